This design comes from an exercise in tuning for small area, a short achievable clock period and few clock cycles on the open sky130 flow, not from production work. Function was checked by simulation only, so behaviour that the tests miss may differ from the original. The runs stand in the order in which they began. Some may have run side by side, so a run need not build on the results above it, and the first need not be the original design. The series may have gaps, and a smaller design here may also do less where the tests do not look.

## flow/constraint.sdc

```tcl
create_clock -name core_clock -period 11.0 [get_ports {clk}]
set_input_delay 2.2000 -clock core_clock [delete_from_list [all_inputs] [get_ports {clk}]]
set_output_delay 2.2000 -clock core_clock [all_outputs]
set_load 0.01 [all_outputs]
```

## flow/run.sh

```bash
#!/bin/bash
# synth_recipe.tcl (not shown) runs the flow's synth.tcl, then flattens the netlist and writes it again
# the make line also repeats each setting of config.mk as NAME=value (left out here)
make -C /OpenROAD-flow-scripts/flow DESIGN_CONFIG=/design/flow/config.mk WORK_HOME=/design/flow/orfs CLKGATE_MAP_FILE= SYNTH_SCRIPT=/design/flow/synth_recipe.tcl finish
```

## flow/config.mk

```make
export PLATFORM = sky130hd
export DESIGN_NAME = CHIP
export DESIGN_NICKNAME = CHIP
export VERILOG_FILES = /design/flow/design.v
export SDC_FILE = /design/flow/constraint.sdc
export NUM_CORES = 8
export LEC_CHECK = 0
export CAP_MARGIN = 60
export CORE_MARGIN = 2
export CORE_UTILIZATION = 30
export SLEW_MARGIN = 60
```

## flow/design.v

```verilog
module CHIP (	clk,
				rst_n,
				mem_read_D,
				mem_write_D,
				mem_addr_D,
				mem_wdata_D,
				mem_rdata_D,
				mem_ready_D,
				mem_read_I,
				mem_write_I,
				mem_addr_I,
				mem_wdata_I,
				mem_rdata_I,
				mem_ready_I,
				DCACHE_addr,
				DCACHE_wdata,
				DCACHE_wen,
				DCACHE_stall
			);
input			clk, rst_n;
output			mem_read_D;
output			mem_write_D;
output	[31:4]	mem_addr_D;
output	[127:0]	mem_wdata_D;
input	[127:0]	mem_rdata_D;
input			mem_ready_D;
output			mem_read_I;
output			mem_write_I;
output	[31:4]	mem_addr_I;
output	[127:0]	mem_wdata_I;
input	[127:0]	mem_rdata_I;
input			mem_ready_I;
output	[29:0]	DCACHE_addr;
output	[31:0]	DCACHE_wdata;
output			DCACHE_wen;
output			DCACHE_stall;
	RISCV_Pipeline i_RISCV(
		.clk         (clk),
		.rst_n       (rst_n),
		.mem_read_D  (mem_read_D),
		.mem_write_D (mem_write_D),
		.mem_addr_D  (mem_addr_D),
		.mem_wdata_D (mem_wdata_D),
		.mem_rdata_D (mem_rdata_D),
		.mem_ready_D (mem_ready_D),
		.mem_read_I  (mem_read_I),
		.mem_addr_I  (mem_addr_I),
		.mem_rdata_I (mem_rdata_I),
		.mem_ready_I (mem_ready_I),
		.DCACHE_addr (DCACHE_addr),
		.DCACHE_wdata(DCACHE_wdata),
		.DCACHE_wen  (DCACHE_wen),
		.DCACHE_stall(DCACHE_stall)
	);
	assign mem_write_I = 1'b0;
	assign mem_wdata_I = 128'd0;
endmodule
module Icache #(
    parameter SL = 2                   
) (
    input              clk,
    input              rst,
    input      [24:0]  pc_line,        
    input      [1:0]   pc_word,        
    input              no_req,         
    output             hit,            
    output     [31:0]  instr,          
    output reg         mem_read,
    output     [27:0]  mem_addr,
    input      [127:0] mem_rdata,
    input              mem_ready
);
localparam NS = 1 << SL;
localparam TW = 25 - SL;
reg [127:0]  d0 [0:NS-1];
reg [127:0]  d1 [0:NS-1];
reg [TW-1:0] t0 [0:NS-1];
reg [TW-1:0] t1 [0:NS-1];
reg [NS-1:0] v0, v1;
reg [NS-1:0] lru;                      
reg          busy;                     
reg [24:0]   rline;                    
assign mem_addr = {3'b000, rline};
wire [SL-1:0] set = pc_line[SL-1:0];
wire [TW-1:0] tag = pc_line[24:SL];
wire h0 = v0[set] & (t0[set] == tag);
wire h1 = v1[set] & (t1[set] == tag);
wire rmatch = (rline == pc_line);
wire arrive = busy & mem_ready & rmatch;
assign hit = h0 | h1 | arrive;
wire [31:0] w0 = d0[set][pc_word*32 +: 32];
wire [31:0] w1 = d1[set][pc_word*32 +: 32];
wire [31:0] wm = mem_rdata[pc_word*32 +: 32];
assign instr = arrive ? wm : (h1 ? w1 : w0);
wire [24:0]   nline = pc_line + 25'd1;
wire [SL-1:0] nset  = nline[SL-1:0];
wire [TW-1:0] ntag  = nline[24:SL];
wire npresent = (v0[nset] & (t0[nset] == ntag)) |
                (v1[nset] & (t1[nset] == ntag)) |
                ((busy | mem_read) & (rline == nline));
wire idle_next = busy ? mem_ready : ~mem_read;
wire inflight  = (busy | mem_read) & rmatch;
wire demand    = ~(h0 | h1) & ~inflight;
wire prefetch  = hit & ~npresent;
wire issue     = idle_next & ~no_req & (demand | prefetch);
always @(posedge clk) begin
    if (rst) begin
        mem_read <= 1'b0;
        busy     <= 1'b0;
    end else begin
        mem_read <= issue;
        busy     <= mem_read | (busy & ~mem_ready);
    end
end
always @(posedge clk) begin
    if (issue) rline <= demand ? pc_line : nline;
end
wire          fill  = busy & mem_ready;
wire [SL-1:0] fset  = rline[SL-1:0];
wire          fway  = lru[fset];
genvar s;
generate
    for (s = 0; s < NS; s = s + 1) begin : g_set
        always @(posedge clk) begin
            if (fill && fset == s && !fway) begin
                d0[s] <= mem_rdata;
                t0[s] <= rline[24:SL];
            end
            if (fill && fset == s && fway) begin
                d1[s] <= mem_rdata;
                t1[s] <= rline[24:SL];
            end
        end
        always @(posedge clk) begin
            if (rst) begin
                v0[s]  <= 1'b0;
                v1[s]  <= 1'b0;
                lru[s] <= 1'b0;
            end else if (fill && fset == s) begin
                if (!fway) v0[s] <= 1'b1;
                else       v1[s] <= 1'b1;
                lru[s] <= ~fway;
            end else if (set == s && (h0 | h1)) begin
                lru[s] <= h0;
            end
        end
    end
endgenerate
endmodule
module Dcache #(
    parameter SL = 2                   
) (
    input              clk,
    input              rst,
    input      [31:0]  ex_addr,        
    input              ex_enter,       
    input              m_valid,
    input              m_load,
    input              m_store,
    input      [31:0]  m_addr,
    input      [31:0]  m_wdata,        
    output             m_stall,        
    output             m_fill,         
    output     [31:0]  m_rdata,        
    output reg         m_miss,         
    output reg         mem_read,
    output reg         mem_write,
    output     [27:0]  mem_addr,
    output reg [127:0] mem_wdata,
    input      [127:0] mem_rdata,
    input              mem_ready
);
localparam NS = 1 << SL;
localparam TW = 28 - SL;
function [31:0] bswap(input [31:0] v);
    bswap = {v[7:0], v[15:8], v[23:16], v[31:24]};
endfunction
reg [127:0]  d0 [0:NS-1];
reg [127:0]  d1 [0:NS-1];
reg [TW-1:0] t0 [0:NS-1];
reg [TW-1:0] t1 [0:NS-1];
reg [NS-1:0] v0, v1, y0, y1;           
reg [NS-1:0] lru;                      
reg          m_way;                    
reg          busy;                     
reg          rd;                       
reg          wpend;                    
reg [27:0]   waddr;
wire [SL-1:0] eset = ex_addr[SL+3:4];
wire [TW-1:0] etag = ex_addr[31:SL+4];
wire eh0 = v0[eset] & (t0[eset] == etag);
wire eh1 = v1[eset] & (t1[eset] == etag);
wire ehit = eh0 | eh1;
wire eway = ehit ? eh1 : lru[eset];
wire [SL-1:0] mset  = m_addr[SL+3:4];
wire [1:0]    mword = m_addr[3:2];
wire [127:0]  mline = m_way ? d1[mset] : d0[mset];
wire [TW-1:0] mvtag = m_way ? t1[mset] : t0[mset];
wire          mvdirty = m_way ? y1[mset] : y0[mset];
wire   fill = busy & rd & mem_ready;
assign m_fill  = fill & m_load;
assign m_stall = m_valid & (m_load | m_store) & m_miss & ~(m_load & fill);
assign m_rdata = bswap(fill ? mem_rdata[mword*32 +: 32] : mline[mword*32 +: 32]);
wire   st_hit = m_valid & m_store & ~m_miss;
wire   ld_hit = m_valid & m_load & ~m_miss;
always @(posedge clk) begin
    if (rst) begin
        m_miss <= 1'b0;
    end else if (!m_stall) begin
        m_miss <= ex_enter & ~ehit;
    end else if (fill) begin
        m_miss <= 1'b0;
    end
end
always @(posedge clk) begin
    if (!m_stall) m_way <= eway;
end
wire idle_next = busy ? mem_ready : ~(mem_read | mem_write);
wire need_mem  = m_valid & (m_load | m_store) & m_miss & ~mem_read & ~(busy & rd);
wire need_ex   = ex_enter & ~ehit & ~m_stall;
wire do_write  = idle_next & wpend;
wire do_read   = idle_next & ~wpend & (need_mem | need_ex);
assign mem_addr = mem_write ? waddr : m_addr[31:4];
always @(posedge clk) begin
    if (rst) begin
        mem_read  <= 1'b0;
        mem_write <= 1'b0;
        busy      <= 1'b0;
        rd        <= 1'b0;
        wpend     <= 1'b0;
    end else begin
        mem_read  <= do_read;
        mem_write <= do_write;
        busy      <= mem_read | mem_write | (busy & ~mem_ready);
        if (mem_read)       rd <= 1'b1;
        else if (mem_ready) rd <= 1'b0;
        if (do_write)                  wpend <= 1'b0;
        else if (mem_read && mvdirty)  wpend <= 1'b1;
    end
end
always @(posedge clk) begin
    if (mem_read && mvdirty) begin
        mem_wdata <= mline;
        waddr     <= {mvtag, mset};
    end
end
wire [127:0] wbus = fill ? mem_rdata : {4{bswap(m_wdata)}};
genvar s, k;
generate
    for (s = 0; s < NS; s = s + 1) begin : g_set
        wire fs = fill & (mset == s);
        wire ss = st_hit & (mset == s);
        for (k = 0; k < 4; k = k + 1) begin : g_word
            always @(posedge clk) begin
                if ((fs | (ss & mword == k)) & !m_way) d0[s][k*32 +: 32] <= wbus[k*32 +: 32];
                if ((fs | (ss & mword == k)) &  m_way) d1[s][k*32 +: 32] <= wbus[k*32 +: 32];
            end
        end
        always @(posedge clk) begin
            if (fs & !m_way) t0[s] <= m_addr[31:SL+4];
            if (fs &  m_way) t1[s] <= m_addr[31:SL+4];
        end
        always @(posedge clk) begin
            if (rst) begin
                v0[s] <= 1'b0; v1[s] <= 1'b0;
                y0[s] <= 1'b0; y1[s] <= 1'b0;
                lru[s] <= 1'b0;
            end else begin
                if (fs) begin
                    if (!m_way) begin v0[s] <= 1'b1; y0[s] <= 1'b0; end
                    else        begin v1[s] <= 1'b1; y1[s] <= 1'b0; end
                    lru[s] <= ~m_way;
                end else if (ss) begin
                    if (!m_way) y0[s] <= 1'b1;
                    else        y1[s] <= 1'b1;
                    lru[s] <= ~m_way;
                end else if (ld_hit & (mset == s)) begin
                    lru[s] <= ~m_way;
                end
            end
        end
    end
endgenerate
endmodule
module RISCV_Pipeline (
    input          clk,
    input          rst_n,
    output         mem_read_D,
    output         mem_write_D,
    output [31:4]  mem_addr_D,
    output [127:0] mem_wdata_D,
    input  [127:0] mem_rdata_D,
    input          mem_ready_D,
    output         mem_read_I,
    output [31:4]  mem_addr_I,
    input  [127:0] mem_rdata_I,
    input          mem_ready_I,
    output [29:0]  DCACHE_addr,
    output [31:0]  DCACHE_wdata,
    output         DCACHE_wen,
    output         DCACHE_stall
);
function [31:0] bswap(input [31:0] v);
    bswap = {v[7:0], v[15:8], v[23:16], v[31:24]};
endfunction
wire rst = ~rst_n;
reg  [26:0] PC;
reg         ID_valid;
reg  [31:0] ID_instr;
reg  [26:0] ID_PC;
reg         EX_valid;
reg  [31:0] EX_a, EX_b;
reg  [11:0] EX_imm;
reg  [26:0] EX_alt;           
reg  [4:0]  EX_rd;
reg         EX_we, EX_load, EX_store, EX_useimm, EX_sub, EX_sra;
reg  [2:0]  EX_f3;
reg         EX_link, EX_jalr, EX_branch, EX_bne, EX_pred;
reg         MEM_valid;
reg  [31:0] MEM_res, MEM_b;
reg  [4:0]  MEM_rd;
reg         MEM_we, MEM_load, MEM_store;
reg  [31:0] rf [1:31];
wire        m_stall, m_fill, m_miss;
wire [31:0] m_rdata;
wire        ex_redir;
wire [26:0] ex_tgt;
wire        id_redir;
wire [26:0] id_tgt;
wire        ld_stall;
wire        front_hold = m_stall | (m_fill & EX_valid & (EX_load | EX_store));
wire        ic_hit;
wire [31:0] ic_instr;
Icache #(.SL(2)) I_cache (
    .clk      (clk),
    .rst      (rst),
    .pc_line  (PC[26:2]),
    .pc_word  (PC[1:0]),
    .no_req   (ex_redir | id_redir),
    .hit      (ic_hit),
    .instr    (ic_instr),
    .mem_read (mem_read_I),
    .mem_addr (mem_addr_I),
    .mem_rdata(mem_rdata_I),
    .mem_ready(mem_ready_I)
);
wire [26:0] next_PC = ex_redir ? ex_tgt :
                      id_redir ? id_tgt :
                      ic_hit   ? PC + 27'd1 : PC;
always @(posedge clk) begin
    if (rst)                        PC <= 27'd0;
    else if (!front_hold && !ld_stall) PC <= next_PC;
end
always @(posedge clk) begin
    if (rst) ID_valid <= 1'b0;
    else if (!front_hold && !ld_stall) ID_valid <= ic_hit & ~ex_redir & ~id_redir;
end
always @(posedge clk) begin
    if (!front_hold && !ld_stall) begin
        ID_instr <= bswap(ic_instr);
        ID_PC    <= PC;
    end
end
wire [31:0] ins = ID_instr;
wire [4:0]  rs1 = ins[19:15];
wire [4:0]  rs2 = ins[24:20];
wire [4:0]  rd  = ins[11:7];
wire [2:0]  f3  = ins[14:12];
wire i_ctl  = ins[6];                         
wire i_R    = ~ins[6] &  ins[5] &  ins[4];
wire i_I    = ~ins[6] & ~ins[5] &  ins[4];
wire i_L    = ~ins[6] & ~ins[5] & ~ins[4];
wire i_S    = ~ins[6] &  ins[5] & ~ins[4];
wire i_B    =  ins[6] & ~ins[2];
wire i_JAL  =  ins[6] &  ins[2] &  ins[3];
wire i_JALR =  ins[6] &  ins[2] & ~ins[3];
wire use1 = ~i_JAL;
wire use2 = i_R | i_S | i_B;
wire wr   = (i_R | i_I | i_L | i_JAL | i_JALR) & (rd != 5'd0);
wire [31:0] ex_res;
wire [31:0] mem_res = MEM_load ? m_rdata : MEM_res;
wire ex_fw1  = EX_valid  & EX_we  & (EX_rd  == rs1);
wire ex_fw2  = EX_valid  & EX_we  & (EX_rd  == rs2);
wire mem_fw1 = MEM_valid & MEM_we & (MEM_rd == rs1);
wire mem_fw2 = MEM_valid & MEM_we & (MEM_rd == rs2);
wire [31:0] rf1 = (rs1 == 5'd0) ? 32'd0 : rf[rs1];
wire [31:0] rf2 = (rs2 == 5'd0) ? 32'd0 : rf[rs2];
wire [31:0] op1 = ex_fw1 ? ex_res : mem_fw1 ? mem_res : rf1;
wire [31:0] op2 = ex_fw2 ? ex_res : mem_fw2 ? mem_res : rf2;
assign ld_stall = ID_valid & EX_valid & EX_load & EX_we &
                  ((use1 & (EX_rd == rs1)) | (use2 & (EX_rd == rs2)));
wire [11:0] imm12 = i_S ? {ins[31:25], ins[11:7]} : ins[31:20];
wire [26:0] immJ  = {{9{ins[31]}}, ins[19:12], ins[20], ins[30:22]};      
wire [26:0] immB  = {{17{ins[31]}}, ins[7], ins[30:25], ins[11:9]};       
assign id_tgt   = ID_PC + (i_JAL ? immJ : immB);
wire   pred     = i_B & ins[31];               
assign id_redir = ID_valid & ~ld_stall & ~ex_redir & (i_JAL | pred);
wire [26:0] id_pc1 = ID_PC + 27'd1;
wire id_adv = ID_valid & ~ld_stall & ~ex_redir;
always @(posedge clk) begin
    if (rst) EX_valid <= 1'b0;
    else if (!front_hold) EX_valid <= id_adv;
end
always @(posedge clk) begin
    if (!front_hold) begin
        EX_a      <= op1;
        EX_b      <= op2;
        EX_imm    <= imm12;
        EX_alt    <= (i_B & ~pred) ? id_tgt : id_pc1;
        EX_rd     <= rd;
        EX_we     <= wr;
        EX_load   <= i_L;
        EX_store  <= i_S;
        EX_useimm <= ~i_R;
        EX_sub    <= i_R & ((f3 == 3'b000) & ins[30] | (f3 == 3'b010)) | i_I & (f3 == 3'b010);
        EX_f3     <= (i_R | i_I) ? f3 : 3'b000;
        EX_sra    <= ins[30];
        EX_link   <= i_JAL | i_JALR;
        EX_jalr   <= i_JALR;
        EX_branch <= i_B;
        EX_bne    <= f3[0];
        EX_pred   <= pred;
    end
end
wire [31:0] bop = EX_useimm ? {{20{EX_imm[11]}}, EX_imm} : EX_b;
wire [31:0] sum = EX_a + (EX_sub ? ~bop : bop) + {31'd0, EX_sub};
wire        slt = (EX_a[31] ^ bop[31]) ? EX_a[31] : sum[31];
wire [4:0]  shamt = bop[4:0];
wire        left  = ~EX_f3[2];
reg  [31:0] shin;
integer j;
always @(*) for (j = 0; j < 32; j = j + 1) shin[j] = left ? EX_a[31-j] : EX_a[j];
wire        fillb = EX_sra & EX_a[31] & ~left;
wire [31:0] shr = $signed({fillb, shin}) >>> shamt;
reg  [31:0] shout;
always @(*) for (j = 0; j < 32; j = j + 1) shout[j] = left ? shr[31-j] : shr[j];
reg [31:0] alu;
always @(*) begin
    case (EX_f3)
        3'b000:  alu = sum;
        3'b010:  alu = {31'd0, slt};
        3'b100:  alu = EX_a ^ bop;
        3'b110:  alu = EX_a | bop;
        3'b111:  alu = EX_a & bop;
        default: alu = shout;           
    endcase
end
assign ex_res = EX_link ? {3'b000, EX_alt, 2'b00} : alu;
wire taken = (EX_a == EX_b) ^ EX_bne;
assign ex_redir = EX_valid & (EX_jalr | (EX_branch & (taken ^ EX_pred)));
assign ex_tgt   = EX_jalr ? sum[28:2] : EX_alt;
Dcache #(.SL(2)) D_cache (
    .clk      (clk),
    .rst      (rst),
    .ex_addr  (sum),
    .ex_enter (EX_valid & (EX_load | EX_store) & ~front_hold),
    .m_valid  (MEM_valid),
    .m_load   (MEM_load),
    .m_store  (MEM_store),
    .m_addr   (MEM_res),
    .m_wdata  (MEM_b),
    .m_stall  (m_stall),
    .m_fill   (m_fill),
    .m_rdata  (m_rdata),
    .m_miss   (m_miss),
    .mem_read (mem_read_D),
    .mem_write(mem_write_D),
    .mem_addr (mem_addr_D),
    .mem_wdata(mem_wdata_D),
    .mem_rdata(mem_rdata_D),
    .mem_ready(mem_ready_D)
);
always @(posedge clk) begin
    if (rst) MEM_valid <= 1'b0;
    else if (!m_stall) MEM_valid <= EX_valid & ~front_hold;
end
always @(posedge clk) begin
    if (!m_stall) begin
        MEM_res   <= ex_res;
        MEM_b     <= EX_b;
        MEM_rd    <= EX_rd;
        MEM_we    <= EX_we;
        MEM_load  <= EX_load;
        MEM_store <= EX_store;
    end
end
genvar r;
generate
    for (r = 1; r < 32; r = r + 1) begin : g_rf
        always @(posedge clk) begin
            if (MEM_valid && MEM_we && MEM_rd == r) rf[r] <= mem_res;
        end
    end
endgenerate
assign DCACHE_addr  = MEM_res[31:2];
assign DCACHE_wdata = bswap(MEM_b);
assign DCACHE_wen   = MEM_valid & MEM_store;
assign DCACHE_stall = m_miss;
endmodule
```

==> results of run 1 <==
-- layer usage --
metal,share of wire [%],up-vias
met1,37,59000
li1,-,47400
met2,42,9073
met3,15,1998
met5,0.10,-
met4,6.0,94
-- final timing paths --
path / start / end / slack (ps) / depth (start not counted)
setup / recovery: i_RISCV.EX_b[4]$_DFFE_PN_ / i_RISCV.D_cache.m_miss$_SDFFE_PN0P_ / 4690 / 16
hold / removal: i_RISCV.D_cache.y0[3]$_SDFFE_PN0P_ / i_RISCV.D_cache.y0[3]$_SDFFE_PN0P_ / 470 / 2
setup reg to reg: i_RISCV.EX_b[4]$_DFFE_PN_ / i_RISCV.D_cache.m_miss$_SDFFE_PN0P_ / 4690 / 16
hold reg to reg: i_RISCV.D_cache.y0[3]$_SDFFE_PN0P_ / i_RISCV.D_cache.y0[3]$_SDFFE_PN0P_ / 470 / 2
-- final cells by class --
class | instances | area (µm²)
tap | 7506 | 9390
clock inverter | 244 | 2330
antenna | 36 | 90.1
fill | 53300 | 363000
sequential | 3870 | 116000
clock buffer | 465 | 10100
timing repair buffer | 1063 | 11200
inverter | 176 | 704
multi-input combinational | 6763 | 51900
-- flip-flops by register name, indices dropped and copies added, names as in the netlist, 32 cells and up --
name                       flops
i_RISCV.D_cache.d1           512
i_RISCV.I_cache.d0           480
i_RISCV.MEM_res               32
i_RISCV.EX_a                  32
i_RISCV.D_cache.d0           512
i_RISCV.D_cache.t0           104
i_RISCV.rf                   992
i_RISCV.MEM_b                 32
i_RISCV.I_cache.t1            92
i_RISCV.D_cache.mem_wdata    128
i_RISCV.I_cache.t0            92
i_RISCV.I_cache.d1           480
i_RISCV.EX_b                  32
i_RISCV.D_cache.t1           104
-- worst reg2reg max path, delay by kind of cell, from the launching register on --
| family | cells | cell delay (ps) |
|---|---|---|
| simple gates | 4 | 2000 |
| compound gates | 5 | 1320 |
| mux | 2 | 770 |
| buf+inv | 2 | 770 |
| flops | 1 | 650 |
| xor+xnor | 2 | 370 |
| fa+ha+maj | 1 | 320 |
-- per-stage QoR --
| stage | hold WS (ps) | utilization (%) | worst slack (ps) | instance area [µm²] |
|---|---|---|---|---|
| floorplan | 403 | - | 1720 | 170000 |
| global placement | 452 | 32.7 | 3820 | 185000 |
| detailed placement | 451 | 33.4 | 4780 | 188000 |
| CTS | 463 | 35.6 | 4740 | 201000 |
| global route | 490 | 35.7 | 4390 | 201000 |
| finish | 472 | 35.7 | 4690 | 201000 |
-- cell usage after synthesis (190+ instances only) --
cell type,number
mux2i_1,418
a22o_1,249
clkbuf_1,644
o21ai_0,305
a221oi_1,250
nand3_1,190
edfxtp_1,3800
a21oi_1,510
nor2_1,477
xnor2_1,280
mux4_2,376
nand2_1,1439
a22oi_1,363
a222oi_1,396
-- cell families after synthesis --
logic type      share of synthesized area, %
mux                                     7.80
buf+inv                                 2.90
compound gates                          11.1
flops                                   68.1
other cells                          0.00221
simple gates                            6.89
xor+xnor                                2.16
fa+ha+maj                              0.991
==> results_dict.tcl, run 1 <==
set metrics [dict create \
    grt_pass1_wl_mm 876 \
    synth-edff-count 3800 \
    busiest_layer "met2" \
    design.die.area_um2 571000 \
    crit_buf_inv 2 \
    yosys_register_bits 3870 \
    worst_setup_path_start_kind "flip-flop" \
    dp.cells 19400 \
    crit_chain "mux2i_2 > buf_4 > xnor2_1 > ha_1 > or4_1 > o2bb2ai_1 > a2111o_1 > or2_4 > buf_4 > mux2i_1 > xor2_1 > a2111o_1 > nor4_1 > nand4_1 > o211ai_1 > o31ai_1" \
    post-dp-hpwl_mm 407 \
    ys.flop_type "edfxtp_1" \
    cp_max_fo 29 \
    synth_area_leaders "edfxtp_1, mux4_2, nand2_1, mux2i_1, a222oi_1" \
    htree_levels 5 \
    hold_path.class "flip-flop to flip-flop" \
    final_nets 12700 \
    worst_slew_pin_slew_ps 736 \
    grt_start_max_net_pins 107 \
    io_buffers 499 \
    post-route-period-util_pct 57.4 \
    slew_violations 0 \
    max_freq_ghz 0.158 \
    routed_wl_mm 641 \
    rsz0062_at_grt "no" \
    via_count 118000 \
    drt-pass1-iter-count 13 \
    die_x_um 756 \
    netlist_instances 11600 \
    clkSinkCount 3870 \
    status "complete, no violations" \
    avgSynthCellArea_um2 14.6 \
    drive_gt1_share_pct 15.3 \
    min_period_ps 6310 \
    synth_cell_type_count 86 \
    grt_util_met1_pct 28.0 \
    layout_common_cells "edfxtp_1, nand2_1, clkdlybuf4s50_1" \
    clockBufferDepth 4 \
    cts_buffers 384 \
    worstPathRequired_ps 11860 \
    tns_ps 0 \
    core-area_um2 564000 \
    finalSetupViolCount 0 \
    die_h_um 756 \
    cp-end-kind "flip-flop" \
    post_cts_buffers 0 \
    async_reset_ff_share_pct 0 \
    root_buffer "clkbuf_16" \
    ctsHoldBuffers 0 \
    clk_pin_slew_worst_paths_ps 60 \
    io-pin-count 640 \
    final_common_cell "edfxtp_1" \
    area_delta_synth_final_pct 18.7 \
    cts_resized 0 \
    drc 0 \
    fin_cells 20100 \
    path_delay_family "simple AND/OR/NAND/NOR gates" \
    floorplan.initialDensity_pct 30.1 \
    finalHoldViolations 0 \
    cts_tree "built" \
    synth_top_area_share_pct 67.3 \
    drtIter0Drc 20100 \
    skew_ps 132 \
    synth_area_um2 170000 \
    grt_util_met2_pct 31.4 \
    critPathKind "flip-flop to flip-flop" \
    ys_warn_count 44 \
    wire_per_inst_um 31.8 \
    track_usage_pct 21.4 \
    maxSlewHeadroom_pct 51.0 \
    critPathArrivalTime_ps 7170 \
    antenna_found_initial 97 \
    rows 276 \
    slowest_delay_ps 650 \
    gp_congestion 0.963 \
    clock_latency_ps 1070 \
    ys_seq_area_share_pct 68.1 \
    grt_use_met3_pct 7.77 \
    crit_slowest_cell "edfxtp_1" \
    gr-total-overflow 0 \
    grt_pass1_vias 110000 \
    vias_per_cell 5.84 \
    yosys.area.top_type "edfxtp_1" \
    maxCapViolations 0 \
    final_antenna_net_count 0 \
]
Testbench counts, summed over its fixed seeds: cycles 304,478.
Power of run 1 is not shown: the default activity estimate is doubtful for this run.
==> run 2: changes to the inputs <==
--- a/flow/design.v
+++ b/flow/design.v
@@ -147,12 +147,12 @@
     end
 endgenerate
 endmodule
-module Dcache #(
-    parameter SL = 2                   
-) (
+module Dcache (
     input              clk,
     input              rst,
-    input      [31:0]  ex_addr,        
+    input      [31:0]  ex_base,        
+    input      [11:0]  ex_off,
+    input      [27:0]  ex_line,        
     input              ex_enter,       
     input              m_valid,
     input              m_load,
@@ -165,44 +165,34 @@
     output reg         m_miss,         
     output reg         mem_read,
     output reg         mem_write,
-    output     [27:0]  mem_addr,
+    output reg [27:0]  mem_addr,
     output reg [127:0] mem_wdata,
     input      [127:0] mem_rdata,
     input              mem_ready
 );
-localparam NS = 1 << SL;
-localparam TW = 28 - SL;
 function [31:0] bswap(input [31:0] v);
     bswap = {v[7:0], v[15:8], v[23:16], v[31:24]};
 endfunction
-reg [127:0]  d0 [0:NS-1];
-reg [127:0]  d1 [0:NS-1];
-reg [TW-1:0] t0 [0:NS-1];
-reg [TW-1:0] t1 [0:NS-1];
-reg [NS-1:0] v0, v1, y0, y1;           
-reg [NS-1:0] lru;                      
-reg          m_way;                    
+reg [127:0]  d;
+reg [27:0]   t;
+reg          v, y;                     
 reg          busy;                     
 reg          rd;                       
 reg          wpend;                    
 reg [27:0]   waddr;
-wire [SL-1:0] eset = ex_addr[SL+3:4];
-wire [TW-1:0] etag = ex_addr[31:SL+4];
-wire eh0 = v0[eset] & (t0[eset] == etag);
-wire eh1 = v1[eset] & (t1[eset] == etag);
-wire ehit = eh0 | eh1;
-wire eway = ehit ? eh1 : lru[eset];
-wire [SL-1:0] mset  = m_addr[SL+3:4];
-wire [1:0]    mword = m_addr[3:2];
-wire [127:0]  mline = m_way ? d1[mset] : d0[mset];
-wire [TW-1:0] mvtag = m_way ? t1[mset] : t0[mset];
-wire          mvdirty = m_way ? y1[mset] : y0[mset];
+wire [31:0] ea = ex_base;
+wire [31:0] eb = {{20{ex_off[11]}}, ex_off};
+wire [4:0]  lo = {1'b0, ea[3:0]} + {1'b0, eb[3:0]};
+wire [31:0] eg = ea & eb;
+wire [31:0] ep = ea ^ eb;
+wire [31:4] cin = {eg[30:4] | (ep[30:4] & ~t[26:0]), lo[4]};
+wire ehit = v & (&(ep[31:4] ^ t ^ ~cin));
+wire [1:0] mword = m_addr[3:2];
 wire   fill = busy & rd & mem_ready;
 assign m_fill  = fill & m_load;
 assign m_stall = m_valid & (m_load | m_store) & m_miss & ~(m_load & fill);
-assign m_rdata = bswap(fill ? mem_rdata[mword*32 +: 32] : mline[mword*32 +: 32]);
+assign m_rdata = bswap(fill ? mem_rdata[mword*32 +: 32] : d[mword*32 +: 32]);
 wire   st_hit = m_valid & m_store & ~m_miss;
-wire   ld_hit = m_valid & m_load & ~m_miss;
 always @(posedge clk) begin
     if (rst) begin
         m_miss <= 1'b0;
@@ -212,15 +202,16 @@
         m_miss <= 1'b0;
     end
 end
-always @(posedge clk) begin
-    if (!m_stall) m_way <= eway;
-end
 wire idle_next = busy ? mem_ready : ~(mem_read | mem_write);
 wire need_mem  = m_valid & (m_load | m_store) & m_miss & ~mem_read & ~(busy & rd);
 wire need_ex   = ex_enter & ~ehit & ~m_stall;
 wire do_write  = idle_next & wpend;
 wire do_read   = idle_next & ~wpend & (need_mem | need_ex);
-assign mem_addr = mem_write ? waddr : m_addr[31:4];
+always @(posedge clk) begin
+    if (do_write)      mem_addr <= waddr;
+    else if (need_mem) mem_addr <= m_addr[31:4];
+    else               mem_addr <= ex_line;
+end
 always @(posedge clk) begin
     if (rst) begin
         mem_read  <= 1'b0;
@@ -234,53 +225,39 @@
         busy      <= mem_read | mem_write | (busy & ~mem_ready);
         if (mem_read)       rd <= 1'b1;
         else if (mem_ready) rd <= 1'b0;
-        if (do_write)                  wpend <= 1'b0;
-        else if (mem_read && mvdirty)  wpend <= 1'b1;
+        if (do_write)           wpend <= 1'b0;
+        else if (mem_read && y) wpend <= 1'b1;
     end
 end
 always @(posedge clk) begin
-    if (mem_read && mvdirty) begin
-        mem_wdata <= mline;
-        waddr     <= {mvtag, mset};
+    if (mem_read && y) begin
+        mem_wdata <= d;
+        waddr     <= t;
     end
 end
 wire [127:0] wbus = fill ? mem_rdata : {4{bswap(m_wdata)}};
-genvar s, k;
+genvar k;
 generate
-    for (s = 0; s < NS; s = s + 1) begin : g_set
-        wire fs = fill & (mset == s);
-        wire ss = st_hit & (mset == s);
-        for (k = 0; k < 4; k = k + 1) begin : g_word
-            always @(posedge clk) begin
-                if ((fs | (ss & mword == k)) & !m_way) d0[s][k*32 +: 32] <= wbus[k*32 +: 32];
-                if ((fs | (ss & mword == k)) &  m_way) d1[s][k*32 +: 32] <= wbus[k*32 +: 32];
-            end
-        end
+    for (k = 0; k < 4; k = k + 1) begin : g_word
         always @(posedge clk) begin
-            if (fs & !m_way) t0[s] <= m_addr[31:SL+4];
-            if (fs &  m_way) t1[s] <= m_addr[31:SL+4];
-        end
-        always @(posedge clk) begin
-            if (rst) begin
-                v0[s] <= 1'b0; v1[s] <= 1'b0;
-                y0[s] <= 1'b0; y1[s] <= 1'b0;
-                lru[s] <= 1'b0;
-            end else begin
-                if (fs) begin
-                    if (!m_way) begin v0[s] <= 1'b1; y0[s] <= 1'b0; end
-                    else        begin v1[s] <= 1'b1; y1[s] <= 1'b0; end
-                    lru[s] <= ~m_way;
-                end else if (ss) begin
-                    if (!m_way) y0[s] <= 1'b1;
-                    else        y1[s] <= 1'b1;
-                    lru[s] <= ~m_way;
-                end else if (ld_hit & (mset == s)) begin
-                    lru[s] <= ~m_way;
-                end
-            end
+            if (fill | (st_hit & mword == k)) d[k*32 +: 32] <= wbus[k*32 +: 32];
         end
     end
 endgenerate
+always @(posedge clk) begin
+    if (fill) t <= m_addr[31:4];
+end
+always @(posedge clk) begin
+    if (rst) begin
+        v <= 1'b0;
+        y <= 1'b0;
+    end else if (fill) begin
+        v <= 1'b1;
+        y <= 1'b0;
+    end else if (st_hit) begin
+        y <= 1'b1;
+    end
+end
 endmodule
 module RISCV_Pipeline (
     input          clk,
@@ -319,7 +296,7 @@
 reg         MEM_valid;
 reg  [31:0] MEM_res, MEM_b;
 reg  [4:0]  MEM_rd;
-reg         MEM_we, MEM_load, MEM_store;
+reg         MEM_we, MEM_load, MEM_store, MEM_st;
 reg  [31:0] rf [1:31];
 wire        m_stall, m_fill, m_miss;
 wire [31:0] m_rdata;
@@ -331,7 +308,7 @@
 wire        front_hold = m_stall | (m_fill & EX_valid & (EX_load | EX_store));
 wire        ic_hit;
 wire [31:0] ic_instr;
-Icache #(.SL(2)) I_cache (
+Icache #(.SL(1)) I_cache (
     .clk      (clk),
     .rst      (rst),
     .pc_line  (PC[26:2]),
@@ -383,8 +360,16 @@
 wire ex_fw2  = EX_valid  & EX_we  & (EX_rd  == rs2);
 wire mem_fw1 = MEM_valid & MEM_we & (MEM_rd == rs1);
 wire mem_fw2 = MEM_valid & MEM_we & (MEM_rd == rs2);
-wire [31:0] rf1 = (rs1 == 5'd0) ? 32'd0 : rf[rs1];
-wire [31:0] rf2 = (rs2 == 5'd0) ? 32'd0 : rf[rs2];
+reg  [31:0] rf1, rf2;
+integer q;
+always @(*) begin
+    rf1 = 32'd0;
+    rf2 = 32'd0;
+    for (q = 1; q < 32; q = q + 1) begin
+        rf1 = rf1 | ({32{rs1 == q}} & rf[q]);
+        rf2 = rf2 | ({32{rs2 == q}} & rf[q]);
+    end
+end
 wire [31:0] op1 = ex_fw1 ? ex_res : mem_fw1 ? mem_res : rf1;
 wire [31:0] op2 = ex_fw2 ? ex_res : mem_fw2 ? mem_res : rf2;
 assign ld_stall = ID_valid & EX_valid & EX_load & EX_we &
@@ -449,10 +434,12 @@
 wire taken = (EX_a == EX_b) ^ EX_bne;
 assign ex_redir = EX_valid & (EX_jalr | (EX_branch & (taken ^ EX_pred)));
 assign ex_tgt   = EX_jalr ? sum[28:2] : EX_alt;
-Dcache #(.SL(2)) D_cache (
+Dcache D_cache (
     .clk      (clk),
     .rst      (rst),
-    .ex_addr  (sum),
+    .ex_base  (EX_a),
+    .ex_off   (EX_imm),
+    .ex_line  (sum[31:4]),
     .ex_enter (EX_valid & (EX_load | EX_store) & ~front_hold),
     .m_valid  (MEM_valid),
     .m_load   (MEM_load),
@@ -475,6 +462,10 @@
     else if (!m_stall) MEM_valid <= EX_valid & ~front_hold;
 end
 always @(posedge clk) begin
+    if (rst) MEM_st <= 1'b0;
+    else if (!m_stall) MEM_st <= EX_valid & ~front_hold & EX_store;
+end
+always @(posedge clk) begin
     if (!m_stall) begin
         MEM_res   <= ex_res;
         MEM_b     <= EX_b;
@@ -494,6 +485,6 @@
 endgenerate
 assign DCACHE_addr  = MEM_res[31:2];
 assign DCACHE_wdata = bswap(MEM_b);
-assign DCACHE_wen   = MEM_valid & MEM_store;
+assign DCACHE_wen   = MEM_st;
 assign DCACHE_stall = m_miss;
 endmodule
--- a/flow/config.mk
+++ b/flow/config.mk
@@ -7,5 +7,6 @@
 export LEC_CHECK = 0
 export CAP_MARGIN = 60
 export CORE_MARGIN = 2
-export CORE_UTILIZATION = 30
+export CORE_UTILIZATION = 50
+export SETUP_SLACK_MARGIN = 5
 export SLEW_MARGIN = 60
==> run 2 against run 1 <==
Register-to-register slack better by 930 ps. Area after synthesis shrank 37%. Cell area is 38% lower. Core utilization is 24 points higher. Highest routed layer unchanged. Synthesized cell count decreased by 31%. Die area is 62% lower. Via count decreased by 31%. Global-route usage is 19 points higher. Hold slack lost 42 ps. Non-clock buffer count down 172. Still clean on timing, DRC and antenna.
==> results_dict.tcl, run 2 <==
set metrics [dict create \
    status "complete, no violations" \
    crit_top_cell "buf_16" \
    maxCapViolations 0 \
    largest_register "i_RISCV.rf" \
    clk_pin_slew_worst_paths_ps 60 \
    vias_per_cell 6.94 \
    crit_chain "clkdlybuf4s50_1 > nand3_4 > buf_16 > inv_8 > buf_16 > buf_16 > mux4_2 > mux2i_1 > a21oi_2 > buf_4 > o22ai_1 > mux2i_1" \
    grt_start_max_net_pins 76 \
    layout_common_cells "edfxtp_1, nand2_1, a22oi_1" \
    synth_area_leaders "edfxtp_1, a22oi_1, mux4_2, nand2_1, mux2i_1" \
    synth-edff-count 2155 \
    antenna_found_initial 39 \
    root_buffer "clkbuf_16" \
    floorplan.initialDensity_pct 50.2 \
    ys_warn_count 8 \
    slew_violations 0 \
    area_delta_synth_final_pct 18.0 \
    routed_wl_mm 446 \
    final_common_cell "edfxtp_1" \
    drt-pass1-iter-count 10 \
    grt_pass1_vias 76000 \
    synth_top_area_share_pct 61.0 \
    rsz0062_at_grt "no" \
    tns_ps 0 \
    clockBufferDepth 3 \
    slowest_delay_ps 550 \
    drtIter0Drc 14500 \
    worstPathRequired_ps 11580 \
    ys.flop_type "edfxtp_1" \
    synth_most_common_cell "edfxtp_1" \
    maxSlewHeadroom_pct 51.2 \
    critPathKind "input port to flip-flop" \
    hold_path.class "flip-flop to flip-flop" \
    die_x_um 465 \
    drc 0 \
    async_reset_ff_share_pct 0 \
    clock_latency_ps 940 \
    worst_slew_pin_slew_ps 732 \
    min_period_ps 5940 \
    grt_pass1_wl_mm 607 \
    ys_seq_area_share_pct 62.4 \
    via_count 81000 \
    biggestRegsByFlops "i_RISCV.rf x992, i_RISCV.I_cache.d0 x240, i_RISCV.I_cache.d1 x240" \
    cp-end-kind "flip-flop" \
    rows 169 \
    max_freq_ghz 0.168 \
    netlist_instances 8037 \
    htree_levels 4 \
    largest_reg_flops 992 \
    synth_cell_type_count 100 \
    skew_ps 91.5 \
    post-route-period-util_pct 54.0 \
    finalSetupViolCount 0 \
    yosys_register_bits 2230 \
    crit_buf_inv 6 \
    cts_buffers 229 \
    cp_max_fo 75 \
    yosys.area.top_type "edfxtp_1" \
    io-pin-count 640 \
    track_usage_pct 40.3 \
    ys_top_cells_by_count "edfxtp_1, nand2_1, a22oi_1" \
    final_nets 9046 \
    critPathArrivalTime_ps 6520 \
    die_h_um 465 \
    post-dp-hpwl_mm 285 \
    synth_area_um2 106000 \
    worst_setup_path_start_kind "input port" \
    final_antenna_net_count 0 \
    finalHoldViolations 0 \
    cts_tree "built" \
    avgSynthCellArea_um2 13.2 \
    clkSinkCount 2230 \
    crit_slowest_cell "clkdlybuf4s50_1" \
    gr-total-overflow 0 \
    design.die.area_um2 216000 \
    io_buffers 499 \
    path_delay_family "buffers and inverters" \
    wire_per_inst_um 38.2 \
    core-area_um2 211000 \
    gp_congestion 1.02 \
    drive_gt1_share_pct 14.7 \
]
-- run 2: worst register-to-register path, delay by kind of cell (launching register included) --
kind	cells	cell delay, ps
flops	1	320
buf+inv	3	910
mux	1	320
compound gates	6	2290
simple gates	4	690
fa+ha+maj	1	310
xor+xnor	1	210
-- run 2: worst paths after layout --
path / startpoint / to / slack [ps] / cells after the start
setup / recovery: mem_ready_D / i_RISCV.EX_a[14]$_DFFE_PN_ / 5060 / 12
hold / removal: i_RISCV.D_cache.d[14]$_DFFE_PP_ / i_RISCV.D_cache.mem_wdata[14]$_DFFE_PP_ / 430 / 0
setup reg to reg: i_RISCV.EX_useimm$_DFFE_PN_ / i_RISCV.MEM_res[28]$_DFFE_PN_ / 5620 / 16
hold reg to reg: i_RISCV.D_cache.d[14]$_DFFE_PP_ / i_RISCV.D_cache.mem_wdata[14]$_DFFE_PP_ / 430 / 0
-- run 2: metrics by stage --
step | worst slack [ps] | util (%) | instance area [µm²] | hold slack (ps) | instances
2_1_floorplan | 4290 | - | 107000 | 403 | 8168
3_5_place_dp | 4290 | 55.4 | 117000 | 429 | 11200
4_1_cts | 5200 | 58.9 | 125000 | 424 | 11600
5_1_grt | 5010 | 59.2 | 125000 | 448 | 11700
3_3_place_gp | 3800 | 54.4 | 115000 | 427 | 11100
6_report | 5060 | 59.2 | 125000 | 429 | 11700
-- run 2: area by class of cell --
type | count | area (µm²)
Clock inverter | 144 | 1380
Sequential cell | 2230 | 66200
Fill cell | 16800 | 86300
Antenna cell | 25 | 62.6
Clock buffer | 286 | 5970
Multi-Input combinational cell | 5114 | 38200
Inverter | 165 | 637
Timing Repair Buffer | 891 | 9160
Tap cell | 2821 | 3530
-- run 2: what timing repair did --
action	in CTS	in global routing
endpoints found under the setup margin	0	4
buffers inserted	0	0
hold buffers	0	0
resized for setup	0	3
-- run 2: routing by layer --
layer / up-vias / share of wire (%) / track usage (%) / routed length (µm)
li1: 32200 / - / - / -
met1: 40000 / 36 / 53.7 / 160000
met2: 7122 / 42 / 58.1 / 188000
met3: 1601 / 15 / 13.8 / 66300
met4: 45 / 7.0 / 21.4 / 31000
met5: - / 0.094 / 0.379 / 419
-- run 2: cell families (layout without fill, tap and decap cells) --
logic type / Yosys count / after routing / synth area share (%)
AND/OR/NAND/NOR: 2118 / 2118 / 8.98
buffers and inverters: 824 / 1486 / 3.72
multiplexers: 477 / 477 / 7.12
flip-flops: 2230 / 2230 / 62.4
AO/OA/AOI/OAI: 1843 / 1843 / 12.3
adder cells (fa/ha/maj): 155 / 155 / 2.03
XOR/XNOR: 389 / 389 / 3.37
other: 1 / 157 / 0.00354
Testbench counts for the RTL of run 2, summed over its fixed seeds: cycles 420,124.
Power of run 2 is not shown: the default activity estimate is doubtful for this run.
==> run 3: changes to the inputs <==
--- a/flow/design.v
+++ b/flow/design.v
@@ -191,7 +191,7 @@
 wire   fill = busy & rd & mem_ready;
 assign m_fill  = fill & m_load;
 assign m_stall = m_valid & (m_load | m_store) & m_miss & ~(m_load & fill);
-assign m_rdata = bswap(fill ? mem_rdata[mword*32 +: 32] : d[mword*32 +: 32]);
+assign m_rdata = bswap(m_miss ? mem_rdata[mword*32 +: 32] : d[mword*32 +: 32]);
 wire   st_hit = m_valid & m_store & ~m_miss;
 always @(posedge clk) begin
     if (rst) begin
@@ -235,7 +235,7 @@
         waddr     <= t;
     end
 end
-wire [127:0] wbus = fill ? mem_rdata : {4{bswap(m_wdata)}};
+wire [127:0] wbus = m_miss ? mem_rdata : {4{bswap(m_wdata)}};
 genvar k;
 generate
     for (k = 0; k < 4; k = k + 1) begin : g_word
==> flow/flow/run.sh (new file) <==
#!/bin/bash
# Layout flow: the standard ORFS flow (standard.sh), with the standard
# synthesis unchanged and a larger setup margin for ORFS's timing repair in
# the later steps. Each step's full output goes to its own log in this folder.
set -uo pipefail
bash standard.sh synth > synth.log 2>&1 || exit 1
bash standard.sh SETUP_SLACK_MARGIN=7 finish > layout.log 2>&1 || exit 1
==> flow/standard.sh (new file) <==
#!/bin/bash
# synth_recipe.tcl (not shown) runs the flow's synth.tcl, then flattens the netlist and writes it again
# the make line also repeats each setting of config.mk as NAME=value (left out here)
make -C /OpenROAD-flow-scripts/flow DESIGN_CONFIG=/design/flow/config.mk WORK_HOME=/design/flow/orfs CLKGATE_MAP_FILE= SYNTH_SCRIPT=/design/flow/synth_recipe.tcl "${@:-finish}"
--- a/flow/config.mk
+++ b/flow/config.mk
@@ -7,6 +7,5 @@
 export LEC_CHECK = 0
 export CAP_MARGIN = 60
 export CORE_MARGIN = 2
-export CORE_UTILIZATION = 50
-export SETUP_SLACK_MARGIN = 5
+export CORE_UTILIZATION = 45
 export SLEW_MARGIN = 60
removed: flow/run.sh
==> run 3 against run 2 <==
Non-clock buffer count increased by 208. Wire length rose by 3.7%. Global-route usage fell by 2.8 points. Core utilization down 4.1 points. Hold slack got worse by 22 ps. Synthesized cell count shrank 0.37%. Flip-flop and latch count did not move. Setup slack improved by 1800 ps. Clock skew is 23 ps higher. Still clean. Via count grew 2.5%. Die area is 11% higher. Critical path depth rose by 4.
==> results_dict.tcl, run 3 <==
set metrics [dict create \
    critPathKind "flip-flop to flip-flop" \
    crit_cells 16 \
    floorplan.initialDensity_pct 45.2 \
    synth_area_um2 106000 \
    via_count 83000 \
    rsz0062_at_grt "yes" \
    drc 0 \
    layout_common_cells "edfxtp_1, nand2_1, a22oi_1" \
    grt_start_max_net_pins 66 \
    largest_reg_flops 992 \
    drtIter0Drc 15100 \
    clkSinkCount 2230 \
    yosys.area.top_type "edfxtp_1" \
    maxCapViolations 0 \
    io_buffers 499 \
    post-dp-hpwl_mm 294 \
    yosys_register_bits 2230 \
    maxSlewHeadroom_pct 52.2 \
    gr-total-overflow 0 \
    multiInputGateArea_um2 39700 \
    biggestRegsByFlops "i_RISCV.rf x992, i_RISCV.I_cache.d0 x240, i_RISCV.I_cache.d1 x240" \
    grt_pass1_vias 78400 \
    netlist_instances 8007 \
    root_buffer "clkbuf_16" \
    critPathArrivalTime_ps 4890 \
    clk_pin_slew_worst_paths_ps 60 \
    synth_top_area_share_pct 61.0 \
    rows 178 \
    synth_cell_type_count 92 \
    clock_latency_ps 980 \
    whs_ps 407 \
    path_delay_family "compound AO/OA/AOI/OAI gates" \
    io-pin-count 640 \
    drive_gt1_share_pct 18.8 \
    grt_pass1_wl_mm 627 \
    min_period_ps 4130 \
    finalSetupViolCount 0 \
    ctsHoldBuffers 0 \
    layout_setup_ws_ps 6870 \
    core-area_um2 235000 \
    ff_latch_area_um2 66300 \
    drt-pass1-iter-count 13 \
    ys_seq_area_share_pct 62.4 \
    min_delay_path_depth 0 \
    skew_ps 115 \
    async_reset_ff_share_pct 0 \
    ys.flop_type "edfxtp_1" \
    cts_buffers 229 \
    design.die.area_um2 240000 \
    post-route-period-util_pct 37.5 \
    final_nets 9219 \
    avgSynthCellArea_um2 13.3 \
    max_freq_ghz 0.242 \
    crit_buf_inv 3 \
    synth-edff-count 2155 \
    crit_slowest_cell "or4b_4" \
    largest_register "i_RISCV.rf" \
    cp_max_fo 8 \
    final_antenna_net_count 0 \
    finalHoldViolations 0 \
    clockBufferDepth 3 \
    cts_tree "built" \
    final_common_cell "edfxtp_1" \
    track_usage_pct 37.5 \
    worst_slew_pin_slew_ps 717 \
    die_x_um 490 \
    wire_per_inst_um 37.9 \
    tns_ps 0 \
    status "complete, no violations" \
    gp_congestion 1.01 \
    pre_cts_ws_ps 5140 \
    area_delta_synth_final_pct 21.8 \
    hold_path.class "flip-flop to flip-flop" \
    worstPathRequired_ps 11760 \
    synth_area_leaders "edfxtp_1, a22oi_1, mux4_2, nand2_1, mux2i_1" \
    ys_warn_count 8 \
    crit_chain "buf_12 > buf_6 > and2_4 > buf_4 > a21oi_4 > xnor2_2 > ha_4 > o21ai_0 > a21boi_1 > o211ai_1 > a31oi_4 > or4b_4 > o31ai_4 > nand2_1 > a311o_2 > a21oi_2" \
    slew_violations 0 \
    ys_top_cells_by_count "edfxtp_1, nand2_1, a22oi_1" \
    routed_wl_mm 462 \
    worst_setup_path_start_kind "flip-flop" \
    htree_levels 4 \
    die_h_um 490 \
    vias_per_cell 6.81 \
    antenna_found_initial 80 \
    fillers 19400 \
    cp-end-kind "flip-flop" \
    synth_most_common_cell "edfxtp_1" \
    reg2reg_depth 16 \
    slowest_delay_ps 580 \
]
==> run 3: path summary, 6_finish.rpt <==
path,start,endpoint,slack [ps]
setup / recovery,i_RISCV.EX_useimm$_DFFE_PN_,i_RISCV.EX_b[30]$_DFFE_PN_,6870
hold / removal,i_RISCV.D_cache.d[76]$_DFFE_PP_,i_RISCV.D_cache.mem_wdata[76]$_DFFE_PP_,410
setup reg to reg,i_RISCV.EX_useimm$_DFFE_PN_,i_RISCV.EX_b[30]$_DFFE_PN_,6870
hold reg to reg,i_RISCV.D_cache.d[76]$_DFFE_PP_,i_RISCV.D_cache.mem_wdata[76]$_DFFE_PP_,410
==> run 3: metrics by stage <==
stage	utilization, %	std cells	instance area (µm²)
2_1_floorplan	-	8138	107000
3_3_place_gp	49.1	11400	115000
3_5_place_dp	50.1	11500	118000
4_1_cts	54.3	12100	127000
5_1_grt	55.0	12200	129000
6_report	55.1	12200	129000
==> run 3: timing repair <==
item                                   4_1_cts  5_1_grt
setup endpoints to repair                  600      265
gates cloned                                16        2
gates resized for setup                    434      200
buffers inserted                           141       58
endpoints found under the hold margin        0        0
pin swaps                                   47       92
==> run 3: metal layers <==
layer	part of all wire (%)	GRT usage (%)
met3	15	13.2
met4	7.8	23.0
met5	0.15	0.101
met1	35	48.8
met2	42	53.6
==> run 3: layout make-up <==
class | count | area share [%]
sequential | 2230 | 51.3
multi-input combinational | 5074 | 30.7
timing repair buffer | 1099 | 8.51
clock buffer | 285 | 4.69
tap | 3150 | 3.05
clock inverter | 144 | 1.11
inverter | 169 | 0.553
antenna | 32 | 0.0620
timing repair inverter | 1 | 0.00678
==> run 3: worst register-to-register path, delay by kind of cell, from the launching register on <==
family	cells	cell delay (ps)
DFF	1	420
xor gates and xnor gates	1	170
AOI/OAI and AO/OA	8	1790
adders and majority gates	1	280
buffers and inverters	3	480
and+or+nand+nor	3	880
==> run 3: logic make-up (layout without fill, tap and decap cells) <==
group / Yosys count / after routing / share of synthesized area, %
buf+inv: 835 / 1698 / 3.67
other cells: 1 / 164 / 0.00353
simple gates: 1982 / 1983 / 8.43
xor+xnor: 395 / 395 / 3.29
fa+ha+maj: 155 / 155 / 2.03
mux: 534 / 534 / 7.53
flops: 2230 / 2230 / 62.4
compound gates: 1875 / 1875 / 12.6
Testbench counts for the RTL of run 3, summed over its fixed seeds: cycles 420,124.
Power of run 3 is not shown: the default activity estimate is doubtful for this run.
==> run 4: changes to the inputs <==
==> flow/design.v (replaced) <==
module CHIP (	clk,
				rst_n,
				mem_read_D,
				mem_write_D,
				mem_addr_D,
				mem_wdata_D,
				mem_rdata_D,
				mem_ready_D,
				mem_read_I,
				mem_write_I,
				mem_addr_I,
				mem_wdata_I,
				mem_rdata_I,
				mem_ready_I,
				DCACHE_addr,
				DCACHE_wdata,
				DCACHE_wen,
				DCACHE_stall
			);
input			clk, rst_n;
output			mem_read_D;
output			mem_write_D;
output	[31:4]	mem_addr_D;
output	[127:0]	mem_wdata_D;
input	[127:0]	mem_rdata_D;
input			mem_ready_D;
output			mem_read_I;
output			mem_write_I;
output	[31:4]	mem_addr_I;
output	[127:0]	mem_wdata_I;
input	[127:0]	mem_rdata_I;
input			mem_ready_I;
output	[29:0]	DCACHE_addr;
output	[31:0]	DCACHE_wdata;
output			DCACHE_wen;
output			DCACHE_stall;
	RISCV_Pipeline i_RISCV(
		.clk         (clk),
		.rst_n       (rst_n),
		.mem_read_D  (mem_read_D),
		.mem_write_D (mem_write_D),
		.mem_addr_D  (mem_addr_D),
		.mem_wdata_D (mem_wdata_D),
		.mem_rdata_D (mem_rdata_D),
		.mem_ready_D (mem_ready_D),
		.mem_read_I  (mem_read_I),
		.mem_addr_I  (mem_addr_I),
		.mem_rdata_I (mem_rdata_I),
		.mem_ready_I (mem_ready_I),
		.DCACHE_addr (DCACHE_addr),
		.DCACHE_wdata(DCACHE_wdata),
		.DCACHE_wen  (DCACHE_wen),
		.DCACHE_stall(DCACHE_stall)
	);
	assign mem_write_I = 1'b0;
	assign mem_wdata_I = 128'd0;
endmodule
module Icache #(
    parameter SL = 2                   
) (
    input              clk,
    input              rst,
    input      [24:0]  pc_line,        
    input      [1:0]   pc_word,        
    input              no_req,         
    output             hit,            
    output     [27:0]  instr,          
    output reg         mem_read,
    output     [27:0]  mem_addr,
    input      [127:0] mem_rdata,
    input              mem_ready
);
localparam NS = 1 << SL;
localparam TW = 25 - SL;
reg [111:0]  d0 [0:NS-1];
reg [111:0]  d1 [0:NS-1];
reg [TW-1:0] t0 [0:NS-1];
reg [TW-1:0] t1 [0:NS-1];
reg [NS-1:0] v0, v1;
reg [NS-1:0] lru;                      
reg [3:0]    s0 [0:NS-1];              
reg [3:0]    s1 [0:NS-1];
function stopw(input [31:0] w);        
    reg [31:0] i;
    begin
        i = {w[7:0], w[15:8], w[23:16], w[31:24]};
        stopw = i[6] & ((~i[2] & i[31]) | (i[2] & ~i[3] & (i[11:7] == 5'd0)));
    end
endfunction
wire [3:0] mstop = {stopw(mem_rdata[127:96]), stopw(mem_rdata[95:64]),
                    stopw(mem_rdata[63:32]),  stopw(mem_rdata[31:0])};
function [27:0] pack(input [31:0] w);   
    reg [31:0] i;
    begin
        i = {w[7:0], w[15:8], w[23:16], w[31:24]};
        pack = {i[31:7], i[6], i[6] ? i[3:2] : i[5:4]};
    end
endfunction
wire [111:0] mpack = {pack(mem_rdata[127:96]), pack(mem_rdata[95:64]),
                      pack(mem_rdata[63:32]),  pack(mem_rdata[31:0])};
reg          busy;                     
reg [24:0]   rline;                    
assign mem_addr = {3'b000, rline};
wire [SL-1:0] set = pc_line[SL-1:0];
wire [TW-1:0] tag = pc_line[24:SL];
reg [NS-1:0] hs0, hs1;                 
reg [27:0]   wsel;                     
reg [3:0]    ssel;
integer q;
always @(*) begin
    wsel = 28'd0;
    ssel = 4'd0;
    for (q = 0; q < NS; q = q + 1) begin
        hs0[q] = v0[q] & (t0[q] == tag) & (set == q);
        hs1[q] = v1[q] & (t1[q] == tag) & (set == q);
        wsel = wsel | ({28{hs0[q]}} & d0[q][pc_word*28 +: 28]) | ({28{hs1[q]}} & d1[q][pc_word*28 +: 28]);
        ssel = ssel | ({4{hs0[q]}} & s0[q]) | ({4{hs1[q]}} & s1[q]);
    end
end
wire h0 = |hs0;
wire h1 = |hs1;
wire rmatch = (rline == pc_line);
wire arrive = busy & mem_ready & rmatch;
assign hit = h0 | h1 | arrive;
wire [27:0] wm = mpack[pc_word*28 +: 28];
assign instr = arrive ? wm : wsel;
wire [24:0]   nline = pc_line + 25'd1;
wire [SL-1:0] nset  = nline[SL-1:0];
wire [TW-1:0] ntag  = nline[24:SL];
wire npresent = (v0[nset] & (t0[nset] == ntag)) |
                (v1[nset] & (t1[nset] == ntag)) |
                ((busy | mem_read) & (rline == nline));
wire idle_next = busy ? mem_ready : ~mem_read;
wire inflight  = (busy | mem_read) & rmatch;
wire demand    = ~(h0 | h1) & ~inflight;
wire [3:0] lstop = arrive ? mstop : ssel;
wire [3:0] wmask = {1'b1, pc_word != 2'd3, pc_word[1] == 1'b0, pc_word == 2'd0};
wire prefetch  = hit & ~npresent & ~|(lstop & wmask);
wire issue     = idle_next & ~no_req & (demand | prefetch);
always @(posedge clk) begin
    if (rst) begin
        mem_read <= 1'b0;
        busy     <= 1'b0;
    end else begin
        mem_read <= issue;
        busy     <= mem_read | (busy & ~mem_ready);
    end
end
always @(posedge clk) begin
    if (idle_next) rline <= demand ? pc_line : nline;
end
wire          fill  = busy & mem_ready;
wire [SL-1:0] fset  = rline[SL-1:0];
wire          fway  = lru[fset];
genvar s;
generate
    for (s = 0; s < NS; s = s + 1) begin : g_set
        always @(posedge clk) begin
            if (fill && fset == s && !fway) begin
                d0[s] <= mpack;
                t0[s] <= rline[24:SL];
                s0[s] <= mstop;
            end
            if (fill && fset == s && fway) begin
                d1[s] <= mpack;
                t1[s] <= rline[24:SL];
                s1[s] <= mstop;
            end
        end
        always @(posedge clk) begin
            if (rst) begin
                v0[s]  <= 1'b0;
                v1[s]  <= 1'b0;
                lru[s] <= 1'b0;
            end else if (fill && fset == s) begin
                if (!fway) v0[s] <= 1'b1;
                else       v1[s] <= 1'b1;
                lru[s] <= ~fway;
            end else if (set == s && (h0 | h1)) begin
                lru[s] <= h0;
            end
        end
    end
endgenerate
endmodule
module Dcache (
    input              clk,
    input              rst,
    input      [31:0]  ex_base,        
    input      [31:0]  ex_off,
    input      [27:0]  ex_line,        
    input              ex_enter,       
    input              m_valid,
    input              m_load,
    input              m_store,
    input      [31:0]  m_addr,
    input      [31:0]  m_wdata,        
    output             m_stall,        
    output             m_stdone,       
    output             m_sbhold,       
    input              m_xhold,        
    output             m_ltake,        
    output             lp_fill,        
    output     [31:0]  lp_data,        
    output     [31:0]  m_rdata,        
    output reg         m_miss,         
    output reg         mem_read,
    output reg         mem_write,
    output reg [27:0]  mem_addr,
    output     [127:0] mem_wdata,
    input      [127:0] mem_rdata,
    input              mem_ready
);
function [31:0] bswap(input [31:0] v);
    bswap = {v[7:0], v[15:8], v[23:16], v[31:24]};
endfunction
reg [127:0]  d;
reg [27:0]   t;
reg          v, y;                     
reg          busy;                     
reg          rd;                       
reg          pend;                     
reg          lpv;                      
reg  [1:0]   lpw;                      
reg          sbv;                      
reg  [31:0]  sbd;
reg  [1:0]   sbw;
assign mem_wdata = d;
wire [31:0] ea = ex_base;
wire [31:0] eb = ex_off;
wire [4:0]  lo = {1'b0, ea[3:0]} + {1'b0, eb[3:0]};
wire [27:0] et  = m_miss ? m_addr[31:4] : t;
wire        ev  = m_miss | v;
wire [31:0] eg = ea & eb;
wire [31:0] ep = ea ^ eb;
wire [31:4] cin = {eg[30:4] | (ep[30:4] & ~et[26:0]), lo[4]};
wire ehit = ev & (&(ep[31:4] ^ et ^ ~cin));
wire [1:0] mword = m_addr[3:2];
wire   fill   = busy & rd & mem_ready;    
wire   fclean = fill & ~y;                 
wire   fdirty = fill & y;                  
wire   rdout  = mem_read | (busy & rd);    
wire   sbtake = m_valid & m_store & m_miss & rdout & ~fill;
assign m_ltake = m_valid & m_load & m_miss & rdout & ~fill & ~m_xhold;
wire   mwait  = m_valid & (m_load | m_store) & m_miss & ~(fill & (m_load | ~y)) & ~sbtake & ~m_ltake;
assign m_stall = mwait | m_xhold;
assign lp_fill = lpv & fill;
assign lp_data = bswap(mem_rdata[lpw*32 +: 32]);
assign m_rdata = bswap((m_miss | pend) ? mem_rdata[mword*32 +: 32] : d[mword*32 +: 32]);
wire   st_hit = m_valid & m_store & ~m_miss;
assign m_stdone = m_valid & m_store & (~m_miss | fclean | sbtake);
assign m_sbhold = sbv | lpv | (m_valid & (m_load | m_store) & m_miss);
always @(posedge clk) begin
    if (rst) begin
        m_miss <= 1'b0;
    end else if (!m_stall) begin
        m_miss <= ex_enter & ~ehit;
    end else if (fill) begin
        m_miss <= 1'b0;
    end
end
wire idle_next = busy ? mem_ready : ~(mem_read | mem_write);
wire need_mem  = m_valid & (m_load | m_store) & m_miss & ~mem_read & ~(busy & rd);
wire need_ex   = ex_enter & ~ehit & ~m_stall;
wire do_read   = idle_next & ~fdirty & (need_mem | need_ex);
always @(posedge clk) begin
    if (fdirty)       mem_addr <= t;
    else if (do_read) mem_addr <= need_mem ? m_addr[31:4] : ex_line;
end
always @(posedge clk) begin
    if (rst) begin
        mem_read  <= 1'b0;
        mem_write <= 1'b0;
        busy      <= 1'b0;
        rd        <= 1'b0;
        pend      <= 1'b0;
        sbv       <= 1'b0;
        lpv       <= 1'b0;
    end else begin
        mem_read  <= do_read;
        mem_write <= fdirty;
        pend      <= fdirty;
        busy      <= mem_read | mem_write | (busy & ~mem_ready);
        if (mem_read)       rd <= 1'b1;
        else if (mem_ready) rd <= 1'b0;
        if (sbtake)              sbv <= 1'b1;
        else if (fclean | pend)  sbv <= 1'b0;
        if (m_ltake)             lpv <= 1'b1;
        else if (fill)           lpv <= 1'b0;
    end
end
always @(posedge clk) begin
    if (sbtake) begin
        sbd <= m_wdata;
        sbw <= mword;
    end
    if (m_ltake) lpw <= mword;
end
wire        lfill = fclean | pend;         
wire        wst   = sbv | m_stdone;
wire [1:0]  ww    = sbv ? sbw : mword;
wire [31:0] wd    = bswap(sbv ? sbd : m_wdata);
genvar k;
generate
    for (k = 0; k < 4; k = k + 1) begin : g_word
        wire [31:0] wbus = (lfill & ~(wst & ww == k)) ? mem_rdata[k*32 +: 32] : wd;
        always @(posedge clk) begin
            if (lfill | (st_hit & mword == k)) d[k*32 +: 32] <= wbus;
        end
    end
endgenerate
always @(posedge clk) begin
    if (fill) t <= mem_addr;
end
always @(posedge clk) begin
    if (rst) begin
        v <= 1'b0;
        y <= 1'b0;
    end else if (fill) begin
        v <= 1'b1;
        if (!y) y <= sbv | (m_valid & m_store);
    end else if (pend) begin
        y <= sbv | st_hit;
    end else if (st_hit) begin
        y <= 1'b1;
    end
end
endmodule
module RISCV_Pipeline (
    input          clk,
    input          rst_n,
    output         mem_read_D,
    output         mem_write_D,
    output [31:4]  mem_addr_D,
    output [127:0] mem_wdata_D,
    input  [127:0] mem_rdata_D,
    input          mem_ready_D,
    output         mem_read_I,
    output [31:4]  mem_addr_I,
    input  [127:0] mem_rdata_I,
    input          mem_ready_I,
    output [29:0]  DCACHE_addr,
    output [31:0]  DCACHE_wdata,
    output         DCACHE_wen,
    output         DCACHE_stall
);
function [31:0] bswap(input [31:0] v);
    bswap = {v[7:0], v[15:8], v[23:16], v[31:24]};
endfunction
wire rst = ~rst_n;
reg  [26:0] PC;
reg         ID_valid;
reg  [27:0] ID_instr;        
reg  [26:0] ID_PC;
reg         EX_valid;
reg  [31:0] EX_a, EX_b;        
reg  [31:0] EX_sd;             
reg  [26:0] EX_alt;           
reg  [4:0]  EX_rd;
reg         EX_we, EX_load, EX_store, EX_sub, EX_sra, EX_left;
reg         EX_radd, EX_rslt, EX_rxor, EX_ror, EX_rand, EX_rsh, EX_rlink;    
reg         EX_jalr, EX_branch, EX_bne, EX_pred;
reg         MEM_valid;
reg  [31:0] MEM_res, MEM_b;
reg  [4:0]  MEM_rd;
reg         MEM_we, MEM_load, MEM_store;
reg         SP_wen;
reg  [29:0] SP_addr;
reg  [31:0] SP_data;
reg  [31:0] rf [1:31];
wire        m_stall, m_miss, m_stdone, m_sbhold, m_ltake, lp_fill;
wire [31:0] lp_data;
reg  [4:0]  lp_rd;             
wire        wconf;
wire [31:0] m_rdata;
wire        ex_redir;
wire [26:0] ex_tgt;
wire        id_redir;
wire [26:0] id_tgt;
wire        ld_stall;
wire        front_hold = m_stall | (EX_valid & (EX_load | EX_store) & m_sbhold);
wire        ic_hit;
wire [27:0] ic_instr;
Icache #(.SL(1)) I_cache (
    .clk      (clk),
    .rst      (rst),
    .pc_line  (PC[26:2]),
    .pc_word  (PC[1:0]),
    .no_req   (ex_redir | id_redir),
    .hit      (ic_hit),
    .instr    (ic_instr),
    .mem_read (mem_read_I),
    .mem_addr (mem_addr_I),
    .mem_rdata(mem_rdata_I),
    .mem_ready(mem_ready_I)
);
wire [26:0] next_PC = ex_redir ? ex_tgt :
                      id_redir ? id_tgt :
                      ic_hit   ? PC + 27'd1 : PC;
always @(posedge clk) begin
    if (rst)                        PC <= 27'd0;
    else if (!front_hold && !ld_stall) PC <= next_PC;
end
always @(posedge clk) begin
    if (rst) ID_valid <= 1'b0;
    else if (!front_hold && !ld_stall) ID_valid <= ic_hit & ~ex_redir & ~id_redir;
end
always @(posedge clk) begin
    if (!front_hold && !ld_stall) begin
        ID_instr <= ic_instr;
        ID_PC    <= PC;
    end
end
wire [31:0] ins = {ID_instr[27:3], 7'd0};
wire [2:0]  knd = ID_instr[2:0];
wire [4:0]  rs1 = ins[19:15];
wire [4:0]  rs2 = ins[24:20];
wire [4:0]  rd  = ins[11:7];
wire [2:0]  f3  = ins[14:12];
wire i_R    = ~knd[2] &  knd[1] &  knd[0];
wire i_I    = ~knd[2] & ~knd[1] &  knd[0];
wire i_L    = ~knd[2] & ~knd[1] & ~knd[0];
wire i_S    = ~knd[2] &  knd[1] & ~knd[0];
wire i_B    =  knd[2] & ~knd[0];
wire i_JAL  =  knd[2] &  knd[1] &  knd[0];
wire i_JALR =  knd[2] & ~knd[1] &  knd[0];
wire use1 = ~i_JAL;
wire use2 = i_R | i_S | i_B;
wire wr   = (i_R | i_I | i_L | i_JAL | i_JALR) & (rd != 5'd0);
wire [31:0] ex_res;
wire [31:0] mem_res = MEM_load ? m_rdata : MEM_res;
wire ex_fw1  = EX_valid  & EX_we  & (EX_rd  == rs1);
wire ex_fw2  = EX_valid  & EX_we  & (EX_rd  == rs2);
wire mem_fw1 = MEM_valid & MEM_we & (MEM_rd == rs1);
wire mem_fw2 = MEM_valid & MEM_we & (MEM_rd == rs2);
wire [31:0] rf1 = (rs1 == 5'd0) ? 32'd0 : rf[rs1];
wire [31:0] rf2 = (rs2 == 5'd0) ? 32'd0 : rf[rs2];
wire [31:0] op1 = ex_fw1 ? ex_res : mem_fw1 ? mem_res : rf1;
wire [31:0] op2 = ex_fw2 ? ex_res : mem_fw2 ? mem_res : rf2;
wire   lp_dep = (lp_rd != 5'd0) & ((use1 & (lp_rd == rs1)) | (use2 & (lp_rd == rs2)));
wire   ml_dep = MEM_valid & MEM_load & MEM_we & m_miss &
                ((use1 & (MEM_rd == rs1)) | (use2 & (MEM_rd == rs2)));
assign ld_stall = ID_valid & ~ex_redir & ((EX_valid & EX_load & EX_we &
                  ((use1 & (EX_rd == rs1)) | (use2 & (EX_rd == rs2)))) | lp_dep | ml_dep);
wire [11:0] imm12 = i_S ? {ins[31:25], ins[11:7]} : ins[31:20];
wire [26:0] immJ  = {{9{ins[31]}}, ins[19:12], ins[20], ins[30:22]};      
wire [26:0] immB  = {{17{ins[31]}}, ins[7], ins[30:25], ins[11:9]};       
assign id_tgt   = ID_PC + (i_JAL ? immJ : immB);
wire   pred     = i_B & ins[31];               
assign id_redir = ID_valid & ~ld_stall & ~ex_redir & (i_JAL | pred);
wire [26:0] id_pc1 = ID_PC + 27'd1;
wire id_adv = ID_valid & ~ld_stall & ~ex_redir;
always @(posedge clk) begin
    if (rst) EX_valid <= 1'b0;
    else if (!front_hold) EX_valid <= id_adv;
end
wire        sub_op = (i_R & (f3 == 3'b000) & ins[30]) | ((i_R | i_I) & (f3 == 3'b010));
wire [31:0] bsel   = (i_R | i_B) ? op2 : {{20{imm12[11]}}, imm12};
wire        arith  = i_R | i_I;
always @(posedge clk) begin
    if (!front_hold) begin
        EX_a      <= op1;
        EX_b      <= bsel;
        EX_sd     <= op2;
        EX_alt    <= (i_B & ~pred) ? id_tgt : id_pc1;
        EX_rd     <= rd;
        EX_we     <= wr;
        EX_load   <= i_L;
        EX_store  <= i_S;
        EX_sub    <= sub_op;
        EX_sra    <= ins[30];
        EX_left   <= ~f3[2];
        EX_radd   <= ~(i_JAL | i_JALR) & ~(arith & (f3 != 3'b000));
        EX_rslt   <= arith & (f3 == 3'b010);
        EX_rxor   <= arith & (f3 == 3'b100);
        EX_ror    <= arith & (f3 == 3'b110);
        EX_rand   <= arith & (f3 == 3'b111);
        EX_rsh    <= arith & (f3[1:0] == 2'b01);
        EX_rlink  <= i_JAL | i_JALR;
        EX_jalr   <= i_JALR;
        EX_branch <= i_B;
        EX_bne    <= f3[0];
        EX_pred   <= pred;
    end
end
function [31:0] ks_add(input [31:0] a, input [31:0] b, input cin);
    reg [31:0] g, p, gg, pp, gn, pn;
    reg [32:0] c;
    integer i, d;
    begin
        g = a & (b ^ {32{cin}});
        p = a ^ b ^ {32{cin}};
        gg = g;
        pp = p;
        gg[0] = g[0] | (p[0] & cin);
        for (d = 1; d < 32; d = d * 2) begin
            gn = gg;
            pn = pp;
            for (i = d; i < 32; i = i + 1) begin
                gn[i] = gg[i] | (pp[i] & gg[i-d]);
                pn[i] = pp[i] & pp[i-d];
            end
            gg = gn;
            pp = pn;
        end
        ks_add = p ^ {gg[30:0], cin};
    end
endfunction
wire [31:0] sum = ks_add(EX_a, EX_b, EX_sub);
wire        slt = (EX_a[31] != EX_b[31]) ? EX_a[31] : sum[31];
wire [4:0]  shamt = EX_b[4:0];
wire        left  = EX_left;
reg  [31:0] shin;
integer j;
always @(*) for (j = 0; j < 32; j = j + 1) shin[j] = left ? EX_a[31-j] : EX_a[j];
wire        fillb = EX_sra & EX_a[31] & ~left;
wire [31:0] shr = $signed({fillb, shin}) >>> shamt;
reg  [31:0] shout;
always @(*) for (j = 0; j < 32; j = j + 1) shout[j] = left ? shr[31-j] : shr[j];
assign ex_res = ({32{EX_radd}}  & sum) |
                ({32{EX_rslt}}  & {31'd0, slt}) |
                ({32{EX_rxor}}  & (EX_a ^ EX_b)) |
                ({32{EX_ror}}   & (EX_a | EX_b)) |
                ({32{EX_rand}}  & (EX_a & EX_b)) |
                ({32{EX_rsh}}   & shout) |
                ({32{EX_rlink}} & {3'b000, EX_alt, 2'b00});
wire taken = (EX_a == EX_b) ^ EX_bne;
assign ex_redir = EX_valid & (EX_jalr | (EX_branch & (taken ^ EX_pred)));
assign ex_tgt   = EX_jalr ? sum[28:2] : EX_alt;
Dcache D_cache (
    .clk      (clk),
    .rst      (rst),
    .ex_base  (EX_a),
    .ex_off   (EX_b),
    .ex_line  (sum[31:4]),
    .ex_enter (EX_valid & (EX_load | EX_store) & ~front_hold),
    .m_valid  (MEM_valid),
    .m_load   (MEM_load),
    .m_store  (MEM_store),
    .m_addr   (MEM_res),
    .m_wdata  (MEM_b),
    .m_stall  (m_stall),
    .m_stdone (m_stdone),
    .m_sbhold (m_sbhold),
    .m_xhold  (wconf),
    .m_ltake  (m_ltake),
    .lp_fill  (lp_fill),
    .lp_data  (lp_data),
    .m_rdata  (m_rdata),
    .m_miss   (m_miss),
    .mem_read (mem_read_D),
    .mem_write(mem_write_D),
    .mem_addr (mem_addr_D),
    .mem_wdata(mem_wdata_D),
    .mem_rdata(mem_rdata_D),
    .mem_ready(mem_ready_D)
);
always @(posedge clk) begin
    if (rst) MEM_valid <= 1'b0;
    else if (!m_stall) MEM_valid <= EX_valid & ~front_hold;
end
always @(posedge clk) begin
    if (rst) SP_wen <= 1'b0;
    else     SP_wen <= m_stdone;
end
always @(posedge clk) begin
    SP_addr <= MEM_res[31:2];
    SP_data <= bswap(MEM_b);
end
always @(posedge clk) begin
    if (!m_stall) begin
        MEM_res   <= ex_res;
        MEM_b     <= EX_sd;
        MEM_rd    <= EX_rd;
        MEM_we    <= EX_we;
        MEM_load  <= EX_load;
        MEM_store <= EX_store;
    end
end
assign wconf = lp_fill & MEM_valid & MEM_we;
wire [4:0]  wr_rd   = lp_fill ? lp_rd : MEM_rd;
wire        wr_en   = lp_fill | (MEM_valid & MEM_we);
wire [31:0] wr_data = lp_fill ? lp_data : mem_res;
genvar r;
generate
    for (r = 1; r < 32; r = r + 1) begin : g_rf
        always @(posedge clk) begin
            if (wr_en && wr_rd == r) rf[r] <= wr_data;
        end
    end
endgenerate
always @(posedge clk) begin
    if (rst)                     lp_rd <= 5'd0;
    else if (m_ltake)            lp_rd <= MEM_we ? MEM_rd : 5'd0;
    else if (lp_fill)            lp_rd <= 5'd0;
    else if (MEM_valid && MEM_we && MEM_rd == lp_rd)
                                 lp_rd <= 5'd0;    
end
assign DCACHE_addr  = SP_addr;
assign DCACHE_wdata = SP_data;
assign DCACHE_wen   = SP_wen;
assign DCACHE_stall = 1'b0;
endmodule
==> flow/flow/run.sh (replaced) <==
#!/bin/bash
# Layout flow: the standard ORFS flow (standard.sh), with the standard
# synthesis unchanged, port buffers of buf_2 cells and a larger setup margin
# for ORFS's timing repair in the later steps. Each step's full output goes
# to its own log in this folder (and ORFS's per-step logs under orfs/logs).
set -uo pipefail
bash standard.sh synth > synth.log 2>&1 || exit 1
bash standard.sh SETUP_SLACK_MARGIN=7 "BUFFER_PORTS_ARGS=-buffer_cell sky130_fd_sc_hd__buf_2" finish > layout.log 2>&1 || exit 1
--- a/flow/config.mk
+++ b/flow/config.mk
@@ -7,5 +7,7 @@
 export LEC_CHECK = 0
 export CAP_MARGIN = 60
 export CORE_MARGIN = 2
-export CORE_UTILIZATION = 45
+export CORE_UTILIZATION = 50
+export CTS_CLUSTER_DIAMETER = 80
+export CTS_CLUSTER_SIZE = 20
 export SLEW_MARGIN = 60
==> run 4 against run 3 <==
Non-clock buffer count fell by 130. Largest cell class unchanged. Sequential share of layout area is 1.5 points higher. Cell area shrank 5.5%.
==> results_dict.tcl, run 4 <==
set metrics [dict create \
    ys_warn_count 42 \
    cts_tree "built" \
    vias_per_cell 7.24 \
    floorplan.initialDensity_pct 50.2 \
    track_usage_pct 41.3 \
    status "complete, no violations" \
    grt_start_max_net_pins 77 \
    rows 169 \
    via_count 83400 \
    slew_violations 0 \
    ys_top_cells_by_count "edfxtp_1, a22oi_1, nor2_1" \
    synth_area_um2 106000 \
    hold_end "i_RISCV.SP_data[4]$_DFF_P_" \
    skew_ps 58.4 \
    min_period_ps 4060 \
    die_x_um 465 \
    rsz0062_at_grt "yes" \
    max_freq_ghz 0.246 \
    post-dp-hpwl_mm 293 \
    drtIter0Drc 15400 \
    drive_gt1_share_pct 22.7 \
    cp-end-kind "flip-flop" \
    worst_setup_path_start_kind "input port" \
    yosys_register_bits 2184 \
    largest_reg_flops 992 \
    hp-start "i_RISCV.MEM_b[28]$_DFFE_PP_" \
    startpoint "mem_ready_D" \
    clockBufferDepth 3 \
    io_buffers 498 \
    drt-pass1-iter-count 10 \
    synth_top_area_share_pct 58.5 \
    synth_cell_type_count 106 \
    final_antenna_net_count 0 \
    root_buffer "clkbuf_16" \
    netlist_instances 8029 \
    wire_per_inst_um 39.9 \
    hold_path.class "flip-flop to flip-flop" \
    htree_levels 4 \
    gr-total-overflow 0 \
    synth-edff-count 2069 \
    cts_buffers 139 \
    layout_common_cells "edfxtp_1, a22oi_1, buf_2" \
    largest_register "i_RISCV.rf" \
    antenna_found_initial 75 \
    yosys.area.top_type "edfxtp_1" \
    regToRegEndpoint "i_RISCV.EX_a[20]$_DFFE_PN_" \
    rrSetupSlack_ps 6950 \
    final_nets 8958 \
    synth_area_leaders "edfxtp_1, mux4_2, a22oi_1, dfxtp_1, a21oi_1" \
    design.die.area_um2 216000 \
    io-pin-count 640 \
    clk_pin_slew_worst_paths_ps 80 \
    die_h_um 465 \
    reg2reg_depth 13 \
    ys_seq_area_share_pct 60.7 \
    finalHoldViolations 0 \
    maxSlewHeadroom_pct 36.6 \
    critPathArrivalTime_ps 4590 \
    drc 0 \
    critPathKind "input port to flip-flop" \
    worstPathRequired_ps 11530 \
    grt_pass1_vias 77900 \
    routed_wl_mm 460 \
    clock_latency_ps 860 \
    timing.rr.start "i_RISCV.ID_instr[13]$_DFFE_PP_" \
    clkSinkCount 2184 \
    avgSynthCellArea_um2 13.2 \
    finalSetupViolCount 0 \
    post-route-period-util_pct 36.9 \
    maxCapViolations 0 \
    synth_most_common_cell "edfxtp_1" \
    cp_max_fo 25 \
    ctsHoldBuffers 0 \
    final_common_cell "edfxtp_1" \
    area_delta_synth_final_pct 14.9 \
    async_reset_ff_share_pct 0 \
    gp_congestion 1.01 \
    ys.flop_type "edfxtp_1" \
    tns_ps 0 \
    biggestRegsByFlops "i_RISCV.rf x992, i_RISCV.I_cache.d0 x224, i_RISCV.I_cache.d1 x224" \
    core-area_um2 212000 \
    grt_pass1_wl_mm 622 \
    min_delay_path_depth 0 \
    worst_slew_pin_slew_ps 940 \
]
[run 4: cell count changes in the layout (fill, tap and decap cells not counted), moves of 128 or more]
cell             delta
a21oi_1           +273
a22oi_1           -222
buf_2             +503
buf_4             -128
clkdlybuf4s50_1   -268
dlygate4sd2_1     -205
nand2_1           -508
nor2_1            +130
[run 4: how the worst max path moves through the flow]
stage / end / slack, ps / cells past startpoint
floorplan: i_RISCV.PC[24]$_SDFFE_PN0P_ / 4680 / 12
global placement: i_RISCV.PC[24]$_SDFFE_PN0P_ / 4740 / 14
detailed placement: i_RISCV.PC[24]$_SDFFE_PN0P_ / 4910 / 15
CTS: i_RISCV.EX_b[31]$_DFFE_PN_ / 6930 / 14
global route: i_RISCV.EX_sd[28]$_DFFE_PN_ / 6940 / 13
finish: i_RISCV.rf[5][27]$_DFFE_PP_ / 6940 / 11
[run 4: logic make-up after synthesis]
logic type               share of synthesized area [%]
AO/OA/AOI/OAI                                     14.1
XOR/XNOR                                          3.65
adder cells (fa/ha/maj)                           1.65
buffers and inverters                             3.61
flip-flops                                        60.7
multiplexers                                      8.45
other                                          0.00353
AND/OR/NAND/NOR                                   7.90
[run 4: final cells by class]
type,count,area (µm²)
Antenna cell,54,135
Clock buffer,171,3660
Clock inverter,45,483
Fill cell,17000,89600
Inverter,144,596
Multi-Input combinational cell,5136,41400
Sequential cell,2184,64500
Tap cell,2821,3530
Timing Repair Buffer,969,7810
Timing Repair inverter,1,11.3
[run 4: timing repair]
item | in CTS | in global routing
buffers inserted | 59 | 41
endpoints found under the setup margin | 1451 | 812
gates cloned | 6 | 10
gates resized for setup | 165 | 103
pin swaps | 27 | 26
endpoints found under the hold margin | 0 | 0
[run 4: layer usage]
metal  wire [µm]  GRT usage (%)  vias to the layer above
li1            -              -                    32600
met1      162000           54.3                    41400
met2      192000           58.9                     7518
met3       68900           14.3                     1851
met4       36700           25.0                       48
met5         363              0                        -
[run 4: metrics by stage]
| step | util [%] | cells | worst slack [ps] | instance area [µm²] | hold slack, ps |
|---|---|---|---|---|---|
| 6_report | 57.7 | 11500 | 6940 | 122000 | 409 |
| 5_1_grt | 57.6 | 11500 | 6940 | 122000 | 420 |
| 4_1_cts | 57.0 | 11400 | 6930 | 121000 | 411 |
| 3_5_place_dp | 54.3 | 11100 | 4910 | 115000 | 393 |
| 3_3_place_gp | 53.1 | 11000 | 4740 | 112000 | 387 |
| 2_1_floorplan | - | 8161 | 4680 | 107000 | 365 |
[run 4: worst max-delay path, cell delays in order]
cell       delay [ps]
buf_2             160
nand3_4           180
clkinv_16         150
and2_4            250
buf_12            170
or3_1             350
o21ai_2           150
nand2_4           150
nor2_4            240
buf_6             230
buf_12            230
Testbench counts for the RTL of run 4, summed over its fixed seeds: cycles 378,700.
Power of run 4 is not shown: the default activity estimate is doubtful for this run.
==> run 5: changes to the inputs <==
--- a/flow/design.v
+++ b/flow/design.v
@@ -203,6 +203,8 @@
     output             lp_fill,        
     output     [31:0]  lp_data,        
     output     [31:0]  m_rdata,        
+    output     [31:0]  m_rdline,       
+    output             m_rdmem,        
     output reg         m_miss,         
     output reg         mem_read,
     output reg         mem_write,
@@ -246,7 +248,9 @@
 assign m_stall = mwait | m_xhold;
 assign lp_fill = lpv & fill;
 assign lp_data = bswap(mem_rdata[lpw*32 +: 32]);
-assign m_rdata = bswap((m_miss | pend) ? mem_rdata[mword*32 +: 32] : d[mword*32 +: 32]);
+assign m_rdmem  = m_miss | pend;
+assign m_rdline = bswap(d[mword*32 +: 32]);
+assign m_rdata  = m_rdmem ? bswap(mem_rdata[mword*32 +: 32]) : m_rdline;
 wire   st_hit = m_valid & m_store & ~m_miss;
 assign m_stdone = m_valid & m_store & (~m_miss | fclean | sbtake);
 assign m_sbhold = sbv | lpv | (m_valid & (m_load | m_store) & m_miss);
@@ -351,6 +355,8 @@
 reg  [26:0] PC;
 reg         ID_valid;
 reg  [27:0] ID_instr;        
+reg  [3:0]  ID_s1h, ID_s2h;   
+reg  [7:0]  ID_s1l, ID_s2l;   
 reg  [26:0] ID_PC;
 reg         EX_valid;
 reg  [31:0] EX_a, EX_b;        
@@ -372,7 +378,8 @@
 wire [31:0] lp_data;
 reg  [4:0]  lp_rd;             
 wire        wconf;
-wire [31:0] m_rdata;
+wire [31:0] m_rdata, m_rdline;
+wire        m_rdmem;
 wire        ex_redir;
 wire [26:0] ex_tgt;
 wire        id_redir;
@@ -408,6 +415,10 @@
 always @(posedge clk) begin
     if (!front_hold && !ld_stall) begin
         ID_instr <= ic_instr;
+        ID_s1h   <= 4'd1 << ic_instr[15:14];
+        ID_s1l   <= 8'd1 << ic_instr[13:11];
+        ID_s2h   <= 4'd1 << ic_instr[20:19];
+        ID_s2l   <= 8'd1 << ic_instr[18:16];
         ID_PC    <= PC;
     end
 end
@@ -429,16 +440,25 @@
 wire wr   = (i_R | i_I | i_L | i_JAL | i_JALR) & (rd != 5'd0);
 wire [31:0] ex_res;
 wire [31:0] mem_res = MEM_load ? m_rdata : MEM_res;
+wire [31:0] mem_fwd = MEM_load ? m_rdline : MEM_res;
 wire ex_fw1  = EX_valid  & EX_we  & (EX_rd  == rs1);
 wire ex_fw2  = EX_valid  & EX_we  & (EX_rd  == rs2);
 wire mem_fw1 = MEM_valid & MEM_we & (MEM_rd == rs1);
 wire mem_fw2 = MEM_valid & MEM_we & (MEM_rd == rs2);
-wire [31:0] rf1 = (rs1 == 5'd0) ? 32'd0 : rf[rs1];
-wire [31:0] rf2 = (rs2 == 5'd0) ? 32'd0 : rf[rs2];
-wire [31:0] op1 = ex_fw1 ? ex_res : mem_fw1 ? mem_res : rf1;
-wire [31:0] op2 = ex_fw2 ? ex_res : mem_fw2 ? mem_res : rf2;
+reg  [31:0] rf1, rf2;
+integer q;
+always @(*) begin
+    rf1 = 32'd0;
+    rf2 = 32'd0;
+    for (q = 1; q < 32; q = q + 1) begin
+        rf1 = rf1 | ({32{ID_s1h[q/8] & ID_s1l[q%8]}} & rf[q]);
+        rf2 = rf2 | ({32{ID_s2h[q/8] & ID_s2l[q%8]}} & rf[q]);
+    end
+end
+wire [31:0] op1 = ex_fw1 ? ex_res : mem_fw1 ? mem_fwd : rf1;
+wire [31:0] op2 = ex_fw2 ? ex_res : mem_fw2 ? mem_fwd : rf2;
 wire   lp_dep = (lp_rd != 5'd0) & ((use1 & (lp_rd == rs1)) | (use2 & (lp_rd == rs2)));
-wire   ml_dep = MEM_valid & MEM_load & MEM_we & m_miss &
+wire   ml_dep = MEM_valid & MEM_load & MEM_we & m_rdmem &
                 ((use1 & (MEM_rd == rs1)) | (use2 & (MEM_rd == rs2)));
 assign ld_stall = ID_valid & ~ex_redir & ((EX_valid & EX_load & EX_we &
                   ((use1 & (EX_rd == rs1)) | (use2 & (EX_rd == rs2)))) | lp_dep | ml_dep);
@@ -547,6 +567,8 @@
     .lp_fill  (lp_fill),
     .lp_data  (lp_data),
     .m_rdata  (m_rdata),
+    .m_rdline (m_rdline),
+    .m_rdmem  (m_rdmem),
     .m_miss   (m_miss),
     .mem_read (mem_read_D),
     .mem_write(mem_write_D),
==> run 5 against run 4 <==
Count of clock-buffer cells in the layout unchanged. Flip-flop and latch count is 24 higher. Final cell count shrank 1.2%. Non-clock buffer count up 77. Cell area up 1.9%. Critical path depth unchanged. Hold slack gained 8.5 ps. Still clean. Fmax grew 0.47%.
==> results_dict.tcl, run 5 <==
set metrics [dict create \
    yosys.area.top_type "edfxtp_1" \
    min_period_ps 4040 \
    crit_slowest_cell "buf_12" \
    track_usage_pct 42.0 \
    io-pin-count 640 \
    max_freq_ghz 0.247 \
    rsz0062_at_grt "yes" \
    post-dp-hpwl_mm 301 \
    gp_congestion 0.971 \
    drc 0 \
    dp.cells 11000 \
    synth-edff-count 2093 \
    drive_gt1_share_pct 23.5 \
    avgSynthCellArea_um2 13.5 \
    largest_register "i_RISCV.rf" \
    layout_common_cells "edfxtp_1, buf_2, a221oi_1" \
    cts_buffers 138 \
    io_buffers 498 \
    post-route-period-util_pct 36.7 \
    slew_violations 0 \
    clock_latency_ps 880 \
    critPathArrivalTime_ps 4540 \
    maxCapViolations 0 \
    grt_pass1_vias 78500 \
    async_reset_ff_share_pct 0 \
    htree_levels 4 \
    largest_reg_flops 992 \
    cts_tree "built" \
    routed_wl_mm 471 \
    vias_per_cell 7.39 \
    crit_chain "buf_2 > and3_4 > buf_16 > and2_4 > buf_8 > or3_1 > o21ai_4 > nand2_2 > buf_4 > nor2_4 > buf_12" \
    final_nets 8843 \
    synth_top_area_share_pct 58.8 \
    worstPathRequired_ps 11490 \
    critPathKind "input port to flip-flop" \
    die_h_um 466 \
    crit_buf_inv 5 \
    ys_seq_area_share_pct 60.9 \
    status "complete, no violations" \
    synth_area_leaders "edfxtp_1, mux4_2, a221oi_1, a22o_1, dfxtp_1" \
    hold_path.class "flip-flop to flip-flop" \
    antenna_found_initial 56 \
    core-area_um2 212000 \
    gr-total-overflow 0 \
    slowest_delay_ps 400 \
    yosys_register_bits 2208 \
    ys.flop_type "edfxtp_1" \
    finalSetupViolCount 0 \
    fin_cells 11400 \
    clk_pin_slew_worst_paths_ps 80 \
    root_buffer "clkbuf_16" \
    drtIter0Drc 15900 \
    netlist_instances 7892 \
    final_antenna_net_count 0 \
    maxSlewHeadroom_pct 52.4 \
    cp-end-kind "flip-flop" \
    cp_max_fo 32 \
    skew_ps 48.9 \
    synth_cell_type_count 96 \
    final_common_cell "edfxtp_1" \
    finalHoldViolations 0 \
    via_count 84100 \
    design.die.area_um2 218000 \
    tns_ps 0 \
    synth_area_um2 107000 \
    floorplan.initialDensity_pct 50.4 \
    rows 169 \
    worst_slew_pin_slew_ps 715 \
    path_delay_family "buffers and inverters" \
    area_delta_synth_final_pct 16.4 \
    ys_top_cells_by_count "edfxtp_1, a221oi_1, a22o_1" \
    wire_per_inst_um 41.3 \
    worst_setup_path_start_kind "input port" \
    grt_start_max_net_pins 104 \
    grt_pass1_wl_mm 634 \
    clkSinkCount 2208 \
    biggestRegsByFlops "i_RISCV.rf x992, i_RISCV.I_cache.d0 x224, i_RISCV.I_cache.d1 x224" \
    die_x_um 466 \
    drt-pass1-iter-count 10 \
    ys_warn_count 10 \
    clockBufferDepth 3 \
    synth_most_common_cell "edfxtp_1" \
]
-- run 5: changes by cell type after synthesis, moves of 18 or more --
cell / before / now
and2_1: 26 / 83
nor2_1: 575 / 398
a22o_1: 151 / 484
edfxtp_1: 2069 / 2093
nand3_1: 162 / 124
a221oi_1: 163 / 504
clkbuf_1: 405 / 483
a21o_1: 67 / 36
o21ai_1: 16 / 46
nand2b_1: 52 / 34
a21oi_1: 458 / 354
o21ai_0: 266 / 303
a22oi_1: 626 / 36
-- run 5: cell type report --
class	count	area, µm²
Fill cell	16500	87900
Tap cell	2821	3530
Clock inverter	41	483
Timing Repair Buffer	1046	10100
Multi-Input combinational cell	4934	40800
Timing Repair inverter	1	8.76
Clock buffer	171	3600
Sequential cell	2208	65200
Inverter	131	559
Antenna cell	31	77.6
-- run 5: final timing paths --
path         cells after the start                         from  slack [ps]                    endpoint
min                              0  i_RISCV.MEM_b[17]$_DFFE_PP_         420  i_RISCV.SP_data[9]$_DFF_P_
max                             11                  mem_ready_D        6960  i_RISCV.rf[5][0]$_DFFE_PP_
max reg2reg                     11    i_RISCV.EX_a[1]$_DFFE_PN_        6970  i_RISCV.EX_b[23]$_DFFE_PN_
min reg2reg                      0  i_RISCV.MEM_b[17]$_DFFE_PP_         420  i_RISCV.SP_data[9]$_DFF_P_
-- run 5: layer usage --
layer  part of all wire (%)  wire length [µm]  global-route usage (%)
met1                     35            163000                    54.2
met4                    8.1             38300                    26.3
met2                     41            192000                    58.7
met5                   0.19               887                   0.264
met3                     16             76100                    17.3
-- run 5: through the flow --
stage                     utilization, %  cell area (µm²)  worst slack (ps)  hold WS (ps)
after floorplan                        -           108000              3650           365
after global placement              53.0           113000              5150           385
after detailed placement            55.1           117000              5060           400
after CTS                           57.8           123000              6960           420
after global routing                58.6           124000              6940           433
final                               58.6           124000              6960           418
-- run 5: logic make-up after synthesis --
group | synth area share (%)
other | 0.00351
muxes | 8.06
buffers and inverters | 3.65
xor gates and xnor gates | 3.62
adders and majority gates | 1.64
and+or+nand+nor | 7.23
AOI/OAI and AO/OA | 14.8
DFF | 60.9
-- run 5: worst reg2reg max path, delay by kind of cell (launching register included) --
family | cells | cell delay [ps]
AOI/OAI and AO/OA | 6 | 2040
muxes | 2 | 790
DFF | 1 | 510
buffers and inverters | 1 | 260
and+or+nand+nor | 2 | 160
-- run 5: what timing repair did --
item | in CTS | in global routing
buffers inserted | 61 | 66
cloned | 18 | 7
gates resized for setup | 174 | 102
hold buffers | 0 | 0
setup endpoints to repair | 1729 | 440
pin swaps | 30 | 37
Testbench counts for the RTL of run 5, summed over its fixed seeds: cycles 378,700.
Power of run 5 is not shown: the default activity estimate is doubtful for this run.
==> run 6: changes to the inputs <==
--- a/flow/config.mk
+++ b/flow/config.mk
@@ -5,9 +5,9 @@
 export SDC_FILE = /design/flow/constraint.sdc
 export NUM_CORES = 8
 export LEC_CHECK = 0
-export CAP_MARGIN = 60
+export CAP_MARGIN = 20
 export CORE_MARGIN = 2
 export CORE_UTILIZATION = 50
 export CTS_CLUSTER_DIAMETER = 80
 export CTS_CLUSTER_SIZE = 20
-export SLEW_MARGIN = 60
+export SLEW_MARGIN = 20
==> run 6 against run 5 <==
Still clean. First-iteration DRC count down 3.4%. Area after synthesis unchanged. Global-route usage down 0.66 points. Flip-flop and latch count unchanged. Die area unchanged. Final cell count down 1.4%. Critical path type unchanged. Largest cell class unchanged. Highest routed layer unchanged.
==> results_dict.tcl, run 6 <==
set metrics [dict create \
    fillers 17100 \
    skew_ps 48.0 \
    synth_cell_type_count 96 \
    critPathKind "input port to flip-flop" \
    clk_pin_slew_worst_paths_ps 80 \
    clock_latency_ps 860 \
    synth_most_common_cell "edfxtp_1" \
    ys.flop_type "edfxtp_1" \
    clockBufferDepth 3 \
    drt-pass1-iter-count 13 \
    final_common_cell "edfxtp_1" \
    floorplan.initialDensity_pct 50.4 \
    io_buffers 498 \
    cts_buffers 136 \
    synth_area_um2 107000 \
    max_freq_ghz 0.242 \
    synth-edff-count 2093 \
    grt_start_max_net_pins 134 \
    drive_gt1_share_pct 20.9 \
    io-pin-count 640 \
    crit_chain "buf_2 > and3_4 > and2_4 > nand2_1 > o21ai_4 > nand2_1 > nor2_4 > buf_4" \
    yosys.area.top_type "edfxtp_1" \
    worstPathRequired_ps 11460 \
    drc 0 \
    crit_slowest_cell "buf_4" \
    largest_register "i_RISCV.rf" \
    ys_warn_count 10 \
    area_delta_synth_final_pct 12.4 \
    maxCapViolations 0 \
    slew_violations 0 \
    ys_seq_area_share_pct 60.9 \
    biggestRegsByFlops "i_RISCV.rf x992, i_RISCV.I_cache.d0 x224, i_RISCV.I_cache.d1 x224" \
    via_count 83400 \
    status "complete, no violations" \
    cts_tree "built" \
    antenna_found_initial 69 \
    core-area_um2 212000 \
    rows 169 \
    multiInputGateArea_um2 40300 \
    die_h_um 466 \
    root_buffer "clkbuf_16" \
    slowest_delay_ps 800 \
    drtIter0Drc 15400 \
    tns_ps 0 \
    crit_buf_inv 2 \
    rsz0062_at_grt "yes" \
    worst_slew_pin_slew_ps 1370 \
    ys_top_cells_by_count "edfxtp_1, a221oi_1, a22o_1" \
    finalSetupViolCount 0 \
    routed_wl_mm 464 \
    post-route-period-util_pct 37.6 \
    vias_per_cell 7.43 \
    layout_common_cells "edfxtp_1, buf_2, a221oi_1" \
    gr-total-overflow 0 \
    track_usage_pct 41.4 \
    synth_area_leaders "edfxtp_1, mux4_2, a221oi_1, a22o_1, dfxtp_1" \
    worst_setup_path_start_kind "input port" \
    min_period_ps 4140 \
    grt_pass1_wl_mm 625 \
    avgSynthCellArea_um2 13.5 \
    design.die.area_um2 218000 \
    largest_reg_flops 992 \
    cp_max_fo 32 \
    ctsHoldBuffers 0 \
    htree_levels 4 \
    hold_path.class "flip-flop to flip-flop" \
    final_nets 8670 \
    async_reset_ff_share_pct 0 \
    crit_top_cell "nand2_1" \
    netlist_instances 7892 \
    path_delay_family "simple AND/OR/NAND/NOR gates" \
    gp_congestion 0.971 \
    final_antenna_net_count 0 \
    grt_pass1_vias 77700 \
    ff_latch_area_um2 65200 \
    synth_top_area_share_pct 58.8 \
    clkSinkCount 2208 \
    yosys_register_bits 2208 \
    critPathArrivalTime_ps 4600 \
    cp-end-kind "flip-flop" \
    finalHoldViolations 0 \
    post-dp-hpwl_mm 275 \
    wire_per_inst_um 41.3 \
    maxSlewHeadroom_pct 7.84 \
    die_x_um 466 \
]
run 6: worst reg2reg max path: cells and delay by family, from the launching register on:
family	cells	cell delay [ps]
DFF	1	530
AOI/OAI and AO/OA	4	1160
muxes	1	280
buffers and inverters	1	390
and+or+nand+nor	4	1530
run 6: final timing paths:
path	start	endpoint	depth (start not counted)	slack, ps
worst min register to register	i_RISCV.EX_sd[14]$_DFFE_PN_	i_RISCV.MEM_b[14]$_DFFE_PP_	0	430
worst max register to register	i_RISCV.ID_s2h[2]$_SDFFCE_PN0P_	i_RISCV.EX_b[7]$_DFFE_PN_	10	6870
worst min-delay path	i_RISCV.EX_sd[14]$_DFFE_PN_	i_RISCV.MEM_b[14]$_DFFE_PP_	0	430
worst max-delay path	mem_ready_D	i_RISCV.rf[26][6]$_DFFE_PP_	8	6860
run 6: what timing repair did:
| action | 4_1_cts | 5_1_grt |
|---|---|---|
| buffers inserted | 82 | 48 |
| gates resized for setup | 274 | 114 |
| cloned | 15 | 6 |
| endpoints found under the setup margin | 2503 | 1016 |
| pin swaps | 33 | 30 |
| hold endpoints to repair | 0 | 0 |
run 6: final cells by class:
class	instances	share of cell area, %
Sequential cell	2208	54.3
Multi-Input combinational cell	4937	33.6
Timing Repair Buffer	872	5.28
Clock buffer	183	3.13
Tap cell	2821	2.94
Inverter	131	0.457
Clock inverter	30	0.266
Antenna cell	46	0.0958
Timing Repair inverter	1	0.00729
run 6: kinds of logic after synthesis:
kind of cell	count (synthesis)	synth area share (%)
compound gates	2139	14.8
xor+xnor	442	3.62
fa+ha+maj	123	1.64
buf+inv	882	3.65
flops	2208	60.9
mux	510	8.06
other cells	1	0.00351
simple gates	1587	7.23
run 6: per-layer routing:
| metal | up-vias | track usage [%] | wire length (µm) |
|---|---|---|---|
| met5 | - | 0.220 | 493 |
| met4 | 62 | 25.4 | 36500 |
| met3 | 1891 | 17.2 | 73700 |
| met2 | 7874 | 57.9 | 190000 |
| met1 | 41500 | 53.3 | 163000 |
| li1 | 32100 | - | - |
run 6: metrics by stage:
| step | area [µm²] | hold slack (ps) | std cells | worst slack [ps] | utilization, % |
|---|---|---|---|---|---|
| global placement | 113000 | 385 | 10800 | 5150 | 53.0 |
| CTS | 119000 | 417 | 11100 | 6990 | 56.0 |
| global route | 120000 | 432 | 11200 | 6910 | 56.5 |
| detailed placement | 113000 | 400 | 10800 | 5080 | 53.1 |
| floorplan | 108000 | 365 | 8024 | 3650 | - |
| finish | 120000 | 429 | 11200 | 6860 | 56.6 |
Power of run 6 is not shown: the default activity estimate is doubtful for this run.
==> run 7: changes to the inputs <==
--- a/flow/design.v
+++ b/flow/design.v
@@ -197,6 +197,7 @@
     input      [31:0]  m_wdata,        
     output             m_stall,        
     output             m_stdone,       
+    output             m_stwait,       
     output             m_sbhold,       
     input              m_xhold,        
     output             m_ltake,        
@@ -225,7 +226,6 @@
 reg          lpv;                      
 reg  [1:0]   lpw;                      
 reg          sbv;                      
-reg  [31:0]  sbd;
 reg  [1:0]   sbw;
 assign mem_wdata = d;
 wire [31:0] ea = ex_base;
@@ -242,9 +242,9 @@
 wire   fclean = fill & ~y;                 
 wire   fdirty = fill & y;                  
 wire   rdout  = mem_read | (busy & rd);    
-wire   sbtake = m_valid & m_store & m_miss & rdout & ~fill;
+wire   sbtake = m_valid & m_store & m_miss & rdout;
 assign m_ltake = m_valid & m_load & m_miss & rdout & ~fill & ~m_xhold;
-wire   mwait  = m_valid & (m_load | m_store) & m_miss & ~(fill & (m_load | ~y)) & ~sbtake & ~m_ltake;
+wire   mwait  = m_valid & (m_load | m_store) & m_miss & ~(fill & m_load) & ~sbtake & ~m_ltake;
 assign m_stall = mwait | m_xhold;
 assign lp_fill = lpv & fill;
 assign lp_data = bswap(mem_rdata[lpw*32 +: 32]);
@@ -252,7 +252,8 @@
 assign m_rdline = bswap(d[mword*32 +: 32]);
 assign m_rdata  = m_rdmem ? bswap(mem_rdata[mword*32 +: 32]) : m_rdline;
 wire   st_hit = m_valid & m_store & ~m_miss;
-assign m_stdone = m_valid & m_store & (~m_miss | fclean | sbtake);
+assign m_stdone = m_valid & m_store & (~m_miss | sbtake);
+assign m_stwait = m_miss & ~rdout;
 assign m_sbhold = sbv | lpv | (m_valid & (m_load | m_store) & m_miss);
 always @(posedge clk) begin
     if (rst) begin
@@ -294,16 +295,13 @@
     end
 end
 always @(posedge clk) begin
-    if (sbtake) begin
-        sbd <= m_wdata;
-        sbw <= mword;
-    end
+    if (sbtake) sbw <= mword;
     if (m_ltake) lpw <= mword;
 end
 wire        lfill = fclean | pend;         
 wire        wst   = sbv | m_stdone;
 wire [1:0]  ww    = sbv ? sbw : mword;
-wire [31:0] wd    = bswap(sbv ? sbd : m_wdata);
+wire [31:0] wd    = bswap(m_wdata);         
 genvar k;
 generate
     for (k = 0; k < 4; k = k + 1) begin : g_word
@@ -355,8 +353,6 @@
 reg  [26:0] PC;
 reg         ID_valid;
 reg  [27:0] ID_instr;        
-reg  [3:0]  ID_s1h, ID_s2h;   
-reg  [7:0]  ID_s1l, ID_s2l;   
 reg  [26:0] ID_PC;
 reg         EX_valid;
 reg  [31:0] EX_a, EX_b;        
@@ -370,11 +366,8 @@
 reg  [31:0] MEM_res, MEM_b;
 reg  [4:0]  MEM_rd;
 reg         MEM_we, MEM_load, MEM_store;
-reg         SP_wen;
-reg  [29:0] SP_addr;
-reg  [31:0] SP_data;
 reg  [31:0] rf [1:31];
-wire        m_stall, m_miss, m_stdone, m_sbhold, m_ltake, lp_fill;
+wire        m_stall, m_miss, m_stdone, m_stwait, m_sbhold, m_ltake, lp_fill;
 wire [31:0] lp_data;
 reg  [4:0]  lp_rd;             
 wire        wconf;
@@ -415,10 +408,6 @@
 always @(posedge clk) begin
     if (!front_hold && !ld_stall) begin
         ID_instr <= ic_instr;
-        ID_s1h   <= 4'd1 << ic_instr[15:14];
-        ID_s1l   <= 8'd1 << ic_instr[13:11];
-        ID_s2h   <= 4'd1 << ic_instr[20:19];
-        ID_s2l   <= 8'd1 << ic_instr[18:16];
         ID_PC    <= PC;
     end
 end
@@ -445,16 +434,8 @@
 wire ex_fw2  = EX_valid  & EX_we  & (EX_rd  == rs2);
 wire mem_fw1 = MEM_valid & MEM_we & (MEM_rd == rs1);
 wire mem_fw2 = MEM_valid & MEM_we & (MEM_rd == rs2);
-reg  [31:0] rf1, rf2;
-integer q;
-always @(*) begin
-    rf1 = 32'd0;
-    rf2 = 32'd0;
-    for (q = 1; q < 32; q = q + 1) begin
-        rf1 = rf1 | ({32{ID_s1h[q/8] & ID_s1l[q%8]}} & rf[q]);
-        rf2 = rf2 | ({32{ID_s2h[q/8] & ID_s2l[q%8]}} & rf[q]);
-    end
-end
+wire [31:0] rf1 = (rs1 == 5'd0) ? 32'd0 : rf[rs1];
+wire [31:0] rf2 = (rs2 == 5'd0) ? 32'd0 : rf[rs2];
 wire [31:0] op1 = ex_fw1 ? ex_res : mem_fw1 ? mem_fwd : rf1;
 wire [31:0] op2 = ex_fw2 ? ex_res : mem_fw2 ? mem_fwd : rf2;
 wire   lp_dep = (lp_rd != 5'd0) & ((use1 & (lp_rd == rs1)) | (use2 & (lp_rd == rs2)));
@@ -561,6 +542,7 @@
     .m_wdata  (MEM_b),
     .m_stall  (m_stall),
     .m_stdone (m_stdone),
+    .m_stwait (m_stwait),
     .m_sbhold (m_sbhold),
     .m_xhold  (wconf),
     .m_ltake  (m_ltake),
@@ -582,23 +564,17 @@
     else if (!m_stall) MEM_valid <= EX_valid & ~front_hold;
 end
 always @(posedge clk) begin
-    if (rst) SP_wen <= 1'b0;
-    else     SP_wen <= m_stdone;
-end
-always @(posedge clk) begin
-    SP_addr <= MEM_res[31:2];
-    SP_data <= bswap(MEM_b);
-end
-always @(posedge clk) begin
     if (!m_stall) begin
         MEM_res   <= ex_res;
-        MEM_b     <= EX_sd;
         MEM_rd    <= EX_rd;
         MEM_we    <= EX_we;
         MEM_load  <= EX_load;
         MEM_store <= EX_store;
     end
 end
+always @(posedge clk) begin
+    if (EX_valid && EX_store && !front_hold) MEM_b <= EX_sd;
+end
 assign wconf = lp_fill & MEM_valid & MEM_we;
 wire [4:0]  wr_rd   = lp_fill ? lp_rd : MEM_rd;
 wire        wr_en   = lp_fill | (MEM_valid & MEM_we);
@@ -618,8 +594,8 @@
     else if (MEM_valid && MEM_we && MEM_rd == lp_rd)
                                  lp_rd <= 5'd0;    
 end
-assign DCACHE_addr  = SP_addr;
-assign DCACHE_wdata = SP_data;
-assign DCACHE_wen   = SP_wen;
-assign DCACHE_stall = 1'b0;
+assign DCACHE_addr  = MEM_res[31:2];
+assign DCACHE_wdata = bswap(MEM_b);
+assign DCACHE_wen   = MEM_valid & MEM_store;
+assign DCACHE_stall = m_stwait;
 endmodule
--- a/flow/config.mk
+++ b/flow/config.mk
@@ -5,9 +5,9 @@
 export SDC_FILE = /design/flow/constraint.sdc
 export NUM_CORES = 8
 export LEC_CHECK = 0
-export CAP_MARGIN = 20
+export CAP_MARGIN = 60
 export CORE_MARGIN = 2
 export CORE_UTILIZATION = 50
 export CTS_CLUSTER_DIAMETER = 80
 export CTS_CLUSTER_SIZE = 20
-export SLEW_MARGIN = 20
+export SLEW_MARGIN = 60
==> run 7 against run 6 <==
Flip-flop and latch count fell by 119. Via count barely moved. Global-route usage rose by 2.4 points. Clock skew rose by 11 ps. Register-to-register slack improved by 40 ps. Wire length rose by 3.1%. First-iteration DRC count rose by 4.7%. Die area fell by 1.8%. Core utilization rose by 1.2 points. Sequential share of layout area fell by 2.8 points. Highest routed layer unchanged. Count of clock-buffer cells in the layout fell by 26. Area after synthesis fell by 1.8%. Critical endpoint is now i_RISCV.EX_b[7]$_DFFE_PN_.
==> results_dict.tcl, run 7 <==
set metrics [dict create \
    status "complete, no violations" \
    slew_violations 0 \
    maxSlewHeadroom_pct 50.5 \
    rsz0062_at_grt "yes" \
    synth_area_um2 105000 \
    synth_most_common_cell "edfxtp_1" \
    drtIter0Drc 16100 \
    routed_wl_mm 478 \
    worstPathRequired_ps 11710 \
    root_buffer "clkbuf_16" \
    wire_per_inst_um 41.8 \
    synth-edff-count 2037 \
    synth_cell_type_count 105 \
    io-pin-count 640 \
    drc 0 \
    worst_slew_pin_slew_ps 742 \
    wl_met3_mm 73.6 \
    cp-end-kind "flip-flop" \
    hold_path.class "flip-flop to flip-flop" \
    synth_top_area_share_pct 58.3 \
    yosys.area.top_type "edfxtp_1" \
    worst_setup_path_start_kind "flip-flop" \
    dr_wl_met2_mm 195 \
    ys_seq_area_share_pct 59.3 \
    min_period_ps 4090 \
    async_reset_ff_share_pct 0 \
    clock_latency_ps 870 \
    ys_top_cells_by_count "edfxtp_1, a22oi_1, nand2_1" \
    final_common_cell "edfxtp_1" \
    finalSetupViolCount 0 \
    grt_pass1_vias 77900 \
    critPathArrivalTime_ps 4800 \
    area_delta_synth_final_pct 15.2 \
    layout_common_cells "edfxtp_1, a22oi_1, nand2_1" \
    critPathKind "flip-flop to flip-flop" \
    gp_congestion 1.02 \
    track_usage_pct 43.7 \
    largest_register "i_RISCV.rf" \
    post-route-period-util_pct 37.2 \
    floorplan.initialDensity_pct 50.2 \
    avgSynthCellArea_um2 13.2 \
    cp_max_fo 27 \
    drt-pass1-iter-count 10 \
    htree_levels 4 \
    gr-total-overflow 0 \
    die_h_um 462 \
    antenna_found_initial 65 \
    fillers 17000 \
    yosys_register_bits 2089 \
    ff_latch_area_um2 62300 \
    grt_start_max_net_pins 70 \
    rows 168 \
    vias_per_cell 7.29 \
    ys_warn_count 42 \
    synth_area_leaders "edfxtp_1, mux4_2, a22oi_1, mux2_2, xnor2_1" \
    ys.flop_type "edfxtp_1" \
    post-dp-hpwl_mm 302 \
    biggestRegsByFlops "i_RISCV.rf x992, i_RISCV.I_cache.d0 x224, i_RISCV.I_cache.d1 x224" \
    netlist_instances 7954 \
    highest_layer "met5" \
    rrSetupSlack_ps 6910 \
    dp.cells 11000 \
    max_freq_ghz 0.244 \
    design.die.area_um2 214000 \
    core-area_um2 209000 \
    die_x_um 462 \
    wl_met1_mm 167 \
    maxCapViolations 0 \
    via_count 83400 \
    clockBufferDepth 3 \
    clk_pin_slew_worst_paths_ps 90 \
    multiInputGateArea_um2 41900 \
    grt_pass1_wl_mm 640 \
    largest_reg_flops 992 \
    cts_buffers 136 \
    clkSinkCount 2089 \
    finalHoldViolations 0 \
    tns_ps 0 \
    fin_cells 11400 \
    skew_ps 58.8 \
    final_nets 8912 \
    cts_tree "built" \
    final_antenna_net_count 0 \
    ctsHoldBuffers 0 \
    drive_gt1_share_pct 25.4 \
    io_buffers 499 \
]
## run 7: critical path, stage by stage, from the launching register on
cell,delay [ps]
edfxtp_1,530
buf_4,240
or3b_2,610
nor2_4,370
buf_6,510
a22oi_1,230
nand4_1,160
nor2_1,70
a21oi_1,460
a211oi_1,120
a21oi_1,380
mux2_2,240
## run 7: per-stage QoR
stage                     hold WS, ps  utilization [%]  instance area, µm²  setup slack [ps]
after floorplan                   400                -              106000              3440
after global placement            405             53.2              111000              5060
final                             402             57.8              121000              6910
after CTS                         393             57.1              119000              6990
after detailed placement          405             54.3              114000              5210
after global routing              409             57.8              121000              6980
## run 7: cell families after synthesis
kind of cell | after synthesis | share of synthesized area [%]
AOI/OAI and AO/OA | 2095 | 13.8
DFF | 2089 | 59.3
and+or+nand+nor | 1719 | 7.93
buffers and inverters | 879 | 3.84
muxes | 624 | 9.66
xor gates and xnor gates | 424 | 3.83
adders and majority gates | 123 | 1.67
other | 1 | 0.00357
## run 7: routing by layer
metal  vias up  GRT usage, %
li1      32300             -
met1     41400          56.5
met2      7788          60.7
met3      1896          16.4
met4        46          30.4
met5         -         0.181
## run 7: final timing paths
kind / startpoint / end / cells after the start
max reg2reg: i_RISCV.ID_instr[18]$_DFFE_PP_ / i_RISCV.EX_b[7]$_DFFE_PN_ / 11
max: i_RISCV.ID_instr[18]$_DFFE_PP_ / i_RISCV.EX_b[7]$_DFFE_PN_ / 11
min: i_RISCV.EX_sd[21]$_DFFE_PN_ / i_RISCV.MEM_b[21]$_DFFE_PP_ / 0
min reg2reg: i_RISCV.EX_sd[21]$_DFFE_PN_ / i_RISCV.MEM_b[21]$_DFFE_PP_ / 0
## run 7: repair_timing
action	4_1_cts	5_1_grt
pin swaps	20	25
buffers inserted	73	55
cloned	13	4
resized for setup	142	87
setup endpoints to repair	579	636
## run 7: area by class of cell
type / instances / area share [%]
diodes: 46 / 0.0952
clock buffers: 157 / 2.96
clock inverters: 44 / 0.528
inverters: 156 / 0.496
multi-input cells: 5118 / 34.7
flip-flops and latches: 2089 / 51.5
well taps: 2805 / 2.90
repair buffers: 1028 / 6.85
Testbench counts for the RTL of run 7, summed over its fixed seeds: cycles 378,604.
Power of run 7 is not shown: the default activity estimate is doubtful for this run.
==> run 8: changes to the inputs <==
--- a/flow/config.mk
+++ b/flow/config.mk
@@ -5,9 +5,9 @@
 export SDC_FILE = /design/flow/constraint.sdc
 export NUM_CORES = 8
 export LEC_CHECK = 0
-export CAP_MARGIN = 60
+export CAP_MARGIN = 20
 export CORE_MARGIN = 2
 export CORE_UTILIZATION = 50
 export CTS_CLUSTER_DIAMETER = 80
 export CTS_CLUSTER_SIZE = 20
-export SLEW_MARGIN = 60
+export SLEW_MARGIN = 20
==> run 8 against run 7 <==
Global-route usage up 0.17 points. Fmax down 2.5%. Hold slack better by 22 ps. Area after synthesis unchanged. Synthesized cell count unchanged. Setup slack worse by 110 ps. Non-clock buffer count down 65. Wire length up 0.36%. Clock skew down 0.63 ps.
==> results_dict.tcl, run 8 <==
set metrics [dict create \
    gp_congestion 1.02 \
    tns_ps 0 \
    fillers 17100 \
    hold_end "i_RISCV.MEM_b[22]$_DFFE_PP_" \
    ys_top_cells_by_count "edfxtp_1, a22oi_1, nand2_1" \
    post-dp-hpwl_mm 297 \
    wire_per_inst_um 42.2 \
    max_freq_ghz 0.238 \
    synth_top_area_share_pct 58.3 \
    cts_buffers 136 \
    async_reset_ff_share_pct 0 \
    cts_tree "built" \
    drc 0 \
    synth_cell_type_count 105 \
    routed_wl_mm 480 \
    final_common_cell "edfxtp_1" \
    synthXorXnorAreaFrac_pct 3.83 \
    clockBufferDepth 3 \
    clkSinkCount 2089 \
    rows 168 \
    gr-total-overflow 0 \
    largest_reg_flops 992 \
    die_h_um 462 \
    drt-pass1-iter-count 13 \
    post-route-period-util_pct 38.2 \
    die_x_um 462 \
    io_buffers 499 \
    vias_per_cell 7.34 \
    synth_most_common_cell "edfxtp_1" \
    skew_ps 58.2 \
    netlist_instances 7954 \
    min_period_ps 4200 \
    synth_compound_area_share_pct 13.8 \
    root_buffer "clkbuf_16" \
    synth_top_family_by_area "compound AO/OA/AOI/OAI gates" \
    crit_chain "or3b_2 > nor2_4 > buf_4 > a22oi_1 > nand3_1 > nor3_1 > a21oi_1 > a21oi_1 > mux2i_1" \
    ys_warn_count 42 \
    core-area_um2 209000 \
    drtIter0Drc 15900 \
    finalSetupViolCount 0 \
    min_delay_path_depth 0 \
    worstPathRequired_ps 11700 \
    maxCapViolations 0 \
    ctsHoldBuffers 0 \
    synth.area.mux_share_pct 9.66 \
    critPathArrivalTime_ps 4900 \
    htree_levels 4 \
    synth_simple_gate_area_share_pct 7.93 \
    crit_top_cell "a21oi_1" \
    worst_setup_path_start_kind "flip-flop" \
    multiInputGateArea_um2 41600 \
    rsz0062_at_grt "yes" \
    status "complete, no violations" \
    critPathKind "flip-flop to flip-flop" \
    path_delay_family "simple AND/OR/NAND/NOR gates" \
    synthAdderAreaFrac_pct 1.67 \
    slowest_delay_ps 730 \
    maxSlewHeadroom_pct 18.9 \
    rrSetupSlack_ps 6800 \
    yosys.area.top_type "edfxtp_1" \
    final_antenna_net_count 0 \
    avgSynthCellArea_um2 13.2 \
    design.die.area_um2 214000 \
    regToRegEndpoint "i_RISCV.EX_a[20]$_DFFE_PN_" \
    ff_latch_area_um2 62200 \
    clock_latency_ps 870 \
    grt_pass1_wl_mm 642 \
    cp-end-kind "flip-flop" \
    yosys_register_bits 2089 \
    clk_pin_slew_worst_paths_ps 90 \
    via_count 83500 \
    biggestRegsByFlops "i_RISCV.rf x992, i_RISCV.I_cache.d0 x224, i_RISCV.I_cache.d1 x224" \
    io-pin-count 640 \
    floorplan.initialDensity_pct 50.2 \
    drive_gt1_share_pct 24.0 \
    ys.flop_type "edfxtp_1" \
    hp-start "i_RISCV.EX_sd[22]$_DFFE_PN_" \
    slew_violations 0 \
    final_nets 8848 \
    layout_common_cells "edfxtp_1, a22oi_1, nand2_1" \
    grt_start_max_net_pins 80 \
    synth_area_um2 105000 \
    hold_path.class "flip-flop to flip-flop" \
    grt_pass1_vias 78400 \
    finalHoldViolations 0 \
    largest_register "i_RISCV.rf" \
    crit_buf_inv 1 \
    cp_max_fo 19 \
    antenna_found_initial 65 \
    synth_area_leaders "edfxtp_1, mux4_2, a22oi_1, mux2_2, xnor2_1" \
    synth-edff-count 2037 \
    timing.rr.start "i_RISCV.ID_instr[13]$_DFFE_PP_" \
    ys_seq_area_share_pct 59.3 \
    area_delta_synth_final_pct 13.6 \
    reg2reg_depth 9 \
    crit_slowest_cell "a21oi_1" \
    track_usage_pct 43.9 \
    worst_slew_pin_slew_ps 1200 \
]
run 8: logic make-up after synthesis:
kind of cell | Yosys count
and+or+nand+nor | 1719
other | 1
DFF | 2089
xor gates and xnor gates | 424
buffers and inverters | 879
muxes | 624
AOI/OAI and AO/OA | 2095
adders and majority gates | 123
run 8: layer usage:
layer,vias to the layer above,GRT usage (%),wire (µm)
met5,-,0.498,406
met4,46,29.9,42500
met3,1868,16.6,75000
met2,7766,60.9,196000
met1,41600,56.9,167000
li1,32200,-,-
run 8: cell type report:
type,instances,area share [%]
sequential,2089,52.2
clock inverter,43,0.516
inverter,156,0.510
timing repair buffer,963,5.94
multi-input combinational,5119,34.9
tap,2805,2.94
clock buffer,156,2.95
antenna,41,0.0860
run 8: worst max path at each step:
stage	start	to	slack (ps)	depth (start not counted)
floorplan	mem_ready_D	i_RISCV.D_cache.mem_addr[0]$_DFFE_PP_	3440	8
global placement	mem_ready_D	i_RISCV.PC[14]$_SDFFE_PN0P_	5060	14
detailed placement	mem_ready_D	i_RISCV.PC[10]$_SDFFE_PN0P_	5010	14
CTS	i_RISCV.EX_b[4]$_DFFE_PN_	i_RISCV.EX_b[29]$_DFFE_PN_	6910	16
global route	mem_ready_D	i_RISCV.PC[10]$_SDFFE_PN0P_	6910	14
finish	i_RISCV.ID_instr[13]$_DFFE_PP_	i_RISCV.EX_a[20]$_DFFE_PN_	6800	9
run 8: through the flow:
stage | hold slack (ps) | util (%) | cell area, µm² | std cells | worst slack (ps)
detailed placement | 405 | 53.2 | 111000 | 10900 | 5010
global placement | 405 | 53.2 | 111000 | 10900 | 5060
floorplan | 400 | - | 106000 | 8085 | 3440
global route | 434 | 57.0 | 119000 | 11300 | 6910
CTS | 426 | 56.4 | 118000 | 11300 | 6910
finish | 424 | 57.0 | 119000 | 11400 | 6800
run 8: what timing repair did:
action | CTS | global route
buffers inserted | 114 | 56
endpoints found under the setup margin | 1578 | 833
pin swaps | 41 | 24
resized for setup | 265 | 122
cloned | 12 | 6
Power of run 8 is not shown: the default activity estimate is doubtful for this run.
==> run 9: changes to the inputs <==
==> flow/config.mk (replaced) <==
export PLATFORM = sky130hd
export DESIGN_NAME = CHIP
export DESIGN_NICKNAME = CHIP
export VERILOG_FILES = /design/flow/design.v
export SDC_FILE = /design/flow/constraint.sdc
export NUM_CORES = 8
export LEC_CHECK = 0
export CAP_MARGIN = 60
export CORE_MARGIN = 2
export CORE_UTILIZATION = 60
export CTS_CLUSTER_DIAMETER = 80
export CTS_CLUSTER_SIZE = 20
export SLEW_MARGIN = 60
==> run 9 against run 8 <==
Cell area is 0.24% higher. Critical path depth is 1 higher. Die area is 17% lower. Clock skew is 0.74 ps lower. Core utilization is 12 points higher. Wire length is 7.3% lower. Global-route usage is 4.9 points higher. Setup slack worse by 33 ps. Still clean. Register-to-register slack worse by 30 ps. Final cell count is 4.1% lower. Critical endpoint is now i_RISCV.EX_b[16]$_DFFE_PN_. Non-clock buffer count is 37 higher. First-iteration DRC count is 7.2% higher.
==> results_dict.tcl, run 9 <==
set metrics [dict create \
    io-pin-count 640 \
    layout_common_cells "edfxtp_1, a22oi_1, nand2_1" \
    ys_seq_area_share_pct 59.3 \
    maxSlewHeadroom_pct 50.7 \
    die_x_um 422 \
    cp-end-kind "flip-flop" \
    clockBufferDepth 3 \
    clkSinkCount 2089 \
    design.die.area_um2 178000 \
    slew_violations 0 \
    biggestRegsByFlops "i_RISCV.rf x992, i_RISCV.I_cache.d0 x224, i_RISCV.I_cache.d1 x224" \
    drt-pass1-iter-count 15 \
    critPathKind "flip-flop to flip-flop" \
    drc 0 \
    status "complete, no violations" \
    fillers 12300 \
    synth_most_common_cell "edfxtp_1" \
    finalSetupViolCount 0 \
    drtIter0Drc 17000 \
    critPathArrivalTime_ps 4820 \
    largest_register "i_RISCV.rf" \
    vias_per_cell 7.71 \
    worst_setup_path_start_kind "flip-flop" \
    ys_top_cells_by_count "edfxtp_1, a22oi_1, nand2_1" \
    core-area_um2 174000 \
    floorplan.initialDensity_pct 60.4 \
    skew_ps 57.4 \
    antenna_found_initial 52 \
    synth_top_area_share_pct 58.3 \
    ys_warn_count 42 \
    reg2reg_depth 10 \
    worstPathRequired_ps 11590 \
    hp-start "i_RISCV.EX_sd[18]$_DFFE_PN_" \
    rows 153 \
    synth_area_um2 105000 \
    finalHoldViolations 0 \
    wire_per_inst_um 40.8 \
    cp_max_fo 25 \
    startpoint "i_RISCV.ID_instr[20]$_DFFE_PP_" \
    async_reset_ff_share_pct 0 \
    whs_ps 413 \
    cts_tree "built" \
    grt_start_max_net_pins 81 \
    gr-total-overflow 0 \
    dp.cells 10500 \
    min_period_ps 4230 \
    min_delay_path_depth 0 \
    root_buffer "clkbuf_16" \
    synth-edff-count 2037 \
    worst_slew_pin_slew_ps 733 \
    maxCapViolations 0 \
    ys.flop_type "edfxtp_1" \
    tns_ps 0 \
    final_antenna_net_count 0 \
    max_freq_ghz 0.236 \
    yosys.area.top_type "edfxtp_1" \
    post-dp-hpwl_mm 280 \
    track_usage_pct 48.8 \
    timing.rr.start "i_RISCV.ID_instr[20]$_DFFE_PP_" \
    hold_path.class "flip-flop to flip-flop" \
    clk_pin_slew_worst_paths_ps 90 \
    final_nets 8883 \
    routed_wl_mm 445 \
    grt_pass1_vias 79200 \
    synth_cell_type_count 105 \
    grt_pass1_wl_mm 608 \
    yosys_register_bits 2089 \
    rsz0062_at_grt "yes" \
    via_count 84200 \
    ctsHoldBuffers 0 \
    cts_buffers 135 \
    synth_area_leaders "edfxtp_1, mux4_2, a22oi_1, mux2_2, xnor2_1" \
    fin_cells 10900 \
    post-route-period-util_pct 38.5 \
    die_h_um 422 \
    drive_gt1_share_pct 24.6 \
    final_common_cell "edfxtp_1" \
    clock_latency_ps 890 \
    gp_congestion 1.06 \
    htree_levels 4 \
    netlist_instances 7954 \
    area_delta_synth_final_pct 13.9 \
    io_buffers 499 \
    largest_reg_flops 992 \
    avgSynthCellArea_um2 13.2 \
]
## run 9: cell counts after synthesis
Identical to the previous run, type by type.
## run 9: timing repair
item	4_1_cts	5_1_grt
setup buffers	54	60
endpoints found under the setup margin	513	567
pin swaps	16	15
resized for setup	119	66
cloned	11	6
## run 9: cell type report
type	count	area [µm²]	share of cell area, %
flip-flops and latches	2089	62300	52.1
repair buffers	1000	7960	6.66
diodes	31	77.6	0.0649
multi-input cells	5117	41700	34.9
well taps	2325	2910	2.43
clock inverters	38	485	0.406
repair inverters	1	5.00	0.00419
clock buffers	154	3530	2.96
inverters	156	622	0.520
## run 9: final timing paths
path	endpoint	slack, ps
hold reg to reg	i_RISCV.MEM_b[18]$_DFFE_PP_	410
hold / removal	i_RISCV.MEM_b[18]$_DFFE_PP_	410
setup / recovery	i_RISCV.EX_b[16]$_DFFE_PN_	6770
setup reg to reg	i_RISCV.EX_b[16]$_DFFE_PN_	6770
## run 9: metrics by stage
step                setup WS (ps)  utilization, %  area (µm²)
floorplan                    3440               -      106000
global placement             4170            63.5      110000
detailed placement           4760            64.8      113000
CTS                          6950            67.9      118000
global route                 6910            68.7      119000
finish                       6770            68.8      120000
## run 9: critical path, cell delays in order (launching register included)
cell and delay [ps]:
edfxtp_1 460, buf_4 240, or3b_2 600, nor2_4 500
buf_8 440, a22oi_1 170, nand4_1 160, nor2_1 70
a21oi_2 520, a211oi_1 220, a221oi_1 510
## run 9: logic make-up (layout without fill, tap and decap cells)
family,count (synthesis),count (layout),synth area share [%]
compound gates,2095,2095,13.8
xor+xnor,424,424,3.83
fa+ha+maj,123,123,1.67
buf+inv,879,1349,3.84
flops,2089,2089,59.3
mux,624,624,9.66
other cells,1,163,0.00357
simple gates,1719,1719,7.93
## run 9: per-layer routing
layer | share of wire [%] | GRT usage [%]
met1 | 32 | 61.7
met2 | 41 | 67.9
met3 | 17 | 19.8
met4 | 9.9 | 35.4
met5 | 0.096 | 0.726
Power of run 9 is not shown: the default activity estimate is doubtful for this run.
==> run 10: changes to the inputs <==
--- a/flow/config.mk
+++ b/flow/config.mk
@@ -7,7 +7,8 @@
 export LEC_CHECK = 0
 export CAP_MARGIN = 60
 export CORE_MARGIN = 2
-export CORE_UTILIZATION = 60
+export CORE_UTILIZATION = 55
 export CTS_CLUSTER_DIAMETER = 80
 export CTS_CLUSTER_SIZE = 20
+export PLACE_DENSITY = 0.7
 export SLEW_MARGIN = 60
==> run 10 against run 9 <==
Area after synthesis is the same. Fmax is 3.6% higher. Final cell count grew 1.6%. Largest cell class unchanged.
==> results_dict.tcl, run 10 <==
set metrics [dict create \
    hold_path.class "flip-flop to flip-flop" \
    cp-end-kind "flip-flop" \
    synth_area_um2 105000 \
    post-route-period-util_pct 37.1 \
    status "complete, no violations" \
    vias_per_cell 7.56 \
    largest_reg_flops 992 \
    yosys.area.top_type "edfxtp_1" \
    io_buffers 499 \
    core-area_um2 190000 \
    floorplan.initialDensity_pct 55.2 \
    drt-pass1-iter-count 17 \
    gp_congestion 1.06 \
    critPathKind "flip-flop to flip-flop" \
    clock_latency_ps 870 \
    maxCapViolations 0 \
    htree_levels 4 \
    post-route-cell-area_um2 120000 \
    dpl-instance-area_um2 113000 \
    skew_ps 57.6 \
    layout_common_cells "edfxtp_1, a22oi_1, nand2_1" \
    via_count 83800 \
    rsz0062_at_grt "no" \
    grt_start_max_net_pins 73 \
    worstPathRequired_ps 11690 \
    max_freq_ghz 0.245 \
    clkSinkCount 2089 \
    worst_slew_pin_slew_ps 732 \
    drc 0 \
    final_common_cell "edfxtp_1" \
    avgSynthCellArea_um2 13.2 \
    clk_pin_slew_worst_paths_ps 90 \
    area_delta_synth_final_pct 14.2 \
    synth-edff-count 2037 \
    routed_wl_mm 451 \
    gr-total-overflow 0 \
    netlist_instances 7954 \
    worst_setup_path_start_kind "flip-flop" \
    grt_pass1_wl_mm 610 \
    dp.cells 10700 \
    tns_ps 0 \
    fillers 14100 \
    largest_register "i_RISCV.rf" \
    synth_top_area_share_pct 58.3 \
    die_h_um 441 \
    min_period_ps 4080 \
    root_buffer "clkbuf_16" \
    post-dp-hpwl_mm 283 \
    grt_pass1_vias 78100 \
    finalHoldViolations 0 \
    design.die.area_um2 194000 \
    die_x_um 441 \
    ys.flop_type "edfxtp_1" \
    track_usage_pct 45.4 \
    ys_seq_area_share_pct 59.3 \
    whs_ps 400 \
    drive_gt1_share_pct 24.6 \
    synth_area_leaders "edfxtp_1, mux4_2, a22oi_1, mux2_2, xnor2_1" \
    finalSetupViolCount 0 \
    wire_per_inst_um 40.7 \
    ys_warn_count 42 \
    cp_max_fo 26 \
    rows 160 \
    synth_most_common_cell "edfxtp_1" \
    clockBufferDepth 3 \
    antenna_found_initial 44 \
    async_reset_ff_share_pct 0 \
    slew_violations 0 \
    synth_cell_type_count 105 \
    critPathArrivalTime_ps 4770 \
    cts_tree "built" \
    cts_buffers 136 \
    ys_top_cells_by_count "edfxtp_1, a22oi_1, nand2_1" \
    biggestRegsByFlops "i_RISCV.rf x992, i_RISCV.I_cache.d0 x224, i_RISCV.I_cache.d1 x224" \
    final_antenna_net_count 0 \
    final_nets 8855 \
    drtIter0Drc 17000 \
    yosys_register_bits 2089 \
    ctsHoldBuffers 0 \
    fin_cells 11100 \
    io-pin-count 640 \
    maxSlewHeadroom_pct 51.2 \
]
==> run 10: cell counts after synthesis <==
Identical to the previous run, type by type.
==> run 10: cell families (layout without fill, tap and decap cells) <==
group | count (synthesis) | count (layout) | synth area share, %
AOI/OAI and AO/OA | 2095 | 2095 | 13.8
DFF | 2089 | 2089 | 59.3
and+or+nand+nor | 1719 | 1720 | 7.93
buffers and inverters | 879 | 1332 | 3.84
muxes | 624 | 624 | 9.66
xor gates and xnor gates | 424 | 424 | 3.83
adders and majority gates | 123 | 123 | 1.67
other | 1 | 170 | 0.00357
==> run 10: final timing paths <==
path | from | end | slack (ps) | cells past startpoint
worst max-delay path | i_RISCV.ID_instr[20]$_DFFE_PP_ | i_RISCV.EX_b[0]$_DFFE_PN_ | 6920 | 12
worst min-delay path | i_RISCV.EX_sd[8]$_DFFE_PN_ | i_RISCV.MEM_b[8]$_DFFE_PP_ | 400 | 0
worst max register to register | i_RISCV.ID_instr[20]$_DFFE_PP_ | i_RISCV.EX_b[0]$_DFFE_PN_ | 6920 | 12
worst min register to register | i_RISCV.EX_sd[8]$_DFFE_PN_ | i_RISCV.MEM_b[8]$_DFFE_PP_ | 400 | 0
==> run 10: layout make-up <==
class	instances	area (µm²)	share of cell area (%)
diodes	38	95.1	0.0793
clock buffers	165	3640	3.04
clock inverters	40	559	0.467
inverters	156	601	0.501
multi-input cells	5118	41900	35.0
flip-flops and latches	2089	62300	51.9
well taps	2511	3140	2.62
repair buffers	971	7660	6.39
==> run 10: routing by layer <==
metal  routed length (µm)  global-route usage, %  vias up
li1                     -                      -    32300
met1               147000                   56.7    40600
met2               184000                   62.9     8515
met3                76600                   19.7     2399
met4                43400                   33.1       56
met5                  548                  0.124        -
==> run 10: what timing repair did <==
| action | CTS | global route |
|---|---|---|
| gates cloned | 5 | 7 |
| setup endpoints to repair | 352 | 352 |
| buffers inserted | 44 | 51 |
| pin swaps | 13 | 18 |
| endpoints found under the hold margin | 0 | 0 |
| gates resized for setup | 105 | 87 |
==> run 10: worst max-delay path: stages (launching register included) <==
cell	delay, ps
edfxtp_1	550
buf_6	210
or3b_2	590
nor2_4	410
buf_6	580
a22oi_1	180
nand4_1	160
nor4_2	60
buf_2	180
o21a_1	270
a211o_1	320
a22o_1	240
a31oi_1	140
==> run 10: metrics by stage <==
step	utilization, %	setup slack [ps]
4_1_cts	62.2	6790
2_1_floorplan	-	3440
5_1_grt	63.1	6930
3_3_place_gp	58.2	5230
6_report	63.1	6920
3_5_place_dp	59.5	5480
Power of run 10 is not shown: the default activity estimate is doubtful for this run.
==> run 11: changes to the inputs <==
--- a/flow/design.v
+++ b/flow/design.v
@@ -231,8 +231,8 @@
 wire [31:0] ea = ex_base;
 wire [31:0] eb = ex_off;
 wire [4:0]  lo = {1'b0, ea[3:0]} + {1'b0, eb[3:0]};
-wire [27:0] et  = m_miss ? m_addr[31:4] : t;
-wire        ev  = m_miss | v;
+wire [27:0] et  = m_miss ? m_addr[31:4] : ((sbv | lpv) ? mem_addr : t);
+wire        ev  = m_miss | sbv | lpv | v;
 wire [31:0] eg = ea & eb;
 wire [31:0] ep = ea ^ eb;
 wire [31:4] cin = {eg[30:4] | (ep[30:4] & ~et[26:0]), lo[4]};
@@ -254,7 +254,7 @@
 wire   st_hit = m_valid & m_store & ~m_miss;
 assign m_stdone = m_valid & m_store & (~m_miss | sbtake);
 assign m_stwait = m_miss & ~rdout;
-assign m_sbhold = sbv | lpv | (m_valid & (m_load | m_store) & m_miss);
+assign m_sbhold = (sbv & ~fclean) | (lpv & ~fill) | (m_valid & (m_load | m_store) & m_miss & ~fill);
 always @(posedge clk) begin
     if (rst) begin
         m_miss <= 1'b0;
--- a/flow/config.mk
+++ b/flow/config.mk
@@ -7,8 +7,7 @@
 export LEC_CHECK = 0
 export CAP_MARGIN = 60
 export CORE_MARGIN = 2
-export CORE_UTILIZATION = 55
+export CORE_UTILIZATION = 50
 export CTS_CLUSTER_DIAMETER = 80
 export CTS_CLUSTER_SIZE = 20
-export PLACE_DENSITY = 0.7
 export SLEW_MARGIN = 60
==> run 11 against run 10 <==
Critical path depth is 1 higher. Via count decreased by 2.0%. Final cell count rose by 2.3%. Register-to-register slack worse by 30 ps. Global-route usage down 3.6 points. Flip-flop and latch count is the same. Critical path type unchanged. Area after synthesis shrank 0.62%. Setup slack got worse by 31 ps. Still clean. Non-clock buffer count rose by 39. First-iteration DRC count shrank 6.9%. Fmax shrank 0.75%. Die area increased by 9.2%.
==> results_dict.tcl, run 11 <==
set metrics [dict create \
    synth_simple_gate_area_share_pct 7.41 \
    final_common_cell "edfxtp_1" \
    pre_cts_ws_ps 5990 \
    startpoint "i_RISCV.ID_instr[20]$_DFFE_PP_" \
    cts_tree "built" \
    fin_cells 11300 \
    io-pin-count 640 \
    area_delta_synth_final_pct 14.6 \
    critPathArrivalTime_ps 4820 \
    clock_latency_ps 870 \
    htree_levels 4 \
    post-route-period-util_pct 37.4 \
    synth_compound_area_share_pct 14.5 \
    synthAdderAreaFrac_pct 1.68 \
    wire_per_inst_um 40.1 \
    reg2reg_depth 13 \
    drtIter0Drc 15800 \
    rsz0062_at_grt "yes" \
    floorplan.initialDensity_pct 50.3 \
    yosys_register_bits 2089 \
    worstPathRequired_ps 11700 \
    design.die.area_um2 212000 \
    grt_util_met1_pct 54.9 \
    rows 167 \
    largest_register "i_RISCV.rf" \
    ctsHoldBuffers 0 \
    synth.area.mux_share_pct 9.21 \
    status "complete, no violations" \
    avgSynthCellArea_um2 13.2 \
    layout_common_cells "edfxtp_1, a22oi_1, buf_2" \
    clk_pin_slew_worst_paths_ps 90 \
    cts_buffers 133 \
    max_freq_ghz 0.243 \
    async_reset_ff_share_pct 0 \
    synth_cell_type_count 97 \
    maxCapViolations 0 \
    grt_pass1_vias 77200 \
    ys_warn_count 42 \
    min_period_ps 4120 \
    grt_util_met2_pct 59.4 \
    io_buffers 499 \
    grt_pass1_wl_mm 616 \
    vias_per_cell 7.24 \
    synth_area_leaders "edfxtp_1, mux4_2, a22oi_1, xnor2_1, o21ai_0" \
    biggestRegsByFlops "i_RISCV.rf x992, i_RISCV.I_cache.d0 x224, i_RISCV.I_cache.d1 x224" \
    worst_setup_path_start_kind "flip-flop" \
    largest_reg_flops 992 \
    ys.flop_type "edfxtp_1" \
    worst_slew_pin_slew_ps 730 \
    final_antenna_net_count 0 \
    slew_violations 0 \
    rrSetupSlack_ps 6890 \
    routed_wl_mm 455 \
    cp-end-kind "flip-flop" \
    ys_seq_area_share_pct 59.6 \
    drive_gt1_share_pct 24.4 \
    worstSetupEndpoint "i_RISCV.EX_b[0]$_DFFE_PN_" \
    layout_setup_ws_ps 6890 \
    regToRegEndpoint "i_RISCV.EX_b[0]$_DFFE_PN_" \
    whs_ps 426 \
    yosys.area.top_type "edfxtp_1" \
    synth_most_common_cell "edfxtp_1" \
    timing.rr.start "i_RISCV.ID_instr[20]$_DFFE_PP_" \
    skew_ps 49.3 \
    critPathKind "flip-flop to flip-flop" \
    synth_top_family_by_area "compound AO/OA/AOI/OAI gates" \
    antenna_found_initial 67 \
    die_x_um 461 \
    synth_area_um2 104000 \
    synth_top_area_share_pct 58.6 \
    grt_use_met3_pct 14.9 \
    die_h_um 461 \
    track_usage_pct 41.8 \
    root_buffer "clkbuf_16" \
    grt_start_max_net_pins 75 \
    tns_ps 0 \
    clkSinkCount 2089 \
    final_nets 8835 \
    post-dp-hpwl_mm 290 \
    maxSlewHeadroom_pct 51.4 \
    finalSetupViolCount 0 \
    clockBufferDepth 3 \
    ys_top_cells_by_count "edfxtp_1, a22oi_1, nand2_1" \
    drt-pass1-iter-count 10 \
    fillers 17000 \
    netlist_instances 7906 \
    gp_congestion 0.994 \
    dp.cells 11000 \
    busiest_layer "met2" \
    via_count 82200 \
    finalHoldViolations 0 \
    synth-edff-count 2037 \
    cp_max_fo 21 \
    core-area_um2 207000 \
    drc 0 \
    hold_path.class "flip-flop to flip-flop" \
    gr-total-overflow 0 \
    synthXorXnorAreaFrac_pct 3.76 \
]
[run 11: changes by cell type in the layout (fill, tap and decap cells not counted), moves of 51 or more]
cell,change
a22o_1,+101
xnor2_1,+61
a221oi_1,+99
buf_4,+52
a22oi_1,-195
o21ai_0,+70
nor3_1,-51
[run 11: worst min-delay path by stage]
stage | end | slack, ps | startpoint | cells after the start
floorplan | i_RISCV.MEM_b[0]$_DFFE_PP_ | 400 | i_RISCV.EX_sd[0]$_DFFE_PN_ | 0
global placement | i_RISCV.MEM_b[15]$_DFFE_PP_ | 410 | i_RISCV.EX_sd[15]$_DFFE_PN_ | 0
detailed placement | i_RISCV.MEM_b[7]$_DFFE_PP_ | 400 | i_RISCV.EX_sd[7]$_DFFE_PN_ | 0
CTS | i_RISCV.MEM_b[7]$_DFFE_PP_ | 430 | i_RISCV.EX_sd[7]$_DFFE_PN_ | 0
global route | i_RISCV.MEM_b[29]$_DFFE_PP_ | 430 | i_RISCV.EX_sd[29]$_DFFE_PN_ | 0
finish | i_RISCV.MEM_b[29]$_DFFE_PP_ | 430 | i_RISCV.EX_sd[29]$_DFFE_PN_ | 0
[run 11: kinds of logic after synthesis]
group | after synthesis
adders and majority gates | 123
buffers and inverters | 873
AOI/OAI and AO/OA | 2162
DFF | 2089
xor gates and xnor gates | 448
muxes | 591
other | 1
and+or+nand+nor | 1619
[run 11: routing by layer]
metal | vias up | wire (µm)
li1 | 32200 | -
met1 | 40700 | 158000
met2 | 7439 | 189000
met3 | 1823 | 70300
met4 | 72 | 36200
met5 | - | 601
[run 11: worst max-delay path, cell delays in order, from the launching register on]
cell,delay (ps)
edfxtp_1,320
buf_4,350
or3b_2,620
nor2_4,200
buf_6,220
buf_4,590
a22oi_1,220
nand3_1,110
nor2_1,80
a21oi_2,410
nor2_4,170
a211o_1,320
o2bb2ai_1,150
a31oi_1,170
[run 11: repair_timing]
action	4_1_cts	5_1_grt
endpoints found under the setup margin	319	324
setup buffers	62	62
pin swaps	29	28
resized for setup	100	76
gates cloned	8	2
[run 11: through the flow]
step	instance area, µm²	utilization, %
2_1_floorplan	105000	-
3_3_place_gp	110000	53.3
3_5_place_dp	113000	54.4
4_1_cts	118000	57.0
5_1_grt	119000	57.6
6_report	120000	57.7
[run 11: area by class of cell]
class,instances,area (µm²),area share (%)
timing repair buffer,1010,7980,6.68
antenna,42,105,0.0879
clock buffer,148,3430,2.87
inverter,142,581,0.486
sequential,2089,62300,52.1
multi-input combinational,5076,41000,34.4
tap,2788,3490,2.92
clock inverter,46,614,0.514
Testbench counts for the RTL of run 11, summed over its fixed seeds: cycles 375,983.
Power of run 11 is not shown: the default activity estimate is doubtful for this run.
==> run 12: changes to the inputs <==
--- a/flow/config.mk
+++ b/flow/config.mk
@@ -11,3 +11,4 @@
 export CTS_CLUSTER_DIAMETER = 80
 export CTS_CLUSTER_SIZE = 20
 export SLEW_MARGIN = 60
+export TNS_END_PERCENT = 20
==> run 12 against run 11 <==
Still clean on timing, DRC and antenna. Non-clock buffer count fell by 35. Core utilization fell by 0.12 points. Synthesized cell count did not move. Setup slack got worse by 11 ps. Critical path type unchanged. Critical path depth fell by 2.
==> results_dict.tcl, run 12 <==
set metrics [dict create \
    worstPathRequired_ps 11730 \
    biggestRegsByFlops "i_RISCV.rf x992, i_RISCV.I_cache.d0 x224, i_RISCV.I_cache.d1 x224" \
    reg2reg_depth 11 \
    finalHoldViolations 0 \
    design.die.area_um2 212000 \
    dr_wl_met2_mm 187 \
    worst_slew_pin_slew_ps 725 \
    clk_pin_slew_worst_paths_ps 90 \
    drtIter0Drc 16100 \
    layout_common_cells "edfxtp_1, a22oi_1, buf_2" \
    core-area_um2 207000 \
    drt-pass1-iter-count 12 \
    critPathKind "flip-flop to flip-flop" \
    min_period_ps 4130 \
    floorplan.initialDensity_pct 50.3 \
    synth_area_um2 104000 \
    tns_ps 0 \
    cp-end-kind "flip-flop" \
    gr-total-overflow 0 \
    largest_reg_flops 992 \
    worstSetupEndpoint "i_RISCV.EX_b[6]$_DFFE_PN_" \
    io_buffers 499 \
    rrSetupSlack_ps 6870 \
    clock_latency_ps 880 \
    ctsHoldBuffers 0 \
    synth_cell_type_count 97 \
    cp_max_fo 26 \
    async_reset_ff_share_pct 0 \
    hold_path.class "flip-flop to flip-flop" \
    status "complete, no violations" \
    gp_congestion 1.00 \
    track_usage_pct 41.5 \
    critPathArrivalTime_ps 4860 \
    area_delta_synth_final_pct 14.3 \
    drc 0 \
    grt_start_max_net_pins 75 \
    io-pin-count 640 \
    htree_levels 4 \
    highest_layer "met5" \
    skew_ps 41.8 \
    final_common_cell "edfxtp_1" \
    post-route-period-util_pct 37.5 \
    yosys.area.top_type "edfxtp_1" \
    ys.flop_type "edfxtp_1" \
    startpoint "i_RISCV.ID_instr[17]$_DFFE_PP_" \
    synth_most_common_cell "edfxtp_1" \
    vias_per_cell 7.27 \
    wl_met3_mm 71.9 \
    slew_violations 0 \
    grt_pass1_wl_mm 612 \
    regToRegEndpoint "i_RISCV.EX_b[6]$_DFFE_PN_" \
    synth-edff-count 2037 \
    ys_warn_count 42 \
    finalSetupViolCount 0 \
    fillers 16700 \
    cts_buffers 136 \
    max_freq_ghz 0.242 \
    netlist_instances 7906 \
    avgSynthCellArea_um2 13.2 \
    wl_met1_mm 157 \
    synth_top_area_share_pct 58.6 \
    maxSlewHeadroom_pct 51.6 \
    rsz0062_at_grt "yes" \
    drive_gt1_share_pct 24.2 \
    final_nets 8803 \
    grt_pass1_vias 77500 \
    largest_register "i_RISCV.rf" \
    synth_area_leaders "edfxtp_1, mux4_2, a22oi_1, xnor2_1, o21ai_0" \
    clkSinkCount 2089 \
    ys_seq_area_share_pct 59.6 \
    die_h_um 461 \
    routed_wl_mm 452 \
    worst_setup_path_start_kind "flip-flop" \
    clockBufferDepth 3 \
    cts_tree "built" \
    via_count 82200 \
    ys_top_cells_by_count "edfxtp_1, a22oi_1, nand2_1" \
    wire_per_inst_um 40.0 \
    antenna_found_initial 66 \
    maxCapViolations 0 \
    root_buffer "clkbuf_16" \
    timing.rr.start "i_RISCV.ID_instr[17]$_DFFE_PP_" \
    die_x_um 461 \
    final_antenna_net_count 0 \
    yosys_register_bits 2089 \
    rows 167 \
    post-dp-hpwl_mm 282 \
]
[run 12: cell counts after synthesis]
No cell type changed its count.
[run 12: cell type report]
| cell class | instances | area (µm²) | area share [%] |
|---|---|---|---|
| Antenna cell | 34 | 85.1 | 0.0714 |
| Clock buffer | 161 | 3560 | 2.99 |
| Clock inverter | 46 | 578 | 0.485 |
| Inverter | 142 | 587 | 0.492 |
| Multi-Input combinational cell | 5076 | 41100 | 34.5 |
| Sequential cell | 2089 | 62300 | 52.2 |
| Tap cell | 2788 | 3490 | 2.93 |
| Timing Repair Buffer | 975 | 7570 | 6.35 |
[run 12: repair_timing]
item                                    in CTS  in global routing
setup buffers                               44                 68
pin swaps                                   16                 24
cloned                                       5                  5
endpoints found under the setup margin     290                243
hold endpoints to repair                     0                  0
resized for setup                           83                 69
[run 12: routing by layer]
metal  track usage, %  vias to the layer above
li1                 -                    32100
met4             25.4                       64
met1             53.9                    40600
met2             58.7                     7576
met5           0.0230                        -
met3             15.6                     1862
[run 12: worst min-delay path by stage]
stage                                           start                           to  slack, ps  cells after the start
after floorplan            i_RISCV.EX_sd[0]$_DFFE_PN_   i_RISCV.MEM_b[0]$_DFFE_PP_        400                      0
after global placement    i_RISCV.EX_sd[28]$_DFFE_PN_  i_RISCV.MEM_b[28]$_DFFE_PP_        400                      0
after detailed placement  i_RISCV.EX_sd[28]$_DFFE_PN_  i_RISCV.MEM_b[28]$_DFFE_PP_        410                      0
after CTS                 i_RISCV.EX_sd[16]$_DFFE_PN_  i_RISCV.MEM_b[16]$_DFFE_PP_        420                      0
after global routing      i_RISCV.EX_sd[25]$_DFFE_PN_  i_RISCV.MEM_b[25]$_DFFE_PP_        430                      0
final                     i_RISCV.EX_sd[29]$_DFFE_PN_  i_RISCV.MEM_b[29]$_DFFE_PP_        420                      0
[run 12: cell families (layout without fill, tap and decap cells)]
family / Yosys count / count (layout) / synth area share [%]
AOI/OAI and AO/OA: 2162 / 2162 / 14.5
other: 1 / 166 / 0.00360
and+or+nand+nor: 1619 / 1620 / 7.41
xor gates and xnor gates: 448 / 448 / 3.76
muxes: 591 / 591 / 9.21
buffers and inverters: 873 / 1324 / 3.84
DFF: 2089 / 2089 / 59.6
adders and majority gates: 123 / 123 / 1.68
[run 12: through the flow]
step                cell area [µm²]  utilization [%]  worst slack, ps  std cells  hold slack, ps
floorplan                    105000                -             4710       8037             400
global placement             110000             53.3             5250      10800             403
detailed placement           113000             54.3             5990      10900             405
CTS                          118000             56.8             6880      11200             421
global route                 119000             57.5             6850      11300             430
finish                       119000             57.5             6870      11300             421
[run 12: worst max-delay path, cell delays in order (launching register included)]
cell,delay (ps)
edfxtp_1,330
buf_4,340
nand2_2,400
nor2_4,590
buf_6,520
a22oi_1,180
nand4_1,130
nor3_1,70
a21oi_2,510
nor2_1,200
a21oi_1,400
mux2_2,250
Power of run 12 is not shown: the default activity estimate is doubtful for this run.
==> run 13: changes to the inputs <==
--- a/flow/config.mk
+++ b/flow/config.mk
@@ -7,8 +7,8 @@
 export LEC_CHECK = 0
 export CAP_MARGIN = 60
 export CORE_MARGIN = 2
-export CORE_UTILIZATION = 50
+export CORE_UTILIZATION = 55
 export CTS_CLUSTER_DIAMETER = 80
 export CTS_CLUSTER_SIZE = 20
+export PLACE_DENSITY = 0.7
 export SLEW_MARGIN = 60
-export TNS_END_PERCENT = 20
==> run 13 against run 12 <==
Setup slack worse by 25 ps. Sequential share of layout area up 0.058 points. Wire length down 2.8%. Critical path depth grew 1. Count of clock-buffer cells in the layout decreased by 11. Fmax fell by 0.61%. Die area is 9.0% lower. Largest cell class unchanged. Highest routed layer unchanged.
==> results_dict.tcl, run 13 <==
set metrics [dict create \
    avgSynthCellArea_um2 13.2 \
    rrSetupSlack_ps 6850 \
    ys_seq_area_share_pct 59.6 \
    design.die.area_um2 193000 \
    maxSlewHeadroom_pct 50.9 \
    slew_violations 0 \
    startpoint "i_RISCV.ID_instr[18]$_DFFE_PP_" \
    gp_congestion 1.05 \
    core-area_um2 188000 \
    timing.rr.start "i_RISCV.ID_instr[18]$_DFFE_PP_" \
    rsz0062_at_grt "yes" \
    via_count 84300 \
    post-route-period-util_pct 37.7 \
    post-route-cell-area_um2 119000 \
    die_x_um 439 \
    clock_latency_ps 860 \
    largest_reg_flops 992 \
    drt-pass1-iter-count 19 \
    critPathArrivalTime_ps 4860 \
    maxCapViolations 0 \
    grt_pass1_wl_mm 597 \
    biggestRegsByFlops "i_RISCV.rf x992, i_RISCV.I_cache.d0 x224, i_RISCV.I_cache.d1 x224" \
    yosys.area.top_type "edfxtp_1" \
    layout_common_cells "edfxtp_1, a22oi_1, buf_2" \
    ys.flop_type "edfxtp_1" \
    dpl-instance-area_um2 112000 \
    reg2reg_depth 12 \
    worstSetupEndpoint "i_RISCV.EX_b[5]$_DFFE_PN_" \
    routed_wl_mm 440 \
    track_usage_pct 44.2 \
    synth_top_area_share_pct 58.6 \
    ys_top_cells_by_count "edfxtp_1, a22oi_1, nand2_1" \
    tns_ps 0 \
    floorplan.initialDensity_pct 55.4 \
    cts_tree "built" \
    skew_ps 50.2 \
    finalSetupViolCount 0 \
    worstPathRequired_ps 11710 \
    io_buffers 499 \
    antenna_found_initial 50 \
    hold_path.class "flip-flop to flip-flop" \
    drtIter0Drc 17800 \
    worst_setup_path_start_kind "flip-flop" \
    synth_most_common_cell "edfxtp_1" \
    max_freq_ghz 0.241 \
    clkSinkCount 2089 \
    io-pin-count 640 \
    cts_buffers 136 \
    clk_pin_slew_worst_paths_ps 80 \
    min_period_ps 4150 \
    grt_pass1_vias 78300 \
    dp.cells 10600 \
    gr-total-overflow 0 \
    fin_cells 11000 \
    wire_per_inst_um 39.8 \
    worst_slew_pin_slew_ps 737 \
    largest_register "i_RISCV.rf" \
    grt_start_max_net_pins 81 \
    yosys_register_bits 2089 \
    finalHoldViolations 0 \
    htree_levels 4 \
    post-dp-hpwl_mm 275 \
    clockBufferDepth 3 \
    final_nets 8824 \
    cp-end-kind "flip-flop" \
    final_common_cell "edfxtp_1" \
    synth-edff-count 2037 \
    critPathKind "flip-flop to flip-flop" \
    area_delta_synth_final_pct 14.2 \
    synth_area_um2 104000 \
    status "complete, no violations" \
    netlist_instances 7906 \
    async_reset_ff_share_pct 0 \
    synth_cell_type_count 97 \
    synth_area_leaders "edfxtp_1, mux4_2, a22oi_1, xnor2_1, o21ai_0" \
    rows 159 \
    regToRegEndpoint "i_RISCV.EX_b[5]$_DFFE_PN_" \
    ys_warn_count 42 \
    drive_gt1_share_pct 24.4 \
    drc 0 \
    final_antenna_net_count 0 \
    root_buffer "clkbuf_16" \
    vias_per_cell 7.63 \
    die_h_um 439 \
    cp_max_fo 18 \
]
==> run 13: changes by cell type in the layout (fill, tap and decap cells not counted), sizes merged <==
cell	before	now
inv	154	158
buf	954	976
dlymetal6s2s	0	1
clkinvlp	8	5
bufbuf	5	9
diode	34	50
clkbuf	176	160
clkinv	24	26
nor2	378	377
==> run 13: worst min path at each step <==
stage	from	to	slack [ps]	cells past startpoint
3_5_place_dp	i_RISCV.EX_sd[13]$_DFFE_PN_	i_RISCV.MEM_b[13]$_DFFE_PP_	400	0
5_1_grt	i_RISCV.EX_sd[14]$_DFFE_PN_	i_RISCV.MEM_b[14]$_DFFE_PP_	430	0
6_report	i_RISCV.EX_sd[13]$_DFFE_PN_	i_RISCV.MEM_b[13]$_DFFE_PP_	430	0
3_3_place_gp	i_RISCV.EX_sd[13]$_DFFE_PN_	i_RISCV.MEM_b[13]$_DFFE_PP_	400	0
4_1_cts	i_RISCV.EX_sd[13]$_DFFE_PN_	i_RISCV.MEM_b[13]$_DFFE_PP_	420	0
2_1_floorplan	i_RISCV.EX_sd[0]$_DFFE_PN_	i_RISCV.MEM_b[0]$_DFFE_PP_	400	0
==> run 13: area by class of cell <==
| cell class | instances | area [µm²] |
|---|---|---|
| diodes | 50 | 125 |
| clock buffers | 150 | 3480 |
| clock inverters | 49 | 613 |
| fillers | 13900 | 69100 |
| inverters | 142 | 574 |
| multi-input cells | 5075 | 41100 |
| flip-flops and latches | 2089 | 62300 |
| well taps | 2495 | 3120 |
| repair buffers | 997 | 7840 |
==> run 13: worst max-delay path, stage by stage, from the launching register on <==
cell and delay (ps):
edfxtp_1 530, buf_4 240, or3b_2 610, nor2_4 410
buf_4 340, buf_6 350, a22oi_1 140, nand4_1 120
nor2_1 80, a21oi_4 400, nor2_1 120, a21oi_2 390
mux2_4 230
==> run 13: per-stage QoR <==
stage	setup WS, ps	utilization (%)	hold WS [ps]
2_1_floorplan	4710	-	400
3_3_place_gp	5670	58.5	404
3_5_place_dp	5940	59.6	405
4_1_cts	6950	62.5	423
5_1_grt	6970	63.3	431
6_report	6850	63.3	425
==> run 13: layer usage <==
layer / track usage (%) / vias up / part of all wire (%)
li1: - / 32200 / -
met1: 55.7 / 40900 / 32
met2: 61.6 / 8795 / 41
met3: 19.5 / 2425 / 18
met4: 29.5 / 46 / 9.2
met5: 0.323 / - / 0.11
==> run 13: kinds of logic after synthesis <==
logic type / after synthesis / synth area share [%]
compound gates: 2162 / 14.5
flops: 2089 / 59.6
simple gates: 1619 / 7.41
buf+inv: 873 / 3.84
mux: 591 / 9.21
xor+xnor: 448 / 3.76
fa+ha+maj: 123 / 1.68
other cells: 1 / 0.00360
==> run 13: repair_timing <==
item	4_1_cts	5_1_grt
gates cloned	9	3
hold buffers	0	0
resized for setup	123	83
endpoints found under the setup margin	242	560
setup buffers	64	71
pin swaps	27	25
Power of run 13 is not shown: the default activity estimate is doubtful for this run.
==> run 14: changes to the inputs <==
--- a/flow/config.mk
+++ b/flow/config.mk
@@ -12,3 +12,4 @@
 export CTS_CLUSTER_SIZE = 20
 export PLACE_DENSITY = 0.7
 export SLEW_MARGIN = 60
+export TNS_END_PERCENT = 20
==> run 14 against run 13 <==
Fmax decreased by 5.0%. Core utilization decreased by 0.31 points. Wire length increased by 0.52%. Via count decreased by 0.68%. Hold slack got worse by 9.9 ps. Final cell count decreased by 0.40%. Setup slack got worse by 220 ps. Clock skew increased by 2.5 ps. First-iteration DRC count decreased by 7.4%. Sequential share of layout area increased by 0.25 points. Global-route usage increased by 0.46 points. Still clean.
==> results_dict.tcl, run 14 <==
set metrics [dict create \
    synth_area_um2 104000 \
    design.die.area_um2 193000 \
    final_antenna_net_count 0 \
    rsz0062_at_grt "yes" \
    post-dp-hpwl_mm 280 \
    layout_common_cells "edfxtp_1, a22oi_1, buf_2" \
    layout_setup_ws_ps 6630 \
    worst_setup_path_start_kind "flip-flop" \
    via_count 83800 \
    busiest_layer "met2" \
    routed_wl_mm 442 \
    grt_util_met2_pct 61.8 \
    ff_latch_area_um2 62300 \
    crit_cells 11 \
    drtIter0Drc 16500 \
    slew_violations 0 \
    ys_top_cells_by_count "edfxtp_1, a22oi_1, nand2_1" \
    vias_per_cell 7.61 \
    worstPathRequired_ps 11710 \
    maxSlewHeadroom_pct 51.1 \
    status "complete, no violations" \
    maxCapViolations 0 \
    dpl-instance-area_um2 112000 \
    io-pin-count 640 \
    clkSinkCount 2089 \
    reg2reg_depth 11 \
    yosys.area.top_type "edfxtp_1" \
    final_nets 8792 \
    pre_cts_ws_ps 5800 \
    synth_area_leaders "edfxtp_1, mux4_2, a22oi_1, xnor2_1, o21ai_0" \
    area_delta_synth_final_pct 13.7 \
    crit_top_cell "buf_4" \
    gr-total-overflow 0 \
    cp-end-kind "flip-flop" \
    clk_pin_slew_worst_paths_ps 90 \
    tns_ps 0 \
    min_period_ps 4370 \
    cts_buffers 133 \
    final_common_cell "edfxtp_1" \
    grt_use_met3_pct 20.4 \
    grt_start_max_net_pins 82 \
    post-route-period-util_pct 39.7 \
    netlist_instances 7906 \
    crit_chain "buf_4 > or3b_2 > nor2_4 > buf_4 > a22oi_1 > nand2_1 > nor3_1 > a21oi_1 > o22a_1 > o21ai_1 > nand3_1" \
    clock_latency_ps 870 \
    fillers 14100 \
    gp_congestion 1.07 \
    wire_per_inst_um 40.2 \
    cp_max_fo 24 \
    finalSetupViolCount 0 \
    skew_ps 52.7 \
    cts_tree "built" \
    worst_slew_pin_slew_ps 733 \
    ys.flop_type "edfxtp_1" \
    clockBufferDepth 3 \
    antenna_found_initial 56 \
    largest_reg_flops 992 \
    timing.rr.start "i_RISCV.ID_instr[20]$_DFFE_PP_" \
    slowest_delay_ps 660 \
    dp.cells 10600 \
    io_buffers 499 \
    crit_buf_inv 2 \
    synth_top_area_share_pct 58.6 \
    avgSynthCellArea_um2 13.2 \
    multiInputGateArea_um2 41200 \
    largest_register "i_RISCV.rf" \
    finalHoldViolations 0 \
    track_usage_pct 44.7 \
    regToRegEndpoint "i_RISCV.EX_b[4]$_DFFE_PN_" \
    synth-edff-count 2037 \
    drc 0 \
    synth_most_common_cell "edfxtp_1" \
    biggestRegsByFlops "i_RISCV.rf x992, i_RISCV.I_cache.d0 x224, i_RISCV.I_cache.d1 x224" \
    die_x_um 439 \
    ys_warn_count 42 \
    crit_slowest_cell "buf_4" \
    hp-start "i_RISCV.EX_sd[28]$_DFFE_PN_" \
    grt_pass1_wl_mm 604 \
    core-area_um2 188000 \
    ys_seq_area_share_pct 59.6 \
    synth_cell_type_count 97 \
    hold_path.class "flip-flop to flip-flop" \
    rrSetupSlack_ps 6630 \
    floorplan.initialDensity_pct 55.4 \
    async_reset_ff_share_pct 0 \
    grt_util_met1_pct 56.0 \
    post-route-cell-area_um2 119000 \
    die_h_um 439 \
    worstSetupEndpoint "i_RISCV.EX_b[4]$_DFFE_PN_" \
    max_freq_ghz 0.229 \
    yosys_register_bits 2089 \
    root_buffer "clkbuf_16" \
    fin_cells 11000 \
    htree_levels 4 \
    startpoint "i_RISCV.ID_instr[20]$_DFFE_PP_" \
    path_delay_family "simple AND/OR/NAND/NOR gates" \
    grt_pass1_vias 78900 \
    critPathKind "flip-flop to flip-flop" \
    drt-pass1-iter-count 30 \
    critPathArrivalTime_ps 5080 \
    rows 159 \
    drive_gt1_share_pct 24.0 \
]
run 14: cell count changes in the layout (fill, tap and decap cells not counted), sizes merged:
| cell | before | now |
|---|---|---|
| clkinvlp | 5 | 6 |
| bufbuf | 9 | 5 |
| diode | 50 | 44 |
| inv | 158 | 154 |
| bufinv | 2 | 4 |
| buf | 976 | 948 |
| clkbuf | 160 | 163 |
| clkinv | 26 | 19 |
| dlymetal6s2s | 1 | 0 |
run 14: how the worst min path moves through the flow:
stage	endpoint	slack [ps]	cells past startpoint
final	i_RISCV.MEM_b[28]$_DFFE_PP_	420	0
after CTS	i_RISCV.MEM_b[31]$_DFFE_PP_	410	0
after global routing	i_RISCV.MEM_b[28]$_DFFE_PP_	410	0
after global placement	i_RISCV.MEM_b[1]$_DFFE_PP_	410	0
after detailed placement	i_RISCV.MEM_b[25]$_DFFE_PP_	400	0
after floorplan	i_RISCV.MEM_b[0]$_DFFE_PP_	400	0
run 14: through the flow:
stage / hold WS, ps / util (%)
floorplan: 400 / -
global placement: 406 / 58.5
detailed placement: 405 / 59.7
CTS: 411 / 62.3
global route: 412 / 63.0
finish: 415 / 63.0
run 14: area by class of cell:
cell class                      instances  share of cell area [%]
Sequential cell                      2089                    52.5
Timing Repair Buffer                  968                    6.23
Inverter                              142                   0.480
Clock buffer                          149                    2.91
Tap cell                             2495                    2.63
Multi-Input combinational cell       5075                    34.7
Clock inverter                         41                   0.420
Antenna cell                           44                  0.0929
run 14: what timing repair did:
item | CTS | global route
buffers inserted | 59 | 36
cloned | 5 | 2
hold buffers | 0 | 0
setup endpoints to repair | 508 | 599
hold endpoints to repair | 0 | 0
resized for setup | 97 | 60
pin swaps | 20 | 21
run 14: logic make-up after synthesis:
| logic type | synth area share, % |
|---|---|
| AOI/OAI and AO/OA | 14.5 |
| DFF | 59.6 |
| and+or+nand+nor | 7.41 |
| buffers and inverters | 3.84 |
| muxes | 9.21 |
| xor gates and xnor gates | 3.76 |
| adders and majority gates | 1.68 |
| other | 0.00360 |
run 14: per-layer routing:
| layer | up-vias | wire, µm |
|---|---|---|
| li1 | 32100 | - |
| met1 | 40600 | 143000 |
| met2 | 8688 | 180000 |
| met3 | 2339 | 77600 |
| met4 | 42 | 40500 |
| met5 | - | 480 |
run 14: worst register-to-register path, stage by stage (launching register included):
cell and delay, ps:
edfxtp_1 330, buf_4 350, or3b_2 660, nor2_4 510, buf_4 670, a22oi_1 160
nand2_1 120, nor3_1 70, a21oi_1 520, o22a_1 580, o21ai_1 180, nand3_1 110
Power of run 14 is not shown: the default activity estimate is doubtful for this run.
==> run 15: changes to the inputs <==
--- a/flow/config.mk
+++ b/flow/config.mk
@@ -7,9 +7,8 @@
 export LEC_CHECK = 0
 export CAP_MARGIN = 60
 export CORE_MARGIN = 2
-export CORE_UTILIZATION = 55
+export CORE_UTILIZATION = 50
 export CTS_CLUSTER_DIAMETER = 80
 export CTS_CLUSTER_SIZE = 20
-export PLACE_DENSITY = 0.7
 export SLEW_MARGIN = 60
-export TNS_END_PERCENT = 20
+export TNS_END_PERCENT = 5
==> run 15 against run 14 <==
Hold slack improved by 8.1 ps. Clock skew fell by 8.1 ps. Area after synthesis did not move. Final cell count up 3.0%. Highest routed layer unchanged. Register-to-register slack gained 170 ps. Sequential share of layout area fell by 0.55 points. Synthesized cell count unchanged. Fmax rose by 4.1%. Via count is 1.3% lower. Die area rose by 9.9%.
==> results_dict.tcl, run 15 <==
set metrics [dict create \
    timing.rr.start "i_RISCV.ID_instr[19]$_DFFE_PP_" \
    routed_wl_mm 459 \
    area_delta_synth_final_pct 14.8 \
    clkSinkCount 2089 \
    gp_congestion 1.02 \
    io_buffers 499 \
    startpoint "i_RISCV.ID_instr[19]$_DFFE_PP_" \
    clock_latency_ps 860 \
    wire_per_inst_um 40.5 \
    layout_common_cells "edfxtp_1, a22oi_1, buf_2" \
    ys_warn_count 42 \
    crit_top_cell "buf_4" \
    max_freq_ghz 0.238 \
    netlist_instances 7906 \
    synth_cell_type_count 97 \
    cts_buffers 136 \
    reg2reg_depth 12 \
    gr-total-overflow 0 \
    synth-edff-count 2037 \
    slowest_delay_ps 630 \
    tns_ps 0 \
    largest_register "i_RISCV.rf" \
    design.die.area_um2 212000 \
    antenna_found_initial 64 \
    regToRegEndpoint "i_RISCV.EX_b[6]$_DFFE_PN_" \
    final_nets 8824 \
    floorplan.initialDensity_pct 50.3 \
    fillers 16800 \
    final_common_cell "edfxtp_1" \
    drive_gt1_share_pct 24.5 \
    crit_chain "buf_4 > or3b_2 > nor2_4 > buf_6 > buf_4 > a22oi_1 > nand2_1 > nor3_1 > a21oi_2 > nor2_1 > a21oi_1 > mux2_2" \
    rows 167 \
    track_usage_pct 41.9 \
    maxSlewHeadroom_pct 12.5 \
    die_h_um 461 \
    finalSetupViolCount 0 \
    synth_top_area_share_pct 58.6 \
    finalHoldViolations 0 \
    critPathArrivalTime_ps 4930 \
    via_count 82700 \
    grt_start_max_net_pins 73 \
    status "complete, no violations" \
    crit_cells 12 \
    hold_path.class "flip-flop to flip-flop" \
    cts_tree "built" \
    clk_pin_slew_worst_paths_ps 90 \
    ys_seq_area_share_pct 59.6 \
    post-dp-hpwl_mm 288 \
    ys_top_cells_by_count "edfxtp_1, a22oi_1, nand2_1" \
    crit_buf_inv 3 \
    io-pin-count 640 \
    vias_per_cell 7.30 \
    synth_area_um2 104000 \
    drtIter0Drc 14700 \
    synth_most_common_cell "edfxtp_1" \
    worstSetupEndpoint "i_RISCV.EX_b[6]$_DFFE_PN_" \
    ctsHoldBuffers 0 \
    rrSetupSlack_ps 6800 \
    largest_reg_flops 992 \
    skew_ps 44.6 \
    synth_area_leaders "edfxtp_1, mux4_2, a22oi_1, xnor2_1, o21ai_0" \
    slew_violations 0 \
    clockBufferDepth 3 \
    htree_levels 4 \
    post-route-period-util_pct 38.2 \
    yosys_register_bits 2089 \
    drt-pass1-iter-count 11 \
    maxCapViolations 0 \
    ys.flop_type "edfxtp_1" \
    min_period_ps 4200 \
    worstPathRequired_ps 11730 \
    worst_setup_path_start_kind "flip-flop" \
    rsz0062_at_grt "yes" \
    final_antenna_net_count 0 \
    core-area_um2 207000 \
    drc 0 \
    grt_pass1_vias 77500 \
    grt_pass1_wl_mm 616 \
    cp-end-kind "flip-flop" \
    path_delay_family "simple AND/OR/NAND/NOR gates" \
    critPathKind "flip-flop to flip-flop" \
    yosys.area.top_type "edfxtp_1" \
    biggestRegsByFlops "i_RISCV.rf x992, i_RISCV.I_cache.d0 x224, i_RISCV.I_cache.d1 x224" \
    async_reset_ff_share_pct 0 \
    crit_slowest_cell "or3b_2" \
    worst_slew_pin_slew_ps 1310 \
    avgSynthCellArea_um2 13.2 \
    die_x_um 461 \
    root_buffer "clkbuf_16" \
    cp_max_fo 23 \
]
## run 15: cell counts after synthesis
Identical to the previous run, type by type.
## run 15: per-layer routing
metal | part of all wire (%) | routed length (µm) | global-route usage (%)
met1 | 35 | 159000 | 53.8
met2 | 42 | 191000 | 59.2
met3 | 16 | 72900 | 16.7
met4 | 7.8 | 35700 | 25.8
met5 | 0.092 | 424 | 0
## run 15: area by class of cell
class                      count  area [µm²]  share of cell area [%]
sequential                  2089       62200                    52.0
multi-input combinational   5078       41300                    34.5
timing repair buffer         993        7850                    6.55
clock buffer                 164        3660                    3.05
tap                         2788        3490                    2.91
clock inverter                46         582                   0.486
inverter                     142         574                   0.479
antenna                       31        77.6                  0.0648
timing repair inverter         1        8.76                 0.00731
## run 15: metrics by stage
| stage | std cells | setup slack [ps] | util, % | hold WS (ps) | area [µm²] |
|---|---|---|---|---|---|
| 3_3_place_gp | 10800 | 5190 | 53.2 | 405 | 110000 |
| 5_1_grt | 11300 | 6850 | 57.8 | 443 | 120000 |
| 4_1_cts | 11200 | 6890 | 56.9 | 424 | 118000 |
| 6_report | 11300 | 6800 | 57.8 | 423 | 120000 |
| 2_1_floorplan | 8037 | 4710 | - | 400 | 105000 |
| 3_5_place_dp | 10900 | 5360 | 54.4 | 405 | 113000 |
## run 15: how the worst min path moves through the flow
stage,startpoint,to,slack (ps),cells past startpoint
finish,i_RISCV.EX_sd[31]$_DFFE_PN_,i_RISCV.MEM_b[31]$_DFFE_PP_,420,0
global route,i_RISCV.EX_sd[10]$_DFFE_PN_,i_RISCV.MEM_b[10]$_DFFE_PP_,440,0
CTS,i_RISCV.EX_sd[25]$_DFFE_PN_,i_RISCV.MEM_b[25]$_DFFE_PP_,420,0
detailed placement,i_RISCV.EX_sd[31]$_DFFE_PN_,i_RISCV.MEM_b[31]$_DFFE_PP_,400,0
global placement,i_RISCV.EX_sd[15]$_DFFE_PN_,i_RISCV.MEM_b[15]$_DFFE_PP_,400,0
floorplan,i_RISCV.EX_sd[0]$_DFFE_PN_,i_RISCV.MEM_b[0]$_DFFE_PP_,400,0
## run 15: cell families (layout without fill, tap and decap cells)
group                      after synthesis  in the layout  synth area share, %
AOI/OAI and AO/OA                     2162           2162                 14.5
xor gates and xnor gates               448            448                 3.76
adders and majority gates              123            123                 1.68
buffers and inverters                  873           1346                 3.84
DFF                                   2089           2089                 59.6
muxes                                  591            591                 9.21
other                                    1            163              0.00360
and+or+nand+nor                       1619           1622                 7.41
## run 15: repair_timing
action                      CTS  global route
setup endpoints to repair  1033           534
gates resized for setup      87           118
gates cloned                  7             7
buffers inserted             51            81
pin swaps                    19            30
Power of run 15 is not shown: the default activity estimate is doubtful for this run.
==> run 16: changes to the inputs <==
--- a/flow/design.v
+++ b/flow/design.v
@@ -361,7 +361,7 @@
 reg  [4:0]  EX_rd;
 reg         EX_we, EX_load, EX_store, EX_sub, EX_sra, EX_left;
 reg         EX_radd, EX_rslt, EX_rxor, EX_ror, EX_rand, EX_rsh, EX_rlink;    
-reg         EX_jalr, EX_branch, EX_bne, EX_pred;
+reg         EX_jalr, EX_branch, EX_bne, EX_pred;    
 reg         MEM_valid;
 reg  [31:0] MEM_res, MEM_b;
 reg  [4:0]  MEM_rd;
@@ -446,9 +446,12 @@
 wire [11:0] imm12 = i_S ? {ins[31:25], ins[11:7]} : ins[31:20];
 wire [26:0] immJ  = {{9{ins[31]}}, ins[19:12], ins[20], ins[30:22]};      
 wire [26:0] immB  = {{17{ins[31]}}, ins[7], ins[30:25], ins[11:9]};       
-assign id_tgt   = ID_PC + (i_JAL ? immJ : immB);
+wire   ret      = i_JALR & (rs1 == 5'd1) & (ins[31:20] == 12'd0) & ~ex_fw1;
+wire [31:0] x1v = mem_fw1 ? mem_fwd : rf[1];
+wire [26:0] jtgt = ID_PC + (i_JAL ? immJ : immB);
+assign id_tgt   = ret ? x1v[28:2] : jtgt;
 wire   pred     = i_B & ins[31];               
-assign id_redir = ID_valid & ~ld_stall & ~ex_redir & (i_JAL | pred);
+assign id_redir = ID_valid & ~ld_stall & ~ex_redir & (i_JAL | pred | ret);
 wire [26:0] id_pc1 = ID_PC + 27'd1;
 wire id_adv = ID_valid & ~ld_stall & ~ex_redir;
 always @(posedge clk) begin
@@ -463,7 +466,7 @@
         EX_a      <= op1;
         EX_b      <= bsel;
         EX_sd     <= op2;
-        EX_alt    <= (i_B & ~pred) ? id_tgt : id_pc1;
+        EX_alt    <= (i_B & ~pred) ? jtgt : id_pc1;
         EX_rd     <= rd;
         EX_we     <= wr;
         EX_load   <= i_L;
@@ -478,7 +481,7 @@
         EX_rand   <= arith & (f3 == 3'b111);
         EX_rsh    <= arith & (f3[1:0] == 2'b01);
         EX_rlink  <= i_JAL | i_JALR;
-        EX_jalr   <= i_JALR;
+        EX_jalr   <= i_JALR & ~ret;
         EX_branch <= i_B;
         EX_bne    <= f3[0];
         EX_pred   <= pred;
--- a/flow/config.mk
+++ b/flow/config.mk
@@ -11,4 +11,4 @@
 export CTS_CLUSTER_DIAMETER = 80
 export CTS_CLUSTER_SIZE = 20
 export SLEW_MARGIN = 60
-export TNS_END_PERCENT = 5
+export TNS_END_PERCENT = 20
==> run 16 against run 15 <==
Fmax down 0.87%. Highest routed layer unchanged. Hold slack better by 1.3 ps. Via count up 1.9%. Clock skew down 2.4 ps. Register-to-register slack worse by 30 ps. Synthesized cell count up 1.1%. Core utilization up 0.057 points. Flip-flop and latch count unchanged. First-iteration DRC count up 6.5%.
==> results_dict.tcl, run 16 <==
set metrics [dict create \
    status "complete, no violations" \
    skew_ps 42.2 \
    floorplan.initialDensity_pct 50.2 \
    via_count 84200 \
    multiInputGateArea_um2 42100 \
    rows 168 \
    routed_wl_mm 470 \
    clockBufferDepth 3 \
    ys_top_cells_by_count "edfxtp_1, nand2_1, a22oi_1" \
    vias_per_cell 7.36 \
    htree_levels 4 \
    clk_pin_slew_worst_paths_ps 80 \
    critPathKind "input port to flip-flop" \
    max_freq_ghz 0.236 \
    cts_tree "built" \
    worst_slew_pin_slew_ps 741 \
    ff_latch_area_um2 62300 \
    gp_congestion 1.02 \
    synth_area_leaders "edfxtp_1, mux4_2, a22oi_1, mux2_2, xnor2_1" \
    critPathArrivalTime_ps 4740 \
    yosys_register_bits 2089 \
    grt_start_max_net_pins 71 \
    final_antenna_net_count 0 \
    die_h_um 462 \
    layout_setup_ws_ps 6760 \
    hold_path.class "flip-flop to flip-flop" \
    largest_register "i_RISCV.rf" \
    cp-end-kind "flip-flop" \
    drc 0 \
    yosys.area.top_type "edfxtp_1" \
    maxCapViolations 0 \
    drt-pass1-iter-count 13 \
    final_nets 8932 \
    pre_cts_ws_ps 5570 \
    ys.flop_type "edfxtp_1" \
    worstPathRequired_ps 11500 \
    dr_wl_met2_mm 196 \
    track_usage_pct 42.4 \
    synth-edff-count 2037 \
    cp_max_fo 40 \
    netlist_instances 7992 \
    core-area_um2 209000 \
    rsz0062_at_grt "yes" \
    design.die.area_um2 214000 \
    finalSetupViolCount 0 \
    drtIter0Drc 15600 \
    die_x_um 462 \
    wire_per_inst_um 41.1 \
    fin_cells 11500 \
    wl_met1_mm 165 \
    layout_common_cells "edfxtp_1, nand2_1, buf_2" \
    antenna_found_initial 52 \
    area_delta_synth_final_pct 15.2 \
    fillers 16800 \
    finalHoldViolations 0 \
    ys_seq_area_share_pct 59.2 \
    synth_cell_type_count 98 \
    root_buffer "clkbuf_16" \
    synth_area_um2 105000 \
    final_common_cell "edfxtp_1" \
    avgSynthCellArea_um2 13.1 \
    clock_latency_ps 870 \
    grt_pass1_wl_mm 635 \
    slew_violations 0 \
    post-route-period-util_pct 38.5 \
    min_period_ps 4240 \
    post-dp-hpwl_mm 296 \
    async_reset_ff_share_pct 0 \
    highest_layer "met5" \
    grt_pass1_vias 78400 \
    rrSetupSlack_ps 6770 \
    largest_reg_flops 992 \
    dp.cells 11100 \
    drive_gt1_share_pct 24.8 \
    wl_met3_mm 70.5 \
    cts_buffers 136 \
    worst_setup_path_start_kind "input port" \
    gr-total-overflow 0 \
    io-pin-count 640 \
    synth_top_area_share_pct 58.2 \
    clkSinkCount 2089 \
    tns_ps 0 \
    io_buffers 499 \
    synth_most_common_cell "edfxtp_1" \
    ys_warn_count 42 \
    biggestRegsByFlops "i_RISCV.rf x992, i_RISCV.I_cache.d0 x224, i_RISCV.I_cache.d1 x224" \
    maxSlewHeadroom_pct 50.6 \
]
## run 16: cell count changes in the layout (fill, tap and decap cells not counted), sizes merged, moves of 37 or more
| cell | previous run | this run |
|---|---|---|
| a221oi | 166 | 232 |
| a22o | 150 | 211 |
| a22oi | 637 | 500 |
| mux2 | 173 | 214 |
| mux2i | 143 | 105 |
| nand2 | 496 | 545 |
| o22ai | 61 | 24 |
| xnor2 | 294 | 249 |
## run 16: final cells by class
cell class / instances / area share [%]
diodes: 38 / 0.0786
clock inverters: 51 / 0.622
inverters: 143 / 0.491
clock buffers: 149 / 2.93
multi-input cells: 5157 / 34.8
repair inverters: 2 / 0.0145
flip-flops and latches: 2089 / 51.5
well taps: 2805 / 2.90
repair buffers: 1020 / 6.69
## run 16: what timing repair did
| item | in CTS | in global routing |
|---|---|---|
| cloned | 9 | 9 |
| hold buffers | 0 | 0 |
| pin swaps | 19 | 28 |
| resized for setup | 92 | 114 |
| endpoints found under the setup margin | 377 | 302 |
| setup buffers | 47 | 70 |
## run 16: kinds of logic (layout without fill, tap and decap cells)
| family | Yosys count | after routing | synth area share (%) |
|---|---|---|---|
| AO/OA/AOI/OAI | 2198 | 2202 | 14.7 |
| XOR/XNOR | 426 | 426 | 3.55 |
| adder cells (fa/ha/maj) | 123 | 123 | 1.67 |
| buffers and inverters | 881 | 1365 | 3.81 |
| flip-flops | 2089 | 2089 | 59.2 |
| multiplexers | 598 | 598 | 9.32 |
| other | 1 | 170 | 0.00357 |
| AND/OR/NAND/NOR | 1676 | 1676 | 7.68 |
## run 16: worst paths after layout
| kind | to | cells after the start | startpoint |
|---|---|---|---|
| worst max-delay path | i_RISCV.rf[21][15]$_DFFE_PP_ | 11 | mem_ready_D |
| worst max register to register | i_RISCV.EX_b[30]$_DFFE_PN_ | 12 | i_RISCV.ID_instr[16]$_DFFE_PP_ |
| worst min-delay path | i_RISCV.MEM_b[24]$_DFFE_PP_ | 0 | i_RISCV.EX_sd[24]$_DFFE_PN_ |
| worst min register to register | i_RISCV.MEM_b[24]$_DFFE_PP_ | 0 | i_RISCV.EX_sd[24]$_DFFE_PN_ |
## run 16: metrics by stage
step / util (%) / hold slack, ps / area [µm²]
final: 57.8 / 425 / 121000
after detailed placement: 54.4 / 405 / 114000
after floorplan: - / 400 / 106000
after global placement: 53.3 / 405 / 111000
after CTS: 57.0 / 421 / 119000
after global routing: 57.8 / 425 / 121000
## run 16: critical path, stage by stage
cell and delay, ps:
buf_2 140, nand3_4 160, nor2_4 140, buf_12 320
nand2_1 100, o21ai_0 230, nand2_1 370, nor2_4 170
buf_6 200, buf_8 190, buf_6 430
## run 16: metal layers
| layer | global-route usage, % | up-vias |
|---|---|---|
| li1 | - | 32700 |
| met2 | 60.6 | 7712 |
| met1 | 54.6 | 41800 |
| met5 | 0.178 | - |
| met4 | 26.2 | 46 |
| met3 | 16.0 | 2070 |
Testbench counts for the RTL of run 16, summed over its fixed seeds: cycles 359,853.
Power of run 16 is not shown: the default activity estimate is doubtful for this run.
==> run 17: changes to the inputs <==
--- a/flow/design.v
+++ b/flow/design.v
@@ -353,6 +353,8 @@
 reg  [26:0] PC;
 reg         ID_valid;
 reg  [27:0] ID_instr;        
+reg  [3:0]  ID_s1h, ID_s2h;   
+reg  [7:0]  ID_s1l, ID_s2l;   
 reg  [26:0] ID_PC;
 reg         EX_valid;
 reg  [31:0] EX_a, EX_b;        
@@ -408,6 +410,10 @@
 always @(posedge clk) begin
     if (!front_hold && !ld_stall) begin
         ID_instr <= ic_instr;
+        ID_s1h   <= 4'd1 << ic_instr[15:14];
+        ID_s1l   <= 8'd1 << ic_instr[13:11];
+        ID_s2h   <= 4'd1 << ic_instr[20:19];
+        ID_s2l   <= 8'd1 << ic_instr[18:16];
         ID_PC    <= PC;
     end
 end
@@ -434,8 +440,16 @@
 wire ex_fw2  = EX_valid  & EX_we  & (EX_rd  == rs2);
 wire mem_fw1 = MEM_valid & MEM_we & (MEM_rd == rs1);
 wire mem_fw2 = MEM_valid & MEM_we & (MEM_rd == rs2);
-wire [31:0] rf1 = (rs1 == 5'd0) ? 32'd0 : rf[rs1];
-wire [31:0] rf2 = (rs2 == 5'd0) ? 32'd0 : rf[rs2];
+reg  [31:0] rf1, rf2;
+integer q;
+always @(*) begin
+    rf1 = 32'd0;
+    rf2 = 32'd0;
+    for (q = 1; q < 32; q = q + 1) begin
+        rf1 = rf1 | ({32{ID_s1h[q/8] & ID_s1l[q%8]}} & rf[q]);
+        rf2 = rf2 | ({32{ID_s2h[q/8] & ID_s2l[q%8]}} & rf[q]);
+    end
+end
 wire [31:0] op1 = ex_fw1 ? ex_res : mem_fw1 ? mem_fwd : rf1;
 wire [31:0] op2 = ex_fw2 ? ex_res : mem_fw2 ? mem_fwd : rf2;
 wire   lp_dep = (lp_rd != 5'd0) & ((use1 & (lp_rd == rs1)) | (use2 & (lp_rd == rs2)));
==> run 17 against run 16 <==
Still clean on timing, DRC and antenna. Wire length rose by 3.4%. Cell area rose by 0.62%. Sequential share of layout area rose by 0.27 points. Die area rose by 1.7%. Non-clock buffer count fell by 19. First-iteration DRC count rose by 4.7%. Area after synthesis rose by 1.7%. Core utilization fell by 0.50 points. Register-to-register slack improved by 40 ps. Clock skew rose by 2.5 ps. Critical endpoint is now i_RISCV.EX_sd[3]$_DFFE_PN_.
==> results_dict.tcl, run 17 <==
set metrics [dict create \
    wire_per_inst_um 42.8 \
    drt-pass1-iter-count 13 \
    yosys.area.top_type "edfxtp_1" \
    clock_latency_ps 880 \
    post-dp-hpwl_mm 313 \
    layout_common_cells "edfxtp_1, buf_2, nand2_1" \
    critPathKind "flip-flop to flip-flop" \
    clk_pin_slew_worst_paths_ps 80 \
    drtIter0Drc 16400 \
    cts_tree "built" \
    ys_top_cells_by_count "edfxtp_1, clkbuf_1, nand2_1" \
    max_freq_ghz 0.239 \
    min_period_ps 4190 \
    finalHoldViolations 0 \
    maxSlewHeadroom_pct 53.1 \
    cp_max_fo 7 \
    ys_seq_area_share_pct 58.9 \
    grt_pass1_vias 79300 \
    yosys_register_bits 2113 \
    synth_top_area_share_pct 57.9 \
    grt_start_max_net_pins 99 \
    clockBufferDepth 3 \
    vias_per_cell 7.48 \
    tns_ps 0 \
    antenna_found_initial 56 \
    hold_path.class "flip-flop to flip-flop" \
    startpoint "i_RISCV.EX_a[27]$_DFFE_PN_" \
    maxCapViolations 0 \
    floorplan.initialDensity_pct 50.3 \
    synth_cell_type_count 107 \
    ys_warn_count 10 \
    io_buffers 499 \
    grt_use_met3_pct 18.4 \
    async_reset_ff_share_pct 0 \
    gp_congestion 0.993 \
    htree_levels 4 \
    gr-total-overflow 0 \
    final_common_cell "edfxtp_1" \
    root_buffer "clkbuf_16" \
    grt_util_met2_pct 60.8 \
    synth-edff-count 2061 \
    grt_util_met1_pct 55.0 \
    die_x_um 466 \
    post-route-period-util_pct 38.1 \
    grt_pass1_wl_mm 653 \
    critPathArrivalTime_ps 4630 \
    ys.flop_type "edfxtp_1" \
    worst_slew_pin_slew_ps 696 \
    cts_buffers 135 \
    cp-end-kind "flip-flop" \
    biggestRegsByFlops "i_RISCV.rf x992, i_RISCV.I_cache.d0 x224, i_RISCV.I_cache.d1 x224" \
    slew_violations 0 \
    synth_area_leaders "edfxtp_1, mux4_2, a221oi_1, a22o_1, mux2_2" \
    die_h_um 466 \
    avgSynthCellArea_um2 13.4 \
    track_usage_pct 43.4 \
    via_count 85100 \
    drc 0 \
    clkSinkCount 2113 \
    rows 169 \
    io-pin-count 640 \
    area_delta_synth_final_pct 13.9 \
    worstPathRequired_ps 11440 \
    core-area_um2 212000 \
    finalSetupViolCount 0 \
    design.die.area_um2 217000 \
    status "complete, no violations" \
    hp-start "i_RISCV.EX_sd[25]$_DFFE_PN_" \
    synth_most_common_cell "edfxtp_1" \
    worst_setup_path_start_kind "flip-flop" \
    rsz0062_at_grt "yes" \
    busiest_layer "met2" \
    skew_ps 44.7 \
    fillers 17100 \
    netlist_instances 7986 \
    largest_register "i_RISCV.rf" \
    drive_gt1_share_pct 25.2 \
    final_nets 8852 \
    largest_reg_flops 992 \
    final_antenna_net_count 0 \
    synth_area_um2 107000 \
    routed_wl_mm 487 \
    timing.rr.start "i_RISCV.EX_a[27]$_DFFE_PN_" \
]
## run 17: cell types whose count changed in the layout (fill, tap and decap cells not counted), moves of 43 or more
| cell | change |
|---|---|
| a21oi_1 | -109 |
| a221oi_1 | +100 |
| a22o_1 | +107 |
| a22oi_1 | -202 |
| and2_4 | +43 |
| buf_6 | -52 |
| inv_1 | +56 |
| nand2_1 | -116 |
| nor2_4 | -56 |
| o21ai_0 | -63 |
## run 17: layout make-up
type                            count  area (µm²)  share of cell area [%]
Multi-Input combinational cell   5022       42500                    34.9
Clock inverter                     41         487                   0.400
Tap cell                         2821        3530                    2.90
Inverter                          196         788                   0.647
Timing Repair Buffer             1001        7820                    6.42
Clock buffer                      151        3610                    2.96
Antenna cell                       29        72.6                  0.0596
Sequential cell                  2113       63000                    51.7
## run 17: path summary, 6_finish.rpt
kind,slack [ps],cells after the start,to
max,6810,10,i_RISCV.EX_sd[3]$_DFFE_PN_
min reg2reg,420,0,i_RISCV.MEM_b[25]$_DFFE_PP_
max reg2reg,6810,10,i_RISCV.EX_sd[3]$_DFFE_PN_
min,420,0,i_RISCV.MEM_b[25]$_DFFE_PP_
## run 17: layer usage
layer	wire, µm	part of all wire [%]
met5	327	0.067
met4	42100	8.6
met3	79100	16
met2	198000	41
met1	167000	34
## run 17: critical path, stage by stage, from the launching register on
cell and delay [ps]:
edfxtp_1 540, buf_4 250, buf_4 200, mux4_2 510, mux4_2 460, and2_1 170
a311oi_2 430, o21ai_1 160, a221o_1 490, nand2_1 140, nand2_1 410
## run 17: cell families after synthesis
kind of cell	synth area share, %
AOI/OAI and AO/OA	14.6
other	0.00351
DFF	58.9
muxes	9.50
xor gates and xnor gates	3.57
adders and majority gates	1.64
buffers and inverters	4.16
and+or+nand+nor	7.61
## run 17: timing repair
item	4_1_cts	5_1_grt
buffers inserted	55	37
gates cloned	4	5
resized for setup	115	99
pin swaps	17	32
hold buffers	0	0
endpoints found under the setup margin	361	691
## run 17: per-stage QoR
stage	utilization, %	hold slack [ps]	setup slack, ps	std cells	instance area [µm²]
2_1_floorplan	-	400	4730	8117	108000
3_3_place_gp	53.1	405	5190	10900	113000
3_5_place_dp	54.3	405	5660	11000	115000
4_1_cts	56.8	422	6880	11300	120000
5_1_grt	57.3	429	6880	11400	122000
6_report	57.3	420	6810	11400	122000
Testbench counts for the RTL of run 17, summed over its fixed seeds: cycles 359,853.
Power of run 17 is not shown: the default activity estimate is doubtful for this run.
==> run 18: changes to the inputs <==
--- a/flow/design.v
+++ b/flow/design.v
@@ -503,7 +503,6 @@
 end
 function [31:0] ks_add(input [31:0] a, input [31:0] b, input cin);
     reg [31:0] g, p, gg, pp, gn, pn;
-    reg [32:0] c;
     integer i, d;
     begin
         g = a & (b ^ {32{cin}});
@@ -593,14 +592,14 @@
     if (EX_valid && EX_store && !front_hold) MEM_b <= EX_sd;
 end
 assign wconf = lp_fill & MEM_valid & MEM_we;
-wire [4:0]  wr_rd   = lp_fill ? lp_rd : MEM_rd;
-wire        wr_en   = lp_fill | (MEM_valid & MEM_we);
 wire [31:0] wr_data = lp_fill ? lp_data : mem_res;
 genvar r;
 generate
     for (r = 1; r < 32; r = r + 1) begin : g_rf
+        wire we_mem = MEM_valid & MEM_we & (MEM_rd == r);
+        wire we_lp  = (lp_rd == r);
         always @(posedge clk) begin
-            if (wr_en && wr_rd == r) rf[r] <= wr_data;
+            if (lp_fill ? we_lp : we_mem) rf[r] <= wr_data;
         end
     end
 endgenerate
==> run 18 against run 17 <==
Final cell count is 0.32% lower. Register-to-register slack worse by 70 ps. Setup slack worse by 73 ps. Hold slack better by 1.2 ps. Critical endpoint is now i_RISCV.rf[20][27]$_DFFE_PP_. Largest cell class unchanged.
==> results_dict.tcl, run 18 <==
set metrics [dict create \
    status "complete, no violations" \
    drtIter0Drc 16600 \
    ys_seq_area_share_pct 59.4 \
    htree_levels 4 \
    final_antenna_net_count 0 \
    min_delay_path_depth 0 \
    yosys.area.top_type "edfxtp_1" \
    track_usage_pct 42.4 \
    floorplan.initialDensity_pct 50.4 \
    path_delay_family "buffers and inverters" \
    async_reset_ff_share_pct 0 \
    synth_top_area_share_pct 58.4 \
    tns_ps 0 \
    synth-edff-count 2061 \
    crit_cells 10 \
    synth_top_family_by_area "compound AO/OA/AOI/OAI gates" \
    largest_register "i_RISCV.rf" \
    root_buffer "clkbuf_16" \
    worst_setup_path_start_kind "input port" \
    ys_top_cells_by_count "edfxtp_1, clkbuf_1, nand2_1" \
    vias_per_cell 7.48 \
    core-area_um2 210000 \
    rsz0062_at_grt "yes" \
    maxSlewHeadroom_pct 52.2 \
    ys.flop_type "edfxtp_1" \
    post-route-period-util_pct 38.7 \
    slew_violations 0 \
    grt_pass1_vias 78500 \
    drc 0 \
    io_buffers 499 \
    crit_buf_inv 5 \
    synth_area_leaders "edfxtp_1, mux4_2, a22oi_1, a221oi_1, xnor2_1" \
    synth_area_um2 106000 \
    critPathArrivalTime_ps 4800 \
    layout_common_cells "edfxtp_1, buf_2, nand2_1" \
    maxCapViolations 0 \
    design.die.area_um2 216000 \
    gr-total-overflow 0 \
    crit_chain "buf_2 > nand3_4 > clkinv_8 > nand2_4 > and3_1 > nand2_1 > o22ai_4 > buf_4 > buf_4 > buf_8" \
    die_h_um 464 \
    max_freq_ghz 0.235 \
    die_x_um 464 \
    dp.cells 11000 \
    final_nets 8843 \
    io-pin-count 640 \
    post-dp-hpwl_mm 301 \
    skew_ps 54.7 \
    crit_top_cell "buf_4" \
    finalSetupViolCount 0 \
    worstPathRequired_ps 11540 \
    critPathKind "input port to flip-flop" \
    worst_slew_pin_slew_ps 714 \
    grt_pass1_wl_mm 637 \
    synth_cell_type_count 107 \
    yosys_register_bits 2113 \
    cts_buffers 133 \
    cts_tree "built" \
    timing.rr.start "i_RISCV.EX_a[8]$_DFFE_PN_" \
    largest_reg_flops 992 \
    clockBufferDepth 3 \
    drt-pass1-iter-count 13 \
    via_count 84800 \
    synthXorXnorAreaFrac_pct 3.57 \
    grt_start_max_net_pins 94 \
    antenna_found_initial 57 \
    cp_max_fo 35 \
    final_common_cell "edfxtp_1" \
    hold_end "i_RISCV.MEM_b[29]$_DFFE_PP_" \
    reg2reg_depth 12 \
    synth_compound_area_share_pct 14.6 \
    multiInputGateArea_um2 42100 \
    synth_simple_gate_area_share_pct 7.80 \
    area_delta_synth_final_pct 15.1 \
    min_period_ps 4260 \
    cp-end-kind "flip-flop" \
    clkSinkCount 2113 \
    drive_gt1_share_pct 25.5 \
    finalHoldViolations 0 \
    fin_cells 11300 \
    biggestRegsByFlops "i_RISCV.rf x992, i_RISCV.I_cache.d0 x224, i_RISCV.I_cache.d1 x224" \
    ys_warn_count 10 \
    hold_path.class "flip-flop to flip-flop" \
    synthAdderAreaFrac_pct 1.65 \
    synth_most_common_cell "edfxtp_1" \
    ctsHoldBuffers 0 \
    synth.area.mux_share_pct 9.02 \
    rows 168 \
    routed_wl_mm 472 \
    hp-start "i_RISCV.EX_sd[29]$_DFFE_PN_" \
    gp_congestion 1.02 \
    ff_latch_area_um2 63000 \
    clk_pin_slew_worst_paths_ps 90 \
    fillers 16700 \
    avgSynthCellArea_um2 13.4 \
    netlist_instances 7931 \
    crit_slowest_cell "o22ai_4" \
    rrSetupSlack_ps 6740 \
    regToRegEndpoint "i_RISCV.EX_b[5]$_DFFE_PN_" \
    clock_latency_ps 870 \
    wire_per_inst_um 41.6 \
    slowest_delay_ps 360 \
]
==> run 18: cell count changes in the layout (fill, tap and decap cells not counted), sizes merged, moves of 24 or more <==
cell    delta
a22oi     +93
xnor2     +71
xor2      -70
inv       -59
o21ai     +51
buf       +47
nand3     +44
a22o      -36
mux2      -29
a32o      +27
a221oi    -24
==> run 18: logic make-up (layout without fill, tap and decap cells) <==
| group | count (synthesis) | in the layout |
|---|---|---|
| AOI/OAI and AO/OA | 2099 | 2099 |
| DFF | 2113 | 2113 |
| other | 1 | 147 |
| buffers and inverters | 921 | 1377 |
| xor gates and xnor gates | 430 | 430 |
| and+or+nand+nor | 1655 | 1655 |
| adders and majority gates | 123 | 123 |
| muxes | 589 | 589 |
==> run 18: worst max-delay path by stage <==
stage / from / to / slack (ps)
2_1_floorplan: mem_ready_I / i_RISCV.I_cache.d0[1][0]$_DFFE_PP_ / 4730
3_3_place_gp: mem_ready_D / i_RISCV.EX_sd[3]$_DFFE_PN_ / 5070
4_1_cts: i_RISCV.EX_b[1]$_DFFE_PN_ / i_RISCV.EX_sd[28]$_DFFE_PN_ / 6880
6_report: mem_ready_D / i_RISCV.rf[20][27]$_DFFE_PP_ / 6740
3_5_place_dp: mem_ready_D / i_RISCV.EX_sd[21]$_DFFE_PN_ / 5490
5_1_grt: i_RISCV.EX_a[8]$_DFFE_PN_ / i_RISCV.EX_b[5]$_DFFE_PN_ / 6760
==> run 18: layout make-up <==
class	instances	area share (%)
antenna	15	0.0308
clock buffer	148	2.83
clock inverter	45	0.434
inverter	135	0.457
multi-input combinational	5028	34.5
sequential	2113	51.6
tap	2805	2.88
timing repair buffer	1049	7.24
==> run 18: routing by layer <==
metal / global-route usage, % / wire length (µm)
met3: 17.2 / 77200
met5: 0.423 / 516
met4: 26.8 / 39600
met1: 54.4 / 162000
met2: 59.4 / 192000
==> run 18: stage by stage <==
| step | hold slack, ps | util [%] | instance area (µm²) | setup WS, ps |
|---|---|---|---|---|
| final | 422 | 58.1 | 122000 | 6740 |
| after global routing | 437 | 58.1 | 122000 | 6760 |
| after CTS | 424 | 57.3 | 120000 | 6880 |
| after detailed placement | 405 | 54.5 | 115000 | 5490 |
| after global placement | 403 | 53.2 | 112000 | 5070 |
| after floorplan | 400 | - | 107000 | 4730 |
==> run 18: timing repair <==
action                                 in CTS  in global routing
setup endpoints to repair                 558                395
pin swaps                                  45                 33
endpoints found under the hold margin       0                  0
resized for setup                         198                110
setup buffers                              94                 57
gates cloned                                7                  4
Testbench counts for the RTL of run 18, summed over its fixed seeds: cycles 359,853.
Power of run 18 is not shown: the default activity estimate is doubtful for this run.
==> run 19: changes to the inputs <==
--- a/flow/design.v
+++ b/flow/design.v
@@ -455,7 +455,7 @@
 wire   lp_dep = (lp_rd != 5'd0) & ((use1 & (lp_rd == rs1)) | (use2 & (lp_rd == rs2)));
 wire   ml_dep = MEM_valid & MEM_load & MEM_we & m_rdmem &
                 ((use1 & (MEM_rd == rs1)) | (use2 & (MEM_rd == rs2)));
-assign ld_stall = ID_valid & ~ex_redir & ((EX_valid & EX_load & EX_we &
+assign ld_stall = ID_valid & ~ex_redir & ((EX_valid & (EX_load | EX_rsh) & EX_we &
                   ((use1 & (EX_rd == rs1)) | (use2 & (EX_rd == rs2)))) | lp_dep | ml_dep);
 wire [11:0] imm12 = i_S ? {ins[31:25], ins[11:7]} : ins[31:20];
 wire [26:0] immJ  = {{9{ins[31]}}, ins[19:12], ins[20], ins[30:22]};      
@@ -539,8 +539,8 @@
                 ({32{EX_rxor}}  & (EX_a ^ EX_b)) |
                 ({32{EX_ror}}   & (EX_a | EX_b)) |
                 ({32{EX_rand}}  & (EX_a & EX_b)) |
-                ({32{EX_rsh}}   & shout) |
                 ({32{EX_rlink}} & {3'b000, EX_alt, 2'b00});
+wire [31:0] ex_all = ex_res | ({32{EX_rsh}} & shout);
 wire taken = (EX_a == EX_b) ^ EX_bne;
 assign ex_redir = EX_valid & (EX_jalr | (EX_branch & (taken ^ EX_pred)));
 assign ex_tgt   = EX_jalr ? sum[28:2] : EX_alt;
@@ -581,7 +581,7 @@
 end
 always @(posedge clk) begin
     if (!m_stall) begin
-        MEM_res   <= ex_res;
+        MEM_res   <= ex_all;
         MEM_rd    <= EX_rd;
         MEM_we    <= EX_we;
         MEM_load  <= EX_load;
==> run 19 against run 18 <==
Largest cell class unchanged. Synthesized cell count shrank 0.77%. Still clean. Area after synthesis shrank 0.36%. Flip-flop and latch count is the same.
==> results_dict.tcl, run 19 <==
set metrics [dict create \
    cts_buffers 138 \
    synth_cell_type_count 100 \
    synth_top_area_share_pct 58.6 \
    largest_register "i_RISCV.rf" \
    status "complete, no violations" \
    ys_seq_area_share_pct 59.6 \
    maxCapViolations 0 \
    area_delta_synth_final_pct 13.9 \
    critPathArrivalTime_ps 4630 \
    gr-total-overflow 0 \
    drt-pass1-iter-count 10 \
    min_delay_path_depth 0 \
    reg2reg_depth 14 \
    worstPathRequired_ps 11480 \
    grt_pass1_wl_mm 642 \
    min_period_ps 4150 \
    synth_area_leaders "edfxtp_1, mux4_2, a221oi_1, a22o_1, xnor2_1" \
    synth_area_um2 106000 \
    final_common_cell "edfxtp_1" \
    synth.area.mux_share_pct 8.89 \
    post-dp-hpwl_mm 306 \
    synth_most_common_cell "edfxtp_1" \
    antenna_found_initial 60 \
    die_x_um 463 \
    synth-edff-count 2061 \
    grt_pass1_vias 77400 \
    core-area_um2 210000 \
    critPathKind "input port to flip-flop" \
    worst_setup_path_start_kind "input port" \
    maxSlewHeadroom_pct 53.7 \
    rrSetupSlack_ps 6930 \
    tns_ps 0 \
    ys_warn_count 10 \
    ff_latch_area_um2 63000 \
    finalHoldViolations 0 \
    design.die.area_um2 215000 \
    track_usage_pct 43.1 \
    synthXorXnorAreaFrac_pct 3.67 \
    clk_pin_slew_worst_paths_ps 80 \
    fin_cells 11300 \
    skew_ps 49.5 \
    io-pin-count 640 \
    layout_common_cells "edfxtp_1, buf_2, nand2_1" \
    synthAdderAreaFrac_pct 1.66 \
    finalSetupViolCount 0 \
    grt_start_max_net_pins 91 \
    rows 168 \
    yosys.area.top_type "edfxtp_1" \
    floorplan.initialDensity_pct 50.3 \
    ys_top_cells_by_count "edfxtp_1, nand2_1, clkbuf_1" \
    clockBufferDepth 3 \
    slew_violations 0 \
    synth_simple_gate_area_share_pct 7.51 \
    biggestRegsByFlops "i_RISCV.rf x992, i_RISCV.I_cache.d0 x224, i_RISCV.I_cache.d1 x224" \
    clock_latency_ps 880 \
    synth_compound_area_share_pct 14.8 \
    worst_slew_pin_slew_ps 690 \
    drc 0 \
    die_h_um 463 \
    synth_top_family_by_area "compound AO/OA/AOI/OAI gates" \
    netlist_instances 7870 \
    yosys_register_bits 2113 \
    vias_per_cell 7.51 \
    cp_max_fo 21 \
    final_nets 8737 \
    dp.cells 10900 \
    cp-end-kind "flip-flop" \
    routed_wl_mm 477 \
    timing.rr.start "i_RISCV.EX_b[2]$_DFFE_PN_" \
    ctsHoldBuffers 0 \
    max_freq_ghz 0.241 \
    async_reset_ff_share_pct 0 \
    clkSinkCount 2113 \
    drive_gt1_share_pct 24.5 \
    hold_path.class "flip-flop to flip-flop" \
    hold_end "i_RISCV.MEM_b[25]$_DFFE_PP_" \
    wire_per_inst_um 42.4 \
    avgSynthCellArea_um2 13.4 \
    final_antenna_net_count 0 \
    fillers 16900 \
    rsz0062_at_grt "yes" \
    post-route-period-util_pct 37.8 \
    root_buffer "clkbuf_16" \
    hp-start "i_RISCV.EX_sd[25]$_DFFE_PN_" \
    io_buffers 499 \
    drtIter0Drc 17600 \
    multiInputGateArea_um2 41400 \
    htree_levels 4 \
    largest_reg_flops 992 \
    ys.flop_type "edfxtp_1" \
    via_count 84500 \
    regToRegEndpoint "i_RISCV.EX_b[23]$_DFFE_PN_" \
    gp_congestion 1.02 \
    cts_tree "built" \
]
[run 19: cell types whose count changed after synthesis, sizes merged, moves of 17 or more]
cell | previous run | this run
a22oi | 391 | 247
nor3 | 110 | 93
or3 | 29 | 49
a32o | 35 | 6
nand2 | 446 | 491
o21ai | 398 | 426
a22o | 283 | 382
buf | 323 | 345
a21o | 28 | 47
nand3 | 216 | 167
o211ai | 41 | 67
inv | 130 | 103
a221oi | 315 | 392
clkbuf | 463 | 430
[run 19: kinds of logic after synthesis]
family / count (synthesis)
adder cells (fa/ha/maj): 123
flip-flops: 2113
buffers and inverters: 882
AND/OR/NAND/NOR: 1601
AO/OA/AOI/OAI: 2130
other: 1
XOR/XNOR: 441
multiplexers: 579
[run 19: timing repair]
item	in CTS	in global routing
pin swaps	19	24
gates resized for setup	91	86
setup buffers	48	59
endpoints found under the setup margin	377	235
cloned	1	6
[run 19: worst max-delay path by stage]
stage | slack [ps] | to | cells past startpoint | from
after global placement | 5180 | i_RISCV.rf[7][16]$_DFFE_PP_ | 6 | mem_ready_D
after floorplan | 4200 | i_RISCV.ID_PC[0]$_DFFE_PP_ | 6 | mem_ready_D
final | 6850 | i_RISCV.rf[7][3]$_DFFE_PP_ | 7 | mem_ready_D
after global routing | 6820 | i_RISCV.EX_alt[25]$_DFFE_PN_ | 16 | i_RISCV.ID_instr[0]$_DFFE_PP_
after CTS | 6890 | DCACHE_stall | 3 | i_RISCV.D_cache.m_miss$_SDFFE_PN0P_
after detailed placement | 5810 | i_RISCV.EX_sd[15]$_DFFE_PN_ | 14 | i_RISCV.EX_b[3]$_DFFE_PN_
[run 19: critical path, stage by stage]
cell and delay [ps]:
buf_2 140, nand3_4 180, nor2_4 300, buf_6 250
nand4b_1 430, o22ai_4 450, buf_4 630
[run 19: area by class of cell]
| cell class | count | area share [%] |
|---|---|---|
| diodes | 28 | 0.0583 |
| clock buffers | 161 | 3.05 |
| clock inverters | 42 | 0.437 |
| inverters | 107 | 0.385 |
| multi-input cells | 5006 | 34.4 |
| flip-flops and latches | 2113 | 52.4 |
| well taps | 2805 | 2.92 |
| repair buffers | 988 | 6.34 |
[run 19: routing by layer]
metal / global-route usage, % / wire, µm / vias to the layer above
met5: 0.178 / 518 / -
met4: 28.1 / 41200 / 64
met3: 17.0 / 77900 / 2152
met2: 59.9 / 194000 / 8392
met1: 55.7 / 164000 / 41700
li1: - / - / 32200
[run 19: metrics by stage]
stage                     util [%]  hold slack (ps)  setup slack (ps)  area, µm²
after floorplan                  -              400              4200     106000
after global placement        53.1              407              5180     111000
after detailed placement      54.2              405              5810     114000
after CTS                     56.6              420              6890     119000
after global routing          57.3              432              6820     120000
final                         57.3              423              6850     120000
Testbench counts for the RTL of run 19, summed over its fixed seeds: cycles 360,345.
Power of run 19 is not shown: the default activity estimate is doubtful for this run.
==> run 20: changes to the inputs <==
--- a/flow/design.v
+++ b/flow/design.v
@@ -201,7 +201,7 @@
     output             m_sbhold,       
     input              m_xhold,        
     output             m_ltake,        
-    output             lp_fill,        
+    output reg         lp_fill,        
     output     [31:0]  lp_data,        
     output     [31:0]  m_rdata,        
     output     [31:0]  m_rdline,       
@@ -246,7 +246,6 @@
 assign m_ltake = m_valid & m_load & m_miss & rdout & ~fill & ~m_xhold;
 wire   mwait  = m_valid & (m_load | m_store) & m_miss & ~(fill & m_load) & ~sbtake & ~m_ltake;
 assign m_stall = mwait | m_xhold;
-assign lp_fill = lpv & fill;
 assign lp_data = bswap(mem_rdata[lpw*32 +: 32]);
 assign m_rdmem  = m_miss | pend;
 assign m_rdline = bswap(d[mword*32 +: 32]);
@@ -281,6 +280,7 @@
         pend      <= 1'b0;
         sbv       <= 1'b0;
         lpv       <= 1'b0;
+        lp_fill   <= 1'b0;
     end else begin
         mem_read  <= do_read;
         mem_write <= fdirty;
@@ -290,6 +290,7 @@
         else if (mem_ready) rd <= 1'b0;
         if (sbtake)              sbv <= 1'b1;
         else if (fclean | pend)  sbv <= 1'b0;
+        lp_fill   <= lpv & fill;
         if (m_ltake)             lpv <= 1'b1;
         else if (fill)           lpv <= 1'b0;
     end
@@ -368,6 +369,7 @@
 reg  [31:0] MEM_res, MEM_b;
 reg  [4:0]  MEM_rd;
 reg         MEM_we, MEM_load, MEM_store;
+reg         MEM_st;            
 reg  [31:0] rf [1:31];
 wire        m_stall, m_miss, m_stdone, m_stwait, m_sbhold, m_ltake, lp_fill;
 wire [31:0] lp_data;
@@ -580,6 +582,10 @@
     else if (!m_stall) MEM_valid <= EX_valid & ~front_hold;
 end
 always @(posedge clk) begin
+    if (rst) MEM_st <= 1'b0;
+    else if (!m_stall) MEM_st <= EX_valid & ~front_hold & EX_store;
+end
+always @(posedge clk) begin
     if (!m_stall) begin
         MEM_res   <= ex_all;
         MEM_rd    <= EX_rd;
@@ -606,12 +612,12 @@
 always @(posedge clk) begin
     if (rst)                     lp_rd <= 5'd0;
     else if (m_ltake)            lp_rd <= MEM_we ? MEM_rd : 5'd0;
-    else if (lp_fill)            lp_rd <= 5'd0;
+    else if (lp_fill)            lp_rd <= 5'd0;    
     else if (MEM_valid && MEM_we && MEM_rd == lp_rd)
                                  lp_rd <= 5'd0;    
 end
 assign DCACHE_addr  = MEM_res[31:2];
 assign DCACHE_wdata = bswap(MEM_b);
-assign DCACHE_wen   = MEM_valid & MEM_store;
+assign DCACHE_wen   = MEM_st;
 assign DCACHE_stall = m_stwait;
 endmodule
==> run 20 against run 19 <==
Die area is 0.39% higher. Final cell count hardly changed. Count of clock-buffer cells in the layout is 5 lower. Non-clock buffer count is 60 lower. Flip-flop and latch count is 2 higher. First-iteration DRC count is 0.86% higher. Synthesized cell count is 0.89% higher. Via count is 0.36% lower. Hold slack better by 3.1 ps. Area after synthesis is 0.39% higher. Fmax is 1.4% higher. Critical endpoint is now DCACHE_addr[6]. Largest cell class unchanged. Highest routed layer unchanged.
==> results_dict.tcl, run 20 <==
set metrics [dict create \
    vias_per_cell 7.49 \
    io_buffers 499 \
    design.die.area_um2 216000 \
    track_usage_pct 42.0 \
    wire_per_inst_um 41.8 \
    drc 0 \
    die_h_um 464 \
    grt_util_met1_pct 54.8 \
    biggestRegsByFlops "i_RISCV.rf x992, i_RISCV.I_cache.d0 x224, i_RISCV.I_cache.d1 x224" \
    finalHoldViolations 0 \
    io-pin-count 640 \
    slowest_delay_ps 590 \
    routed_wl_mm 469 \
    critPathArrivalTime_ps 1900 \
    ys_warn_count 10 \
    final_common_cell "edfxtp_1" \
    grt_start_max_net_pins 84 \
    maxCapViolations 0 \
    cp-end-kind "primary output" \
    min_period_ps 4100 \
    clk_pin_slew_worst_paths_ps 80 \
    ys_top_cells_by_count "edfxtp_1, nand2_1, o21ai_0" \
    drive_gt1_share_pct 23.7 \
    grt_pass1_wl_mm 630 \
    clkSinkCount 2115 \
    core-area_um2 210000 \
    cts_buffers 136 \
    yosys_register_bits 2115 \
    drt-pass1-iter-count 12 \
    final_nets 8740 \
    async_reset_ff_share_pct 0 \
    max_freq_ghz 0.244 \
    tns_ps 0 \
    ff_latch_area_um2 63000 \
    cp_max_fo 3 \
    area_delta_synth_final_pct 13.2 \
    synth_area_um2 106000 \
    critPathKind "flip-flop to primary output" \
    rsz0062_at_grt "yes" \
    ctsHoldBuffers 0 \
    die_x_um 464 \
    hold_path.class "flip-flop to flip-flop" \
    avgSynthCellArea_um2 13.3 \
    clockBufferDepth 3 \
    ys_seq_area_share_pct 59.4 \
    crit_chain "buf_4 > buf_2" \
    synth_most_common_cell "edfxtp_1" \
    skew_ps 44.3 \
    maxSlewHeadroom_pct 51.2 \
    largest_reg_flops 992 \
    multiInputGateArea_um2 41600 \
    grt_pass1_vias 77100 \
    grt_use_met3_pct 16.2 \
    finalSetupViolCount 0 \
    status "complete, no violations" \
    worst_setup_path_start_kind "flip-flop" \
    gp_congestion 1.02 \
    netlist_instances 7940 \
    largest_register "i_RISCV.rf" \
    fillers 17000 \
    slew_violations 0 \
    floorplan.initialDensity_pct 50.4 \
    layout_common_cells "edfxtp_1, buf_2, nand2_1" \
    via_count 84200 \
    htree_levels 4 \
    ys.flop_type "edfxtp_1" \
    yosys.area.top_type "edfxtp_1" \
    synth-edff-count 2061 \
    root_buffer "clkbuf_16" \
    drtIter0Drc 17800 \
    cts_tree "built" \
    rows 168 \
    crit_slowest_cell "edfxtp_1" \
    synth_area_leaders "edfxtp_1, mux4_2, a221oi_1, a22o_1, xnor2_1" \
    final_antenna_net_count 0 \
    busiest_layer "met2" \
    worstPathRequired_ps 8800 \
    grt_util_met2_pct 58.4 \
    clock_latency_ps 870 \
    worst_slew_pin_slew_ps 732 \
    post-route-period-util_pct 37.2 \
    synth_cell_type_count 111 \
    post-dp-hpwl_mm 294 \
    synth_top_area_share_pct 58.4 \
    gr-total-overflow 0 \
    antenna_found_initial 55 \
]
## run 20: cell count changes after synthesis, moves of 14 or more
cell	delta
a22o_1	-45
a21oi_1	+43
a221oi_1	-40
a32o_1	+25
nand3_1	+25
and3_1	+21
or3_1	-17
a21o_1	-16
a22oi_1	+15
buf_2	+14
## run 20: logic make-up (layout without fill, tap and decap cells)
kind of cell    Yosys count  in the layout  synth area share, %
flops                  2115           2115                 59.4
simple gates           1642           1642                 7.76
other cells               1            153              0.00354
buf+inv                 894           1242                 3.95
compound gates         2148           2148                 14.7
fa+ha+maj               123            123                 1.65
xor+xnor                442            442                 3.67
mux                     575            575                 8.82
## run 20: critical path, delay by kind of cell, from the launching register on
| kind | cells | cell delay (ps) |
|---|---|---|
| flip-flops | 1 | 590 |
| buffers and inverters | 2 | 450 |
## run 20: final timing paths
path | startpoint | to | slack, ps | cells after the start
setup / recovery | i_RISCV.MEM_res[8]$_DFFE_PP_ | DCACHE_addr[6] | 6900 | 2
hold / removal | i_RISCV.EX_sd[25]$_DFFE_PN_ | i_RISCV.MEM_b[25]$_DFFE_PP_ | 430 | 0
setup reg to reg | i_RISCV.EX_a[1]$_DFFE_PN_ | i_RISCV.EX_b[12]$_DFFE_PN_ | 6960 | 15
hold reg to reg | i_RISCV.EX_sd[25]$_DFFE_PN_ | i_RISCV.MEM_b[25]$_DFFE_PP_ | 430 | 0
## run 20: stage by stage
stage	instance area [µm²]	setup slack, ps	std cells	util [%]	hold WS [ps]
2_1_floorplan	107000	4730	8071	-	400
3_3_place_gp	112000	5480	10900	53.1	404
3_5_place_dp	114000	6060	10900	54.0	405
4_1_cts	119000	6910	11200	56.5	425
5_1_grt	120000	6940	11200	57.1	432
6_report	120000	6900	11200	57.1	426
## run 20: layout make-up
type                            count  area share [%]
Sequential cell                  2115            52.5
Antenna cell                       21          0.0438
Inverter                          114           0.388
Clock inverter                     44           0.489
Tap cell                         2805            2.93
Clock buffer                      156            2.95
Multi-Input combinational cell   5062            34.7
Timing Repair Buffer              928            6.00
## run 20: routing by layer
metal	up-vias	part of all wire, %	wire [µm]
li1	32200	-	-
met1	41600	35	162000
met2	8135	41	191000
met3	2166	16	75100
met4	52	8.5	40100
met5	-	0.18	833
## run 20: timing repair
action / in CTS / in global routing
pin swaps: 21 / 41
gates resized for setup: 96 / 89
buffers inserted: 43 / 36
cloned: 2 / 5
endpoints found under the setup margin: 252 / 210
Testbench counts for the RTL of run 20, summed over its fixed seeds: cycles 362,496.
Power of run 20 is not shown: the default activity estimate is doubtful for this run.
==> run 21: changes to the inputs <==
--- a/flow/design.v
+++ b/flow/design.v
@@ -462,7 +462,7 @@
 wire [11:0] imm12 = i_S ? {ins[31:25], ins[11:7]} : ins[31:20];
 wire [26:0] immJ  = {{9{ins[31]}}, ins[19:12], ins[20], ins[30:22]};      
 wire [26:0] immB  = {{17{ins[31]}}, ins[7], ins[30:25], ins[11:9]};       
-wire   ret      = i_JALR & (rs1 == 5'd1) & (ins[31:20] == 12'd0) & ~ex_fw1;
+wire   ret      = i_JALR & ((rs1 == 5'd1) | mem_fw1) & (ins[31:20] == 12'd0) & ~ex_fw1;
 wire [31:0] x1v = mem_fw1 ? mem_fwd : rf[1];
 wire [26:0] jtgt = ID_PC + (i_JAL ? immJ : immB);
 assign id_tgt   = ret ? x1v[28:2] : jtgt;
==> run 21 against run 20 <==
Die area decreased by 0.35%. Clock skew is 9.0 ps higher. Setup slack got worse by 13 ps. Sequential share of layout area is 0.28 points lower. Register-to-register slack got worse by 70 ps. Via count grew 0.64%. Fmax is 0.33% lower. Synthesized cell count is 0.54% lower. Highest routed layer unchanged.
==> results_dict.tcl, run 21 <==
set metrics [dict create \
    gr-total-overflow 0 \
    clockBufferDepth 3 \
    grt_pass1_wl_mm 639 \
    finalSetupViolCount 0 \
    floorplan.initialDensity_pct 50.3 \
    maxSlewHeadroom_pct 50.6 \
    cts_tree "built" \
    grt_start_max_net_pins 80 \
    synth_top_area_share_pct 58.6 \
    post-route-util_pct 57.5 \
    post-route-cell-area_um2 121000 \
    area_delta_synth_final_pct 14.3 \
    synthXorXnorAreaFrac_pct 3.64 \
    track_usage_pct 42.6 \
    clk_pin_slew_worst_paths_ps 80 \
    biggestRegsByFlops "i_RISCV.rf x992, i_RISCV.I_cache.d0 x224, i_RISCV.I_cache.d1 x224" \
    clock_latency_ps 870 \
    slew_violations 0 \
    min_period_ps 4110 \
    synth_most_common_cell "edfxtp_1" \
    synth_cell_type_count 104 \
    final_antenna_net_count 0 \
    maxCapViolations 0 \
    design.die.area_um2 215000 \
    drtIter0Drc 17700 \
    layout_common_cells "edfxtp_1, buf_2, nand2_1" \
    ctsHoldBuffers 0 \
    synth_simple_gate_area_share_pct 7.72 \
    synth.area.mux_share_pct 8.75 \
    post-dp-hpwl_mm 302 \
    yosys_register_bits 2115 \
    max_freq_ghz 0.243 \
    min_delay_path_depth 0 \
    ys_warn_count 10 \
    drt-pass1-iter-count 15 \
    multiInputGateArea_um2 41500 \
    wire_per_inst_um 42.0 \
    worst_setup_path_start_kind "flip-flop" \
    status "complete, no violations" \
    antenna_found_initial 65 \
    yosys.area.top_type "edfxtp_1" \
    die_x_um 464 \
    fillers 17000 \
    die_h_um 464 \
    critPathKind "flip-flop to flip-flop" \
    async_reset_ff_share_pct 0 \
    htree_levels 4 \
    worstPathRequired_ps 11580 \
    ys_top_cells_by_count "edfxtp_1, nand2_1, clkbuf_1" \
    post-route-period-util_pct 37.4 \
    avgSynthCellArea_um2 13.4 \
    largest_register "i_RISCV.rf" \
    clkSinkCount 2115 \
    drive_gt1_share_pct 24.4 \
    critPathArrivalTime_ps 4690 \
    largest_reg_flops 992 \
    hold_path.class "flip-flop to flip-flop" \
    reg2reg_depth 12 \
    cp_max_fo 22 \
    io-pin-count 640 \
    ff_latch_area_um2 63000 \
    synth_area_um2 106000 \
    synth_area_leaders "edfxtp_1, mux4_2, a221oi_1, a22o_1, xnor2_1" \
    drc 0 \
    io_buffers 499 \
    final_common_cell "edfxtp_1" \
    root_buffer "clkbuf_16" \
    routed_wl_mm 474 \
    dpl-instance-area_um2 114000 \
    skew_ps 53.3 \
    core-area_um2 210000 \
    rsz0062_at_grt "yes" \
    finalHoldViolations 0 \
    rows 168 \
    vias_per_cell 7.51 \
    final_nets 8765 \
    gp_congestion 1.03 \
    ys_seq_area_share_pct 59.6 \
    ys.flop_type "edfxtp_1" \
    synthAdderAreaFrac_pct 1.66 \
    netlist_instances 7897 \
    synth-edff-count 2061 \
    cts_buffers 140 \
    tns_ps 0 \
    synth_top_family_by_area "compound AO/OA/AOI/OAI gates" \
    worst_slew_pin_slew_ps 731 \
    via_count 84700 \
    cp-end-kind "flip-flop" \
    synth_compound_area_share_pct 14.8 \
    grt_pass1_vias 78200 \
]
==> run 21: cell types whose count changed in the layout (fill, tap and decap cells not counted), sizes merged, moves of 17 or more <==
cell / delta
a221oi: +30
and3: -25
a32o: -22
o21ai: -22
a211oi: -22
nor4: +17
nand2: +20
a22o: +36
buf: +47
a21oi: -18
==> run 21: logic make-up (layout without fill, tap and decap cells) <==
| kind of cell | Yosys count | count (layout) |
|---|---|---|
| flip-flops | 2115 | 2115 |
| XOR/XNOR | 438 | 438 |
| adder cells (fa/ha/maj) | 123 | 123 |
| buffers and inverters | 875 | 1298 |
| AO/OA/AOI/OAI | 2135 | 2135 |
| AND/OR/NAND/NOR | 1645 | 1645 |
| other | 1 | 164 |
| multiplexers | 565 | 565 |
==> run 21: worst max-delay path, stage by stage, from the launching register on <==
cell      delay (ps)
edfxtp_1         530
and2_2           470
buf_4            450
a22o_1           270
a221oi_1         330
nand4_1          160
nor3_2           150
buf_2            250
nand2_1           90
o211ai_1         230
buf_2            280
a21bo_2          240
o41a_1           360
==> run 21: final cells by class <==
cell class | count | share of cell area [%]
clock inverter | 51 | 0.544
sequential | 2115 | 52.2
clock buffer | 160 | 3.05
inverter | 111 | 0.399
timing repair buffer | 975 | 6.38
tap | 2805 | 2.91
antenna | 32 | 0.0664
multi-input combinational | 5038 | 34.4
timing repair inverter | 1 | 0.00726
==> run 21: repair_timing <==
action / CTS / global route
setup buffers: 61 / 43
pin swaps: 27 / 18
setup endpoints to repair: 279 / 189
resized for setup: 139 / 53
cloned: 4 / 5
==> run 21: through the flow <==
stage	cells	setup slack [ps]	hold slack (ps)
2_1_floorplan	8028	4930	400
3_3_place_gp	10800	4750	403
3_5_place_dp	10900	5830	405
4_1_cts	11200	6890	417
5_1_grt	11300	6840	417
6_report	11300	6890	419
==> run 21: final timing paths <==
check	slack (ps)	end	startpoint
max reg2reg	6890	i_RISCV.EX_b[30]$_DFFE_PN_	i_RISCV.ID_s2h[0]$_SDFFCE_PP0P_
min	420	i_RISCV.MEM_b[25]$_DFFE_PP_	i_RISCV.EX_sd[25]$_DFFE_PN_
max	6890	i_RISCV.EX_b[30]$_DFFE_PN_	i_RISCV.ID_s2h[0]$_SDFFCE_PP0P_
min reg2reg	420	i_RISCV.MEM_b[25]$_DFFE_PP_	i_RISCV.EX_sd[25]$_DFFE_PN_
==> run 21: layer usage <==
metal,vias to the layer above,track usage [%],share of wire [%]
met1,41800,54.2,34
li1,32300,-,-
met5,-,0.646,0.15
met2,8327,59.3,40
met4,74,29.0,9.4
met3,2232,17.4,16
Testbench counts for the RTL of run 21, summed over its fixed seeds: cycles 361,684.
Power of run 21 is not shown: the default activity estimate is doubtful for this run.
==> run 22: changes to the inputs <==
--- a/flow/design.v
+++ b/flow/design.v
@@ -367,6 +367,7 @@
 reg         EX_jalr, EX_branch, EX_bne, EX_pred;    
 reg         MEM_valid;
 reg  [31:0] MEM_res, MEM_b;
+reg  [29:0] MEM_sa;            
 reg  [4:0]  MEM_rd;
 reg         MEM_we, MEM_load, MEM_store;
 reg         MEM_st;            
@@ -595,7 +596,10 @@
     end
 end
 always @(posedge clk) begin
-    if (EX_valid && EX_store && !front_hold) MEM_b <= EX_sd;
+    if (EX_valid && EX_store && !front_hold) begin
+        MEM_b  <= EX_sd;
+        MEM_sa <= sum[31:2];
+    end
 end
 assign wconf = lp_fill & MEM_valid & MEM_we;
 wire [31:0] wr_data = lp_fill ? lp_data : mem_res;
@@ -616,7 +620,7 @@
     else if (MEM_valid && MEM_we && MEM_rd == lp_rd)
                                  lp_rd <= 5'd0;    
 end
-assign DCACHE_addr  = MEM_res[31:2];
+assign DCACHE_addr  = MEM_sa;
 assign DCACHE_wdata = bswap(MEM_b);
 assign DCACHE_wen   = MEM_st;
 assign DCACHE_stall = m_stwait;
==> run 22 against run 21 <==
First-iteration DRC count is 3.5% lower. Cell area rose by 1.2%. Die area up 0.99%. Non-clock buffer count increased by 7. Count of clock-buffer cells in the layout grew 2. Via count increased by 0.53%. Flip-flop and latch count grew 30. Clock skew decreased by 10 ps. Critical path depth rose by 1. Final cell count is 1.2% higher. Core utilization about the same.
==> results_dict.tcl, run 22 <==
set metrics [dict create \
    status "complete, no violations" \
    avgSynthCellArea_um2 13.3 \
    critPathArrivalTime_ps 4950 \
    clockBufferDepth 3 \
    synth_top_area_share_pct 58.9 \
    final_antenna_net_count 0 \
    maxCapViolations 0 \
    clock_latency_ps 880 \
    biggestRegsByFlops "i_RISCV.rf x992, i_RISCV.I_cache.d0 x224, i_RISCV.I_cache.d1 x224" \
    synth_area_um2 107000 \
    gr-total-overflow 0 \
    crit_top_cell "a21oi_2" \
    track_usage_pct 43.4 \
    grt_start_max_net_pins 77 \
    synth_cell_type_count 95 \
    maxSlewHeadroom_pct 52.4 \
    grt_pass1_vias 78900 \
    core-area_um2 212000 \
    rsz0062_at_grt "yes" \
    crit_chain "buf_4 > clkinv_1 > ha_4 > a32o_1 > a22oi_1 > o221a_1 > or4_4 > a21oi_2 > nor2_1 > xnor2_2 > a21oi_2 > o21ai_0 > o21a_1" \
    post-dp-hpwl_mm 309 \
    via_count 85200 \
    drt-pass1-iter-count 33 \
    layout_common_cells "edfxtp_1, buf_2, nand2_1" \
    finalHoldViolations 0 \
    root_buffer "clkbuf_16" \
    cp-end-kind "flip-flop" \
    ff_latch_area_um2 63900 \
    drc 0 \
    whs_ps 424 \
    die_h_um 466 \
    hold_path.class "flip-flop to flip-flop" \
    netlist_instances 7988 \
    area_delta_synth_final_pct 14.5 \
    tns_ps 0 \
    path_delay_family "compound AO/OA/AOI/OAI gates" \
    finalSetupViolCount 0 \
    clk_pin_slew_worst_paths_ps 90 \
    timing.rr.start "i_RISCV.EX_b[1]$_DFFE_PN_" \
    post-route-util_pct 57.5 \
    max_freq_ghz 0.238 \
    final_common_cell "edfxtp_1" \
    die_x_um 466 \
    vias_per_cell 7.45 \
    gp_congestion 1.02 \
    crit_slowest_cell "or4_4" \
    cp_max_fo 10 \
    cts_buffers 142 \
    startpoint "i_RISCV.EX_b[1]$_DFFE_PN_" \
    largest_register "i_RISCV.rf" \
    antenna_found_initial 56 \
    hp-start "i_RISCV.EX_sd[26]$_DFFE_PN_" \
    synth_most_common_cell "edfxtp_1" \
    drtIter0Drc 17000 \
    floorplan.initialDensity_pct 50.3 \
    io-pin-count 640 \
    worst_setup_path_start_kind "flip-flop" \
    min_period_ps 4200 \
    multiInputGateArea_um2 41800 \
    rows 169 \
    cts_tree "built" \
    worst_slew_pin_slew_ps 714 \
    yosys_register_bits 2145 \
    wire_per_inst_um 42.3 \
    fillers 16800 \
    drive_gt1_share_pct 24.2 \
    htree_levels 4 \
    final_nets 8875 \
    async_reset_ff_share_pct 0 \
    worstPathRequired_ps 11760 \
    yosys.area.top_type "edfxtp_1" \
    grt_pass1_wl_mm 652 \
    post-route-period-util_pct 38.1 \
    critPathKind "flip-flop to flip-flop" \
    synth_area_leaders "edfxtp_1, mux4_2, a221oi_1, a22o_1, xnor2_1" \
    largest_reg_flops 992 \
    ys.flop_type "edfxtp_1" \
    skew_ps 43.2 \
    ctsHoldBuffers 0 \
    synth-edff-count 2091 \
    slowest_delay_ps 550 \
    slew_violations 0 \
    ys_top_cells_by_count "edfxtp_1, clkbuf_1, nand2_1" \
    clkSinkCount 2145 \
    ys_seq_area_share_pct 59.9 \
    io_buffers 499 \
    crit_buf_inv 2 \
    design.die.area_um2 217000 \
    ys_warn_count 10 \
    routed_wl_mm 484 \
]
## run 22: worst paths after layout
kind	to	cells past startpoint	slack, ps
max	i_RISCV.EX_b[13]$_DFFE_PN_	13	6800
min	i_RISCV.MEM_b[26]$_DFFE_PP_	0	420
max reg2reg	i_RISCV.EX_b[13]$_DFFE_PN_	13	6800
min reg2reg	i_RISCV.MEM_b[26]$_DFFE_PP_	0	420
## run 22: layout make-up
cell class | count | area share [%]
inverter | 140 | 0.466
tap | 2821 | 2.89
clock inverter | 51 | 0.483
antenna | 47 | 0.0964
timing repair buffer | 982 | 6.38
multi-input combinational | 5081 | 34.2
sequential | 2145 | 52.4
clock buffer | 162 | 3.08
## run 22: metal layers
layer  up-vias  track usage, %  routed length, µm
met5         -               0                324
met3      2196            17.0              77800
met2      8367            60.8             196000
met4        40            28.4              43100
met1     41800            55.9             166000
li1      32700               -                  -
## run 22: cells by family after synthesis
group	share of synthesized area [%]
AND/OR/NAND/NOR	7.79
AO/OA/AOI/OAI	14.7
flip-flops	59.9
XOR/XNOR	3.51
adder cells (fa/ha/maj)	1.64
multiplexers	8.79
other	0.00352
buffers and inverters	3.68
## run 22: through the flow
step	instances	instance area (µm²)	setup slack, ps
after floorplan	8119	107000	4630
after global placement	11000	113000	4450
after detailed placement	11000	115000	5160
after CTS	11300	121000	6870
after global routing	11400	122000	6820
final	11400	122000	6800
## run 22: timing repair
item / in CTS / in global routing
pin swaps: 20 / 21
endpoints found under the setup margin: 300 / 152
resized for setup: 146 / 59
hold endpoints to repair: 0 / 0
buffers inserted: 66 / 37
cloned: 9 / 3
Testbench counts for the RTL of run 22, summed over its fixed seeds: cycles 361,684.
Power of run 22 is not shown: the default activity estimate is doubtful for this run.

==> what the ideal ports hide <==
How much do the figures lean on ideal ports? The routed layouts below were timed once more, with nothing changed but the port constraints. Step 1 sets driving cells, clkbuf_16 on the clock port and buf_2 on the other inputs (assumed; they add their load-dependent delay and slew). Step 2 also shifts input and output timing later by t, the mid clock arrival at the registers, as if the neighbouring blocks saw the same clock. Slacks: ideal ports / drivers / drivers and shift; pairs: ideal ports / drivers.
run	t (ns)	setup slack, ns	hold slack, ns	pins driven straight from the clock port
run 1	1.106	4.687 / 4.687 / 4.619	0.472 / 0.472 / 0.472	1
run 2	0.982	5.060 / 5.044 / 4.063	0.429 / 0.429 / 0.429	1
run 3	1.005	6.871 / 6.871 / 5.983	0.407 / 0.407 / 0.407	1
run 4	0.926	6.940 / 6.911 / 6.080	0.409 / 0.409 / 0.409	1
run 5	0.961	6.959 / 6.957 / 6.034	0.418 / 0.418 / 0.418	1
run 6	0.929	6.862 / 6.873 / 5.946	0.429 / 0.429 / 0.429	1
run 7	0.930	6.907 / 6.883 / 6.105	0.402 / 0.402 / 0.402	1
run 8	0.933	6.801 / 6.801 / 6.028	0.424 / 0.424 / 0.424	1
run 9	0.956	6.768 / 6.768 / 6.024	0.413 / 0.413 / 0.413	1
run 10	0.943	6.916 / 6.854 / 6.097	0.400 / 0.400 / 0.400	1
run 11	0.938	6.885 / 6.885 / 6.054	0.426 / 0.426 / 0.426	1
run 12	0.948	6.874 / 6.784 / 5.968	0.421 / 0.421 / 0.421	1
run 13	0.932	6.849 / 6.849 / 6.102	0.425 / 0.425 / 0.425	1
run 14	0.927	6.629 / 6.629 / 5.858	0.415 / 0.415 / 0.415	1
run 15	0.933	6.799 / 6.799 / 5.913	0.423 / 0.423 / 0.423	1
run 16	0.951	6.763 / 6.727 / 5.776	0.425 / 0.425 / 0.425	1
run 17	0.942	6.813 / 6.813 / 5.995	0.420 / 0.420 / 0.420	1
run 18	0.953	6.740 / 6.742 / 5.868	0.422 / 0.422 / 0.422	1
run 19	0.950	6.847 / 6.799 / 5.961	0.423 / 0.423 / 0.423	1
run 20	0.940	6.905 / 6.808 / 6.328	0.426 / 0.426 / 0.426	1
run 21	0.949	6.891 / 6.799 / 6.179	0.419 / 0.419 / 0.419	1
run 22	0.951	6.804 / 6.804 / 6.563	0.424 / 0.424 / 0.424	1
After both steps every run listed still meets setup and hold. For run 2, which loses most, drivers alone change the setup slack by -0.016 ns; drivers and shift together by -0.997 ns.
